Context: an optimization exercise on an open-source flow, tuned for small area. The choices shown serve that exercise and are no tape-out recipe. RTL that was checked went through simulation tests only; none was proved equivalent to the original. Order is by start time. A run may have started before the one above it ended, and the first run may already hold edits. Some runs may be left out. An edit can pass the tests and still lose a function that they never use. Function not checked in runs 3 to 8: the RTL went through the layout flow alone. In runs 9 to 17 the design's own scripts or RTL, not TritonCTS, make the clock network. The clock port is modelled as an ideal driver, which makes a skipped or thinned clock tree look cheaper than it is; a real chip needs a root buffer or a tree. Power and IR drop assume default switching activity.

--- flow/config.mk ---
export PLATFORM = sky130hd
export DESIGN_NAME = FinalProject
export DESIGN_NICKNAME = FinalProject
export VERILOG_FILES = /design/flow/design.v
export SDC_FILE = /design/flow/constraint.sdc
export NUM_CORES = 4
export LEC_CHECK = 0
export CAP_MARGIN = 20
export CORE_MARGIN = 2
export CORE_UTILIZATION = 40
export PLACE_DENSITY = 0.6
export SLEW_MARGIN = 20
--- flow/constraint.sdc ---
create_clock -name core_clock -period 200.0 [get_ports {clk}]
set_input_delay 40.0000 -clock core_clock [delete_from_list [all_inputs] [get_ports {clk}]]
set_output_delay 40.0000 -clock core_clock [all_outputs]
set_load 0.01 [all_outputs]
--- flow/design.v ---
module HeatControl (input [9:0] currentTemp, targetTemp, output reg heat);
	always @(*) begin
		if (currentTemp < targetTemp) begin
			heat = 1;
		end else begin
			heat = 0;
		end
	end
endmodule
module Temperature (input [9:0] targetTemp, input heat, input tempInputDone, input clk, rst, en, output reg [9:0] currentTemp, output reg preheated);
	reg [9:0] n_temp;
	reg n_pre;
	always @ (posedge clk) begin
		n_temp = currentTemp;
		n_pre = preheated;
		if (n_temp < 65) begin
			n_temp = 65;
		end
		if (tempInputDone) begin
			if (heat) begin
				n_temp = n_temp + 2;
			end else begin
				if ((n_temp - 1) <= 65) begin
					n_temp = 65;
				end else begin
					n_temp = n_temp - 1;
				end
			end
			if ((n_temp >= targetTemp - 2) && (n_temp <= targetTemp + 2)) begin
				n_pre = 1;
			end else begin
				n_pre = 0;
			end
		end else begin
			n_pre = 0;
		end
		if (rst) begin
			currentTemp <= 10'd65;
			preheated <= 1'b0;
		end else if (en) begin
			currentTemp <= n_temp;
			preheated <= n_pre;
		end
	end
endmodule
module OvenTimer (input [12:0] currentTime, cookTime, input preheated, timeinputdone, clk, rst, output reg done);
	integer target_time;
	integer n_target;
	reg n_done;
	always @ (posedge clk) begin
		n_target = target_time;
		n_done = done;
		if (preheated&&timeinputdone) begin
			if (n_target == 0) begin
				n_target = (currentTime + cookTime) % 3600;
			end
			if (currentTime >= n_target) begin
				n_done = 1;
				n_target=0;
			end
		end else begin
			n_done = 0;
			n_target=0;
		end
		if (rst) begin
			n_done = 0;
			n_target = 0;
		end
		done <= n_done;
		target_time <= n_target;
	end
endmodule
module timeclk(input clk, rst, output reg [12:0] current_time);
	reg [31:0] count;
	reg [31:0] n_count;
	reg [12:0] n_time;
	parameter max_count = 23;  
	always @ (posedge clk) begin
			n_count = count;
			n_time = current_time;
			if(n_count <= max_count) begin
				n_count = n_count + 1;
			end else begin
				n_count = 0;
				n_time = n_time + 1;
			end
			if(n_time >= 3600)begin
				n_time = 0;
			end
			if (rst) begin
				n_count = 0;
				n_time = 0;
			end
			count <= n_count;
			current_time <= n_time;
	end
endmodule 
module ovenDisplay(input power, tempInputDone, timeInputDone, input [9:0] current_temp, input [9:0] target_temp, input [12:0] current_time, input [12:0] target_time, output reg [0:6] hex0, output reg [0:6] hex1, output reg [0:6] hex2, output reg [0:6] hex3, output reg [0:6] hex4, output reg [0:6] hex5);
	localparam [6:0] hex_1 = 7'b1001111;  
	localparam [6:0] hex_2 = 7'b0010010;  
	localparam [6:0] hex_3 = 7'b0000110;  
	localparam [6:0] hex_4 = 7'b1001100;  
	localparam [6:0] hex_5 = 7'b0100100;  
	localparam [6:0] hex_6 = 7'b0100000;  
	localparam [6:0] hex_7 = 7'b0001111;  
	localparam [6:0] hex_8 = 7'b0000000;  
	localparam [6:0] hex_9 = 7'b0000100;  
	localparam [6:0] hex_0 = 7'b0000001;  
	localparam [6:0] hex_blank = 7'b1111111;
	integer current_time_minutes, current_time_minutes_ones_place, current_time_minutes_tens_place, current_time_seconds, current_time_seconds_ones_place, current_time_seconds_tens_place;
	integer target_time_minutes, target_time_minutes_ones_place, target_time_minutes_tens_place, target_time_seconds, target_time_seconds_ones_place, target_time_seconds_tens_place;
	integer current_temp_ones_place, current_temp_tens_place, current_temp_hundreds_place;
	integer target_temp_ones_place, target_temp_tens_place, target_temp_hundreds_place;
	always @ (*) begin
		current_time_minutes = (current_time - (current_time % 60)) / 60;
		current_time_minutes_ones_place = current_time_minutes % 10;
		current_time_minutes_tens_place = (current_time_minutes - current_time_minutes_ones_place) / 10;
		current_time_seconds = current_time - (current_time_minutes * 60);
		current_time_seconds_ones_place = current_time_seconds % 10;
		current_time_seconds_tens_place = (current_time_seconds - current_time_seconds_ones_place) / 10;
		target_time_minutes = (target_time - (target_time % 60)) / 60;
		target_time_minutes_ones_place = target_time_minutes % 10;
		target_time_minutes_tens_place = (target_time_minutes - target_time_minutes_ones_place) / 10;
		target_time_seconds = target_time - (target_time_minutes * 60);
		target_time_seconds_ones_place = target_time_seconds % 10;
		target_time_seconds_tens_place = (target_time_seconds - target_time_seconds_ones_place) / 10;
		current_temp_ones_place = current_temp % 10;
		current_temp_tens_place = ((current_temp % 100) - current_temp_ones_place) / 10;
		current_temp_hundreds_place = (current_temp - (current_temp_tens_place * 10) - current_temp_ones_place) / 100;
		target_temp_ones_place = target_temp % 10;
		target_temp_tens_place = ((target_temp % 100) - target_temp_ones_place) / 10;
		target_temp_hundreds_place = (target_temp - (target_temp_tens_place * 10) - target_temp_ones_place) / 100;
	end
	always@(*)begin
		hex0 = hex_blank;
		hex1 = hex_blank;
		hex2 = hex_blank;
		hex3 = hex_blank;
		hex4 = hex_blank;
		hex5 = hex_blank;
		if (power) begin
			if (~tempInputDone) begin
				case (target_temp_ones_place)
					1: hex0 = hex_1;
					2: hex0 = hex_2;
					3: hex0 = hex_3;
					4: hex0 = hex_4;
					5: hex0 = hex_5;
					6: hex0 = hex_6;
					7: hex0 = hex_7;
					8: hex0 = hex_8;
					9: hex0 = hex_9;
					0: hex0 = hex_0;
				endcase
				case (target_temp_tens_place)
					1: hex1 = hex_1;
					2: hex1 = hex_2;
					3: hex1 = hex_3;
					4: hex1 = hex_4;
					5: hex1 = hex_5;
					6: hex1 = hex_6;
					7: hex1 = hex_7;
					8: hex1 = hex_8;
					9: hex1 = hex_9;
					0: hex1 = hex_0;
				endcase
				case (target_temp_hundreds_place)
					1: hex2 = hex_1;
					2: hex2 = hex_2;
					3: hex2 = hex_3;
					4: hex2 = hex_4;
					5: hex2 = hex_5;
					6: hex2 = hex_6;
					7: hex2 = hex_7;
					8: hex2 = hex_8;
					9: hex2 = hex_9;
					0: hex2 = hex_0;
				endcase
				hex3 = hex_blank;
				hex4 = hex_blank;
				hex5 = hex_blank;
			end else begin
				if (~timeInputDone) begin
					hex2 = 7'b1111110;
					case (target_time_seconds_ones_place)
						1: hex0 = hex_1;
						2: hex0 = hex_2;
						3: hex0 = hex_3;
						4: hex0 = hex_4;
						5: hex0 = hex_5;
						6: hex0 = hex_6;
						7: hex0 = hex_7;
						8: hex0 = hex_8;
						9: hex0 = hex_9;
						0: hex0 = hex_0;
					endcase
					case (target_time_seconds_tens_place)
						1: hex1 = hex_1;
						2: hex1 = hex_2;
						3: hex1 = hex_3;
						4: hex1 = hex_4;
						5: hex1 = hex_5;
						0: hex1 = hex_0;
					endcase
					case (target_time_minutes_ones_place)
						1: hex3 = hex_1;
						2: hex3 = hex_2;
						3: hex3 = hex_3;
						4: hex3 = hex_4;
						5: hex3 = hex_5;
						6: hex3 = hex_6;
						7: hex3 = hex_7;
						8: hex3 = hex_8;
						9: hex3 = hex_9;
						0: hex3 = hex_0;
					endcase
					case (target_time_minutes_tens_place)
						1: hex4 = hex_1;
						2: hex4 = hex_2;
						3: hex4 = hex_3;
						4: hex4 = hex_4;
						5: hex4 = hex_5;
						0: hex4 = hex_0;
					endcase
				end else begin
					case (current_temp_ones_place)
						1: hex0 = hex_1;
						2: hex0 = hex_2;
						3: hex0 = hex_3;
						4: hex0 = hex_4;
						5: hex0 = hex_5;
						6: hex0 = hex_6;
						7: hex0 = hex_7;
						8: hex0 = hex_8;
						9: hex0 = hex_9;
						0: hex0 = hex_0;
					endcase
					case (current_temp_tens_place)
						1: hex1 = hex_1;
						2: hex1 = hex_2;
						3: hex1 = hex_3;
						4: hex1 = hex_4;
						5: hex1 = hex_5;
						6: hex1 = hex_6;
						7: hex1 = hex_7;
						8: hex1 = hex_8;
						9: hex1 = hex_9;
						0: hex1 = hex_0;
					endcase
					case (current_temp_hundreds_place)
						1: hex2 = hex_1;
						2: hex2 = hex_2;
						3: hex2 = hex_3;
						4: hex2 = hex_4;
						5: hex2 = hex_5;
						6: hex2 = hex_6;
						7: hex2 = hex_7;
						8: hex2 = hex_8;
						9: hex2 = hex_9;
						0: hex2 = hex_0;
					endcase
					case (target_temp_ones_place)
						1: hex3 = hex_1;
						2: hex3 = hex_2;
						3: hex3 = hex_3;
						4: hex3 = hex_4;
						5: hex3 = hex_5;
						6: hex3 = hex_6;
						7: hex3 = hex_7;
						8: hex3 = hex_8;
						9: hex3 = hex_9;
						0: hex3 = hex_0;
					endcase
					case (target_temp_tens_place)
						1: hex4 = hex_1;
						2: hex4 = hex_2;
						3: hex4 = hex_3;
						4: hex4 = hex_4;
						5: hex4 = hex_5;
						6: hex4 = hex_6;
						7: hex4 = hex_7;
						8: hex4 = hex_8;
						9: hex4 = hex_9;
						0: hex4 = hex_0;
					endcase
					case (target_temp_hundreds_place)
						1: hex5 = hex_1;
						2: hex5 = hex_2;
						3: hex5 = hex_3;
						4: hex5 = hex_4;
						5: hex5 = hex_5;
						6: hex5 = hex_6;
						7: hex5 = hex_7;
						8: hex5 = hex_8;
						9: hex5 = hex_9;
						0: hex5 = hex_0;
					endcase
				end
			end
		end else begin
			hex5 = hex_blank;
			hex2 = 7'b1111110;
			case(current_time_minutes_ones_place)
				1: hex3 = hex_1;
				2: hex3 = hex_2;
				3: hex3 = hex_3;
				4: hex3 = hex_4;
				5: hex3 = hex_5;
				6: hex3 = hex_6;
				7: hex3 = hex_7;
				8: hex3 = hex_8;
				9: hex3 = hex_9;
				0: hex3 = hex_0;
			endcase
			case(current_time_minutes_tens_place)
				1: hex4 = hex_1;
				2: hex4 = hex_2;
				3: hex4 = hex_3;
				4: hex4 = hex_4;
				5: hex4 = hex_5;
				0: hex4 = hex_0;
			endcase
			case(current_time_seconds_ones_place)
				1: hex0 = hex_1;
				2: hex0 = hex_2;
				3: hex0 = hex_3;
				4: hex0 = hex_4;
				5: hex0 = hex_5;
				6: hex0 = hex_6;
				7: hex0 = hex_7;
				8: hex0 = hex_8;
				9: hex0 = hex_9;
				0: hex0 = hex_0;
			endcase
			case(current_time_seconds_tens_place)
				1: hex1 = hex_1;
				2: hex1 = hex_2;
				3: hex1 = hex_3;
				4: hex1 = hex_4;
				5: hex1 = hex_5;
				0: hex1 = hex_0;
			endcase
		end
	end
endmodule 
module FinalProject (input clk, rst, pwr, key0, key1, sw5, sw4, sw3, sw2, sw1, sw0, output wire [0:6] hex0, hex1, hex2, hex3, hex4, hex5, output wire preheated, output wire done);
	parameter default_temp = 300;
	parameter max_temp = 500;
	parameter min_temp = 65;
	parameter max_time = 1800;	
	reg new_clk;
	parameter MAX_COUNT = 3; 
	reg [25:0] count;
	wire temp_tick = (count > MAX_COUNT) && ~new_clk;
	always @ (posedge clk) begin
		if (rst) begin
			count <= 0;
			new_clk <= 1'b0;
		end
		else if (count <= MAX_COUNT) begin
			count <= count + 1;
		end
		else begin
			count <= 0;
			new_clk <= ~new_clk;
		end
	end
	reg key0_old, key1_old;
	reg key0_edge, key1_edge;
	always @ (posedge clk) begin
		if (rst) begin
			key0_old <= 1'b1;
			key0_edge <= 1'b1;
			key1_old <= 1'b1;
			key1_edge <= 1'b1;
		end else begin
			key0_old <= key0;
			key0_edge <= ~(~key0 && key0_old);
			key1_old <= key1;
			key1_edge <= ~(~key1 && key1_old);
		end
	end
	wire [12:0] current_time;
	wire [9:0] current_temp;
	wire heat;
	integer target_temp;
	integer target_time;
	reg tempInputDone, timeInputDone;
	timeclk timeclk(clk, rst, current_time);
	HeatControl heatcontrol(current_temp, target_temp[9:0], heat);
	Temperature tempcontrol(target_temp[9:0], heat, tempInputDone, clk, rst, temp_tick, current_temp, preheated);
	ovenDisplay display(pwr, tempInputDone, timeInputDone, current_temp, target_temp[9:0], current_time, target_time[12:0], hex0, hex1, hex2, hex3, hex4, hex5);
	OvenTimer timer(current_time, target_time[12:0], preheated, timeInputDone, clk, rst, done);
	integer tempChange, timeChange;
	integer n_temp, n_time;
	reg n_tempDone, n_timeDone;
	always @ (posedge clk) begin
		n_temp = target_temp;
		n_time = target_time;
		n_tempDone = tempInputDone;
		n_timeDone = timeInputDone;
		tempChange = 0;
		timeChange = 0;
		if (pwr) begin
			if (n_temp == 65) begin
				n_temp = 300;
			end
			if(~(key0 == 0 && key1 == 0)&&~n_tempDone) begin
				case ({sw5, sw4, sw3, sw2, sw1, sw0})
					5'b00001: tempChange = 5;
					5'b00010: tempChange = 10;
					5'b00100: tempChange = 25;
					5'b01000: tempChange = 50;
					5'b10000: tempChange = 100;
					default: tempChange = 0;
				endcase
				if (~key0_edge && key1_edge) begin
					if ((n_temp + tempChange) >= max_temp) begin
						n_temp = max_temp;
					end else begin
						n_temp = n_temp + tempChange;
					end
				end
				if (~key1_edge && key0_edge) begin
					if ((n_temp - tempChange) <= min_temp) begin
						n_temp = min_temp;
					end else begin
						n_temp = n_temp - tempChange;
					end
				end
			end else begin
				n_tempDone = 1;
				if((~(key0 == 0 && key1 == 0)&&~n_timeDone)||n_time <= 0) begin
					case ({sw5, sw4, sw3, sw2, sw1, sw0})
						5'b00001: timeChange = 5;
						5'b00010: timeChange = 10;
						5'b00100: timeChange = 30;
						5'b01000: timeChange = 60;
						5'b10000: timeChange = 300;
						default: timeChange = 0;
					endcase
					if (~key0_edge && key1_edge) begin
						if ((n_time + timeChange) >= max_time) begin
							n_time = max_time;
						end else begin
							n_time = n_time + timeChange;
						end
					end
					if (~key1_edge && key0_edge) begin
						if ((n_time - timeChange) <= 0) begin
							n_time = 0;
						end else begin
							n_time = n_time - timeChange;
						end
					end
				end else begin
					n_timeDone = 1;
				end
			end
		end else begin
			n_temp = default_temp;
			n_time = 0;
			n_timeDone = 0;
			n_tempDone = 0;
		end
		if (rst) begin
			n_temp = 65;
			n_time = 0;
			n_timeDone = 0;
			n_tempDone = 0;
		end
		target_temp <= n_temp;
		target_time <= n_time;
		tempInputDone <= n_tempDone;
		timeInputDone <= n_timeDone;
	end
endmodule
--- flow/run.sh ---
#!/bin/bash
# synth_recipe.tcl (not shown) runs the flow's synth.tcl, then flattens the netlist and writes it again
# the make line also repeats each setting of config.mk as NAME=value (left out here)
make -C /OpenROAD-flow-scripts/flow DESIGN_CONFIG=/design/flow/config.mk WORK_HOME=/design/flow/orfs CLKGATE_MAP_FILE= SYNTH_SCRIPT=/design/flow/synth_recipe.tcl finish
==> results of run 1 <==
-- path summary, 6_finish.rpt --
kind	from	endpoint	slack, ps	cells after the start
worst min-delay path	key0_old	key0_edge	370	1
worst min register to register	key0_old	key0_edge	370	1
worst max register to register	target_temp[6]	target_temp[22]	185690	57
worst max-delay path	target_time[9]	hex4[4]	54370	293
-- per-layer routing --
metal,share of wire,GRT usage,up-vias
met5,0,0,-
met1,0.47,0.352,75800
met4,0.034,0.0777,0
li1,-,-,78300
met2,0.44,0.402,5299
met3,0.056,0.0184,767
-- sequential cells by signal, indices dropped and copies added, names as in the netlist --
register	count
count	26
key1_old	1
key0_old	1
tempcontrol.currentTemp	10
target_time	32
key0_edge	1
timeclk.current_time	13
timer.done	1
key1_edge	1
target_temp	32
new_clk	1
tempInputDone	1
timer.target_time	32
timeInputDone	1
timeclk.count	32
tempcontrol.preheated	1
-- cells by family after synthesis --
group           after synthesis
compound gates             6454
fa+ha+maj                  1037
simple gates               8693
xor+xnor                   2569
other cells                   2
buf+inv                    1788
flops                       186
mux                         431
-- stage by stage --
stage / setup WS (ps) / std cells / area, sq um
5_1_grt: 46890 / 25700 / 153000
6_report: 54370 / 25700 / 153000
3_3_place_gp: 58200 / 25700 / 152000
2_1_floorplan: 79890 / 21200 / 149000
4_1_cts: 55560 / 25700 / 153000
3_5_place_dp: 56470 / 25700 / 152000
-- critical path: cells and delay by family, from the launching register on --
| kind | cells | cell delay, ps |
|---|---|---|
| AO/OA/AOI/OAI | 122 | 40980 |
| XOR/XNOR | 21 | 6540 |
| adder cells (fa/ha/maj) | 7 | 2500 |
| buffers and inverters | 13 | 2940 |
| flip-flops | 1 | 710 |
| multiplexers | 7 | 2130 |
| AND/OR/NAND/NOR | 123 | 48990 |
-- layout make-up --
cell class                      count  share of cell area
Multi-Input combinational cell  19200               0.891
Tap cell                         4950              0.0405
Sequential cell                   186              0.0243
Inverter                          953              0.0236
Timing Repair Buffer              326              0.0169
Clock buffer                       17             0.00278
Clock inverter                     15             0.00126
-- cell usage in the layout (no fill, tap or decap), types with 323 or more instances in the layout --
cell type     n
a21oi_1    1297
ha_1        761
xor2_1      789
nand2_1    1833
nand3_1     763
inv_1       921
xnor2_1    1668
o21ai_0    1113
nor2_1     2103
a21o_1      323
nor3_1      787
==> reports/metrics.csv, run 1 <==
metric,value,unit
endpoints failing setup,0,
Die Wd,614,um
vias per cell,6.23,
CP peak stage delay,1060,ps
"FF+latch count, synth",186,
adder and majority gate portion of the synthesized area,0.0912,
sequential element share of the synthesized area,0.0250,
slowest library cell on the worst path,and4_1,
grt total ovfl,0,
initial core utilization,0.402,
Post-Syn Area,149000,sq um
mux cell area share after synthesis,0.0314,
synth warn,6,
Iter 0 DRT Violations,14900,
Core Area,370000,sq um
xor/xnor share of the synthesized area,0.157,
most frequent cell after synthesis,nor2_1,
hold slack,372,ps
fin crit share,0.728,
"Top FF cell, synth",dfxtp_1,
clk slew on worst S/H paths,80,ps
total routed wirelength,500000,um
Post-synth ARST share,0,
Max-Slew Margin vs Limit,0.202,
setup TNS,0,ps
Detail Route Antenna Nets,0,
RSZ-0062 raised after global routing,no,
ANT cells,0,
CTS Hold Bufs,0,
cells after synthesis,21200,
Post-CTS Setup Repair Bufs,0,
Synth Area in Compound Gates,0.318,
Clock Latency Late Sink,500,ps
Critical Path AT,105630,ps
Crit. End Element,output pin,
largest net degree at the start of global routing,66,
first-pass GRT wire length,794000,um
Placer Congestion,0.991,
Rows,223,
multi-input logic area,136000,sq um
Die ar.,377000,sq um
largest family of logic cells by synthesized area,compound AO/OA/AOI/OAI gates,
"Slew Viols, Final",0,
PortBufs,54,
Synth Area in Simple Gates,0.314,
cts bufs inserted,17,
fmax,0.00687,GHz
area fraction of the dominant cell type after synthesis,0.0988,
Synth area leader,xnor2_1,
Commonest cells post-synth,"nor2_1 (2,104), nand2_1 (1,833), xnor2_1 (1,678)",
area growth from synthesis to layout,2.78,%
crit path launch type,flip-flop,
chip height,614,um
kind of critical path,reg -> out,
Worst Tran Pin Value,1190,ps
share of layout cells above drive strength 1,0.112,
fin crit period,145630,ps
maximum root-to-sink buffer count,2,
post-synth cell types,239,
fin nets,21600,
Layout Skew,20.6,ps
Max-Cap Viols,0,
Hold Crit Class,reg -> reg,
HPWL after detailed placement,405000,um
Fillers,38700,
Synth area leaders,"xnor2_1 (9.9%), ha_1 (6.4%), nor2_1 (5.3%)",
top-level port count,55,
Fin. Hold Viols,0,
CTS-repair resized insts,0,
required time of the critical path,160000,ps
Post-synth EDFFs,0,
initial antenna violation count,4,
clk sinks,186,
# DRC,0,
Root Buffer,clkbuf_16,
vias in the first global route,144000,
via count,160000,
final core occ,0.414,
WL/cell,19.4,um
H-tree levels,4,
Crit Path Max Fanout,39,
drt first pass iters,8,
register area,3720,sq um
CTS tree,done,
Global Route Usage Sum,0.250,
"Avg Cell Area, Syn",7.03,sq um
CP dominant cell by count,a21o_1,
status,no timing/DRC/antenna violations,
Power of run 1 is not shown: default switching activity piles up to over one toggle a cycle in this logic, so the estimate is an artifact.
==> run 2, diff against run 1 <==
==> flow/design.v (replaced) <==
module FinalProject (input clk, rst, pwr, key0, key1, sw5, sw4, sw3, sw2, sw1, sw0, output [0:6] hex0, hex1, hex2, hex3, hex4, hex5, output reg preheated, output reg done);
	localparam [6:0] hex_1 = 7'b1001111;
	localparam [6:0] hex_2 = 7'b0010010;
	localparam [6:0] hex_3 = 7'b0000110;
	localparam [6:0] hex_4 = 7'b1001100;
	localparam [6:0] hex_5 = 7'b0100100;
	localparam [6:0] hex_6 = 7'b0100000;
	localparam [6:0] hex_7 = 7'b0001111;
	localparam [6:0] hex_8 = 7'b0000000;
	localparam [6:0] hex_9 = 7'b0000100;
	localparam [6:0] hex_0 = 7'b0000001;
	localparam [6:0] hex_blank = 7'b1111111;
	localparam [6:0] hex_dash = 7'b1111110;
	function [6:0] seg(input [3:0] d);
		case (d)
			4'd0: seg = hex_0;
			4'd1: seg = hex_1;
			4'd2: seg = hex_2;
			4'd3: seg = hex_3;
			4'd4: seg = hex_4;
			4'd5: seg = hex_5;
			4'd6: seg = hex_6;
			4'd7: seg = hex_7;
			4'd8: seg = hex_8;
			4'd9: seg = hex_9;
			4'd14: seg = hex_dash;
			default: seg = hex_blank;
		endcase
	endfunction
	function [6:0] b2d(input [5:0] x);
		reg [2:0] t;
		reg [3:0] o;
		begin
			t = (x >= 6'd50) ? 3'd5 : (x >= 6'd40) ? 3'd4 : (x >= 6'd30) ? 3'd3 :
			    (x >= 6'd20) ? 3'd2 : (x >= 6'd10) ? 3'd1 : 3'd0;
			o = x[3:0] - {t[2:0], 1'b0} - {t[0], 3'b000};
			b2d = {t, o};
		end
	endfunction
	reg [2:0] u, w;
	reg v;
	wire u4 = (u == 3'd4);
	wire temp_tick = u4 & ~v;
	wire time_tick = u4 & (w == 3'd4);
	always @(posedge clk) begin
		if (rst) begin
			u <= 0; v <= 0; w <= 0;
		end else begin
			u <= u4 ? 3'd0 : u + 3'd1;
			if (u4) begin
				v <= ~v;
				w <= (w == 3'd4) ? 3'd0 : w + 3'd1;
			end
		end
	end
	reg [5:0] wm;
	reg [3:0] wq;
	reg [2:0] ws;
	always @(posedge clk) begin
		if (rst) begin
			wm <= 0; wq <= 0; ws <= 0;
		end else if (time_tick) begin
			if (ws == 3'd4) begin
				ws <= 0;
				if (wq == 4'd11) begin
					wq <= 0;
					wm <= (wm == 6'd59) ? 6'd0 : wm + 6'd1;
				end else
					wq <= wq + 4'd1;
			end else
				ws <= ws + 3'd1;
		end
	end
	reg k0o, k1o, f0, f1;  
	always @(posedge clk) begin
		if (rst) begin
			k0o <= 1; k1o <= 1; f0 <= 0; f1 <= 0;
		end else begin
			k0o <= key0; k1o <= key1;
			f0 <= ~key0 & k0o;
			f1 <= ~key1 & k1o;
		end
	end
	wire kinc = f0 & ~f1;
	wire kdec = f1 & ~f0;
	wire both = ~key0 & ~key1;
	reg [6:0] tk;
	reg [4:0] cm;
	reg [3:0] cq;
	reg tdone, cdone;
	wire [5:0] swv = {sw5, sw4, sw3, sw2, sw1, sw0};
	reg [6:0] dT;
	reg [6:0] dC;  
	always @(*) begin
		case (swv)
			6'b000001: begin dT = 1;  dC = 1;  end
			6'b000010: begin dT = 2;  dC = 2;  end
			6'b000100: begin dT = 5;  dC = 6;  end
			6'b001000: begin dT = 10; dC = 12; end
			6'b010000: begin dT = 20; dC = 60; end
			default:   begin dT = 0;  dC = 0;  end
		endcase
	end
	wire [6:0] t0 = (tk == 7'd13) ? 7'd60 : tk;
	wire [7:0] tsum = t0 + dT;
	wire [7:0] tdif = t0 - dT;
	reg [6:0] tnext;
	always @(*) begin
		tnext = t0;
		if (kinc) tnext = (tsum >= 8'd100) ? 7'd100 : tsum[6:0];
		if (kdec) tnext = ({1'b0, t0} <= dT + 8'd13) ? 7'd13 : tdif[6:0];
	end
	reg [4:0] cmn;
	reg [3:0] cqn;
	reg [6:0] mt;
	reg [4:0] qt;
	always @(*) begin
		cmn = cm; cqn = cq; qt = cq; mt = cm;
		if (kinc) begin
			case (dC)
				7'd1, 7'd2, 7'd6: begin
					qt = cq + dC[3:0];
					if (qt >= 5'd12) begin qt = qt - 5'd12; mt = cm + 7'd1; end
					else mt = cm;
				end
				7'd12: begin qt = cq; mt = cm + 7'd1; end
				7'd60: begin qt = cq; mt = cm + 7'd5; end
				default: begin qt = cq; mt = cm; end
			endcase
			if (mt >= 7'd30) begin cmn = 5'd30; cqn = 4'd0; end
			else begin cmn = mt[4:0]; cqn = qt[3:0]; end
		end
		if (kdec) begin
			case (dC)
				7'd1, 7'd2, 7'd6: begin
					qt = {1'b0, cq} - dC[4:0];
					if (qt[4]) begin qt = qt + 5'd12; mt = {2'b0, cm} - 7'd1; end
					else mt = cm;
				end
				7'd12: begin qt = cq; mt = {2'b0, cm} - 7'd1; end
				7'd60: begin qt = cq; mt = {2'b0, cm} - 7'd5; end
				default: begin qt = cq; mt = cm; end
			endcase
			if (mt[6] | (mt == 0 && qt[3:0] == 0)) begin cmn = 0; cqn = 0; end
			else begin cmn = mt[4:0]; cqn = qt[3:0]; end
		end
	end
	wire czero = (cm == 0) && (cq == 0);
	always @(posedge clk) begin
		if (rst) begin
			tk <= 7'd13; cm <= 0; cq <= 0; tdone <= 0; cdone <= 0;
		end else if (~pwr) begin
			tk <= 7'd60; cm <= 0; cq <= 0; tdone <= 0; cdone <= 0;
		end else if (~both & ~tdone) begin
			tk <= tnext;
		end else begin
			tk <= t0;
			tdone <= 1;
			if ((~both & ~cdone) | czero) begin
				cm <= cmn;
				cq <= cqn;
			end else
				cdone <= 1;
		end
	end
	reg [5:0] xg;
	reg [3:0] xo;
	wire [5:0] tj = tk[6:1];
	wire tf = tk[0];
	wire geq = (xg == tj);
	wire g1 = (xg + 6'd1 == tj);
	wire heat = (xg < tj) | (geq & tf & (xo < 4'd5));
	wire inband = tf ? (geq & (xo >= 4'd1) & (xo <= 4'd8))
	                 : ((geq & (xo <= 4'd3)) | (g1 & (xo >= 4'd6)));
	always @(posedge clk) begin
		if (rst) begin
			xg <= 6'd6; xo <= 4'd5; preheated <= 0;
		end else if (temp_tick) begin
			preheated <= tdone & inband;
			if (tdone) begin
				if (heat) begin
					if (xo >= 4'd8) begin xo <= xo - 4'd8; xg <= xg + 6'd1; end
					else xo <= xo + 4'd2;
				end else begin
					if (xo == 4'd0) begin xo <= 4'd9; xg <= xg - 6'd1; end
					else xo <= xo - 4'd1;
				end
			end
		end
	end
	reg [4:0] rm;
	reg [3:0] rq;
	reg [2:0] rs;
	reg tst;
	wire run = preheated & cdone;
	wire wrap = (wm + cm >= 7'd60) | ((wm + cm == 7'd59) & (wq + cq >= 5'd12));
	wire rzero = (rm == 0) & (rq == 0) & (rs == 0);
	wire [4:0] am = tst ? rm : cm;
	wire [3:0] aq = tst ? rq : cq;
	wire [2:0] as = tst ? rs : 3'd0;
	always @(posedge clk) begin
		if (rst | ~run) begin
			done <= 0; tst <= 0;
			rm <= 0; rq <= 0; rs <= 0;
		end else begin
			tst <= 1;
			if (tst ? rzero : wrap) done <= 1;
			rm <= am; rq <= aq; rs <= as;
			if (time_tick) begin
				if (as == 0) begin
					rs <= 3'd4;
					if (aq == 0) begin rq <= 4'd11; rm <= am - 5'd1; end
					else rq <= aq - 4'd1;
				end else rs <= as - 3'd1;
			end
		end
	end
	reg [5:0] cin;
	wire [2:0] ctens, xtens;
	wire [3:0] cones, xones;
	assign {ctens, cones} = b2d(cin);
	assign {xtens, xones} = b2d(xg);
	always @(*) begin
		if (~pwr) cin = wm;
		else if (~tdone | cdone) cin = tj;
		else cin = {1'b0, cm};
	end
	wire [3:0] wsec1 = wq[0] ? {1'b0, ws} + 4'd5 : {1'b0, ws};
	reg [3:0] d0, d1, d2, d3, d4, d5;
	always @(*) begin
		d0 = 4'd15; d1 = 4'd15; d2 = 4'd15; d3 = 4'd15; d4 = 4'd15; d5 = 4'd15;
		if (~pwr) begin
			d2 = 4'd14;
			d4 = {1'b0, ctens};
			d3 = cones;
			d1 = {1'b0, wq[3:1]};
			d0 = wsec1;
		end else if (~tdone) begin
			d2 = {1'b0, ctens};
			d1 = cones;
			d0 = tf ? 4'd5 : 4'd0;
		end else if (~cdone) begin
			d2 = 4'd14;
			d4 = {1'b0, ctens};
			d3 = cones;
			d1 = {1'b0, cq[3:1]};
			d0 = cq[0] ? 4'd5 : 4'd0;
		end else begin
			d5 = {1'b0, ctens};
			d4 = cones;
			d3 = tf ? 4'd5 : 4'd0;
			d2 = {1'b0, xtens};
			d1 = xones;
			d0 = xo;
		end
	end
	assign hex0 = seg(d0);
	assign hex1 = seg(d1);
	assign hex2 = seg(d2);
	assign hex3 = seg(d3);
	assign hex4 = seg(d4);
	assign hex5 = seg(d5);
endmodule
--- a/flow/config.mk
+++ b/flow/config.mk
@@ -6,7 +6,8 @@
 export NUM_CORES = 4
 export LEC_CHECK = 0
+export ABC_AREA = 1
 export CAP_MARGIN = 20
 export CORE_MARGIN = 2
-export CORE_UTILIZATION = 40
-export PLACE_DENSITY = 0.6
+export CORE_UTILIZATION = 60
+export PLACE_DENSITY = 0.7
 export SLEW_MARGIN = 20
==> reports/metrics.csv, run 2 <==
metric,value,unit,change
status,no timing/DRC/antenna violations,,
CTS tree,done,,
fmax,0.0118,GHz,+72%
Rows,41,,-82%
Die ar.,14100,sq um,-96%
initial antenna violation count,0,,-4
maximum vdd drop,0.00000307,V,
Post-synth ARST share,0,,unchanged
Post-synth EDFFs,0,,unchanged
Layout Skew,11.1,ps,-9.45 ps
Hold Crit Class,reg -> reg,,
area growth from synthesis to layout,12.2,%,
most frequent cell after synthesis,nand2_1,,
final core occ,0.695,,+0.282
top-level port count,55,,unchanged
"Avg Cell Area, Syn",6.26,sq um,-11%
Clock Latency Late Sink,340,ps,-160 ps
share of layout cells above drive strength 1,0.0473,,-0.0652
RSZ-0062 raised after global routing,no,,
Max-Cap Viols,0,,unchanged
largest net degree at the start of global routing,19,,-71%
"Top FF cell, synth",dfxtp_1,,
fin crit share,0.423,,-0.305
first-pass GRT wire length,34300,um,-96%
PortBufs,54,,unchanged
most frequent cells in the layout,"nand2_1 (315), inv_1 (177), nor2_1 (112)",,
fin crit period,84600,ps,"-61,030 ps"
cts bufs inserted,9,,-8
area fraction of the dominant cell type after synthesis,0.169,,+0.0706
Global Route Usage Sum,0.290,,+0.0404
Core Area,12800,sq um,-97%
Root Buffer,clkbuf_16,,
initial core utilization,0.620,,+0.217
HPWL after detailed placement,15900,um,-96%
Worst Tran Pin Value,714,ps,-479 ps
"commonest non-fill, non-tap cell in the layout",nand2_1,,
Reg with most FFs,tk,,
combinational share of power,0.319,,
Leakage,4.45,nW,
endpoints failing setup,0,,unchanged
switching pwr,0.0148,mW,
Hold Path Cell Cnt,2,,+1
vias in the first global route,7376,,-95%
part of the power in registers,0.315,,
Detail Route Antenna Nets,0,,unchanged
required time of the critical path,160000,ps,about the same
post-synth cell types,49,,-79%
clk slew on worst S/H paths,50,ps,-30 ps
Commonest cells post-synth,"nand2_1 (315), inv_1 (177), nor2_1 (112)",,
crit path launch type,primary input,,
H-tree levels,3,,-1
Largest regs,"tk (7), wm (6), xg (6)",,
grt total ovfl,0,,unchanged
reg2reg path depth,20,,-65%
Iter 0 DRT Violations,449,,-97%
hold slack,422,ps,+49.2 ps
max FFs per register,7,,
CTS-repair resized insts,0,,unchanged
setup TNS,0,ps,unchanged
maximum root-to-sink buffer count,2,,unchanged
internal power,0.0295,mW,
"FF+latch count, synth",67,,-64%
met1 wire length,9270,um,-96%
synth warn,1,,-5
clk sinks,67,,-64%
Placer Congestion,0.916,,-7.6%
sw frac,0.333,,
kind of critical path,in -> out,,
Post-Syn Area,7920,sq um,-95%
chip height,119,um,-81%
WL/cell,13.6,um,-30%
Max-Slew Margin vs Limit,0.521,,+0.318
clock power share,0.367,,
Fin. Hold Viols,0,,unchanged
Met2 Wirelength,9360,um,-96%
cells after synthesis,1264,,-94%
Synth area leader,dfxtp_1,,
DR top layer,met4,,
Post-CTS Setup Repair Bufs,0,,unchanged
Power Density,4.99,nW/um^2,
Crit Path Max Fanout,18,,-54%
via count,8083,,-95%
Crit. End Element,output pin,,
# DRC,0,,unchanged
Critical Path AT,44600,ps,"-61,030 ps"
"Slew Viols, Final",0,,unchanged
total routed wirelength,20200,um,-96%
vias per cell,5.45,,-13%
drt first pass iters,5,,-3
Fillers,1177,,-97%
sequential element share of the synthesized area,0.169,,+0.144
met3 wire len,1020,um,-96%
Synth area leaders,"dfxtp_1 (17%), ha_1 (17%), nand2_1 (15%)",,
ANT cells,0,,unchanged
Die Wd,119,um,-81%
CTS Hold Bufs,0,,unchanged
fin nets,1429,,-93%
==> run 2: cells by family after synthesis <==
group,Yosys count,share of synthesized area
adders and majority gates,111,0.181
and+or+nand+nor,588,0.329
DFF,67,0.169
buffers and inverters,212,0.102
xor gates and xnor gates,41,0.0454
AOI/OAI and AO/OA,245,0.174
==> run 2: routing by layer <==
metal,GRT usage,up-vias
met2,0.486,201
met4,0.105,0
met1,0.379,3622
met3,0.0426,38
li1,-,4222
met5,0,-
==> run 2: path summary, 6_finish.rpt <==
kind / startpoint / end / slack [ps]
worst max-delay path: pwr / hex3[6] / 115400
worst max register to register: cq[1] / cq[1] / 196530
worst min-delay path: k0o / f0 / 420
worst min register to register: k0o / f0 / 420
==> run 2: power by group through the flow <==
stage / sequential [mW] / clock [mW] / combinational [mW]
after floorplan: 0.0141 / 0 / 0.00954
after global placement: 0.0142 / 0 / 0.0139
after detailed placement: 0.0142 / 0 / 0.0141
after CTS: 0.0139 / 0.0163 / 0.0141
after global routing: 0.0140 / 0.0170 / 0.0161
final: 0.0139 / 0.0162 / 0.0141
==> run 2: critical path: stages <==
cell,delay (ps)
clkdlybuf4s50_1,750
inv_1,500
nand2_1,170
nand2_4,140
inv_2,60
ha_1,220
o31ai_4,320
nand2_4,110
ha_1,300
inv_1,60
o21ai_0,490
inv_1,180
ha_1,210
or2_2,300
o21ai_0,80
nand3_1,100
nand2_1,90
clkdlybuf4s50_1,520
==> run 2: area by class of cell <==
class	count	area [sq um]	area share
Inverter	190	713	0.0803
Clock buffer	11	243	0.0273
Tap cell	172	215	0.0242
Multi-Input combinational cell	985	5770	0.649
Clock inverter	5	61.3	0.00690
Timing Repair Buffer	54	541	0.0608
Sequential cell	67	1340	0.151
==> run 2: stage by stage <==
| step | setup WS (ps) | std cells | area (sq um) | power [mW] |
|---|---|---|---|---|
| 2_1_floorplan | 117150 | 1264 | 7920 | 0.0236 |
| 3_3_place_gp | 115580 | 1468 | 8580 | 0.0281 |
| 3_5_place_dp | 115420 | 1468 | 8580 | 0.0283 |
| 4_1_cts | 115410 | 1484 | 8880 | 0.0443 |
| 5_1_grt | 114980 | 1484 | 8880 | 0.0470 |
| 6_report | 115400 | 1484 | 8880 | 0.0443 |
==> run 3, diff against run 2 <==
--- a/flow/design.v
+++ b/flow/design.v
@@ -111,4 +111,7 @@
 		if (kdec) tnext = ({1'b0, t0} <= dT + 8'd13) ? 7'd13 : tdif[6:0];
 	end
+	wire cinc = ~cdone & kinc;
+	wire cdn = cdone | kdec;
+	wire [6:0] dCe = cdone ? 7'd1 : dC;
 	reg [4:0] cmn;
 	reg [3:0] cqn;
@@ -117,8 +120,8 @@
 	always @(*) begin
 		cmn = cm; cqn = cq; qt = cq; mt = cm;
-		if (kinc) begin
-			case (dC)
+		if (cinc) begin
+			case (dCe)
 				7'd1, 7'd2, 7'd6: begin
-					qt = cq + dC[3:0];
+					qt = cq + dCe[3:0];
 					if (qt >= 5'd12) begin qt = qt - 5'd12; mt = cm + 7'd1; end
 					else mt = cm;
@@ -131,8 +134,8 @@
 			else begin cmn = mt[4:0]; cqn = qt[3:0]; end
 		end
-		if (kdec) begin
-			case (dC)
+		if (cdn) begin
+			case (dCe)
 				7'd1, 7'd2, 7'd6: begin
-					qt = {1'b0, cq} - dC[4:0];
+					qt = {1'b0, cq} - dCe[4:0];
 					if (qt[4]) begin qt = qt + 5'd12; mt = {2'b0, cm} - 7'd1; end
 					else mt = cm;
@@ -157,9 +160,14 @@
 			tk <= t0;
 			tdone <= 1;
-			if ((~both & ~cdone) | czero) begin
+			if (~cdone & (~both | czero)) begin
 				cm <= cmn;
 				cq <= cqn;
-			end else
+			end else begin
 				cdone <= 1;
+				if (cdec) begin
+					cm <= cmn;
+					cq <= cqn;
+				end
+			end
 		end
 	end
@@ -189,29 +197,17 @@
 		end
 	end
-	reg [4:0] rm;
-	reg [3:0] rq;
 	reg [2:0] rs;
-	reg tst;
 	wire run = preheated & cdone;
+	wire rs4 = (rs == 3'd4);
+	wire rs0 = (rs == 3'd0);
+	wire cdec = run & time_tick & rs4;
 	wire wrap = (wm + cm >= 7'd60) | ((wm + cm == 7'd59) & (wq + cq >= 5'd12));
-	wire rzero = (rm == 0) & (rq == 0) & (rs == 0);
-	wire [4:0] am = tst ? rm : cm;
-	wire [3:0] aq = tst ? rq : cq;
-	wire [2:0] as = tst ? rs : 3'd0;
 	always @(posedge clk) begin
 		if (rst | ~run) begin
-			done <= 0; tst <= 0;
-			rm <= 0; rq <= 0; rs <= 0;
-		end else begin
-			tst <= 1;
-			if (tst ? rzero : wrap) done <= 1;
-			rm <= am; rq <= aq; rs <= as;
-			if (time_tick) begin
-				if (as == 0) begin
-					rs <= 3'd4;
-					if (aq == 0) begin rq <= 4'd11; rm <= am - 5'd1; end
-					else rq <= aq - 4'd1;
-				end else rs <= as - 3'd1;
-			end
+			done <= 0;
+			rs <= 0;
+		end else begin
+			if (rs0 & (czero | wrap)) done <= 1;
+			if (time_tick) rs <= rs4 ? 3'd0 : rs + 3'd1;
 		end
 	end
==> flow/flow/run.sh (new file) <==
#!/bin/bash
# Own layout flow: the standard flow (standard.sh) with an area-oriented synthesis
# script (flow/my_synth.tcl) and the smallest buffer for the port buffers.
set -euo pipefail
W=$(pwd)
VARS=(SYNTH_SCRIPT="$W/flow/my_synth.tcl" BUFFER_PORTS_ARGS="-buffer_cell sky130_fd_sc_hd__buf_1")
bash standard.sh "${VARS[@]}" synth > "$W/synth.log" 2>&1
bash standard.sh "${VARS[@]}" finish > "$W/layout.log" 2>&1
==> flow/flow/abc_area.script (new file) <==
strash
&get -n
&deepsyn -T 30
&put
strash
&get -n
&dch -f
&nf -R 1000 -p
&put
topo
stime -c
==> flow/flow/my_synth.tcl (new file) <==
# The standard synthesis (synth_recipe.tcl, sourced unchanged below) with two changes:
# ABC runs the area script beside this file, and full/half-adder extraction is skipped so
# that ABC sees all of the logic. Registers are inferred and mapped exactly as standard.
set my_dir [file dirname [file normalize [info script]]]
proc abc {args} {
  set i [lsearch -exact $args -script]
  if {$i >= 0} { set args [lreplace $args [expr {$i+1}] [expr {$i+1}] $::my_dir/abc_area.script] }
  yosys abc {*}$args
}
proc extract_fa {args} { puts "skipping extract_fa" }
source [file dirname $my_dir]/synth_recipe.tcl
==> flow/standard.sh (new file) <==
#!/bin/bash
# synth_recipe.tcl (not shown) runs the flow's synth.tcl, then flattens the netlist and writes it again
# the make line also repeats each setting of config.mk as NAME=value (left out here)
make -C /OpenROAD-flow-scripts/flow DESIGN_CONFIG=/design/flow/config.mk WORK_HOME=/design/flow/orfs CLKGATE_MAP_FILE= SYNTH_SCRIPT=/design/flow/synth_recipe.tcl "${@:-finish}"
--- a/flow/config.mk
+++ b/flow/config.mk
@@ -10,4 +10,5 @@
 export CORE_MARGIN = 2
 export CORE_UTILIZATION = 60
+export CTS_BUF_LIST = sky130_fd_sc_hd__clkbuf_4 sky130_fd_sc_hd__clkbuf_2
 export PLACE_DENSITY = 0.7
 export SLEW_MARGIN = 20
removed: flow/run.sh
==> reports/metrics.csv, run 3 <==
metric,value,unit,change
status,no timing/DRC/antenna violations,,
Detail Route Antenna Nets,0,,unchanged
# DRC,0,,unchanged
Root Buffer,clkbuf_4,,
drt first pass iters,5,,unchanged
met1 wire length,5650,um,-39%
CTS tree,done,,
Clock Latency Late Sink,420,ps,+80 ps
Met2 Wirelength,6040,um,-35%
Die Wd,89.9,um,-24%
top-level port count,55,,unchanged
DR top layer,met4,,
chip height,89.9,um,-24%
met3 wire len,976,um,-4.6%
fmax,0.0118,GHz,-0.37%
slowest library cell on the worst path,a211oi_1,,
via count,5284,,-35%
Post-CTS Setup Repair Bufs,0,,unchanged
kind of critical path,in -> out,,
pre-CTS WS,115150,ps,-266 ps
"FF+latch count, synth",57,,-15%
multi-input logic area,3190,sq um,-45%
Commonest cells post-synth,"nor2_1 (105), nand2_1 (75), a21oi_1 (68)",,
initial core utilization,0.613,,-0.00642
area growth from synthesis to layout,11.1,%,
family with the most delay on the worst path,compound AO/OA/AOI/OAI gates,,
setup TNS,0,ps,unchanged
largest net degree at the start of global routing,38,,+19
area fraction of the dominant cell type after synthesis,0.258,,+0.0884
required time of the critical path,160000,ps,about the same
HPWL after detailed placement,9750,um,-39%
"commonest non-fill, non-tap cell in the layout",nor2_1,,
"Slew Viols, Final",0,,unchanged
Post-synth EDFFs,0,,unchanged
Leakage,1.69,nW,-62%
vias per cell,6.37,,+17%
maximum vdd drop,0.00000388,V,+26%
maximum root-to-sink buffer count,2,,unchanged
Post-synth ARST share,0,,unchanged
cells after synthesis,657,,-48%
WL/cell,15.8,um,+16%
fin crit share,0.425,,+0.00157
synth warn,1,,unchanged
CP Cell Sequence,buf_1 -> buf_4 -> clkinv_1 -> nor2_1 -> nand2_1 -> nor2_1 -> a21oi_1 -> o21ai_0 -> o21ai_0 -> a21oi_1 -> nor2_1 -> a211oi_1 -> nor3b_1 -> nor2_1 -> o21ai_0 -> nor2_1 -> a311oi_1 -> a31o_1 -> or2_0 -> a21boi_0 -> nor2b_1 -> buf_1,,
CTS Hold Bufs,0,,unchanged
R2R setup slack,196200,ps,-330 ps
Fin. Hold Viols,0,,unchanged
PortBufs,54,,unchanged
initial antenna violation count,0,,unchanged
max FFs per register,7,,unchanged
"Power, Total",0.0276,mW,-38%
Crit Path Max Fanout,19,,+1
"Avg Cell Area, Syn",6.74,sq um,+7.5%
Worst Tran Pin Value,1080,ps,+366 ps
ANT cells,0,,unchanged
Largest regs,"tk (7), wm (6), xg (6)",,
final setup margin,115090,ps,-314 ps
share of layout cells above drive strength 1,0.0247,,-0.0226
Non-Filler Instances,829,,-44%
total routed wirelength,13100,um,-35%
crit path launch type,primary input,,
first-pass GRT wire length,21500,um,-37%
post-synth cell types,53,,+8.2%
cts bufs inserted,9,,unchanged
clk sinks,57,,-15%
H-tree levels,3,,unchanged
Max-Cap Viols,0,,unchanged
CTS-repair resized insts,0,,unchanged
"Top FF cell, synth",dfxtp_1,,
Power Density,5.61,nW/um^2,+12%
Rows,31,,-24%
RSZ-0062 raised after global routing,no,,
sequential element share of the synthesized area,0.258,,+0.0884
Critical Path AT,44920,ps,+320 ps
Cells after DPL,813,,-45%
Reg with most FFs,tk,,
Fillers,658,,-44%
Crit path buffers/inverters,4,,-2
Synth area leaders,"dfxtp_1 (26%), nor2_1 (8.9%), a21oi_1 (7.7%)",,
fin crit period,84920,ps,+314 ps
Max-Slew Margin vs Limit,0.275,,-0.245
Hold Crit Class,reg -> reg,,
Global Route Usage Sum,0.316,,+0.0259
Synth area leader,dfxtp_1,,
clk slew on worst S/H paths,120,ps,+70 ps
vias in the first global route,4609,,-38%
Die ar.,8080,sq um,-43%
Core Area,7210,sq um,-44%
most frequent cells in the layout,"nor2_1 (105), nand2_1 (75), a21oi_1 (68)",,
Layout Skew,16.9,ps,+5.80 ps
Iter 0 DRT Violations,386,,-14%
CP peak stage delay,750,ps,about the same
endpoints failing setup,0,,unchanged
Crit. End Element,output pin,,
Placer Congestion,0.973,,+6.2%
CP dominant cell by count,nor2_1,,
most frequent cell after synthesis,nor2_1,,
grt total ovfl,0,,unchanged
register area,1140,sq um,-15%
Post-Syn Area,4430,sq um,-44%
fin nets,736,,-48%
-- run 3: changes by cell type after synthesis, moves of 11 or more --
cell	change
nand2b_1	+29
clkbuf_1	-15
nand3_1	-61
nand2_1	-240
nand2_2	-13
inv_1	-177
nor2b_1	+13
nand4_1	-11
xor2_1	-21
o21ai_0	-48
ha_1	-105
a21oi_1	-16
clkinv_1	+17
and3_1	+15
-- run 3: through the flow --
stage	instance area [sq um]	hold WS [ps]	util
after floorplan	4430	414	-
after global placement	4770	421	0.662
after detailed placement	4770	437	0.662
after CTS	4920	463	0.682
after global routing	4920	472	0.682
final	4920	462	0.682
-- run 3: area by class of cell --
class,count,share of cell area
clock buffers,9,0.0137
flip-flops and latches,57,0.232
inverters,25,0.0191
well taps,99,0.0252
multi-input cells,575,0.649
clock inverters,7,0.0155
repair buffers,57,0.0458
-- run 3: worst paths after layout --
kind                            startpoint       to  cells past startpoint
worst max-delay path                   pwr  hex4[2]                     22
worst min-delay path                   k1o       f1                      1
worst max register to register       cdone    cq[3]                     13
worst min register to register         k1o       f1                      1
-- run 3: worst reg2reg max path, delay by kind of cell (launching register included) --
family | cells | cell delay (ps)
flops | 1 | 710
compound gates | 7 | 1860
simple gates | 5 | 800
fa+ha+maj | 1 | 380
-- run 3: cells by family (layout without fill, tap and decap cells) --
group / after synthesis / after routing / share of synthesized area
simple gates: 322 / 322 / 0.351
mux: 4 / 4 / 0.00933
compound gates: 220 / 220 / 0.303
buf+inv: 25 / 98 / 0.0212
xor+xnor: 28 / 28 / 0.0554
flops: 57 / 57 / 0.258
fa+ha+maj: 1 / 1 / 0.00226
-- run 3: report_power, final --
group          switching, mW  internal [mW]
logic                0.00436        0.00231
clock network        0.00512        0.00391
registers           0.000323         0.0116
-- run 3: per-layer routing --
layer / track usage / vias up
met1: 0.404 / 2406
met3: 0.0469 / 52
met2: 0.532 / 281
li1: - / 2545
met5: 0 / -
met4: 0.138 / 0
==> run 4, diff against run 3 <==
--- a/flow/flow/run.sh
+++ b/flow/flow/run.sh
@@ -4,5 +4,5 @@
 set -euo pipefail
 W=$(pwd)
-VARS=(SYNTH_SCRIPT="$W/flow/my_synth.tcl" BUFFER_PORTS_ARGS="-buffer_cell sky130_fd_sc_hd__buf_1")
+VARS=(SYNTH_SCRIPT="$W/flow/my_synth.tcl" BUFFER_PORTS_ARGS="-buffer_cell sky130_fd_sc_hd__buf_1" "CTS_ARGS=-repair_clock_nets -dont_use_dummy_load -buf_list sky130_fd_sc_hd__clkbuf_16")
 bash standard.sh "${VARS[@]}" synth > "$W/synth.log" 2>&1
 bash standard.sh "${VARS[@]}" finish > "$W/layout.log" 2>&1
==> reports/metrics.csv, run 4 <==
metric,value,unit,change
Fin. Hold Viols,0,,unchanged
reg2reg path depth,13,,unchanged
switching pwr,0.00917,mW,-6.4%
vias in the first global route,4586,,-0.50%
Clock Latency Late Sink,330,ps,-90 ps
crit path launch type,primary input,,
Post-Syn Area,4430,sq um,unchanged
WL/cell,15.9,um,+0.57%
vias per cell,6.34,,-0.56%
Crit. End Element,output pin,,
max FFs per register,7,,unchanged
Placer Congestion,0.973,,unchanged
Die ar.,8080,sq um,unchanged
clk sinks,57,,unchanged
"Slew Viols, Final",0,,unchanged
internal power,0.0217,mW,+22%
clk slew on worst S/H paths,60,ps,-60 ps
share of layout cells above drive strength 1,0.0166,,-0.00806
drt first pass iters,5,,unchanged
Synth area leaders,"dfxtp_1 (26%), nor2_1 (8.9%), a21oi_1 (7.7%)",,
Worst Tran Pin Value,1140,ps,+56.1 ps
Post-CTS Setup Repair Bufs,0,,unchanged
Iter 0 DRT Violations,406,,+5.2%
fin crit period,84890,ps,-21.0 ps
cts bufs inserted,9,,unchanged
synth warn,1,,unchanged
area fraction of the dominant cell type after synthesis,0.258,,unchanged
largest net degree at the start of global routing,38,,unchanged
Max-Slew Margin vs Limit,0.238,,-0.0377
most frequent cell after synthesis,nor2_1,,
grt total ovfl,0,,unchanged
top-level port count,55,,unchanged
Post-synth ARST share,0,,unchanged
RR Startpoint,cdone,,
via count,5210,,-1.4%
CTS Hold Bufs,0,,unchanged
"commonest non-fill, non-tap cell in the layout",nor2_1,,
Root Buffer,clkbuf_16,,
first-pass GRT wire length,21500,um,+0.41%
CTS tree,done,,
Core Area,7210,sq um,unchanged
"Top FF cell, synth",dfxtp_1,,
Power Density,6.18,nW/um^2,+10%
maximum vdd drop,0.00000538,V,+39%
Rows,31,,unchanged
R2R Path End,cq[3],,
H-tree levels,3,,unchanged
# DRC,0,,unchanged
Global Route Usage Sum,0.319,,+0.00261
Critical Path AT,44890,ps,-30 ps
part of the power in registers,0.386,,-0.045
Die Wd,89.9,um,unchanged
clock power share,0.399,,+0.072
setup TNS,0,ps,unchanged
Synth area leader,dfxtp_1,,
ANT cells,0,,unchanged
hold slack,451,ps,-11.3 ps
Detail Route Antenna Nets,0,,unchanged
CTS-repair resized insts,0,,unchanged
total routed wirelength,13100,um,-0.27%
end point of the critical path,hex4[2],,
R2R setup slack,196240,ps,+40 ps
fin nets,736,,unchanged
cells after synthesis,657,,unchanged
sw frac,0.297,,-0.0583
initial antenna violation count,0,,unchanged
fmax,0.0118,GHz,about the same
post-synth cell types,53,,unchanged
chip height,89.9,um,unchanged
Post-synth EDFFs,0,,unchanged
"FF+latch count, synth",57,,unchanged
"Avg Cell Area, Syn",6.74,sq um,unchanged
Leakage,1.72,nW,+2.1%
Commonest cells post-synth,"nor2_1 (105), nand2_1 (75), a21oi_1 (68)",,
HPWL after detailed placement,9750,um,unchanged
maximum root-to-sink buffer count,2,,unchanged
sequential element share of the synthesized area,0.258,,unchanged
kind of critical path,in -> out,,
Hold Crit Class,reg -> reg,,
PortBufs,54,,unchanged
endpoints failing setup,0,,unchanged
status,no timing/DRC/antenna violations,,
Largest regs,"tk (7), wm (6), xg (6)",,
CP Launch Point,pwr,,
fin crit share,0.424,,about the same
RSZ-0062 raised after global routing,no,,
Reg with most FFs,tk,,
Crit Path Max Fanout,19,,unchanged
Layout Skew,20.0,ps,+3.02 ps
area growth from synthesis to layout,13.0,%,
initial core utilization,0.613,,unchanged
Max-Cap Viols,0,,unchanged
combinational share of power,0.216,,-0.026
required time of the critical path,160000,ps,about the same
most frequent cells in the layout,"nor2_1 (105), nand2_1 (75), a21oi_1 (68)",,
run 4: cell counts after synthesis:
Identical to the previous run, type by type.
run 4: metal layers:
metal,vias up,wire (um),GRT usage
met5,-,0,0
met4,0,408,0.135
met3,45,984,0.0562
met2,260,6020,0.528
met1,2373,5660,0.411
li1,2532,-,-
run 4: power groups by stage:
stage          registers (mW)  logic, mW  clock network (mW)
2_1_floorplan          0.0120    0.00458                   0
3_3_place_gp           0.0121    0.00639                   0
3_5_place_dp           0.0121    0.00650                   0
4_1_cts                0.0119    0.00653              0.0124
5_1_grt                0.0119    0.00732              0.0130
6_report               0.0119    0.00666              0.0123
run 4: kinds of logic (layout without fill, tap and decap cells):
family / after synthesis / after routing / synth area share
DFF: 57 / 57 / 0.258
and+or+nand+nor: 322 / 322 / 0.351
buffers and inverters: 25 / 91 / 0.0212
adders and majority gates: 1 / 1 / 0.00226
muxes: 4 / 4 / 0.00933
xor gates and xnor gates: 28 / 28 / 0.0554
AOI/OAI and AO/OA: 220 / 220 / 0.303
run 4: through the flow:
step                total power, mW  std cells  worst slack [ps]  instance area (sq um)  utilization
finish                       0.0309        822            115110                   5000        0.693
global route                 0.0323        822            114440                   5000        0.693
detailed placement           0.0186        813            115150                   4770        0.662
global placement             0.0185        813            115520                   4770        0.662
CTS                          0.0309        822            115150                   5000        0.693
floorplan                    0.0166        657            116000                   4430            -
run 4: how the worst min path moves through the flow:
stage / depth (start not counted) / slack (ps) / endpoint / start
floorplan: 1 / 410 / f0 / k0o
global placement: 1 / 420 / f1 / k1o
detailed placement: 1 / 440 / f0 / k0o
CTS: 1 / 450 / f1 / k1o
global route: 1 / 460 / f1 / k1o
finish: 1 / 450 / f1 / k1o
run 4: cell type report:
cell class	instances	area, sq um
Inverter	25	93.8
Fill cell	650	2210
Multi-Input combinational cell	575	3190
Tap cell	99	124
Clock buffer	9	225
Sequential cell	57	1140
Timing Repair Buffer	57	225
run 4: critical path, cell delays in order:
cell,delay [ps]
buf_1,60
buf_4,220
clkinv_1,290
nor2_1,280
nand2_1,180
nor2_1,130
a21oi_1,60
o21ai_0,120
o21ai_0,210
a21oi_1,260
nor2_1,80
a211oi_1,750
nor3b_1,260
nor2_1,120
o21ai_0,400
nor2_1,90
a311oi_1,430
a31o_1,250
or2_0,160
a21boi_0,220
nor2b_1,160
buf_1,150
==> run 5, diff against run 4 <==
==> flow/flow/run.sh (replaced) <==
#!/bin/bash
# Own layout flow: the standard flow (standard.sh) with an area-oriented synthesis
# script (flow/my_synth.tcl) and the smallest buffer for the port buffers.
set -euo pipefail
W=$(pwd)
VARS=(SYNTH_SCRIPT="$W/flow/my_synth.tcl" BUFFER_PORTS_ARGS="-buffer_cell sky130_fd_sc_hd__buf_1" "CTS_ARGS=-sink_clustering_enable -repair_clock_nets -dont_use_dummy_load -buf_list sky130_fd_sc_hd__clkbuf_4 sky130_fd_sc_hd__clkbuf_8")
bash standard.sh "${VARS[@]}" synth > "$W/synth.log" 2>&1
bash standard.sh "${VARS[@]}" finish > "$W/layout.log" 2>&1
==> reports/metrics.csv, run 5 <==
metric,value,unit,change
Die Wd,89.9,um,unchanged
PortBufs,54,,unchanged
chip height,89.9,um,unchanged
most frequent cell after synthesis,nor2_1,,
sequential element share of the synthesized area,0.258,,unchanged
"Top FF cell, synth",dfxtp_1,,
synth warn,1,,unchanged
error msg,[ERROR STA-0564] clock_tree_synthesis positional arguments not supported.,,
Synth area leaders,"dfxtp_1 (26%), nor2_1 (8.9%), a21oi_1 (7.7%)",,
Placer Congestion,0.973,,unchanged
Commonest cells post-synth,"nor2_1 (105), nand2_1 (75), a21oi_1 (68)",,
Rows,31,,unchanged
status,aborted with a tool error,,
"FF+latch count, synth",57,,unchanged
post-synth cell types,53,,unchanged
Fail Step,clock tree synthesis (4_1_cts),,
cells after synthesis,657,,unchanged
area fraction of the dominant cell type after synthesis,0.258,,unchanged
"Avg Cell Area, Syn",6.74,sq um,unchanged
HPWL after detailed placement,9750,um,unchanged
Post-synth EDFFs,0,,unchanged
initial core utilization,0.613,,unchanged
top-level port count,55,,unchanged
Post-Syn Area,4430,sq um,unchanged
Post-synth ARST share,0,,unchanged
Synth area leader,dfxtp_1,,
run 5: how the worst max path moves through the flow:
| stage | startpoint | to | slack [ps] | cells past startpoint |
|---|---|---|---|---|
| 2_1_floorplan | pwr | hex4[2] | 116000 | 19 |
| 3_3_place_gp | pwr | hex4[2] | 115520 | 23 |
| 3_5_place_dp | pwr | hex4[2] | 115150 | 22 |
run 5: kinds of logic after synthesis:
group                      synth area share
buffers and inverters                0.0212
muxes                               0.00933
xor gates and xnor gates             0.0554
adders and majority gates           0.00226
and+or+nand+nor                       0.351
DFF                                   0.258
AOI/OAI and AO/OA                     0.303
run 5: per-stage QoR:
step                      cells  setup WS (ps)  area [sq um]  utilization
after detailed placement    813         115150          4770        0.662
after global placement      813         115520          4770        0.662
after floorplan             657         116000          4430            -
==> run 6, diff against run 5 <==
==> flow/flow/run.sh (replaced) <==
#!/bin/bash
# Own layout flow: the standard flow (standard.sh) with an area-oriented synthesis
# script (flow/my_synth.tcl) and the smallest buffer for the port buffers.
set -euo pipefail
W=$(pwd)
VARS=(SYNTH_SCRIPT="$W/flow/my_synth.tcl" BUFFER_PORTS_ARGS="-buffer_cell sky130_fd_sc_hd__buf_1" "CTS_ARGS=-sink_clustering_enable -repair_clock_nets -dont_use_dummy_load -buf_list {sky130_fd_sc_hd__clkbuf_4 sky130_fd_sc_hd__clkbuf_8}")
bash standard.sh "${VARS[@]}" synth > "$W/synth.log" 2>&1
bash standard.sh "${VARS[@]}" finish > "$W/layout.log" 2>&1
==> reports/metrics.csv, run 6 <==
metric,value,unit,change
status,no timing/DRC/antenna violations,,
R2R setup slack,196240,ps,
CTS-repair resized insts,0,,
Worst Tran Pin Value,1060,ps,
Die Wd,89.9,um,unchanged
# DRC,0,,
Min-Delay Endpoint,f1,,
HPWL after detailed placement,9750,um,unchanged
part of the power in registers,0.449,,
Synth area leader,dfxtp_1,,
switching pwr,0.00861,mW,
share of layout cells above drive strength 1,0.0166,,
Crit. End Element,output pin,,
clk slew on worst S/H paths,80,ps,
area fraction of the dominant cell type after synthesis,0.258,,unchanged
vias per cell,6.33,,
fin nets,736,,
PortBufs,54,,unchanged
sequential element share of the synthesized area,0.258,,unchanged
cts bufs inserted,9,,
Iter 0 DRT Violations,355,,
WL/cell,15.6,um,
H-tree levels,3,,
Hold Crit Class,reg -> reg,,
CTS tree,done,,
"Top FF cell, synth",dfxtp_1,,
"Slew Viols, Final",0,,
Core Area,7210,sq um,
endpoints failing setup,0,,
most frequent cells in the layout,"nor2_1 (105), nand2_1 (75), a21oi_1 (68)",,
initial core utilization,0.613,,unchanged
fin crit share,0.425,,
vias in the first global route,4544,,
Post-synth EDFFs,0,,unchanged
RSZ-0062 raised after global routing,no,,
Crit Path Max Fanout,19,,
required time of the critical path,160000,ps,
Detail Route Antenna Nets,0,,
setup TNS,0,ps,
clk sinks,57,,
fin crit period,84900,ps,
internal power,0.0179,mW,
Max-Slew Margin vs Limit,0.291,,
max FFs per register,7,,
post-synth cell types,53,,unchanged
Max-Cap Viols,0,,
Layout Skew,29.4,ps,
top-level port count,55,,unchanged
Leakage,1.68,nW,
first-pass GRT wire length,21200,um,
Fin. Hold Viols,0,,
Commonest cells post-synth,"nor2_1 (105), nand2_1 (75), a21oi_1 (68)",,
Rows,31,,unchanged
hold slack,455,ps,
clock power share,0.301,,
total routed wirelength,12900,um,
grt total ovfl,0,,
initial antenna violation count,0,,
"commonest non-fill, non-tap cell in the layout",nor2_1,,
Post-Syn Area,4430,sq um,unchanged
"FF+latch count, synth",57,,unchanged
Post-synth ARST share,0,,unchanged
most frequent cell after synthesis,nor2_1,,
cells after synthesis,657,,unchanged
Cells after DPL,813,,unchanged
reg2reg path depth,13,,
Placed Area,4770,sq um,unchanged
kind of critical path,in -> out,,
pre-CTS WS,115150,ps,unchanged
largest net degree at the start of global routing,38,,
Clock Latency Late Sink,330,ps,
Global Route Usage Sum,0.311,,
Hold Path Cell Cnt,1,,
maximum root-to-sink buffer count,2,,
fmax,0.0118,GHz,
Synth area leaders,"dfxtp_1 (26%), nor2_1 (8.9%), a21oi_1 (7.7%)",,
ANT cells,0,,
"Avg Cell Area, Syn",6.74,sq um,unchanged
crit path launch type,primary input,,
maximum vdd drop,0.00000497,V,
min-delay src,k1o,,
Placer Congestion,0.973,,unchanged
post-route cell area,4900,sq um,
sw frac,0.325,,
Die ar.,8080,sq um,
Largest regs,"tk (7), wm (6), xg (6)",,
Critical Path AT,44900,ps,
via count,5200,,
RR Startpoint,cdone,,
synth warn,1,,unchanged
Non-Filler Instances,822,,
Root Buffer,clkbuf_8,,
drt first pass iters,7,,
Post-CTS Setup Repair Bufs,0,,
chip height,89.9,um,unchanged
Power Density,5.41,nW/um^2,
CTS Hold Bufs,0,,
combinational share of power,0.250,,
Reg with most FFs,tk,,
R2R Path End,cq[3],,
area growth from synthesis to layout,10.7,%,
final setup margin,115100,ps,
## run 6: final cells by class
type	instances	area [sq um]
Fill cell	662	2320
Multi-Input combinational cell	575	3190
Timing Repair Buffer	57	225
Tap cell	99	124
Inverter	25	93.8
Clock buffer	9	124
Sequential cell	57	1140
## run 6: worst max path at each step
stage | from | to | slack (ps) | cells after the start
floorplan | pwr | hex4[2] | 116000 | 19
global placement | pwr | hex4[2] | 115520 | 23
detailed placement | pwr | hex4[2] | 115150 | 22
CTS | pwr | hex4[2] | 115160 | 22
global route | pwr | hex4[2] | 114450 | 22
finish | pwr | hex4[2] | 115100 | 22
## run 6: per-stage QoR
step | utilization | total power [mW]
floorplan | - | 0.0166
global placement | 0.662 | 0.0185
detailed placement | 0.662 | 0.0186
CTS | 0.679 | 0.0265
global route | 0.679 | 0.0278
finish | 0.679 | 0.0265
## run 6: cells by family (layout without fill, tap and decap cells)
kind of cell,after synthesis,after routing,synth area share
and+or+nand+nor,322,322,0.351
AOI/OAI and AO/OA,220,220,0.303
DFF,57,57,0.258
xor gates and xnor gates,28,28,0.0554
buffers and inverters,25,91,0.0212
muxes,4,4,0.00933
adders and majority gates,1,1,0.00226
## run 6: power groups by stage
stage	registers, mW	logic (mW)	clock network [mW]
final	0.0119	0.00663	0.00796
after global routing	0.0119	0.00731	0.00858
after CTS	0.0119	0.00652	0.00807
after detailed placement	0.0121	0.00650	0
after global placement	0.0121	0.00639	0
after floorplan	0.0120	0.00458	0
## run 6: per-layer routing
metal	up-vias	GRT usage	wire length (um)
met2	246	0.516	5910
li1	2544	-	-
met4	0	0.135	430
met1	2365	0.402	5660
met5	-	0	0
met3	45	0.0511	865
## run 6: worst max-delay path, stage by stage
cell,delay (ps)
buf_1,60
buf_4,220
clkinv_1,290
nor2_1,280
nand2_1,190
nor2_1,130
a21oi_1,60
o21ai_0,120
o21ai_0,220
a21oi_1,260
nor2_1,80
a211oi_1,740
nor3b_1,260
nor2_1,120
o21ai_0,400
nor2_1,90
a311oi_1,430
a31o_1,250
or2_0,160
a21boi_0,220
nor2b_1,160
buf_1,150
==> run 7, diff against run 6 <==
==> flow/flow/run.sh (replaced) <==
#!/bin/bash
# Own layout flow: the standard flow (standard.sh) with an area-oriented synthesis
# script (flow/my_synth.tcl) and the smallest buffer for the port buffers.
set -euo pipefail
W=$(pwd)
VARS=(SYNTH_SCRIPT="$W/flow/my_synth.tcl" BUFFER_PORTS_ARGS="-buffer_cell sky130_fd_sc_hd__buf_1" "CTS_ARGS=-sink_clustering_enable -sink_clustering_size 30 -sink_clustering_max_diameter 500 -repair_clock_nets -dont_use_dummy_load -buf_list {sky130_fd_sc_hd__clkbuf_4}")
bash standard.sh "${VARS[@]}" synth > "$W/synth.log" 2>&1
bash standard.sh "${VARS[@]}" finish > "$W/layout.log" 2>&1
==> reports/metrics.csv, run 7 <==
metric,value,unit,change
status,no timing/DRC/antenna violations,,
H-tree levels,3,,unchanged
CTS Hold Bufs,0,,unchanged
Power Density,5.04,nW/um^2,-6.8%
required time of the critical path,160000,ps,about the same
internal power,0.0160,mW,-11%
Max-Cap Viols,0,,unchanged
register area,1140,sq um,unchanged
crit path launch type,primary input,,
Layout Skew,45.4,ps,+16.0 ps
RR Startpoint,cdone,,
total routed wirelength,12900,um,+0.42%
min-delay src,k1o,,
"FF+latch count, synth",57,,unchanged
CP Launch Point,pwr,,
Global Route met2 Usage,0.523,,+0.00694
ANT cells,0,,unchanged
Iter 0 DRT Violations,405,,+14%
setup TNS,0,ps,unchanged
Post-Syn Area,4430,sq um,unchanged
family with the most delay on the worst path,compound AO/OA/AOI/OAI gates,,
Die ar.,8080,sq um,unchanged
Global Route Usage Sum,0.313,,+0.00142
post-synth cell types,53,,unchanged
part of the power in registers,0.487,,+0.038
fin crit period,84920,ps,+11.0 ps
"Top FF cell, synth",dfxtp_1,,
CP dominant cell by count,nor2_1,,
fmax,0.0118,GHz,about the same
largest net degree at the start of global routing,38,,unchanged
slowest library cell on the worst path,a211oi_1,,
initial antenna violation count,0,,unchanged
Fillers,677,,+2.3%
Reg with most FFs,tk,,
Crit path buffers/inverters,4,,unchanged
most used routing layer,met2,,
Die Wd,89.9,um,unchanged
Hold Path Cell Cnt,1,,unchanged
vias in the first global route,4575,,+0.68%
most frequent cells in the layout,"nor2_1 (105), nand2_1 (75), a21oi_1 (68)",,
cts bufs inserted,9,,unchanged
"Slew Viols, Final",0,,unchanged
Post-CTS Setup Repair Bufs,0,,unchanged
end point of the critical path,hex4[2],,
clk sinks,57,,unchanged
PortBufs,54,,unchanged
reg2reg path depth,13,,unchanged
Clock Latency Late Sink,410,ps,+80 ps
combinational share of power,0.272,,+0.022
WL/cell,15.7,um,+0.42%
RSZ-0062 raised after global routing,no,,
first-pass GRT wire length,21300,um,+0.62%
Hold Crit Class,reg -> reg,,
Critical Path AT,44920,ps,+20 ps
fin nets,736,,unchanged
share of layout cells above drive strength 1,0.0166,,unchanged
Crit. End Element,output pin,,
Leakage,1.65,nW,-1.4%
Post-synth EDFFs,0,,unchanged
via count,5209,,+0.17%
Commonest cells post-synth,"nor2_1 (105), nand2_1 (75), a21oi_1 (68)",,
Post-synth ARST share,0,,unchanged
Max-Slew Margin vs Limit,0.267,,-0.0245
clk slew on worst S/H paths,120,ps,+40 ps
met1 Use GR,0.403,,+0.000524
CP peak stage delay,740,ps,about the same
cells after synthesis,657,,unchanged
top-level port count,55,,unchanged
most frequent cell after synthesis,nor2_1,,
fin crit share,0.425,,about the same
Worst Tran Pin Value,1090,ps,+36.5 ps
endpoints failing setup,0,,unchanged
met3 usage,0.0461,,-0.00503
switching pwr,0.00844,mW,-1.9%
Fin. Hold Viols,0,,unchanged
Detail Route Antenna Nets,0,,unchanged
Synth area leaders,"dfxtp_1 (26%), nor2_1 (8.9%), a21oi_1 (7.7%)",,
sequential element share of the synthesized area,0.258,,unchanged
initial core utilization,0.613,,unchanged
Core Area,7210,sq um,unchanged
CTS-repair resized insts,0,,unchanged
kind of critical path,in -> out,,
HPWL after detailed placement,9750,um,unchanged
Placer Congestion,0.973,,unchanged
R2R setup slack,196220,ps,-20 ps
multi-input logic area,3190,sq um,unchanged
final setup margin,115090,ps,-11.0 ps
vias per cell,6.34,,+0.17%
synth warn,1,,unchanged
"commonest non-fill, non-tap cell in the layout",nor2_1,,
Largest regs,"tk (7), wm (6), xg (6)",,
"Avg Cell Area, Syn",6.74,sq um,unchanged
grt total ovfl,0,,unchanged
hold slack,462,ps,+7.16 ps
pre-CTS WS,115150,ps,unchanged
clock power share,0.241,,-0.060
sw frac,0.346,,+0.0208
# DRC,0,,unchanged
R2R Path End,cq[3],,
area growth from synthesis to layout,9.41,%,
Crit Path Max Fanout,19,,unchanged
CP Depth,22,,unchanged
Rows,31,,unchanged
area fraction of the dominant cell type after synthesis,0.258,,unchanged
chip height,89.9,um,unchanged
maximum vdd drop,0.00000414,V,-17%
maximum root-to-sink buffer count,2,,unchanged
Synth area leader,dfxtp_1,,
final core occ,0.671,,-0.00780
CTS tree,done,,
CP Cell Sequence,buf_1 -> buf_4 -> clkinv_1 -> nor2_1 -> nand2_1 -> nor2_1 -> a21oi_1 -> o21ai_0 -> o21ai_0 -> a21oi_1 -> nor2_1 -> a211oi_1 -> nor3b_1 -> nor2_1 -> o21ai_0 -> nor2_1 -> a311oi_1 -> a31o_1 -> or2_0 -> a21boi_0 -> nor2b_1 -> buf_1,,
max FFs per register,7,,unchanged
drt first pass iters,6,,-1
Root Buffer,clkbuf_4,,
[run 7: kinds of logic after synthesis]
family	Yosys count	synth area share
compound gates	220	0.303
xor+xnor	28	0.0554
fa+ha+maj	1	0.00226
buf+inv	25	0.0212
flops	57	0.258
mux	4	0.00933
simple gates	322	0.351
[run 7: cell type report]
type                            instances  area share
Clock buffer                            9      0.0140
Multi-Input combinational cell        575       0.659
Sequential cell                        57       0.236
Inverter                               25      0.0194
Tap cell                               99      0.0256
Timing Repair Buffer                   57      0.0465
[run 7: how the worst min path moves through the flow]
stage,end
3_3_place_gp,f1
6_report,f1
2_1_floorplan,f0
4_1_cts,f1
3_5_place_dp,f0
5_1_grt,f1
[run 7: through the flow]
step | power (mW) | instances | cell area [sq um]
global placement | 0.0185 | 813 | 4770
detailed placement | 0.0186 | 813 | 4770
global route | 0.0256 | 822 | 4840
floorplan | 0.0166 | 657 | 4430
CTS | 0.0243 | 822 | 4840
finish | 0.0244 | 822 | 4840
[run 7: per-layer routing]
| layer | up-vias | share of wire |
|---|---|---|
| met5 | - | 0 |
| met4 | 0 | 0.034 |
| met3 | 47 | 0.079 |
| met2 | 257 | 0.46 |
| met1 | 2361 | 0.43 |
| li1 | 2544 | - |
[run 7: power groups by stage]
stage	clock, mW	sequential [mW]	combinational, mW
5_1_grt	0.00639	0.0119	0.00732
6_report	0.00588	0.0119	0.00664
3_3_place_gp	0	0.0121	0.00639
4_1_cts	0.00592	0.0119	0.00652
3_5_place_dp	0	0.0121	0.00650
2_1_floorplan	0	0.0120	0.00458
==> run 8, diff against run 7 <==
==> flow/flow/run.sh (replaced) <==
#!/bin/bash
# Own layout flow: the standard flow (standard.sh) with an area-oriented synthesis
# script (flow/my_synth.tcl) and the smallest buffer for the port buffers.
set -euo pipefail
W=$(pwd)
VARS=(SYNTH_SCRIPT="$W/flow/my_synth.tcl" BUFFER_PORTS_ARGS="-buffer_cell sky130_fd_sc_hd__buf_1" "CTS_ARGS=-sink_clustering_enable -sink_clustering_size 64 -sink_clustering_max_diameter 500 -repair_clock_nets -dont_use_dummy_load -buf_list {sky130_fd_sc_hd__clkbuf_8}")
bash standard.sh "${VARS[@]}" synth > "$W/synth.log" 2>&1
bash standard.sh "${VARS[@]}" finish > "$W/layout.log" 2>&1
==> reports/metrics.csv, run 8 <==
metric,value,unit,change
WL/cell,15.6,um,-0.42%
area growth from synthesis to layout,10.7,%,
Crit path buffers/inverters,4,,unchanged
Post-synth ARST share,0,,unchanged
R2R setup slack,196240,ps,+20 ps
min-delay src,k1o,,
Hold Crit Class,reg -> reg,,
largest net degree at the start of global routing,38,,unchanged
Crit Path Max Fanout,19,,unchanged
Hold Path Cell Cnt,1,,unchanged
maximum vdd drop,0.00000497,V,+20%
Die Wd,89.9,um,unchanged
Critical Path AT,44900,ps,-20 ps
CTS-repair resized insts,0,,unchanged
"Slew Viols, Final",0,,unchanged
initial antenna violation count,0,,unchanged
R2R Path End,cq[3],,
clk sinks,57,,unchanged
Crit. End Element,output pin,,
Synth area leaders,"dfxtp_1 (26%), nor2_1 (8.9%), a21oi_1 (7.7%)",,
CTS tree,done,,
RR Startpoint,cdone,,
reg2reg path depth,13,,unchanged
vias per cell,6.33,,-0.17%
cts bufs inserted,9,,unchanged
Global Route Usage Sum,0.311,,-0.00142
CP dominant cell by count,nor2_1,,
internal power,0.0179,mW,+12%
required time of the critical path,160000,ps,about the same
Core Area,7210,sq um,unchanged
clock power share,0.301,,+0.060
via count,5200,,-0.17%
Post-Syn Area,4430,sq um,unchanged
"Top FF cell, synth",dfxtp_1,,
switching pwr,0.00861,mW,+2.0%
initial core utilization,0.613,,unchanged
Power Density,5.41,nW/um^2,+7.3%
Fillers,662,,-2.2%
Post-synth EDFFs,0,,unchanged
Iter 0 DRT Violations,355,,-12%
cells after synthesis,657,,unchanged
Worst Tran Pin Value,1060,ps,-36.5 ps
Die ar.,8080,sq um,unchanged
fin crit share,0.425,,about the same
Largest regs,"tk (7), wm (6), xg (6)",,
synth warn,1,,unchanged
kind of critical path,in -> out,,
Leakage,1.68,nW,+1.4%
top-level port count,55,,unchanged
Non-Filler Instances,822,,unchanged
post-route cell area,4900,sq um,+1.2%
Commonest cells post-synth,"nor2_1 (105), nand2_1 (75), a21oi_1 (68)",,
Synth area leader,dfxtp_1,,
CTS Hold Bufs,0,,unchanged
"Avg Cell Area, Syn",6.74,sq um,unchanged
combinational share of power,0.250,,-0.022
grt total ovfl,0,,unchanged
HPWL after detailed placement,9750,um,unchanged
PortBufs,54,,unchanged
family with the most delay on the worst path,compound AO/OA/AOI/OAI gates,,
ANT cells,0,,unchanged
crit path launch type,primary input,,
Max-Slew Margin vs Limit,0.291,,+0.0245
max FFs per register,7,,unchanged
status,no timing/DRC/antenna violations,,
RSZ-0062 raised after global routing,no,,
most frequent cells in the layout,"nor2_1 (105), nand2_1 (75), a21oi_1 (68)",,
Rows,31,,unchanged
part of the power in registers,0.449,,-0.038
Clock Latency Late Sink,330,ps,-80 ps
hold slack,455,ps,-7.16 ps
Reg with most FFs,tk,,
most frequent cell after synthesis,nor2_1,,
area fraction of the dominant cell type after synthesis,0.258,,unchanged
chip height,89.9,um,unchanged
Placed Area,4770,sq um,unchanged
CP peak stage delay,740,ps,about the same
H-tree levels,3,,unchanged
Min-Delay Endpoint,f1,,
endpoints failing setup,0,,unchanged
sw frac,0.325,,-0.0208
drt first pass iters,7,,+1
fin nets,736,,unchanged
maximum root-to-sink buffer count,2,,unchanged
share of layout cells above drive strength 1,0.0166,,unchanged
Post-CTS Setup Repair Bufs,0,,unchanged
Cells after DPL,813,,unchanged
"Power, Total",0.0265,mW,+8.5%
# DRC,0,,unchanged
first-pass GRT wire length,21200,um,-0.62%
total routed wirelength,12900,um,-0.42%
vias in the first global route,4544,,-0.68%
Placer Congestion,0.973,,unchanged
Layout Skew,29.4,ps,-16.0 ps
Detail Route Antenna Nets,0,,unchanged
fmax,0.0118,GHz,about the same
clk slew on worst S/H paths,80,ps,-40 ps
sequential element share of the synthesized area,0.258,,unchanged
fin crit period,84900,ps,-11.0 ps
Root Buffer,clkbuf_8,,
slowest library cell on the worst path,a211oi_1,,
CP Cell Sequence,buf_1 -> buf_4 -> clkinv_1 -> nor2_1 -> nand2_1 -> nor2_1 -> a21oi_1 -> o21ai_0 -> o21ai_0 -> a21oi_1 -> nor2_1 -> a211oi_1 -> nor3b_1 -> nor2_1 -> o21ai_0 -> nor2_1 -> a311oi_1 -> a31o_1 -> or2_0 -> a21boi_0 -> nor2b_1 -> buf_1,,
"FF+latch count, synth",57,,unchanged
setup TNS,0,ps,unchanged
"commonest non-fill, non-tap cell in the layout",nor2_1,,
post-synth cell types,53,,unchanged
Fin. Hold Viols,0,,unchanged
Max-Cap Viols,0,,unchanged
## run 8: cell counts after synthesis
No cell type changed its count.
## run 8: area by class of cell
| cell class | instances | area (sq um) | area share |
|---|---|---|---|
| inverters | 25 | 93.8 | 0.0192 |
| clock buffers | 9 | 124 | 0.0253 |
| flip-flops and latches | 57 | 1140 | 0.233 |
| multi-input cells | 575 | 3190 | 0.651 |
| repair buffers | 57 | 225 | 0.0460 |
| well taps | 99 | 124 | 0.0253 |
## run 8: how the worst max path moves through the flow
stage	from	cells past startpoint	end	slack, ps
2_1_floorplan	pwr	19	hex4[2]	116000
3_3_place_gp	pwr	23	hex4[2]	115520
3_5_place_dp	pwr	22	hex4[2]	115150
4_1_cts	pwr	22	hex4[2]	115160
5_1_grt	pwr	22	hex4[2]	114450
6_report	pwr	22	hex4[2]	115100
## run 8: metal layers
metal | global-route usage | up-vias | routed length (um)
met2 | 0.516 | 246 | 5910
met1 | 0.402 | 2365 | 5660
met3 | 0.0511 | 45 | 865
met5 | 0 | - | 0
met4 | 0.135 | 0 | 430
li1 | - | 2544 | -
## run 8: power groups by stage
stage / registers (mW) / clock network [mW] / logic [mW]
after floorplan: 0.0120 / 0 / 0.00458
after global placement: 0.0121 / 0 / 0.00639
after detailed placement: 0.0121 / 0 / 0.00650
after CTS: 0.0119 / 0.00807 / 0.00652
after global routing: 0.0119 / 0.00858 / 0.00731
final: 0.0119 / 0.00796 / 0.00663
## run 8: stage by stage
stage / util / setup WS [ps]
global placement: 0.662 / 115520
global route: 0.679 / 114450
detailed placement: 0.662 / 115150
floorplan: - / 116000
CTS: 0.679 / 115160
finish: 0.679 / 115100
## run 8: cells by family (layout without fill, tap and decap cells)
kind of cell,count (synthesis),in the layout,share of synthesized area
XOR/XNOR,28,28,0.0554
multiplexers,4,4,0.00933
flip-flops,57,57,0.258
adder cells (fa/ha/maj),1,1,0.00226
AO/OA/AOI/OAI,220,220,0.303
AND/OR/NAND/NOR,322,322,0.351
buffers and inverters,25,91,0.0212
## run 8: worst register-to-register path: stages (launching register included)
cell and delay (ps):
dfxtp_1 680, o21ai_0 230, nand2b_1 160, nor2_1 60
o21a_1 220, nor3b_1 150, a21oi_1 200, nor3_1 120
maj3_1 370, a21oi_1 520, a211oi_1 150, a311o_1 350
or3_1 310, a21oi_1 140
==> run 9, diff against run 8 <==
--- a/flow/design.v
+++ b/flow/design.v
@@ -90,63 +90,33 @@
 	reg tdone, cdone;
 	wire [5:0] swv = {sw5, sw4, sw3, sw2, sw1, sw0};
-	reg [6:0] dT;
-	reg [6:0] dC;  
+	reg [4:0] dT;
+	reg [2:0] dm;
+	reg [2:0] dq;
 	always @(*) begin
 		case (swv)
-			6'b000001: begin dT = 1;  dC = 1;  end
-			6'b000010: begin dT = 2;  dC = 2;  end
-			6'b000100: begin dT = 5;  dC = 6;  end
-			6'b001000: begin dT = 10; dC = 12; end
-			6'b010000: begin dT = 20; dC = 60; end
-			default:   begin dT = 0;  dC = 0;  end
+			6'b000001: begin dT = 5'd1;  dm = 3'd0; dq = 3'd1; end
+			6'b000010: begin dT = 5'd2;  dm = 3'd0; dq = 3'd2; end
+			6'b000100: begin dT = 5'd5;  dm = 3'd0; dq = 3'd6; end
+			6'b001000: begin dT = 5'd10; dm = 3'd1; dq = 3'd0; end
+			6'b010000: begin dT = 5'd20; dm = 3'd5; dq = 3'd0; end
+			default:   begin dT = 5'd0;  dm = 3'd0; dq = 3'd0; end
 		endcase
 	end
+	wire tent = ~both & ~tdone;
 	wire [6:0] t0 = (tk == 7'd13) ? 7'd60 : tk;
-	wire [7:0] tsum = t0 + dT;
-	wire [7:0] tdif = t0 - dT;
-	reg [6:0] tnext;
-	always @(*) begin
-		tnext = t0;
-		if (kinc) tnext = (tsum >= 8'd100) ? 7'd100 : tsum[6:0];
-		if (kdec) tnext = ({1'b0, t0} <= dT + 8'd13) ? 7'd13 : tdif[6:0];
-	end
+	wire [5:0] tstep = (tent & kinc) ? {1'b0, dT} : (tent & kdec) ? -{1'b0, dT} : 6'd0;
+	wire [7:0] tsum = {1'b0, t0} + {{2{tstep[5]}}, tstep};
+	wire [6:0] tnext = tsum[7] ? 7'd13 : (tsum >= 8'd100) ? 7'd100 : (tsum <= 8'd13) ? 7'd13 : tsum[6:0];
 	wire cinc = ~cdone & kinc;
 	wire cdn = cdone | kdec;
-	wire [6:0] dCe = cdone ? 7'd1 : dC;
-	reg [4:0] cmn;
-	reg [3:0] cqn;
-	reg [6:0] mt;
-	reg [4:0] qt;
-	always @(*) begin
-		cmn = cm; cqn = cq; qt = cq; mt = cm;
-		if (cinc) begin
-			case (dCe)
-				7'd1, 7'd2, 7'd6: begin
-					qt = cq + dCe[3:0];
-					if (qt >= 5'd12) begin qt = qt - 5'd12; mt = cm + 7'd1; end
-					else mt = cm;
-				end
-				7'd12: begin qt = cq; mt = cm + 7'd1; end
-				7'd60: begin qt = cq; mt = cm + 7'd5; end
-				default: begin qt = cq; mt = cm; end
-			endcase
-			if (mt >= 7'd30) begin cmn = 5'd30; cqn = 4'd0; end
-			else begin cmn = mt[4:0]; cqn = qt[3:0]; end
-		end
-		if (cdn) begin
-			case (dCe)
-				7'd1, 7'd2, 7'd6: begin
-					qt = {1'b0, cq} - dCe[4:0];
-					if (qt[4]) begin qt = qt + 5'd12; mt = {2'b0, cm} - 7'd1; end
-					else mt = cm;
-				end
-				7'd12: begin qt = cq; mt = {2'b0, cm} - 7'd1; end
-				7'd60: begin qt = cq; mt = {2'b0, cm} - 7'd5; end
-				default: begin qt = cq; mt = cm; end
-			endcase
-			if (mt[6] | (mt == 0 && qt[3:0] == 0)) begin cmn = 0; cqn = 0; end
-			else begin cmn = mt[4:0]; cqn = qt[3:0]; end
-		end
-	end
+	wire [2:0] dqe = cdone ? 3'd1 : dq;
+	wire [2:0] dme = cdone ? 3'd0 : dm;
+	wire [5:0] qs = cinc ? {3'b0, dqe} + cq : cdn ? {2'b0, cq} - {3'b0, dqe} : {2'b0, cq};   
+	wire qhi = ~qs[5] & (qs >= 6'd12);
+	wire [3:0] qn = qhi ? qs[3:0] - 4'd12 : qs[5] ? qs[3:0] + 4'd12 : qs[3:0];
+	wire [3:0] mstep = (cinc ? {1'b0, dme} : cdn ? -{1'b0, dme} : 4'd0) + (qhi ? 4'd1 : qs[5] ? 4'b1111 : 4'd0);
+	wire [6:0] ms = {2'b0, cm} + {{3{mstep[3]}}, mstep};
+	wire [4:0] cmn = ms[6] ? 5'd0 : (ms >= 7'd30) ? 5'd30 : ms[4:0];
+	wire [3:0] cqn = (ms[6] | (ms >= 7'd30) | ((ms == 7'd0) & (qn == 4'd0))) ? 4'd0 : qn;
 	wire czero = (cm == 0) && (cq == 0);
 	always @(posedge clk) begin
@@ -155,9 +125,9 @@
 		end else if (~pwr) begin
 			tk <= 7'd60; cm <= 0; cq <= 0; tdone <= 0; cdone <= 0;
-		end else if (~both & ~tdone) begin
+		end else begin
 			tk <= tnext;
-		end else begin
-			tk <= t0;
-			tdone <= 1;
+			if (~tent) tdone <= 1;
+		end
+		if (~rst & pwr & ~tent) begin
 			if (~cdone & (~both | czero)) begin
 				cm <= cmn;
@@ -176,7 +146,8 @@
 	wire [5:0] tj = tk[6:1];
 	wire tf = tk[0];
-	wire geq = (xg == tj);
-	wire g1 = (xg + 6'd1 == tj);
-	wire heat = (xg < tj) | (geq & tf & (xo < 4'd5));
+	wire [6:0] dg = {1'b0, tj} - {1'b0, xg};    
+	wire geq = (dg == 7'd0);
+	wire g1 = (dg == 7'd1);
+	wire heat = (~dg[6] & ~geq) | (geq & tf & (xo < 4'd5));
 	wire inband = tf ? (geq & (xo >= 4'd1) & (xo <= 4'd8))
 	                 : ((geq & (xo <= 4'd3)) | (g1 & (xo >= 4'd6)));
@@ -202,5 +173,5 @@
 	wire rs0 = (rs == 3'd0);
 	wire cdec = run & time_tick & rs4;
-	wire wrap = (wm + cm >= 7'd60) | ((wm + cm == 7'd59) & (wq + cq >= 5'd12));
+	wire wrap = ({1'b0, wm} + cm + (wq + cq >= 5'd12) >= 7'd60);
 	always @(posedge clk) begin
 		if (rst | ~run) begin
==> flow/flow/run.sh (replaced) <==
#!/bin/bash
# Own layout flow: the standard flow (standard.sh) with
#  - an area-oriented synthesis (my_synth.tcl: synth_recipe.tcl with a stronger ABC
#    script and no adder extraction; registers are inferred exactly as standard),
#  - the smallest buffer cell for the port buffers,
#  - a smaller two-level clock tree (clock_tree.tcl, run after TritonCTS).
# Each make run's full output goes to its own log here; ORFS's per-step logs are
# under orfs/logs.
set -euo pipefail
W=$(pwd)
VARS=(SYNTH_SCRIPT="$W/flow/my_synth.tcl"
      BUFFER_PORTS_ARGS="-buffer_cell sky130_fd_sc_hd__buf_1"
      "CTS_ARGS=-sink_clustering_enable -repair_clock_nets -dont_use_dummy_load -buf_list {sky130_fd_sc_hd__clkbuf_4}"
      POST_CTS_TCL="$W/flow/clock_tree.tcl"
      CLK_LEAVES=4 CLK_LEAF_BUF=sky130_fd_sc_hd__clkbuf_8 CLK_ROOT_BUF=sky130_fd_sc_hd__clkbuf_4)
bash standard.sh "${VARS[@]}" synth > "$W/synth.log" 2>&1
bash standard.sh "${VARS[@]}" finish > "$W/layout.log" 2>&1
==> flow/flow/abc_area.script (replaced) <==
strash
&get -n
&deepsyn -J 100 -T 120
&put
strash
&get -n
&dch -f
&nf -R 1000 -p -F 10 -A 10 -a
&put
topo
stime -c
==> flow/flow/clock_tree.tcl (new file) <==
# POST_CTS hook: rebuild the clock tree TritonCTS made as a two-level tree: its root
# buffer drives CLK_LEAVES leaf buffers, each placed at the centre of a group of nearby
# registers (k-means on register positions) and driving that group's clock pins. Every
# register is two buffers from the clock port, as in TritonCTS's tree.
set block [ord::get_db_block]
set db [ord::get_db]
set nleaf $::env(CLK_LEAVES)
set leaf_master [$db findMaster $::env(CLK_LEAF_BUF)]
set root [$block findInst clkbuf_0_clk]
set root_net [[$root findITerm X] getNet]

# collect the register clock pins and remove TritonCTS's leaf buffers
set sinks {}
set old {}
foreach it [$root_net getITerms] {
  set inst [$it getInst]
  if {$inst eq $root} { continue }
  if {[string match clkbuf_* [$inst getName]]} {
    lappend old $inst
  } else {
    lappend sinks $it
  }
}
foreach inst $old {
  set leaf_net [[$inst findITerm X] getNet]
  foreach s [$leaf_net getITerms] {
    if {[$s getInst] ne $inst} { lappend sinks $s }
  }
}
foreach s $sinks { $s disconnect }
foreach inst $old {
  set leaf_net [[$inst findITerm X] getNet]
  odb::dbInst_destroy $inst
  odb::dbNet_destroy $leaf_net
}

if {$nleaf == 0} {
  # no leaves: the root buffer drives every register
  foreach s $sinks { $s connect $root_net }
  $root swapMaster [$db findMaster $::env(CLK_ROOT_BUF)]
  puts "clock_tree.tcl: root drives [llength $sinks] registers"
  detailed_placement
  check_placement -verbose
  estimate_parasitics -placement
  return
}
# k-means on the registers' centres
set pts {}
foreach s $sinks {
  set b [[$s getInst] getBBox]
  lappend pts [list [expr {([$b xMin] + [$b xMax]) / 2.0}] [expr {([$b yMin] + [$b yMax]) / 2.0}]]
}
set n [llength $pts]
set order [lsort -real -index 0 $pts]
set cent {}
for {set k 0} {$k < $nleaf} {incr k} {
  lappend cent [lindex $order [expr {int(($k + 0.5) * $n / $nleaf)}]]
}
for {set iter 0} {$iter < 50} {incr iter} {
  set asg {}
  foreach p $pts {
    set best 0; set bd 1e30
    for {set k 0} {$k < $nleaf} {incr k} {
      set c [lindex $cent $k]
      set d [expr {abs([lindex $p 0] - [lindex $c 0]) + abs([lindex $p 1] - [lindex $c 1])}]
      if {$d < $bd} { set bd $d; set best $k }
    }
    lappend asg $best
  }
  set new {}
  for {set k 0} {$k < $nleaf} {incr k} {
    set sx 0.0; set sy 0.0; set cnt 0
    foreach p $pts a $asg {
      if {$a == $k} { set sx [expr {$sx + [lindex $p 0]}]; set sy [expr {$sy + [lindex $p 1]}]; incr cnt }
    }
    if {$cnt > 0} { lappend new [list [expr {$sx / $cnt}] [expr {$sy / $cnt}]] } else { lappend new [lindex $cent $k] }
  }
  set cent $new
}

# one leaf buffer per group
for {set k 0} {$k < $nleaf} {incr k} {
  set net [odb::dbNet_create $block clknet_leaf_$k]
  $net setSigType CLOCK
  set buf [odb::dbInst_create $block $leaf_master clkleaf_$k]
  [$buf findITerm A] connect $root_net
  [$buf findITerm X] connect $net
  set c [lindex $cent $k]
  $buf setLocation [expr {int([lindex $c 0])}] [expr {int([lindex $c 1])}]
  $buf setPlacementStatus PLACED
  set cnt 0
  foreach s $sinks a $asg {
    if {$a == $k} { $s connect $net; incr cnt }
  }
  puts "clock_tree.tcl: leaf $k drives $cnt registers"
}
$root swapMaster [$db findMaster $::env(CLK_ROOT_BUF)]
detailed_placement
check_placement -verbose
estimate_parasitics -placement
--- a/flow/config.mk
+++ b/flow/config.mk
@@ -6,9 +6,7 @@
 export NUM_CORES = 4
 export LEC_CHECK = 0
-export ABC_AREA = 1
 export CAP_MARGIN = 20
 export CORE_MARGIN = 2
 export CORE_UTILIZATION = 60
-export CTS_BUF_LIST = sky130_fd_sc_hd__clkbuf_4 sky130_fd_sc_hd__clkbuf_2
 export PLACE_DENSITY = 0.7
 export SLEW_MARGIN = 20
==> reports/metrics.csv, run 9 <==
metric,value,unit,change
Rows,30,,-3.2%
Placer Congestion,0.946,,-2.7%
Critical Path AT,44190,ps,-710 ps
vias per cell,6.33,,about the same
Largest regs,"tk (7), wm (6), xg (6)",,
Synth area leader,dfxtp_1,,
RSZ-0062 raised after global routing,no,,
sequential element share of the synthesized area,0.270,,+0.0123
first-pass GRT wire length,19300,um,-8.9%
Power Density,5.18,nW/um^2,-4.2%
Crit Path Max Fanout,31,,+12
Iter 0 DRT Violations,561,,+58%
Reg with most FFs,tk,,
Fillers,631,,-4.7%
Crit. End Element,output pin,,
clk sinks,57,,unchanged
fin nets,686,,-6.8%
final setup margin,115810,ps,+717 ps
maximum vdd drop,0.00000432,V,-13%
drt first pass iters,6,,-1
most frequent cell after synthesis,nor2_1,,
"Top FF cell, synth",dfxtp_1,,
ANT cells,0,,unchanged
Layout Skew,38.6,ps,+9.24 ps
Hold Crit Class,reg -> reg,,
Global Route Usage Sum,0.310,,-0.00162
cells after synthesis,612,,-6.8%
endpoints failing setup,0,,unchanged
Leakage,1.61,nW,-3.8%
"Power, Total",0.0240,mW,-9.5%
via count,4864,,-6.5%
share of layout cells above drive strength 1,0.0104,,-0.00620
Max-Slew Margin vs Limit,0.391,,+0.0999
Commonest cells post-synth,"nor2_1 (84), nand2_1 (72), a21oi_1 (57), dfxtp_1 (57), o21ai_0 (57)",,
# DRC,0,,unchanged
required time of the critical path,160000,ps,about the same
setup TNS,0,ps,unchanged
Non-Filler Instances,769,,-6.4%
area growth from synthesis to layout,9.48,%,
max FFs per register,7,,unchanged
"Avg Cell Area, Syn",6.90,sq um,+2.5%
Synth area leaders,"dfxtp_1 (27%), nor2_1 (7.5%), a21oi_1 (6.8%)",,
HPWL after detailed placement,9030,um,-7.4%
"FF+latch count, synth",57,,unchanged
largest net degree at the start of global routing,40,,+5.3%
initial core utilization,0.622,,+0.00831
"Slew Viols, Final",0,,unchanged
Fin. Hold Viols,0,,unchanged
initial antenna violation count,0,,unchanged
"commonest non-fill, non-tap cell in the layout",nor2_1,,
kind of critical path,in -> out,,
fmax,0.0119,GHz,+0.85%
post-synth cell types,55,,+3.8%
status,no timing/DRC/antenna violations,,
most frequent cells in the layout,"nor2_1 (84), nand2_1 (72), a21oi_1 (57), o21ai_0 (57), dfxtp_1 (57)",,
Cells after DPL,764,,-6.0%
Die Wd,87.9,um,-2.2%
WL/cell,15.5,um,-0.85%
Detail Route Antenna Nets,0,,unchanged
fin crit period,84190,ps,-717 ps
Max-Cap Viols,0,,unchanged
crit path launch type,primary input,,
PortBufs,54,,unchanged
Worst Tran Pin Value,903,ps,-152 ps
grt total ovfl,0,,unchanged
chip height,87.9,um,-2.2%
pre-CTS WS,116010,ps,+861 ps
top-level port count,55,,unchanged
Post-synth EDFFs,0,,unchanged
Die ar.,7730,sq um,-4.3%
synth warn,1,,unchanged
Post-synth ARST share,0,,unchanged
area fraction of the dominant cell type after synthesis,0.270,,+0.0123
Post-Syn Area,4220,sq um,-4.6%
total routed wirelength,11900,um,-7.2%
Core Area,6790,sq um,-5.8%
Clock Latency Late Sink,370,ps,+40 ps
vias in the first global route,4204,,-7.5%
clk slew on worst S/H paths,80,ps,about the same
fin crit share,0.421,,-0.00359
-- run 9: final cells by class, without the clock buffers --
class	count	area, sq um	share of cell area
Inverter	24	90.1	0.0195
Sequential cell	57	1140	0.247
Multi-Input combinational cell	531	2990	0.647
Buffer	4	55.1	0.0119
Tap cell	96	120	0.0260
Timing Repair Buffer	56	218	0.0471
-- run 9: path summary, 6_finish.rpt --
kind         startpoint       to  slack, ps  cells after the start
max                 pwr  hex1[1]     115810                     19
min reg2reg         k0o       f0        450                      1
min                 k0o       f0        450                      1
max reg2reg       tk[3]    tk[3]     195550                     19
-- run 9: logic make-up (layout without fill, tap and decap cells) --
group	Yosys count	after routing	share of synthesized area
xor gates and xnor gates	37	37	0.0767
AOI/OAI and AO/OA	203	203	0.296
muxes	4	4	0.0104
DFF	57	57	0.270
buffers and inverters	24	85	0.0213
and+or+nand+nor	286	286	0.323
adders and majority gates	1	1	0.00237
-- run 9: worst max-delay path, cell delays in order --
cell	delay (ps)
buf_1	70
buf_4	300
nand2_1	200
o221ai_1	350
clkinv_1	160
nor3_1	450
o31ai_1	110
nor2_1	160
o21ai_0	90
o21ai_0	370
nor2_1	130
xnor2_1	350
a221oi_1	130
a21oi_1	350
nor2_1	140
o21ai_0	420
nand3_1	130
o21ai_0	90
buf_1	170
-- run 9: layer usage --
layer | vias to the layer above | wire length, um | track usage
met5 | - | 0 | 0
met4 | 0 | 256 | 0.0811
met3 | 29 | 1050 | 0.0490
met2 | 232 | 5570 | 0.512
met1 | 2227 | 5060 | 0.421
li1 | 2376 | - | -
-- run 9: stage by stage --
| step | util | area [sq um] | hold WS, ps |
|---|---|---|---|
| floorplan | - | 4220 | 414 |
| global placement | 0.671 | 4560 | 419 |
| detailed placement | 0.671 | 4560 | 432 |
| global route | 0.681 | 4620 | 461 |
| finish | 0.681 | 4620 | 454 |
-- run 9: report_power, final --
| group | switching [mW] | total [mW] | internal, mW | leakage (nW) |
|---|---|---|---|---|
| clock network | 0.00342 | 0.00546 | 0.00204 | 0.0334 |
| registers | 0.000420 | 0.0120 | 0.0116 | 0.462 |
| logic | 0.00428 | 0.00646 | 0.00218 | 1.12 |
==> run 10, diff against run 9 <==
--- a/flow/design.v
+++ b/flow/design.v
@@ -38,19 +38,10 @@
 		end
 	endfunction
-	reg [2:0] u, w;
-	reg v;
-	wire u4 = (u == 3'd4);
-	wire temp_tick = u4 & ~v;
-	wire time_tick = u4 & (w == 3'd4);
-	always @(posedge clk) begin
-		if (rst) begin
-			u <= 0; v <= 0; w <= 0;
-		end else begin
-			u <= u4 ? 3'd0 : u + 3'd1;
-			if (u4) begin
-				v <= ~v;
-				w <= (w == 3'd4) ? 3'd0 : w + 3'd1;
-			end
-		end
+	reg [5:0] c;
+	wire temp_tick = (c == 6'd4) | (c == 6'd14) | (c == 6'd24) | (c == 6'd34) | (c == 6'd44);
+	wire time_tick = (c == 6'd24) | (c == 6'd49);
+	always @(posedge clk) begin
+		if (rst | (c == 6'd49)) c <= 0;
+		else c <= c + 6'd1;
 	end
 	reg [5:0] wm;
--- a/flow/flow/run.sh
+++ b/flow/flow/run.sh
@@ -2,5 +2,6 @@
 # Own layout flow: the standard flow (standard.sh) with
 #  - an area-oriented synthesis (my_synth.tcl: synth_recipe.tcl with a stronger ABC
-#    script and no adder extraction; registers are inferred exactly as standard),
+#    script tried with several seeds, keeping the smallest, and no adder extraction;
+#    registers are inferred exactly as standard),
 #  - the smallest buffer cell for the port buffers,
 #  - a smaller two-level clock tree (clock_tree.tcl, run after TritonCTS).
@@ -9,4 +10,5 @@
 set -euo pipefail
 W=$(pwd)
+export ABC_SEEDS="0 1 2 3"
 VARS=(SYNTH_SCRIPT="$W/flow/my_synth.tcl"
       BUFFER_PORTS_ARGS="-buffer_cell sky130_fd_sc_hd__buf_1"
==> flow/flow/abc_area.script (replaced) <==
strash
&get -n
&deepsyn -S @SEED@ -J 100 -T 300
&put
strash
&get -n
&dch -f
&nf -R 1000 -p -F 10 -A 10 -a
&put
topo
stime -c
==> flow/flow/my_synth.tcl (replaced) <==
# The standard synthesis (synth_recipe.tcl, sourced unchanged below) with two changes:
#  - full/half-adder extraction is skipped, so that ABC sees all of the logic;
#  - ABC runs an area-oriented script (deep synthesis, then area-recovering mapping)
#    with each of the seeds in ABC_SEEDS, and the smallest result is kept.
# Registers are inferred and mapped exactly as in the standard synthesis.
set my_dir [file dirname [file normalize [info script]]]
proc extract_fa {args} { puts "skipping extract_fa" }
proc abc {args} {
  set i [lsearch -exact $args -script]
  set j [lsearch -exact $args -liberty]
  set lib [lindex $args [expr {$j + 1}]]
  set tmpl [read [open $::my_dir/abc_area.script]]
  yosys design -save my_pre_abc
  set best_area 1e30
  foreach seed $::env(ABC_SEEDS) {
    set f $::env(OBJECTS_DIR)/abc_seed_$seed.script
    set fh [open $f w]; puts -nonewline $fh [string map [list @SEED@ $seed] $tmpl]; close $fh
    yosys design -load my_pre_abc
    yosys abc {*}[lreplace $args [expr {$i+1}] [expr {$i+1}] $f]
    yosys tee -q -o $::env(OBJECTS_DIR)/abc_seed_$seed.stat stat -liberty $lib
    set fh [open $::env(OBJECTS_DIR)/abc_seed_$seed.stat]; set txt [read $fh]; close $fh
    regexp {Chip area for module[^:]*:\s*([0-9.]+)} $txt -> area
    puts "ABC seed $seed: area $area"
    if {$area < $best_area} {
      set best_area $area
      yosys design -save my_best_abc
    }
  }
  yosys design -load my_best_abc
  puts "ABC kept area $best_area"
}
source [file dirname $my_dir]/synth_recipe.tcl
==> reports/metrics.csv, run 10 <==
metric,value,unit,change
endpoints failing setup,0,,unchanged
largest net degree at the start of global routing,30,,-25%
ANT cells,0,,unchanged
"Top FF cell, synth",dfxtp_1,,
first-pass GRT wire length,17800,um,-7.5%
Rows,30,,unchanged
share of layout cells above drive strength 1,0.0118,,+0.00138
Hold Path Cell Cnt,1,,unchanged
chip height,87.8,um,-0.15%
Synth area leaders,"dfxtp_1 (27%), nand2_1 (8.3%), nor2_1 (7.4%)",,
initial antenna violation count,0,,unchanged
PortBufs,54,,unchanged
final setup margin,115390,ps,-427 ps
"FF+latch count, synth",56,,-1.8%
CP dominant cell by count,nand2_1,,
Detail Route Antenna Nets,0,,unchanged
fin crit period,84610,ps,+427 ps
Max-Slew Margin vs Limit,0.597,,+0.206
via count,4684,,-3.7%
required time of the critical path,160000,ps,about the same
vias in the first global route,3969,,-5.6%
crit path launch type,primary input,,
"Slew Viols, Final",0,,unchanged
Synth area leader,dfxtp_1,,
clk sinks,56,,-1.8%
CP Cell Sequence,buf_1 -> buf_4 -> clkinv_1 -> nor2_1 -> a221o_1 -> nand2_1 -> o21ai_0 -> o2111ai_1 -> a41o_1 -> nand2_1 -> nor2_1 -> xor2_1 -> nand2_1 -> o21ai_0 -> nand2b_1 -> and2_0 -> or3_1 -> a21boi_0 -> nand2b_1 -> o21bai_1 -> buf_1,,
Global Route Usage Sum,0.287,,-0.0226
Post-synth EDFFs,0,,unchanged
"commonest non-fill, non-tap cell in the layout",nand2_1,,
Post-Syn Area,4210,sq um,-0.33%
max FFs per register,7,,unchanged
Core Area,6790,sq um,unchanged
Die Wd,87.8,um,-0.15%
post-synth cell types,49,,-11%
clk slew on worst S/H paths,100,ps,+20 ps
area growth from synthesis to layout,9.69,%,
most frequent cells in the layout,"nand2_1 (93), nor2_1 (83), o21ai_0 (57)",,
family with the most delay on the worst path,simple AND/OR/NAND/NOR gates,,
fin nets,692,,+0.87%
Crit Path Max Fanout,21,,-32%
synth warn,1,,unchanged
reg2reg path depth,25,,+6
top-level port count,55,,unchanged
Max-Cap Viols,0,,unchanged
Power Density,5.09,nW/um^2,-1.8%
total routed wirelength,10900,um,-8.4%
Die ar.,7700,sq um,-0.31%
area fraction of the dominant cell type after synthesis,0.266,,-0.00387
fin crit share,0.423,,+0.00213
Reg with most FFs,tk,,
Fin. Hold Viols,0,,unchanged
pre-CTS WS,115470,ps,-540 ps
# DRC,0,,unchanged
"Avg Cell Area, Syn",6.82,sq um,-1.1%
kind of critical path,in -> out,,
CP peak stage delay,550,ps,+100 ps
Post-synth ARST share,0,,unchanged
HPWL after detailed placement,8390,um,-7.1%
Critical Path AT,44610,ps,+420 ps
slowest library cell on the worst path,nor2_1,,
sequential element share of the synthesized area,0.266,,-0.00387
Worst Tran Pin Value,589,ps,-314 ps
Crit path buffers/inverters,4,,unchanged
Placer Congestion,0.958,,+1.2%
Placed Area,4560,sq um,-0.14%
Clock Latency Late Sink,400,ps,+30 ps
Hold Crit Class,reg -> reg,,
Iter 0 DRT Violations,281,,-50%
maximum vdd drop,0.00000717,V,+66%
RSZ-0062 raised after global routing,no,,
WL/cell,14.1,um,-9.1%
CP Depth,21,,+2
Crit. End Element,output pin,,
most frequent cell after synthesis,nand2_1,,
post-route cell area,4620,sq um,-0.14%
R2R setup slack,194950,ps,-600 ps
vias per cell,6.04,,-4.4%
setup TNS,0,ps,unchanged
fmax,0.0118,GHz,-0.51%
Layout Skew,42.1,ps,+3.49 ps
Commonest cells post-synth,"nand2_1 (93), nor2_1 (83), o21ai_0 (57)",,
status,no timing/DRC/antenna violations,,
drt first pass iters,5,,-1
Leakage,1.70,nW,+5.3%
cells after synthesis,617,,+0.82%
Fillers,627,,-0.63%
initial core utilization,0.620,,-0.00203
grt total ovfl,0,,unchanged
## run 10: cell types whose count changed after synthesis, moves of 4 or more
cell      change
a211oi_1      -4
a21o_1        +5
a21oi_1       -8
and2_0        +6
clkinv_1      -7
nand2_1      +21
nor2b_1       +5
o21a_1        +5
o22ai_1       -5
xnor2_1       +4
xor2_1        -5
## run 10: metrics by stage
step	util	std cells	hold WS (ps)	power [mW]
finish	0.680	775	451	0.0235
global route	0.680	775	473	0.0248
detailed placement	0.671	770	432	0.0181
global placement	0.671	770	428	0.0180
floorplan	-	617	414	0.0162
## run 10: final cells by class, without the clock buffers
cell class | instances | area [sq um] | share of cell area
multi-input combinational | 544 | 3030 | 0.655
sequential | 56 | 1120 | 0.243
timing repair buffer | 57 | 225 | 0.0488
tap | 96 | 120 | 0.0260
inverter | 17 | 63.8 | 0.0138
buffer | 4 | 55.1 | 0.0119
## run 10: logic make-up (layout without fill, tap and decap cells)
family | after synthesis | in the layout | share of synthesized area
flip-flops | 56 | 56 | 0.266
XOR/XNOR | 36 | 36 | 0.0749
multiplexers | 4 | 4 | 0.00981
buffers and inverters | 17 | 79 | 0.0152
AO/OA/AOI/OAI | 187 | 187 | 0.276
AND/OR/NAND/NOR | 317 | 317 | 0.358
## run 10: power by group
part | total (mW) | switching, mW | internal [mW]
sequential | 0.0117 | 0.000364 | 0.0114
combinational | 0.00624 | 0.00400 | 0.00224
clock | 0.00553 | 0.00350 | 0.00203
total | 0.0235 | 0.00787 | 0.0156
## run 10: worst register-to-register path, cell delays in order, from the launching register on
cell and delay [ps]:
dfxtp_1 440, nor2b_1 350, nor2_1 100, nor2_1 210, o21a_1 190, nand2_1 70
nand2_1 70, o21ai_0 100, nor3b_1 260, o21a_1 160, nor2b_1 250, o21ai_0 150
nand2b_1 180, nor2_1 50, nor2_1 160, xnor2_1 170, nor2_1 70, a31o_1 210
xor2_1 240, nand2_1 120, a21o_1 220, a2111oi_0 550, or3_1 320, a21oi_1 80
o21ai_0 150, a21oi_1 60
## run 10: routing by layer
metal | part of all wire | global-route usage | up-vias
li1 | - | - | 2375
met3 | 0.078 | 0.0603 | 22
met1 | 0.46 | 0.387 | 2111
met4 | 0.023 | 0.106 | 0
met5 | 0 | 0 | -
met2 | 0.44 | 0.454 | 176
## run 10: path summary, 6_finish.rpt
| kind | to | startpoint |
|---|---|---|
| hold / removal | f1 | k1o |
| setup / recovery | hex4[1] | pwr |
| setup reg to reg | cm[3] | f0 |
| hold reg to reg | f1 | k1o |
==> run 11, diff against run 10 <==
--- a/flow/config.mk
+++ b/flow/config.mk
@@ -6,7 +6,7 @@
 export NUM_CORES = 4
 export LEC_CHECK = 0
-export CAP_MARGIN = 20
+export CAP_MARGIN = 0
 export CORE_MARGIN = 2
 export CORE_UTILIZATION = 60
 export PLACE_DENSITY = 0.7
-export SLEW_MARGIN = 20
+export SLEW_MARGIN = 0
==> reports/metrics.csv, run 11 <==
metric,value,unit,change
status,no timing/DRC/antenna violations,,
CP peak stage delay,550,ps,about the same
Hold Crit Class,reg -> reg,,
maximum vdd drop,0.00000717,V,unchanged
WL/cell,14.1,um,unchanged
HPWL after detailed placement,8390,um,unchanged
sw frac,0.335,,unchanged
area fraction of the dominant cell type after synthesis,0.266,,unchanged
drt first pass iters,5,,unchanged
chip height,87.8,um,unchanged
PortBufs,54,,unchanged
Synth area leaders,"dfxtp_1 (27%), nand2_1 (8.3%), nor2_1 (7.4%)",,
Clock Latency Late Sink,400,ps,about the same
Detail Route Antenna Nets,0,,unchanged
Core Area,6790,sq um,unchanged
area growth from synthesis to layout,9.69,%,unchanged
# DRC,0,,unchanged
Die Wd,87.8,um,unchanged
"Top FF cell, synth",dfxtp_1,,
"Avg Cell Area, Syn",6.82,sq um,unchanged
largest net degree at the start of global routing,30,,unchanged
Critical Path AT,44610,ps,about the same
fin crit share,0.423,,unchanged
share of layout cells above drive strength 1,0.0118,,unchanged
synth warn,1,,unchanged
Worst Tran Pin Value,589,ps,unchanged
"Slew Viols, Final",0,,unchanged
clock power share,0.235,,about the same
RSZ-0062 raised after global routing,no,,
vias per cell,6.04,,unchanged
endpoints failing setup,0,,unchanged
Placer Congestion,0.958,,unchanged
first-pass GRT wire length,17800,um,unchanged
Leakage,1.70,nW,unchanged
Post-synth ARST share,0,,unchanged
Commonest cells post-synth,"nand2_1 (93), nor2_1 (83), o21ai_0 (57)",,
Crit path buffers/inverters,4,,unchanged
Layout Skew,42.1,ps,unchanged
hold slack,451,ps,unchanged
Max-Slew Margin vs Limit,0.597,,unchanged
slowest library cell on the worst path,nor2_1,,
kind of critical path,in -> out,,
Crit Path Max Fanout,21,,unchanged
sequential element share of the synthesized area,0.266,,unchanged
ANT cells,0,,unchanged
most frequent cell after synthesis,nand2_1,,
Power Density,5.09,nW/um^2,unchanged
most frequent cells in the layout,"nand2_1 (93), nor2_1 (83), o21ai_0 (57)",,
family with the most delay on the worst path,simple AND/OR/NAND/NOR gates,,
vias in the first global route,3969,,unchanged
Placed Area,4560,sq um,unchanged
required time of the critical path,160000,ps,about the same
max FFs per register,7,,unchanged
clk slew on worst S/H paths,100,ps,about the same
combinational share of power,0.266,,about the same
top-level port count,55,,unchanged
switching pwr,0.00787,mW,unchanged
crit path launch type,primary input,,
grt total ovfl,0,,unchanged
clk sinks,56,,unchanged
Die ar.,7700,sq um,unchanged
initial antenna violation count,0,,unchanged
Iter 0 DRT Violations,281,,unchanged
fmax,0.0118,GHz,unchanged
"FF+latch count, synth",56,,unchanged
Fin. Hold Viols,0,,unchanged
Post-Syn Area,4210,sq um,unchanged
via count,4684,,unchanged
min-delay src,k1o,,
fin nets,692,,unchanged
RR Startpoint,f0,,
Post-synth EDFFs,0,,unchanged
initial core utilization,0.620,,unchanged
final core occ,0.680,,unchanged
CP dominant cell by count,nand2_1,,
Reg with most FFs,tk,,
Max-Cap Viols,0,,unchanged
CP Launch Point,pwr,,
Global Route Usage Sum,0.287,,unchanged
internal power,0.0156,mW,unchanged
setup TNS,0,ps,unchanged
Synth area leader,dfxtp_1,,
cells after synthesis,617,,unchanged
Crit. End Element,output pin,,
total routed wirelength,10900,um,unchanged
Rows,30,,unchanged
fin crit period,84610,ps,unchanged
post-synth cell types,49,,unchanged
part of the power in registers,0.499,,about the same
post-route cell area,4620,sq um,unchanged
CP Cell Sequence,buf_1 -> buf_4 -> clkinv_1 -> nor2_1 -> a221o_1 -> nand2_1 -> o21ai_0 -> o2111ai_1 -> a41o_1 -> nand2_1 -> nor2_1 -> xor2_1 -> nand2_1 -> o21ai_0 -> nand2b_1 -> and2_0 -> or3_1 -> a21boi_0 -> nand2b_1 -> o21bai_1 -> buf_1,,
"commonest non-fill, non-tap cell in the layout",nand2_1,,
run 11: final cells by class, without the clock buffers:
type                            instances  area, sq um
Buffer                                  4         55.1
Fill cell                             627         2180
Tap cell                               96          120
Inverter                               17         63.8
Multi-Input combinational cell        544         3030
Timing Repair Buffer                   57          225
Sequential cell                        56         1120
run 11: kinds of logic (layout without fill, tap and decap cells):
logic type	Yosys count	after routing	share of synthesized area
AOI/OAI and AO/OA	187	187	0.276
xor gates and xnor gates	36	36	0.0749
buffers and inverters	17	79	0.0152
DFF	56	56	0.266
muxes	4	4	0.00981
and+or+nand+nor	317	317	0.358
run 11: per-stage QoR:
step,setup WS (ps),total power [mW],instances
detailed placement,115470,0.0181,770
global route,114900,0.0248,775
finish,115390,0.0235,775
global placement,115760,0.0180,770
floorplan,116340,0.0162,617
run 11: power by group through the flow:
| stage | sequential (mW) | combinational (mW) | clock, mW |
|---|---|---|---|
| final | 0.0117 | 0.00624 | 0.00553 |
| after global routing | 0.0118 | 0.00702 | 0.00602 |
| after detailed placement | 0.0120 | 0.00617 | 0 |
| after global placement | 0.0120 | 0.00601 | 0 |
| after floorplan | 0.0118 | 0.00438 | 0 |
run 11: worst paths after layout:
check | endpoint | slack, ps | depth (start not counted)
setup reg to reg | cm[3] | 194950 | 25
setup / recovery | hex4[1] | 115390 | 21
hold reg to reg | f1 | 450 | 1
hold / removal | f1 | 450 | 1
run 11: routing by layer:
metal,global-route usage,up-vias,wire length (um)
li1,-,2375,-
met1,0.387,2111,5040
met2,0.454,176,4790
met3,0.0603,22,850
met4,0.106,0,253
met5,0,-,0
==> run 12, diff against run 11 <==
--- a/flow/design.v
+++ b/flow/design.v
@@ -24,4 +24,8 @@
 			4'd8: seg = hex_8;
 			4'd9: seg = hex_9;
+			4'd10: seg = 7'b0010000;
+			4'd11: seg = 7'b0000100;
+			4'd12: seg = 7'b1011100;
+			4'd13: seg = 7'b1111100;
 			4'd14: seg = hex_dash;
 			default: seg = hex_blank;
@@ -38,10 +42,19 @@
 		end
 	endfunction
-	reg [5:0] c;
-	wire temp_tick = (c == 6'd4) | (c == 6'd14) | (c == 6'd24) | (c == 6'd34) | (c == 6'd44);
-	wire time_tick = (c == 6'd24) | (c == 6'd49);
-	always @(posedge clk) begin
-		if (rst | (c == 6'd49)) c <= 0;
-		else c <= c + 6'd1;
+	reg [2:0] u, w;
+	reg v;
+	wire u4 = u[2];    
+	wire temp_tick = u4 & ~v;
+	wire time_tick = u4 & w[2];    
+	always @(posedge clk) begin
+		if (rst) begin
+			u <= 0; v <= 0; w <= 0;
+		end else begin
+			u <= u4 ? 3'd0 : u + 3'd1;
+			if (u4) begin
+				v <= ~v;
+				w <= w[2] ? 3'd0 : w + 3'd1;
+			end
+		end
 	end
 	reg [5:0] wm;
@@ -52,9 +65,9 @@
 			wm <= 0; wq <= 0; ws <= 0;
 		end else if (time_tick) begin
-			if (ws == 3'd4) begin
+			if (ws[2]) begin    
 				ws <= 0;
-				if (wq == 4'd11) begin
+				if (wq[3] & wq[1] & wq[0]) begin    
 					wq <= 0;
-					wm <= (wm == 6'd59) ? 6'd0 : wm + 6'd1;
+					wm <= (wm[5] & wm[4] & wm[3] & wm[1] & wm[0]) ? 6'd0 : wm + 6'd1;    
 				end else
 					wq <= wq + 4'd1;
@@ -95,5 +108,6 @@
 	end
 	wire tent = ~both & ~tdone;
-	wire [6:0] t0 = (tk == 7'd13) ? 7'd60 : tk;
+	wire t65 = ~tk[6] & ~tk[5] & ~tk[4] & ~tk[1];    
+	wire [6:0] t0 = t65 ? 7'd60 : tk;
 	wire [5:0] tstep = (tent & kinc) ? {1'b0, dT} : (tent & kdec) ? -{1'b0, dT} : 6'd0;
 	wire [7:0] tsum = {1'b0, t0} + {{2{tstep[5]}}, tstep};
@@ -150,5 +164,5 @@
 			if (tdone) begin
 				if (heat) begin
-					if (xo >= 4'd8) begin xo <= xo - 4'd8; xg <= xg + 6'd1; end
+					if (xo[3]) begin xo <= {3'b0, xo[0]}; xg <= xg + 6'd1; end    
 					else xo <= xo + 4'd2;
 				end else begin
@@ -161,5 +175,5 @@
 	reg [2:0] rs;
 	wire run = preheated & cdone;
-	wire rs4 = (rs == 3'd4);
+	wire rs4 = rs[2];    
 	wire rs0 = (rs == 3'd0);
 	wire cdec = run & time_tick & rs4;
--- a/flow/config.mk
+++ b/flow/config.mk
@@ -6,7 +6,7 @@
 export NUM_CORES = 4
 export LEC_CHECK = 0
-export CAP_MARGIN = 0
+export CAP_MARGIN = 20
 export CORE_MARGIN = 2
 export CORE_UTILIZATION = 60
 export PLACE_DENSITY = 0.7
-export SLEW_MARGIN = 0
+export SLEW_MARGIN = 20
==> reports/metrics.csv, run 12 <==
metric,value,unit,change
via count,4452,,-5.0%
largest net degree at the start of global routing,37,,+23%
sequential element share of the synthesized area,0.274,,+0.00818
Max-Cap Viols,0,,unchanged
# DRC,0,,unchanged
"FF+latch count, synth",57,,+1.8%
switching pwr,0.00774,mW,-1.6%
Crit. End Element,output pin,,
Post-synth ARST share,0,,unchanged
crit path launch type,primary input,,
top-level port count,55,,unchanged
grt total ovfl,0,,unchanged
"commonest non-fill, non-tap cell in the layout",nand2_1,,
Critical Path AT,44260,ps,-350 ps
Post-Syn Area,4160,sq um,-1.2%
Hold Path Cell Cnt,1,,unchanged
"Top FF cell, synth",dfxtp_1,,
Layout Skew,50.6,ps,+8.44 ps
internal power,0.0157,mW,+0.75%
"Slew Viols, Final",0,,unchanged
Post-synth EDFFs,0,,unchanged
area fraction of the dominant cell type after synthesis,0.274,,+0.00818
fin crit period,84260,ps,-355 ps
Crit Path Max Fanout,19,,-9.5%
Global Route Usage Sum,0.282,,-0.00568
family with the most delay on the worst path,compound AO/OA/AOI/OAI gates,,
Placer Congestion,0.924,,-3.5%
combinational share of power,0.258,,-0.008
HPWL after detailed placement,7960,um,-5.2%
chip height,87.2,um,-0.60%
CP Cell Sequence,buf_1 -> buf_4 -> nand2b_1 -> nand2_1 -> a222oi_1 -> nor3_1 -> nor2_1 -> a31oi_1 -> a21oi_1 -> nand2_1 -> xor2_1 -> nand2_1 -> o21ai_0 -> nand2b_1 -> nand2b_1 -> nor2b_1 -> o21ai_0 -> nand2b_1 -> buf_1,,
Power Density,5.17,nW/um^2,+1.7%
most frequent cell after synthesis,nand2_1,,
fin nets,673,,-2.7%
required time of the critical path,160000,ps,about the same
slowest library cell on the worst path,a222oi_1,,
clk slew on worst S/H paths,80,ps,-20 ps
Synth area leader,dfxtp_1,,
synth warn,1,,unchanged
total routed wirelength,10400,um,-4.4%
Reg with most FFs,tk,,
max FFs per register,7,,unchanged
WL/cell,14.1,um,+0.11%
vias per cell,6.02,,-0.46%
clk sinks,57,,+1.8%
maximum vdd drop,0.00000498,V,-30%
fin crit share,0.421,,-0.00178
post-synth cell types,51,,+4.1%
setup TNS,0,ps,unchanged
post-route cell area,4540,sq um,-1.7%
initial core utilization,0.615,,-0.00433
fmax,0.0119,GHz,+0.42%
sw frac,0.330,,-0.00524
Commonest cells post-synth,"nand2_1 (86), nor2_1 (73), dfxtp_1 (57)",,
drt first pass iters,5,,unchanged
part of the power in registers,0.505,,+0.006
Rows,30,,unchanged
ANT cells,0,,unchanged
CP peak stage delay,920,ps,+370 ps
status,no timing/DRC/antenna violations,,
first-pass GRT wire length,17200,um,-3.4%
kind of critical path,in -> out,,
RSZ-0062 raised after global routing,no,,
Crit path buffers/inverters,3,,-1
Leakage,1.55,nW,-8.6%
cells after synthesis,599,,-2.9%
Worst Tran Pin Value,1010,ps,+422 ps
CP dominant cell by count,nand2b_1,,
reg2reg path depth,20,,-20%
area growth from synthesis to layout,9.15,%,
endpoints failing setup,0,,unchanged
Fin. Hold Viols,0,,unchanged
Core Area,6760,sq um,-0.55%
"Power, Total",0.0235,mW,about the same
Placed Area,4480,sq um,-1.8%
most frequent cells in the layout,"nand2_1 (86), nor2_1 (73), dfxtp_1 (57)",,
Largest regs,"tk (7), wm (6), xg (6)",,
"Avg Cell Area, Syn",6.94,sq um,+1.7%
PortBufs,54,,unchanged
Hold Crit Class,reg -> reg,,
Clock Latency Late Sink,400,ps,about the same
Iter 0 DRT Violations,298,,+6.0%
Detail Route Antenna Nets,0,,unchanged
share of layout cells above drive strength 1,0.0106,,-0.00118
Synth area leaders,"dfxtp_1 (27%), nand2_1 (7.8%), a21oi_1 (6.7%)",,
initial antenna violation count,0,,unchanged
clock power share,0.237,,+0.002
Max-Slew Margin vs Limit,0.326,,-0.271
Die ar.,7610,sq um,-1.2%
vias in the first global route,3834,,-3.4%
Die Wd,87.2,um,-0.60%
CP Depth,19,,-9.5%
run 12: cell count changes after synthesis, sizes merged, moves of 4 or more:
| cell | change |
|---|---|
| a2111oi | -4 |
| a211oi | +5 |
| a21oi | +7 |
| a222oi | +4 |
| nand2 | -7 |
| nand3 | -5 |
| nand3b | +4 |
| nor2 | -10 |
| nor2b | -9 |
| nor3 | +8 |
| o21ai | -7 |
| or2 | -4 |
| or3 | -4 |
run 12: logic make-up after synthesis:
group / count (synthesis) / synth area share
AOI/OAI and AO/OA: 187 / 0.275
xor gates and xnor gates: 39 / 0.0822
adders and majority gates: 3 / 0.00722
buffers and inverters: 19 / 0.0172
DFF: 57 / 0.274
muxes: 4 / 0.0105
and+or+nand+nor: 290 / 0.333
run 12: layout make-up, without the clock buffers:
| type | count | area (sq um) |
|---|---|---|
| plain buffers | 4 | 55.1 |
| fillers | 640 | 2220 |
| inverters | 19 | 71.3 |
| multi-input cells | 523 | 2950 |
| flip-flops and latches | 57 | 1140 |
| well taps | 80 | 100 |
| repair buffers | 56 | 218 |
run 12: per-stage QoR:
stage	setup slack [ps]	hold slack [ps]	util	instances
floorplan	116670	411	-	599
global placement	116060	424	0.662	735
detailed placement	115860	436	0.662	735
global route	115220	467	0.672	740
finish	115740	445	0.672	740
run 12: final timing paths:
check                           startpoint  endpoint  slack, ps
worst max-delay path                   pwr   hex4[3]     115740
worst min-delay path                  u[0]      u[0]        450
worst max register to register       tk[5]     tk[0]     195750
worst min register to register        u[0]      u[0]        450
run 12: power by group through the flow:
stage | Sequential [mW] | Clock, mW | Combinational (mW)
after floorplan | 0.0120 | 0 | 0.00425
after global placement | 0.0121 | 0 | 0.00586
after detailed placement | 0.0121 | 0 | 0.00598
after global routing | 0.0119 | 0.00608 | 0.00681
final | 0.0119 | 0.00556 | 0.00605
run 12: routing by layer:
layer | vias up | global-route usage | part of all wire
met2 | 101 | 0.466 | 0.47
met3 | 12 | 0.0493 | 0.036
met1 | 2040 | 0.375 | 0.48
met4 | 0 | 0.0825 | 0.014
met5 | - | 0 | 0
li1 | 2299 | - | -
==> run 13, diff against run 12 <==
--- a/flow/flow/run.sh
+++ b/flow/flow/run.sh
@@ -5,5 +5,6 @@
 #    registers are inferred exactly as standard),
 #  - the smallest buffer cell for the port buffers,
-#  - a smaller two-level clock tree (clock_tree.tcl, run after TritonCTS).
+#  - a smaller two-level clock tree (clock_tree.tcl, run after TritonCTS): four
+#    leaf buffers, each driving a quarter of the registers.
 # Each make run's full output goes to its own log here; ORFS's per-step logs are
 # under orfs/logs.
--- a/flow/flow/clock_tree.tcl
+++ b/flow/flow/clock_tree.tcl
@@ -1,5 +1,5 @@
 # POST_CTS hook: rebuild the clock tree TritonCTS made as a two-level tree: its root
 # buffer drives CLK_LEAVES leaf buffers, each placed at the centre of a group of nearby
-# registers (k-means on register positions) and driving that group's clock pins. Every
+# registers (equal-size groups by recursive bisection) and driving that group's clock pins. Every
 # register is two buffers from the clock port, as in TritonCTS's tree.
 set block [ord::get_db_block]
@@ -45,5 +45,16 @@
   return
 }
-# k-means on the registers' centres
+# split the registers into CLK_LEAVES groups of equal size (a power of two): halve by
+# x, then each half by y, and so on
+proc split_groups {idx pts depth axis} {
+  if {$depth == 0} { return [list $idx] }
+  set sorted [lsort -real -command [list apply {{pts axis a b} {
+    expr {[lindex $pts $a $axis] < [lindex $pts $b $axis] ? -1 : [lindex $pts $a $axis] > [lindex $pts $b $axis] ? 1 : 0}
+  }} $pts $axis] $idx]
+  set half [expr {[llength $sorted] / 2}]
+  set next [expr {1 - $axis}]
+  return [concat [split_groups [lrange $sorted 0 [expr {$half - 1}]] $pts [expr {$depth - 1}] $next] \
+                 [split_groups [lrange $sorted $half end] $pts [expr {$depth - 1}] $next]]
+}
 set pts {}
 foreach s $sinks {
@@ -51,31 +62,21 @@
   lappend pts [list [expr {([$b xMin] + [$b xMax]) / 2.0}] [expr {([$b yMin] + [$b yMax]) / 2.0}]]
 }
-set n [llength $pts]
-set order [lsort -real -index 0 $pts]
+set depth [expr {int(round(log($nleaf) / log(2)))}]
+set all {}
+for {set i 0} {$i < [llength $pts]} {incr i} { lappend all $i }
+set groups [split_groups $all $pts $depth 0]
+set asg [lrepeat [llength $pts] 0]
 set cent {}
-for {set k 0} {$k < $nleaf} {incr k} {
-  lappend cent [lindex $order [expr {int(($k + 0.5) * $n / $nleaf)}]]
+set k 0
+foreach g $groups {
+  set sx 0.0; set sy 0.0
+  foreach i $g {
+    lset asg $i $k
+    set sx [expr {$sx + [lindex $pts $i 0]}]; set sy [expr {$sy + [lindex $pts $i 1]}]
+  }
+  lappend cent [list [expr {$sx / [llength $g]}] [expr {$sy / [llength $g]}]]
+  incr k
 }
-for {set iter 0} {$iter < 50} {incr iter} {
-  set asg {}
-  foreach p $pts {
-    set best 0; set bd 1e30
-    for {set k 0} {$k < $nleaf} {incr k} {
-      set c [lindex $cent $k]
-      set d [expr {abs([lindex $p 0] - [lindex $c 0]) + abs([lindex $p 1] - [lindex $c 1])}]
-      if {$d < $bd} { set bd $d; set best $k }
-    }
-    lappend asg $best
-  }
-  set new {}
-  for {set k 0} {$k < $nleaf} {incr k} {
-    set sx 0.0; set sy 0.0; set cnt 0
-    foreach p $pts a $asg {
-      if {$a == $k} { set sx [expr {$sx + [lindex $p 0]}]; set sy [expr {$sy + [lindex $p 1]}]; incr cnt }
-    }
-    if {$cnt > 0} { lappend new [list [expr {$sx / $cnt}] [expr {$sy / $cnt}]] } else { lappend new [lindex $cent $k] }
-  }
-  set cent $new
-}
+set nleaf [llength $groups]
 
 # one leaf buffer per group
==> reports/metrics.csv, run 13 <==
metric,value,unit,change
initial antenna violation count,0,,unchanged
post-synth cell types,51,,unchanged
area growth from synthesis to layout,9.15,%,unchanged
initial core utilization,0.615,,unchanged
HPWL after detailed placement,7960,um,unchanged
most frequent cells in the layout,"nand2_1 (86), nor2_1 (73), dfxtp_1 (57)",,
via count,4498,,+1.0%
RR Startpoint,tk[5],,
slowest library cell on the worst path,a222oi_1,,
CP Cell Sequence,buf_1 -> buf_4 -> nand2b_1 -> nand2_1 -> a222oi_1 -> a21oi_1 -> nor2_1 -> a31oi_1 -> a21oi_1 -> nand2_1 -> xor2_1 -> nand2_1 -> o21ai_0 -> nand2b_1 -> nand2b_1 -> nor2b_1 -> o21ai_0 -> nand2b_1 -> buf_1,,
chip height,87.2,um,unchanged
Max-Slew Margin vs Limit,0.334,,+0.00868
Die ar.,7610,sq um,unchanged
"Top FF cell, synth",dfxtp_1,,
synth warn,1,,unchanged
Reg with most FFs,tk,,
R2R setup slack,195750,ps,about the same
clk sinks,57,,unchanged
final core occ,0.672,,unchanged
fin crit period,84230,ps,-30.0 ps
Largest regs,"tk (7), wm (6), xg (6)",,
"Avg Cell Area, Syn",6.94,sq um,unchanged
maximum vdd drop,0.00000494,V,-0.82%
ANT cells,0,,unchanged
kind of critical path,in -> out,,
clk slew on worst S/H paths,100,ps,+20 ps
Layout Skew,19.2,ps,-31.4 ps
Iter 0 DRT Violations,352,,+18%
drt first pass iters,7,,+2
Global Route Usage Sum,0.284,,+0.00276
Fillers,643,,+0.47%
reg2reg path depth,20,,unchanged
vias per cell,6.08,,+1.0%
Synth area leaders,"dfxtp_1 (27%), nand2_1 (7.8%), a21oi_1 (6.7%)",,
PortBufs,54,,unchanged
first-pass GRT wire length,17400,um,+1.2%
Crit. End Element,output pin,,
Rows,30,,unchanged
total routed wirelength,10500,um,+0.94%
Post-synth ARST share,0,,unchanged
Leakage,1.55,nW,unchanged
Detail Route Antenna Nets,0,,unchanged
cells after synthesis,599,,unchanged
Synth area leader,dfxtp_1,,
Clock Latency Late Sink,400,ps,about the same
CP dominant cell by count,nand2b_1,,
# DRC,0,,unchanged
Core Area,6760,sq um,unchanged
Placer Congestion,0.924,,unchanged
most frequent cell after synthesis,nand2_1,,
status,no timing/DRC/antenna violations,,
max FFs per register,7,,unchanged
vias in the first global route,3886,,+1.4%
fin crit share,0.421,,about the same
R2R Path End,tk[0],,
required time of the critical path,160000,ps,about the same
area fraction of the dominant cell type after synthesis,0.274,,unchanged
"Slew Viols, Final",0,,unchanged
crit path launch type,primary input,,
Post-synth EDFFs,0,,unchanged
Hold Path Cell Cnt,1,,unchanged
Fin. Hold Viols,0,,unchanged
Post-Syn Area,4160,sq um,unchanged
Crit Path Max Fanout,19,,unchanged
share of layout cells above drive strength 1,0.0106,,unchanged
largest net degree at the start of global routing,37,,unchanged
family with the most delay on the worst path,compound AO/OA/AOI/OAI gates,,
Max-Cap Viols,0,,unchanged
sequential element share of the synthesized area,0.274,,unchanged
Min-Delay Endpoint,f1,,
fmax,0.0119,GHz,about the same
WL/cell,14.2,um,+0.94%
Worst Tran Pin Value,998,ps,-13.0 ps
grt total ovfl,0,,unchanged
fin nets,673,,unchanged
Die Wd,87.2,um,unchanged
CP Launch Point,pwr,,
Critical Path AT,44230,ps,-30 ps
Commonest cells post-synth,"nand2_1 (86), nor2_1 (73), dfxtp_1 (57)",,
Hold Crit Class,reg -> reg,,
Crit path buffers/inverters,3,,unchanged
CP peak stage delay,860,ps,-60 ps
"FF+latch count, synth",57,,unchanged
"commonest non-fill, non-tap cell in the layout",nand2_1,,
top-level port count,55,,unchanged
min-delay src,k1o,,
RSZ-0062 raised after global routing,no,,
Power Density,5.22,nW/um^2,+0.92%
setup TNS,0,ps,unchanged
endpoints failing setup,0,,unchanged
[run 13: worst max-delay path by stage]
stage	cells past startpoint	endpoint
3_3_place_gp	19	hex4[3]
5_1_grt	19	hex4[3]
6_report	19	hex4[3]
3_5_place_dp	19	hex4[3]
2_1_floorplan	16	hex4[3]
[run 13: kinds of logic (layout without fill, tap and decap cells)]
family / Yosys count / count (layout) / share of synthesized area
AOI/OAI and AO/OA: 187 / 187 / 0.275
buffers and inverters: 19 / 80 / 0.0172
DFF: 57 / 57 / 0.274
muxes: 4 / 4 / 0.0105
xor gates and xnor gates: 39 / 39 / 0.0822
adders and majority gates: 3 / 3 / 0.00722
and+or+nand+nor: 290 / 290 / 0.333
[run 13: area by class of cell, without the clock buffers]
| class | instances | area (sq um) | share of cell area |
|---|---|---|---|
| multi-input cells | 523 | 2950 | 0.649 |
| well taps | 80 | 100 | 0.0221 |
| inverters | 19 | 71.3 | 0.0157 |
| flip-flops and latches | 57 | 1140 | 0.251 |
| plain buffers | 4 | 55.1 | 0.0121 |
| repair buffers | 56 | 218 | 0.0480 |
[run 13: layer usage]
metal  wire length (um)  track usage  vias to the layer above  share of wire
li1                   -            -                     2305              -
met1               4880        0.383                     2038           0.46
met2               4890        0.464                      142           0.46
met3                615       0.0597                       13          0.058
met4                151       0.0713                        0          0.014
met5                  0            0                        -              0
[run 13: through the flow]
step	setup WS, ps	std cells	instance area, sq um	power [mW]	hold WS, ps
after global placement	116060	735	4480	0.0180	424
after global routing	115220	740	4540	0.0249	458
after floorplan	116670	599	4160	0.0163	411
final	115770	740	4540	0.0237	437
after detailed placement	115860	735	4480	0.0181	436
[run 13: report_power, final]
| part | switching, mW | internal, mW |
|---|---|---|
| registers | 0.000321 | 0.0115 |
| clock network | 0.00374 | 0.00204 |
| logic | 0.00390 | 0.00215 |
| total | 0.00796 | 0.0157 |
[run 13: worst reg2reg max path: cells and delay by family, from the launching register on]
| family | cells | cell delay, ps |
|---|---|---|
| adder cells (fa/ha/maj) | 2 | 560 |
| buffers and inverters | 3 | 250 |
| AO/OA/AOI/OAI | 6 | 1000 |
| flip-flops | 1 | 420 |
| XOR/XNOR | 2 | 360 |
| AND/OR/NAND/NOR | 7 | 1570 |
==> run 14, diff against run 13 <==
--- a/flow/design.v
+++ b/flow/design.v
@@ -76,14 +76,15 @@
 		end
 	end
-	reg k0o, k1o, f0, f1;  
-	always @(posedge clk) begin
-		if (rst) begin
-			k0o <= 1; k1o <= 1; f0 <= 0; f1 <= 0;
+	reg k0o, k1o, k0p, k1p;
+	always @(posedge clk) begin
+		k0p <= k0o; k1p <= k1o;
+		if (rst) begin
+			k0o <= 1; k1o <= 1;
 		end else begin
 			k0o <= key0; k1o <= key1;
-			f0 <= ~key0 & k0o;
-			f1 <= ~key1 & k1o;
-		end
-	end
+		end
+	end
+	wire f0 = ~k0o & k0p;
+	wire f1 = ~k1o & k1p;
 	wire kinc = f0 & ~f1;
 	wire kdec = f1 & ~f0;
==> reports/metrics.csv, run 14 <==
metric,value,unit,change
Max-Slew Margin vs Limit,0.379,,+0.0447
chip height,86.9,um,-0.44%
total routed wirelength,11500,um,+9.3%
PortBufs,54,,unchanged
Max-Cap Viols,0,,unchanged
R2R Path End,cm[4],,
Cells after DPL,737,,+0.27%
R2R setup slack,196100,ps,+350 ps
fin crit share,0.428,,+0.00666
Core Area,6720,sq um,-0.56%
largest family of logic cells by synthesized area,simple AND/OR/NAND/NOR gates,,
Iter 0 DRT Violations,394,,+12%
Largest regs,"tk (7), wm (6), xg (6)",,
fin nets,676,,+0.45%
Synth Area in Simple Gates,0.342,,+0.00880
"commonest non-fill, non-tap cell in the layout",nand2_1,,
required time of the critical path,160000,ps,about the same
setup TNS,0,ps,unchanged
"Slew Viols, Final",0,,unchanged
Critical Path AT,45560,ps,+1330 ps
post-synth cell types,55,,+7.8%
Commonest cells post-synth,"nand2_1 (87), nor2_1 (80), dfxtp_1 (57)",,
"FF+latch count, synth",57,,unchanged
Non-Filler Instances,743,,+0.41%
top-level port count,55,,unchanged
endpoints failing setup,0,,unchanged
area fraction of the dominant cell type after synthesis,0.277,,+0.00250
status,no timing/DRC/antenna violations,,
Synth area leader,dfxtp_1,,
Min-Delay Endpoint,k0p,,
# DRC,0,,unchanged
Fin. Hold Viols,0,,unchanged
Crit Path Max Fanout,19,,unchanged
grt total ovfl,0,,unchanged
fin crit period,85560,ps,+1330 ps
sequential element share of the synthesized area,0.277,,+0.00250
Clock Latency Late Sink,380,ps,-20 ps
largest net degree at the start of global routing,32,,-14%
initial core utilization,0.613,,-0.00215
Die ar.,7550,sq um,-0.87%
WL/cell,15.5,um,+8.9%
Power Density,5.15,nW/um^2,-1.3%
HPWL after detailed placement,8660,um,+8.8%
max FFs per register,7,,unchanged
Rows,30,,unchanged
ANT cells,0,,unchanged
crit path launch type,primary input,,
Hold Path Cell Cnt,0,,-1
synth warn,1,,unchanged
vias in the first global route,4051,,+4.2%
Post-synth ARST share,0,,unchanged
min-delay src,k0o,,
most frequent cell after synthesis,nand2_1,,
cells after synthesis,602,,+0.50%
drt first pass iters,5,,-2
mux cell area share after synthesis,0.00729,,-0.00324
via count,4739,,+5.4%
clk slew on worst S/H paths,90,ps,about the same
Post-Syn Area,4120,sq um,-0.90%
"Avg Cell Area, Syn",6.84,sq um,-1.4%
adder and majority gate portion of the synthesized area,0.00486,,-0.00236
clk sinks,57,,unchanged
share of layout cells above drive strength 1,0.0121,,+0.00146
area growth from synthesis to layout,9.32,%,
Reg with most FFs,tk,,
Synth area leaders,"dfxtp_1 (28%), nand2_1 (7.9%), nor2_1 (7.3%)",,
RR Startpoint,k1o,,
vias per cell,6.38,,+4.9%
kind of critical path,in -> out,,
Layout Skew,10.2,ps,-8.94 ps
xor/xnor share of the synthesized area,0.0595,,-0.0226
initial antenna violation count,0,,unchanged
first-pass GRT wire length,18700,um,+7.0%
Synth Area in Compound Gates,0.286,,+0.0104
Detail Route Antenna Nets,0,,unchanged
Global Route Usage Sum,0.309,,+0.0244
Worst Tran Pin Value,931,ps,-67.0 ps
fmax,0.0117,GHz,-1.6%
Crit. End Element,output pin,,
maximum vdd drop,0.00000624,V,+26%
most frequent cells in the layout,"nand2_1 (87), nor2_1 (80), dfxtp_1 (57)",,
Post-synth EDFFs,0,,unchanged
Placer Congestion,1.04,,+13%
reg2reg path depth,13,,-35%
Leakage,1.60,nW,+2.7%
Hold Crit Class,reg -> reg,,
RSZ-0062 raised after global routing,no,,
"Top FF cell, synth",dfxtp_1,,
Die Wd,86.9,um,-0.44%
==> run 14: cells by family after synthesis <==
logic type | count (synthesis)
compound gates | 186
xor+xnor | 28
fa+ha+maj | 2
flops | 57
mux | 3
buf+inv | 26
simple gates | 300
==> run 14: report_power, final <==
| group | internal, mW | switching (mW) | total [mW] |
|---|---|---|---|
| Combinational | 0.00196 | 0.00367 | 0.00563 |
| Clock | 0.00204 | 0.00362 | 0.00566 |
| Sequential | 0.0116 | 0.000359 | 0.0119 |
| Total | 0.0155 | 0.00766 | 0.0232 |
==> run 14: final cells by class, without the clock buffers <==
class	count	area (sq um)
multi-input combinational	519	2890
fill	609	2210
sequential	57	1140
timing repair buffer	56	215
tap	80	100
inverter	26	97.6
buffer	4	55.1
==> run 14: how the worst max path moves through the flow <==
stage,depth (start not counted),start,slack [ps],endpoint
3_5_place_dp,16,pwr,114600,hex1[5]
3_3_place_gp,16,pwr,114940,hex1[5]
6_report,16,pwr,114440,hex1[5]
5_1_grt,16,pwr,113920,hex1[5]
2_1_floorplan,15,pwr,116400,hex1[3]
==> run 14: critical path: stages <==
cell      delay (ps)
buf_1            670
clkinv_1         460
a21oi_1          810
a222oi_1         390
and2_0           320
a211oi_1         320
nor2b_1          110
nor2_1           320
xnor2_1          240
a31oi_1          310
nand2_1          200
a211oi_1         540
clkinv_1         190
maj3_1           390
nor2b_1          130
buf_1            130
==> run 14: through the flow <==
stage                     hold slack [ps]   util  area [sq um]  worst slack, ps  total power [mW]
after floorplan                       323      -          4120           116400            0.0159
after global placement                329  0.659          4430           114940            0.0175
after detailed placement              338  0.659          4430           114600            0.0176
after global routing                  368  0.670          4500           113920            0.0244
final                                 354  0.670          4500           114440            0.0232
==> run 14: layer usage <==
layer / vias to the layer above / routed length [um] / GRT usage
met5: - / 0 / 0
met1: 2122 / 5200 / 0.428
li1: 2329 / - / -
met4: 0 / 465 / 0.126
met3: 44 / 994 / 0.0635
met2: 244 / 4860 / 0.468
==> run 15, diff against run 14 <==
--- a/flow/config.mk
+++ b/flow/config.mk
@@ -8,5 +8,5 @@
 export CAP_MARGIN = 20
 export CORE_MARGIN = 2
-export CORE_UTILIZATION = 60
-export PLACE_DENSITY = 0.7
+export CORE_UTILIZATION = 50
+export PLACE_DENSITY = 0.6
 export SLEW_MARGIN = 20
==> reports/metrics.csv, run 15 <==
metric,value,unit,change
ANT cells,0,,unchanged
most frequent cell after synthesis,nand2_1,,
area fraction of the dominant cell type after synthesis,0.277,,unchanged
required time of the critical path,160000,ps,about the same
Die Wd,94.8,um,+9.1%
slowest library cell on the worst path,a21oi_1,,
family with the most delay on the worst path,compound AO/OA/AOI/OAI gates,,
via count,4616,,-2.6%
Die ar.,8980,sq um,+19%
vias in the first global route,4064,,+0.32%
"Power, Total",0.0236,mW,+1.6%
Post-synth EDFFs,0,,unchanged
post-synth cell types,55,,unchanged
crit path launch type,primary input,,
pre-CTS WS,115140,ps,+535 ps
endpoints failing setup,0,,unchanged
Leakage,1.60,nW,about the same
sequential element share of the synthesized area,0.277,,unchanged
grt total ovfl,0,,unchanged
WL/cell,15.9,um,+2.5%
met3 usage,0.0527,,-0.0108
kind of critical path,in -> out,,
HPWL after detailed placement,9360,um,+8.1%
Synth area leaders,"dfxtp_1 (28%), nand2_1 (7.9%), nor2_1 (7.3%)",,
RSZ-0062 raised after global routing,no,,
Power Density,5.20,nW/um^2,+0.85%
vias per cell,6.01,,-5.8%
"Slew Viols, Final",0,,unchanged
Post-Syn Area,4120,sq um,unchanged
PortBufs,54,,unchanged
area growth from synthesis to layout,10.1,%,
initial antenna violation count,0,,unchanged
Crit Path Max Fanout,19,,unchanged
Max-Slew Margin vs Limit,0.289,,-0.0899
Rows,33,,+10%
drt first pass iters,7,,+2
max FFs per register,7,,unchanged
Non-Filler Instances,768,,+3.4%
Reg with most FFs,tk,,
fmax,0.0118,GHz,+0.61%
fin crit period,85050,ps,-515 ps
most used routing layer,met2,,
Placer Congestion,0.948,,-9.2%
clk sinks,57,,unchanged
Hold Crit Class,reg -> reg,,
Commonest cells post-synth,"nand2_1 (87), nor2_1 (80), dfxtp_1 (57)",,
Crit. End Element,output pin,,
setup TNS,0,ps,unchanged
CP peak stage delay,710,ps,-100 ps
# DRC,0,,unchanged
maximum vdd drop,0.00000529,V,-15%
first-pass GRT wire length,19700,um,+5.8%
Largest regs,"tk (7), wm (6), xg (6)",,
"commonest non-fill, non-tap cell in the layout",nand2_1,,
most frequent cells in the layout,"nand2_1 (87), nor2_1 (80), dfxtp_1 (57)",,
cells after synthesis,602,,unchanged
final setup margin,114960,ps,+515 ps
largest net degree at the start of global routing,32,,unchanged
Clock Latency Late Sink,410,ps,+30 ps
Global Route Usage Sum,0.283,,-0.0260
CP Cell Sequence,buf_1 -> buf_4 -> clkinv_1 -> a21oi_1 -> a222oi_1 -> and2_0 -> a211oi_1 -> nor2b_1 -> nor2_1 -> xnor2_1 -> a31oi_1 -> nand2_1 -> a211oi_1 -> clkinv_1 -> maj3_1 -> nor2_1 -> buf_1,,
"Top FF cell, synth",dfxtp_1,,
Global Route met2 Usage,0.459,,-0.00851
chip height,94.8,um,+9.1%
"Avg Cell Area, Syn",6.84,sq um,unchanged
Max-Cap Viols,0,,unchanged
Post-synth ARST share,0,,unchanged
Synth area leader,dfxtp_1,,
Crit path buffers/inverters,5,,+1
synth warn,1,,unchanged
Layout Skew,33.1,ps,+22.8 ps
total routed wirelength,12200,um,+5.9%
Iter 0 DRT Violations,370,,-6.1%
"FF+latch count, synth",57,,unchanged
Worst Tran Pin Value,1070,ps,+135 ps
initial core utilization,0.509,,-0.104
Fin. Hold Viols,0,,unchanged
Core Area,8090,sq um,+20%
Cells after DPL,763,,+3.5%
status,no timing/DRC/antenna violations,,
share of layout cells above drive strength 1,0.0121,,unchanged
fin nets,676,,unchanged
met1 Use GR,0.384,,-0.0439
top-level port count,55,,unchanged
Detail Route Antenna Nets,0,,unchanged
Critical Path AT,45050,ps,-510 ps
clk slew on worst S/H paths,90,ps,about the same
fin crit share,0.425,,-0.00257
[run 15: cell counts after synthesis]
No cell type changed its count.
[run 15: kinds of logic after synthesis]
| kind of cell | Yosys count | synth area share |
|---|---|---|
| flip-flops | 57 | 0.277 |
| XOR/XNOR | 28 | 0.0595 |
| buffers and inverters | 26 | 0.0237 |
| multiplexers | 3 | 0.00729 |
| adder cells (fa/ha/maj) | 2 | 0.00486 |
| AO/OA/AOI/OAI | 186 | 0.286 |
| AND/OR/NAND/NOR | 300 | 0.342 |
[run 15: worst paths after layout]
| path | end | slack (ps) | cells past startpoint | start |
|---|---|---|---|---|
| max | hex1[1] | 114960 | 17 | pwr |
| min | k0p | 350 | 0 | k0o |
| max reg2reg | xg[5] | 195890 | 15 | tk[1] |
| min reg2reg | k0p | 350 | 0 | k0o |
[run 15: report_power, final]
group          internal, mW  switching, mW
combinational       0.00196        0.00382
clock               0.00204        0.00389
sequential           0.0116       0.000306
total                0.0156        0.00802
[run 15: cell type report, without the clock buffers]
type	count	area [sq um]
fillers	817	3550
multi-input cells	519	2890
flip-flops and latches	57	1140
repair buffers	56	218
well taps	105	131
inverters	26	97.6
plain buffers	4	55.1
[run 15: stage by stage]
step / util / instance area, sq um / hold slack (ps)
after global placement: 0.552 / 4470 / 331
after detailed placement: 0.552 / 4470 / 334
after floorplan: - / 4120 / 323
after global routing: 0.561 / 4540 / 364
final: 0.561 / 4540 / 350
[run 15: layer usage]
layer	part of all wire	vias to the layer above
li1	-	2330
met1	0.47	2115
met2	0.45	149
met3	0.059	22
met4	0.021	0
met5	0	-
==> run 16, diff against run 15 <==
--- a/flow/config.mk
+++ b/flow/config.mk
@@ -8,5 +8,5 @@
 export CAP_MARGIN = 20
 export CORE_MARGIN = 2
-export CORE_UTILIZATION = 50
-export PLACE_DENSITY = 0.6
+export CORE_UTILIZATION = 75
+export PLACE_DENSITY = 0.85
 export SLEW_MARGIN = 20
==> reports/metrics.csv, run 16 <==
metric,value,unit,change
status,no timing/DRC/antenna violations,,
post-route cell area,4490,sq um,-1.1%
area fraction of the dominant cell type after synthesis,0.277,,unchanged
Clock Latency Late Sink,370,ps,-40 ps
fin crit share,0.424,,-0.00117
Max-Cap Viols,0,,unchanged
kind of critical path,in -> out,,
first-pass GRT wire length,19900,um,+0.60%
initial antenna violation count,0,,unchanged
fin crit period,84810,ps,-235 ps
Synth area leaders,"dfxtp_1 (28%), nand2_1 (7.9%), nor2_1 (7.3%)",,
Die ar.,6100,sq um,-32%
area growth from synthesis to layout,8.93,%,
final core occ,0.862,,+0.301
end point of the critical path,hex1[5],,
reg2reg path depth,15,,unchanged
Power Density,5.15,nW/um^2,-0.82%
ANT cells,0,,unchanged
Post-synth EDFFs,0,,unchanged
PortBufs,54,,unchanged
Crit. End Element,output pin,,
RR Startpoint,tk[1],,
Leakage,1.59,nW,about the same
Iter 0 DRT Violations,559,,+51%
total routed wirelength,11800,um,-3.1%
Non-Filler Instances,733,,-4.6%
# DRC,0,,unchanged
Detail Route Antenna Nets,0,,unchanged
Fillers,314,,-62%
R2R Path End,xg[5],,
post-synth cell types,55,,unchanged
Largest regs,"tk (7), wm (6), xg (6)",,
Core Area,5200,sq um,-36%
Fin. Hold Viols,0,,unchanged
vias in the first global route,4461,,+9.8%
sequential element share of the synthesized area,0.277,,unchanged
Cells after DPL,728,,-4.6%
clk slew on worst S/H paths,90,ps,about the same
initial core utilization,0.792,,+0.282
R2R setup slack,195980,ps,+90 ps
pre-CTS WS,115340,ps,+201 ps
fmax,0.0118,GHz,+0.28%
Layout Skew,11.9,ps,-21.1 ps
"Slew Viols, Final",0,,unchanged
endpoints failing setup,0,,unchanged
"commonest non-fill, non-tap cell in the layout",nand2_1,,
synth warn,1,,unchanged
"Avg Cell Area, Syn",6.84,sq um,unchanged
max FFs per register,7,,unchanged
"Top FF cell, synth",dfxtp_1,,
share of layout cells above drive strength 1,0.0106,,-0.00151
Reg with most FFs,tk,,
via count,4911,,+6.4%
Post-Syn Area,4120,sq um,unchanged
clk sinks,57,,unchanged
top-level port count,55,,unchanged
most frequent cells in the layout,"nand2_1 (87), nor2_1 (80), dfxtp_1 (57)",,
Commonest cells post-synth,"nand2_1 (87), nor2_1 (80), dfxtp_1 (57)",,
RSZ-0062 raised after global routing,no,,
"FF+latch count, synth",57,,unchanged
most frequent cell after synthesis,nand2_1,,
drt first pass iters,8,,+1
cells after synthesis,602,,unchanged
Placed Area,4430,sq um,-0.98%
Crit Path Max Fanout,19,,unchanged
WL/cell,16.1,um,+1.5%
Worst Tran Pin Value,1120,ps,+52.2 ps
HPWL after detailed placement,8710,um,-6.9%
Post-synth ARST share,0,,unchanged
largest net degree at the start of global routing,32,,unchanged
Placer Congestion,1.09,,+15%
fin nets,676,,unchanged
chip height,78.1,um,-18%
Die Wd,78.1,um,-18%
Max-Slew Margin vs Limit,0.248,,-0.0417
Critical Path AT,44810,ps,-240 ps
required time of the critical path,160000,ps,about the same
CP Launch Point,pwr,,
Synth area leader,dfxtp_1,,
final setup margin,115190,ps,+235 ps
Hold Crit Class,reg -> reg,,
Rows,26,,-21%
vias per cell,6.70,,+11%
grt total ovfl,0,,unchanged
Global Route Usage Sum,0.399,,+0.117
crit path launch type,primary input,,
maximum vdd drop,0.00000544,V,+2.9%
setup TNS,0,ps,unchanged
[run 16: worst max-delay path, stage by stage]
cell and delay, ps:
buf_1 70, buf_4 240, clkinv_1 230, a21oi_1 660, a222oi_1 380, and2_0 310, a211oi_1 290, nor2b_1 100
nor2_1 330, xnor2_1 250, a31oi_1 350, nand2_1 200, a211oi_1 520, clkinv_1 200, maj3_1 400, nor2b_1 140
buf_1 130
[run 16: how the worst min path moves through the flow]
| stage | start | depth (start not counted) | slack [ps] | end |
|---|---|---|---|---|
| after floorplan | k0o | 0 | 320 | k0p |
| after global placement | k0o | 0 | 330 | k0p |
| after detailed placement | k0o | 0 | 340 | k0p |
| after global routing | k0o | 0 | 360 | k0p |
| final | k0o | 0 | 360 | k0p |
[run 16: area by class of cell, without the clock buffers]
class	count	area, sq um	share of cell area
multi-input combinational	519	2880	0.642
sequential	57	1140	0.254
timing repair buffer	56	218	0.0485
inverter	26	97.6	0.0217
tap	70	87.6	0.0195
buffer	4	55.1	0.0123
[run 16: kinds of logic (layout without fill, tap and decap cells)]
family	Yosys count	after routing	share of synthesized area
flops	57	57	0.277
xor+xnor	28	28	0.0595
simple gates	300	300	0.342
compound gates	186	186	0.286
fa+ha+maj	2	2	0.00486
mux	3	3	0.00729
buf+inv	26	87	0.0237
[run 16: layer usage]
layer	vias to the layer above	track usage	wire, um
li1	2327	-	-
met5	-	0	0
met3	66	0.0782	1240
met2	336	0.663	5420
met1	2182	0.486	4540
met4	0	0.223	624
[run 16: where the power goes]
group / switching [mW] / internal, mW
logic: 0.00372 / 0.00195
clock network: 0.00353 / 0.00204
registers: 0.000333 / 0.0116
total: 0.00758 / 0.0155
[run 16: metrics by stage]
step / power, mW / hold slack [ps]
global route: 0.0242 / 363
floorplan: 0.0159 / 323
global placement: 0.0174 / 331
finish: 0.0231 / 360
detailed placement: 0.0176 / 344
==> run 17, diff against run 16 <==
--- a/flow/design.v
+++ b/flow/design.v
@@ -24,9 +24,9 @@
 			4'd8: seg = hex_8;
 			4'd9: seg = hex_9;
-			4'd10: seg = 7'b0010000;
-			4'd11: seg = 7'b0000100;
-			4'd12: seg = 7'b1011100;
-			4'd13: seg = 7'b1111100;
-			4'd14: seg = hex_dash;
+			4'd12: seg = hex_dash;
+			4'd10: seg = 7'b0010010;
+			4'd11: seg = 7'b0000110;
+			4'd13: seg = 7'b1110110;
+			4'd14: seg = 7'b1110010;
 			default: seg = hex_blank;
 		endcase
@@ -204,5 +204,5 @@
 		d0 = 4'd15; d1 = 4'd15; d2 = 4'd15; d3 = 4'd15; d4 = 4'd15; d5 = 4'd15;
 		if (~pwr) begin
-			d2 = 4'd14;
+			d2 = 4'd12;
 			d4 = {1'b0, ctens};
 			d3 = cones;
@@ -214,5 +214,5 @@
 			d0 = tf ? 4'd5 : 4'd0;
 		end else if (~cdone) begin
-			d2 = 4'd14;
+			d2 = 4'd12;
 			d4 = {1'b0, ctens};
 			d3 = cones;
--- a/flow/flow/run.sh
+++ b/flow/flow/run.sh
@@ -11,5 +11,5 @@
 set -euo pipefail
 W=$(pwd)
-export ABC_SEEDS="0 1 2 3"
+export ABC_SEEDS="0 1 2 3 4 5 6 7"
 VARS=(SYNTH_SCRIPT="$W/flow/my_synth.tcl"
       BUFFER_PORTS_ARGS="-buffer_cell sky130_fd_sc_hd__buf_1"
==> reports/metrics.csv, run 17 <==
metric,value,unit,change
Leakage,1.61,nW,+0.78%
fin crit period,85240,ps,+434 ps
Post-Syn Area,4110,sq um,-0.15%
first-pass GRT wire length,19800,um,-0.35%
drt first pass iters,7,,-1
clk slew on worst S/H paths,100,ps,about the same
final core occ,0.861,,-0.00120
Reg with most FFs,tk,,
Power Density,5.56,nW/um^2,+8.0%
ANT cells,0,,unchanged
Placer Congestion,1.03,,-5.6%
"Avg Cell Area, Syn",7.06,sq um,+3.1%
largest net degree at the start of global routing,36,,+13%
fmax,0.0117,GHz,-0.51%
fin nets,657,,-2.8%
Crit. End Element,output pin,,
mux cell area share after synthesis,0.00730,,+0.0000111
top-level port count,55,,unchanged
end point of the critical path,hex3[2],,
Worst Tran Pin Value,838,ps,-281 ps
clk sinks,57,,unchanged
vias in the first global route,4269,,-4.3%
Synth Area in Compound Gates,0.305,,+0.0196
most frequent cell after synthesis,nor2_1,,
Layout Skew,25.5,ps,+13.5 ps
"Top FF cell, synth",dfxtp_1,,
synth warn,1,,unchanged
setup TNS,0,ps,unchanged
R2R setup slack,195660,ps,-320 ps
Synth area leaders,"dfxtp_1 (28%), nor2_1 (7.1%), o21ai_0 (7.1%)",,
Max-Slew Margin vs Limit,0.437,,+0.189
slowest library cell on the worst path,nor3_1,,
reg2reg path depth,16,,+1
status,no timing/DRC/antenna violations,,
grt total ovfl,0,,unchanged
# DRC,0,,unchanged
CP peak stage delay,660,ps,about the same
Rows,26,,unchanged
xor/xnor share of the synthesized area,0.0757,,+0.0162
R2R Path End,cm[0],,
family with the most delay on the worst path,simple AND/OR/NAND/NOR gates,,
crit path launch type,primary input,,
endpoints failing setup,0,,unchanged
most frequent cells in the layout,"nor2_1 (78), nand2_1 (69), o21ai_0 (58)",,
area growth from synthesis to layout,8.94,%,about the same
required time of the critical path,160000,ps,about the same
Iter 0 DRT Violations,613,,+9.7%
pre-CTS WS,115040,ps,-299 ps
RSZ-0062 raised after global routing,no,,
"FF+latch count, synth",57,,unchanged
Post-synth ARST share,0,,unchanged
initial antenna violation count,0,,unchanged
share of layout cells above drive strength 1,0.0109,,+0.000311
Detail Route Antenna Nets,0,,unchanged
hold slack,351,ps,-8.39 ps
Core Area,5200,sq um,unchanged
Synth Area in Simple Gates,0.298,,-0.0436
WL/cell,17.2,um,+6.4%
kind of critical path,in -> out,,
via count,4915,,+0.081%
Commonest cells post-synth,"nor2_1 (78), nand2_1 (69), o21ai_0 (58)",,
Largest regs,"tk (7), wm (6), xg (6)",,
Fin. Hold Viols,0,,unchanged
PortBufs,54,,unchanged
initial core utilization,0.790,,-0.00120
post-synth cell types,55,,unchanged
fin crit share,0.426,,+0.00217
vias per cell,6.88,,+2.7%
"Slew Viols, Final",0,,unchanged
Die ar.,6090,sq um,-0.15%
Hold Crit Class,reg -> reg,,
Crit Path Max Fanout,25,,+6
Clock Latency Late Sink,390,ps,+20 ps
cells after synthesis,583,,-3.2%
Die Wd,78.1,um,about the same
RR Startpoint,cdone,,
area fraction of the dominant cell type after synthesis,0.277,,+0.000421
Max-Cap Viols,0,,unchanged
largest family of logic cells by synthesized area,compound AO/OA/AOI/OAI gates,,
final setup margin,114760,ps,-434 ps
Global Route Usage Sum,0.398,,-0.00167
Synth area leader,dfxtp_1,,
Post-synth EDFFs,0,,unchanged
HPWL after detailed placement,8920,um,+2.4%
"Power, Total",0.0249,mW,+7.8%
max FFs per register,7,,unchanged
total routed wirelength,12300,um,+3.7%
Crit path buffers/inverters,3,,-2
CP Depth,16,,-1
sequential element share of the synthesized area,0.277,,+0.000421
CP Launch Point,pwr,,
maximum vdd drop,0.00000721,V,+33%
CP Cell Sequence,buf_1 -> buf_4 -> nand3_1 -> and3_1 -> a222oi_1 -> a21oi_1 -> or2_0 -> nand2b_1 -> a21oi_1 -> nor3_1 -> xor2_1 -> o311ai_0 -> o21ai_0 -> maj3_1 -> o21ai_0 -> buf_1,,
adder and majority gate portion of the synthesized area,0.0122,,+0.00731
"commonest non-fill, non-tap cell in the layout",nor2_1,,
Critical Path AT,45240,ps,+430 ps
chip height,78.1,um,about the same
run 17: final cells by class, without the clock buffers:
| type | count | area, sq um |
|---|---|---|
| Inverter | 26 | 97.6 |
| Timing Repair Buffer | 56 | 218 |
| Buffer | 4 | 55.1 |
| Multi-Input combinational cell | 500 | 2880 |
| Tap cell | 70 | 87.6 |
| Sequential cell | 57 | 1140 |
| Fill cell | 324 | 723 |
run 17: per-stage QoR:
step,area [sq um],cells
2_1_floorplan,4110,583
3_3_place_gp,4420,709
3_5_place_dp,4420,709
5_1_grt,4480,714
6_report,4480,714
run 17: worst min path at each step:
stage | start | endpoint | slack, ps | depth (start not counted)
floorplan | k0o | k0p | 320 | 0
global placement | k0o | k0p | 330 | 0
detailed placement | k0o | k0p | 340 | 0
global route | k0o | k0p | 360 | 0
finish | k1o | k1p | 350 | 0
run 17: worst register-to-register path, delay by kind of cell, from the launching register on:
kind                     cells  cell delay, ps
XOR/XNOR                     1             150
adder cells (fa/ha/maj)      2             890
multiplexers                 1             340
flip-flops                   1             700
AO/OA/AOI/OAI                7            1450
AND/OR/NAND/NOR              5             740
run 17: cells by family after synthesis:
logic type                 Yosys count
adders and majority gates            5
buffers and inverters               26
muxes                                3
and+or+nand+nor                    261
DFF                                 57
xor gates and xnor gates            34
AOI/OAI and AO/OA                  197
run 17: where the power goes:
part	switching (mW)	internal [mW]	leakage (nW)
clock	0.00373	0.00204	0.0334
sequential	0.000477	0.0116	0.463
combinational	0.00465	0.00241	1.11
run 17: routing by layer:
metal,up-vias,GRT usage,routed length (um)
met3,81,0.0655,1220
li1,2289,-,-
met5,-,0,0
met4,0,0.202,525
met2,353,0.653,5620
met1,2192,0.505,4890

-- afterwards: timing with drivers on the ports --
The flow's constraints put no driver on any port. The routed layouts listed below were extracted and timed again, unchanged, in two steps. Step 1, drivers: a clkbuf_16 drives clk and a buf_2 each remaining input, both assumed. Step 2 moves the port delays by t, midway between the first and last clock arrival at a register: inputs arrive t later, outputs are due t later. That takes back most of the time a late clock gives input paths. a / b / c = ideal / step 1 / step 2; a / b = the first two.
| run | shift t [ns] | setup WS [ns] | worst hold slack (ns) | worst setup path after step 2 | pins driven straight from the clock port |
|---|---|---|---|---|---|
| run 1 | 0.550 | 54.367 / 54.306 / 54.856 | 0.372 / 0.372 / 0.372 | register to output | 1 |
| run 2 | 0.382 | 115.399 / 115.361 / 115.361 | 0.422 / 0.422 / 0.422 | input to output | 1 |
| run 3 | 0.439 | 115.085 / 115.062 / 115.062 | 0.462 / 0.462 / 0.462 | input to output | 1 |
| run 4 | 0.355 | 115.106 / 115.084 / 115.084 | 0.451 / 0.451 / 0.451 | input to output | 1 |
| run 6 | 0.353 | 115.096 / 115.074 / 115.074 | 0.455 / 0.455 / 0.455 | input to output | 1 |
| run 7 | 0.422 | 115.085 / 115.063 / 115.063 | 0.462 / 0.462 / 0.462 | input to output | 1 |
| run 8 | 0.353 | 115.096 / 115.074 / 115.074 | 0.455 / 0.455 / 0.455 | input to output | 1 |
| run 9 | 0.385 | 115.813 / 115.791 / 115.791 | 0.454 / 0.454 / 0.454 | input to output | 1 |
| run 10 | 0.404 | 115.386 / 115.363 / 115.363 | 0.451 / 0.451 / 0.451 | input to output | 1 |
| run 11 | 0.404 | 115.386 / 115.363 / 115.363 | 0.451 / 0.451 / 0.451 | input to output | 1 |
| run 12 | 0.400 | 115.741 / 115.722 / 115.722 | 0.445 / 0.445 / 0.445 | input to output | 1 |
| run 13 | 0.414 | 115.771 / 115.752 / 115.752 | 0.437 / 0.437 / 0.437 | input to output | 1 |
| run 14 | 0.409 | 114.440 / 114.413 / 114.413 | 0.354 / 0.354 / 0.354 | input to output | 1 |
| run 15 | 0.423 | 114.955 / 114.931 / 114.931 | 0.350 / 0.350 / 0.350 | input to output | 1 |
| run 16 | 0.395 | 115.190 / 115.164 / 115.164 | 0.360 / 0.360 / 0.360 | input to output | 1 |
| run 17 | 0.406 | 114.756 / 114.733 / 114.733 | 0.351 / 0.351 / 0.351 | input to output | 1 |
After both steps setup and hold are still met in every run listed. For run 2, which loses most, drivers alone change the setup slack by -0.038 ns; drivers and shift together by -0.038 ns.
